What follows belongs to an exercise in optimizing a design on an open flow for small area; a production flow would make more cautious choices. In this exercise RTL edits were held to simulation tests only and were not proved equivalent to the original. Runs are listed by start time; runs that overlapped did not see each other's results, and the first one shown may already differ from the original design. Some runs may be left out. An edit can pass the tests and still lose a function that they never use. Power is estimated from default activity; no workload was simulated.

## design.v

```verilog
`timescale 1ns / 1ps
module Btn_Debounce(
    input               iClk,
    input               iRst,
    input               iBtn,
    output              oBtn
    );
    parameter           COUNT   = 5,
                        WIDTH   = $clog2(COUNT),
                        SHIFT   = 4;
    reg     [SHIFT-1:0] rReg;
    reg     [SHIFT-1:0] rNext;
    reg                 rBtn;
    reg                 rEdge_reg;
    wire                wDebounce;
    reg     [WIDTH-1:0] rCounter;
    reg                 rDB_Clk;
    always  @(posedge iClk, posedge iRst)
    begin
        if  (iRst)
        begin
            rCounter    <= 0;
            rDB_Clk     <= 0;
        end
        else
        begin
            if  (rCounter == COUNT)
            begin
                rCounter    <= 0;
                rDB_Clk     <= 1'b1;
            end else
            begin
                rCounter    <= rCounter + 1'b1;
                rDB_Clk     <= 1'b0;
            end
        end
    end
    always  @(posedge iClk, posedge iRst)
    begin
        if  (iRst)
            rReg        <= 0;
        else if (rDB_Clk)
            rReg        <= rNext;
    end
    always  @(*)
    begin
        rNext   = {iBtn, rReg[SHIFT-1:1]};
    end
    assign  wDebounce   = &rReg;
    always  @(posedge iClk, posedge iRst)
    begin
        if  (iRst)
            rEdge_reg   <= 1'b0;
        else
            rEdge_reg   <= wDebounce;
    end
    assign  oBtn    = ~rEdge_reg & wDebounce;
endmodule
`timescale 1ns / 1ps
module Clock(
    input           iClk,
    input           iRst,
    input           iClock,
    input           iSet,
    input           iBtn_U,
    input           iBtn_D,
    input           iBtn_L,
    input           iBtn_R,
    output  [1:0]   oSet,
    output  [6:0]   omSec,
    output  [5:0]   oSec,
    output  [5:0]   oMin,
    output  [4:0]   oHour,
    output          omSec_Tick,
    output          oSec_Tick
    );
    wire            wHour_Up;
    wire            wHour_Down;
    wire            wMin_Up;
    wire            wMin_Down;
    wire            wSet_Hour;
    wire            wSet_Min;
    wire            wSet;
    assign  oSet =  (wSet_Hour) ? 2'b10 :
                    (wSet_Min ) ? 2'b01 : 2'b00;
    assign  wSet    = (iClock && iSet);
    Clock_Ctrl      U_CLK_Ctrl  (
        .iClk           (iClk),
        .iRst           (iRst),
        .iClock         (iClock),
        .iSet           (wSet),
        .iBtn_U         (iBtn_U),
        .iBtn_D         (iBtn_D),
        .iBtn_L         (iBtn_L),
        .iBtn_R         (iBtn_R),
        .oHour_Up       (wHour_Up),
        .oHour_Down     (wHour_Down),
        .oMin_Up        (wMin_Up),
        .oMin_Down      (wMin_Down),
        .oSet_Hour      (wSet_Hour),
        .oSet_Min       (wSet_Min)
    );
    Clock_DP        U_CLK_DP    (
        .iClk           (iClk),
        .iRst           (iRst),
        .iSet           (wSet),
        .iHour_Up       (wHour_Up),
        .iHour_Down     (wHour_Down),
        .iMin_Up        (wMin_Up),
        .iMin_Down      (wMin_Down),
        .omSec          (omSec),
        .oSec           (oSec),
        .oMin           (oMin),
        .oHour          (oHour),
        .omSec_Tick     (omSec_Tick),
        .oSec_Tick      (oSec_Tick)
    );
endmodule
`timescale 1ns / 1ps
module Clock_Ctrl(
    input           iClk,
    input           iRst,
    input           iClock,
    input           iSet,
    input           iBtn_U,
    input           iBtn_D,
    input           iBtn_L,
    input           iBtn_R,
    output          oHour_Up,
    output          oHour_Down,
    output          oMin_Up,
    output          oMin_Down,
    output          oSet_Hour,
    output          oSet_Min
);
    parameter       p_Clock = 2'b00,
                    p_Hour  = 2'b01,
                    p_Min   = 2'b10;
    reg     [1:0]   rState_Cur;
    reg     [1:0]   rState_Nxt;
    always  @(posedge iClk, posedge iRst)
    begin
        if  (iRst)
            rState_Cur  <= p_Clock;
        else
            rState_Cur  <= rState_Nxt;
    end
    always  @(*)
    begin
        rState_Nxt  = rState_Cur;
        case (rState_Cur)
            p_Clock : begin
                if  (iSet)
                    rState_Nxt  = p_Hour;
                else
                    rState_Nxt  = rState_Cur;
            end
            p_Hour  : begin
                if      (iBtn_R)
                    rState_Nxt  = p_Min;
                else if (!iSet)
                    rState_Nxt  = p_Clock;
                else
                    rState_Nxt  = rState_Cur;
            end
            p_Min   : begin
                if      (iBtn_L)
                    rState_Nxt  = p_Hour;
                else if (!iSet)
                    rState_Nxt  = p_Clock;
                else
                    rState_Nxt  = rState_Cur;
            end
            default :
                    rState_Nxt  = rState_Cur;
        endcase
    end
    assign  oHour_Up    = ((rState_Cur == p_Hour)   && iBtn_U   && iClock)  ? 1'b1 : 1'b0;
    assign  oHour_Down  = ((rState_Cur == p_Hour)   && iBtn_D   && iClock)  ? 1'b1 : 1'b0;
    assign  oMin_Up     = ((rState_Cur == p_Min)    && iBtn_U   && iClock)  ? 1'b1 : 1'b0;
    assign  oMin_Down   = ((rState_Cur == p_Min)    && iBtn_D   && iClock)  ? 1'b1 : 1'b0;
    assign  oSet_Hour   =  (rState_Cur == p_Hour)                           ? 1'b1 : 1'b0;
    assign  oSet_Min    =  (rState_Cur == p_Min)                            ? 1'b1 : 1'b0;
endmodule
`timescale 1ns / 1ps
module Clock_DP(
    input           iClk,
    input           iRst,
    input           iSet,
    input           iHour_Up,
    input           iHour_Down,
    input           iMin_Up,
    input           iMin_Down,
    output  [6:0]   omSec,
    output  [5:0]   oSec,
    output  [5:0]   oMin,
    output  [4:0]   oHour,
    output          omSec_Tick,
    output          oSec_Tick
    );
    wire            wTick_100Hz;
    wire            wTick_mSec;
    wire            wTick_Sec;
    wire            wTick_Min;
    assign  omSec_Tick  = wTick_100Hz;
    assign  oSec_Tick   = wTick_mSec;
    Tick_gen_100Hz  U_Tick_100Hz    (
        .iClk       (iClk),
        .iRst       (iRst),
        .iRun_Stop  (!iSet),
        .iClear     (1'b0),
        .oTick      (wTick_100Hz)
    );
    Tick_Counter    #   (
        .TICK_COUNT (100),
        .WIDTH      ($clog2(100)),
        .INIT_TIME  (0)
    )   U_CLK_mSec  (
        .iClk       (iClk),
        .iRst       (iRst),
        .iClear     (1'b0),
        .iDown      (1'b0),
        .iInc       (1'b0),
        .iDec       (1'b0),
        .iTick      (wTick_100Hz),
        .oTime      (omSec),
        .oTick      (wTick_mSec)
    );
    Tick_Counter    #   (
        .TICK_COUNT (60),
        .WIDTH      ($clog2(60)),
        .INIT_TIME  (0)
    )   U_CLK_Sec   (
        .iClk       (iClk),
        .iRst       (iRst),
        .iClear     (1'b0),
        .iDown      (1'b0),
        .iInc       (1'b0),
        .iDec       (1'b0),
        .iTick      (wTick_mSec),
        .oTime      (oSec),
        .oTick      (wTick_Sec)
    );
    Tick_Counter    #   (
        .TICK_COUNT (60),
        .WIDTH      ($clog2(60)),
        .INIT_TIME  (0)
    )   U_CLK_Min   (
        .iClk       (iClk),
        .iRst       (iRst),
        .iClear     (1'b0),
        .iDown      (1'b0),
        .iInc       (iMin_Up),
        .iDec       (iMin_Down),
        .iTick      (wTick_Sec),
        .oTime      (oMin),
        .oTick      (wTick_Min)
    );
    Tick_Counter    #   (
        .TICK_COUNT (24),
        .WIDTH      ($clog2(24)),
        .INIT_TIME  (12)
    )   U_CLK_Hour  (
        .iClk       (iClk),
        .iRst       (iRst),
        .iClear     (1'b0),
        .iDown      (1'b0),
        .iInc       (iHour_Up),
        .iDec       (iHour_Down),
        .iTick      (wTick_Min),
        .oTime      (oHour),
        .oTick      ()
    );
endmodule
`timescale 1ns / 1ps
module DHT_Ctrl(
    input           iClk,
    input           iRst,
    input           iDHT,
    input           iStart,
    input           iDHT_In,
    output          oDHT_Out,
    output          oDHT_En,
    input           iTick_10us,
    output  [7:0]   oHumid_int,
    output  [7:0]   oHumid_Dec,
    output  [7:0]   oTemp_int,
    output  [7:0]   oTemp_Dec,
    output          oDone
    );
    parameter       p_Idle  = 0,
                    p_Start = 1,
                    p_Wait  = 2,
                    p_SyncL = 3,
                    p_SyncH = 4,
                    p_Data  = 5,
                    p_Check = 6,
                    p_Error = 7;
    parameter       TICK        = 180,
                    WIDTH       = $clog2(TICK),
                    TIME_OVER   = 2_000,
                    AUTO_IDLE   = 10_000,
                    AUTO_ERR    = 100,
                    AUTOSTART   = $clog2(AUTO_IDLE);
    reg                 riDHT_Prev;  
    reg                 riDHT_sync1;
    reg                 riDHT_sync2;
    wire                wiDHT_Raw;
    wire                wiDHT;
    reg                 roEn_Cur;        
    reg                 roEn_Nxt;
    reg                 roDHT_Cur;       
    reg                 roDHT_Nxt;
    reg     [2:0]       rState_Cur;
    reg     [2:0]       rState_Nxt;
    reg     [WIDTH-1:0] rTick_Cur;
    reg     [WIDTH-1:0] rTick_Nxt;
    reg     [5:0]       rCount_Cur;
    reg     [5:0]       rCount_Nxt;
    reg     [39:0]      rData_Cur;
    reg     [39:0]      rData_Nxt;
    reg     [AUTOSTART-1:0] rAutostart_Cur;
    reg     [AUTOSTART-1:0] rAutostart_Nxt;
    wire                wValid;
    assign  oDHT_Out    = roDHT_Cur;
    assign  oDHT_En     = roEn_Cur;
    assign  wiDHT_Raw   = iDHT_In;
    assign  wiDHT       = riDHT_sync2;
    always  @(posedge iClk, posedge iRst)
    begin
        if  (iRst)
        begin
            riDHT_sync1 <= 1;
            riDHT_sync2 <= 1;
        end else
        begin
            riDHT_sync1 <= wiDHT_Raw;
            riDHT_sync2 <= riDHT_sync1;
        end
    end
    always  @(posedge iClk, posedge iRst)
    begin
        if  (iRst)
        begin
            rState_Cur  <= p_Idle;
            rTick_Cur   <= 0;
            rCount_Cur  <= 0;
            riDHT_Prev  <= 0;
            rData_Cur   <= 0;
            roEn_Cur    <= 1;
            roDHT_Cur   <= 1;
            rAutostart_Cur <= 0;
        end else
        begin
            rState_Cur  <= rState_Nxt;
            rTick_Cur   <= rTick_Nxt;
            rCount_Cur  <= rCount_Nxt;
            riDHT_Prev  <= wiDHT;
            rData_Cur   <= rData_Nxt;
            roEn_Cur    <= roEn_Nxt;
            roDHT_Cur   <= roDHT_Nxt;
            rAutostart_Cur <= rAutostart_Nxt;
        end
    end
    always  @(*)
    begin
        rState_Nxt  = rState_Cur;
        rTick_Nxt   = rTick_Cur;
        rCount_Nxt  = rCount_Cur;
        rData_Nxt   = rData_Cur;
        roEn_Nxt    = roEn_Cur;
        roDHT_Nxt   = roDHT_Cur;
        rAutostart_Nxt = rAutostart_Cur;    
        case (rState_Cur)
            p_Idle  :
            begin
                if  (iStart && iDHT)
                begin
                    rState_Nxt  = p_Start;
                    roEn_Nxt    = 1;
                    roDHT_Nxt   = 0;
                end else
                    rState_Nxt  = rState_Cur;
                if  (iTick_10us)
                begin
                    rAutostart_Nxt = rAutostart_Cur + 1;
                    if  (rAutostart_Cur >= AUTO_IDLE)
                    begin
                        rState_Nxt     = p_Start;
                        rAutostart_Nxt = 0;
                        roEn_Nxt    = 1;
                        roDHT_Nxt   = 0;
                    end
                end
            end
            p_Start :
            begin
                if  (iTick_10us)
                begin
                    if  (rTick_Cur >= (TICK - 1))
                    begin
                        rTick_Nxt   = 0;
                        rState_Nxt  = p_Wait;
                        roDHT_Nxt   = 1;
                    end else
                    begin
                        rTick_Nxt   = rTick_Cur + 1;
                    end
                end else
                    rState_Nxt  = rState_Cur;
            end
            p_Wait  :
            begin
                if  (iTick_10us)              
                begin
                    if  (rTick_Cur  >= 2)
                    begin
                        rTick_Nxt   = 0;
                        rState_Nxt  = p_SyncL;
                        roEn_Nxt    = 0;
                    end else
                        rTick_Nxt   = rTick_Cur + 1;
                end else
                    rState_Nxt  = rState_Cur;
            end
            p_SyncL :
            begin
                if  (iTick_10us)
                    rTick_Nxt   = rTick_Cur + 1;
                else
                    rTick_Nxt   = rTick_Cur;
                if  (!riDHT_Prev && wiDHT && (rTick_Cur  >= 5))
                begin
                    rState_Nxt  = p_SyncH;
                    rTick_Nxt   = 0;
                end else
                    rState_Nxt  = rState_Cur;
            end
            p_SyncH :
            begin
                if  (iTick_10us)
                    rTick_Nxt   = rTick_Cur + 1;
                else
                    rTick_Nxt   = rTick_Cur;
                if  (riDHT_Prev && !wiDHT && (rTick_Cur >= 5))
                begin
                    rState_Nxt  = p_Data;
                    rTick_Nxt   = 0;
                end else
                    rState_Nxt  = rState_Cur;
            end
            p_Data  :
            begin
                if  (iTick_10us)
                begin
                    if  (wiDHT)
                        rTick_Nxt   = rTick_Cur + 1;
                    else
                        rTick_Nxt  = rTick_Cur;
                end else
                    rTick_Nxt   = rTick_Cur;
                if  (riDHT_Prev && !wiDHT)
                begin
                    if  (rCount_Cur == 39)
                    begin
                        rState_Nxt  = p_Check;
                        rCount_Nxt  = 0;
                        rTick_Nxt   = 0;
                    end else
                    begin
                        rState_Nxt  = p_Data;
                        rCount_Nxt  = rCount_Cur + 1;
                        rTick_Nxt   = 0;
                    end
                    if  (rTick_Cur >= 4)
                        rData_Nxt   = {rData_Cur[38:0],1'b1};
                    else
                        rData_Nxt   = {rData_Cur[38:0],1'b0};
                end else
                    rCount_Nxt  = rCount_Cur;
            end
            p_Check :
            begin
                if  (wValid == 1)
                begin
                    rState_Nxt  = p_Idle;
                    roEn_Nxt    = 1;
                    roDHT_Nxt   = 1;
                end else
                begin
                    rState_Nxt  = p_Error;
                    rTick_Nxt   = 0;
                end
            end
            p_Error :
            begin
                if (iStart)
                    rState_Nxt  = p_Idle;
                else
                    rState_Nxt  = rState_Cur;
                if (iTick_10us)
                begin
                    rAutostart_Nxt = rAutostart_Cur + 1;
                    if  (rAutostart_Cur >= AUTO_ERR)
                    begin
                        rState_Nxt      = p_Idle;
                        rTick_Nxt       = 0;
                        rCount_Nxt      = 0;
                        rData_Nxt       = 0;
                        rAutostart_Nxt  = 0;
                    end
                end
            end
            default: ;
        endcase
    end
    assign  oHumid_int  =   rData_Cur[39:32];
    assign  oHumid_Dec  =   rData_Cur[31:24];
    assign  oTemp_int   =   rData_Cur[23:16];
    assign  oTemp_Dec   =   rData_Cur[15:8];
    assign  wValid      =   rState_Cur  == p_Check  &&
                            (rData_Cur[7:0] == (rData_Cur[39:32] + 
                                                rData_Cur[31:24] + 
                                                rData_Cur[23:16] + 
                                                rData_Cur[15:8]     ))  ? 1'b1 : 1'b0;
    assign  oDone       =   (rState_Cur == p_Check) && wValid           ? 1'b1 : 1'b0;
endmodule
`timescale 1ns / 1ps
module DHT_Sensor(
    input           iClk,
    input           iRst,
    input           iDHT,
    input           iStart,
    input           iDHT_In,
    output          oDHT_Out,
    output          oDHT_En,
    output  [7:0]   oHumid_int,
    output  [7:0]   oHumid_Dec,
    output  [7:0]   oTemp_int,
    output  [7:0]   oTemp_Dec
);
    wire            wTick;
    Tick_10uS   U_Tick_10uS (
        .iClk       (iClk),
        .iRst       (iRst),
        .iRun_Stop  (iDHT),
        .iClear     (!iDHT),
        .oTick      (wTick)
    );
    DHT_Ctrl    U_DHT_Ctrl  (
        .iClk       (iClk),
        .iRst       (iRst),
        .iDHT       (iDHT),
        .iStart     (iStart),
        .iDHT_In    (iDHT_In),
        .oDHT_Out   (oDHT_Out),
        .oDHT_En    (oDHT_En),
        .iTick_10us (wTick),
        .oHumid_int (oHumid_int),
        .oHumid_Dec (oHumid_Dec),
        .oTemp_int  (oTemp_int),
        .oTemp_Dec  (oTemp_Dec),
        .oDone      ()
    );
endmodule
`timescale 1ns / 1ps
module Fnd_Controller(
    input           iClk,
    input           iRst,
    input   [1:0]   iSet,
    input   [4:0]   iMode,
    input           iEnd,
    input   [31:0]  iData,
    output  [7:0]   oFnd_Data,
    output  [3:0]   oFnd_Com,
    output  [3:0]   oLed_Alarm,
    output  [9:0]   oLed,
    output  [3:0]   oDigit_Hour_10,
    output  [3:0]   oDigit_Hour_1,
    output  [3:0]   oDigit_Min_10,
    output  [3:0]   oDigit_Min_1,
    output  [3:0]   oDigit_Sec_10,
    output  [3:0]   oDigit_Sec_1,
    output  [3:0]   oDigit_mSec_10,
    output  [3:0]   oDigit_mSec_1
);
    wire            wClk_1kHz;
    wire            wTick_100Hz;
    wire    [6:0]   wmSec;
    wire    [2:0]   wSel;
    wire    [3:0]   wDigit_mSec_1;
    wire    [3:0]   wDigit_mSec_10;
    wire    [3:0]   wDigit__off_mSec_1;
    wire    [3:0]   wDigit__off_mSec_10;
    wire    [3:0]   wDigit_Sec_1;
    wire    [3:0]   wDigit_Sec_10;
    wire    [3:0]   wDigit_off_Sec_1;
    wire    [3:0]   wDigit_off_Sec_10;
    wire    [3:0]   wDigit_Min_1;
    wire    [3:0]   wDigit_Min_10;
    wire    [3:0]   wDigit_Hour_1;
    wire    [3:0]   wDigit_Hour_10;
    wire    [3:0]   wDigit_Ultra_1;
    wire    [3:0]   wDigit_Ultra_10;
    wire    [3:0]   wDigit_Ultra_100;     
    wire    [3:0]   wDigit_Temp_1;
    wire    [3:0]   wDigit_Temp_10;
    wire    [3:0]   wDigit_Humid_Dec_1;
    wire    [3:0]   wDigit_Humid_Dec_10;
    wire    [3:0]   wDigit_Humid_int_1;
    wire    [3:0]   wDigit_Humid_int_10;
    wire    [3:0]   wBCD_Sec_mSec;
    wire    [3:0]   wBCD_Hour_Min;
    wire    [3:0]   wBCD_Set_Hour;
    wire    [3:0]   wBCD_Set_Min;
    wire    [3:0]   wBCD_Set_Sec;
    wire    [3:0]   wBCD_Ultra;
    wire    [3:0]   wBCD_Temp;
    wire    [3:0]   wBCD_Humid;
    wire    [3:0]   wSet;
    wire            wDot;
    wire    [3:0]   wBCD_Data;
    assign  oDigit_Hour_10  = wDigit_Hour_10;
    assign  oDigit_Hour_1   = wDigit_Hour_1;
    assign  oDigit_Min_10   = wDigit_Min_10;
    assign  oDigit_Min_1    = wDigit_Min_1;
    assign  oDigit_Sec_10   = wDigit_Sec_10;
    assign  oDigit_Sec_1    = wDigit_Sec_1;
    assign  oDigit_mSec_10  = wDigit_mSec_10;
    assign  oDigit_mSec_1   = wDigit_mSec_1;
    Clk_Div_1kHz    U_Clk_1kHz  (
        .iClk               (iClk),
        .iRst               (iRst),
        .oClk_1kHz          (wClk_1kHz)
    );
    Tick_gen_100Hz  U_Tick_100Hz    (
        .iClk               (iClk),
        .iRst               (iRst),
        .iRun_Stop          (1'b1),
        .iClear             (1'b0),
        .oTick              (wTick_100Hz)
    );
    Tick_Counter    #           (
        .TICK_COUNT         (100),
        .WIDTH              ($clog2(100)),
        .INIT_TIME          (0)
    )   U_CLK_mSec          (
        .iClk               (iClk),
        .iRst               (iRst),
        .iClear             (1'b0),
        .iDown              (1'b0),
        .iInc               (1'b0),
        .iDec               (1'b0),
        .iTick              (wTick_100Hz),
        .oTime              (wmSec),
        .oTick              ()
    );
    Mod8_Counter    U_MOD8      (
        .iClk               (iClk),
        .iEn                (wClk_1kHz),
        .iRst               (iRst),
        .oSel               (wSel)
    );
    Decoder_2X4     U_Decoder   (
        .iSel               (wSel[1:0]),
        .oFnd_Com           (oFnd_Com)
    );
    Mux_Seg7        U_Mux       (
    .iMode                  ({iMode[4:3], iMode[0]}),
    .iSet                   (iSet),
    .iDigit_Hour_Min        (wBCD_Hour_Min),
    .iDigit_Sec_mSec        (wBCD_Sec_mSec),
    .iDigit_Set_Hour        (wBCD_Set_Hour),
    .iDigit_Set_Min         (wBCD_Set_Min),
    .iDigit_Set_Sec         (wBCD_Set_Sec),
    .iDigit_Ultra           (wBCD_Ultra),
    .iDigit_Temp            (wBCD_Temp),
    .iDigit_Humid           (wBCD_Humid),
    .oBCD_Data              (wBCD_Data)
    );
    Mux_8X1         U_Hour_Min  (
        .iSel               (wSel),
        .iDigit_1           (wDigit_Min_1),
        .iDigit_10          (wDigit_Min_10),
        .iDigit_100         (wDigit_Hour_1),
        .iDigit_1000        (wDigit_Hour_10),
        .iDigit_off_1       (4'he),
        .iDigit_off_10      (4'he),
        .iDigit_off_100     ({3'b111,wDot}),
        .iDigit_off_1000    (4'he),
        .oBCD_Data          (wBCD_Hour_Min)
    );
    Mux_8X1         U_Sec_mSec  (
        .iSel               (wSel),
        .iDigit_1           (wDigit_mSec_1),
        .iDigit_10          (wDigit_mSec_10),
        .iDigit_100         (wDigit_Sec_1),
        .iDigit_1000        (wDigit_Sec_10),
        .iDigit_off_1       (4'he),
        .iDigit_off_10      (4'he),
        .iDigit_off_100     ({3'b111,wDot}),
        .iDigit_off_1000    (4'he),
        .oBCD_Data          (wBCD_Sec_mSec)
    );
    Mux_8X1         U_Set_Hour  (
        .iSel               ({wDot,wSel[1:0]}),
        .iDigit_1           (wDigit_Min_1),
        .iDigit_10          (wDigit_Min_10),
        .iDigit_100         (wDigit_Hour_1),
        .iDigit_1000        (wDigit_Hour_10),
        .iDigit_off_1       (wDigit_Min_1),
        .iDigit_off_10      (wDigit_Min_10),
        .iDigit_off_100     (4'he),
        .iDigit_off_1000    (4'he),
        .oBCD_Data          (wBCD_Set_Hour)
    );
    Mux_8X1         U_Set_Min  (
        .iSel               ({wDot,wSel[1:0]}),
        .iDigit_1           (wDigit_Min_1),
        .iDigit_10          (wDigit_Min_10),
        .iDigit_100         (wDigit_Hour_1),
        .iDigit_1000        (wDigit_Hour_10),
        .iDigit_off_1       (4'he),
        .iDigit_off_10      (4'he),
        .iDigit_off_100     (wDigit_Hour_1),
        .iDigit_off_1000    (wDigit_Hour_10),
        .oBCD_Data          (wBCD_Set_Min)
    );
    Mux_8X1         U_Set_Sec   (
        .iSel               ({wDot,wSel[1:0]}),
        .iDigit_1           (wDigit_mSec_1),
        .iDigit_10          (wDigit_mSec_10),
        .iDigit_100         (wDigit_Sec_1),
        .iDigit_1000        (wDigit_Sec_10),
        .iDigit_off_1       (wDigit_mSec_1),
        .iDigit_off_10      (wDigit_mSec_10),
        .iDigit_off_100     (4'he),
        .iDigit_off_1000    (4'he),
        .oBCD_Data          (wBCD_Set_Sec)
    );
    Mux_8X1         U_Ultra     (
        .iSel               (wSel),
        .iDigit_1           (wDigit_Ultra_1),
        .iDigit_10          (wDigit_Ultra_10),
        .iDigit_100         (wDigit_Ultra_100),
        .iDigit_1000        (4'h0),
        .iDigit_off_1       (wDigit_Ultra_1),
        .iDigit_off_10      (wDigit_Ultra_10),
        .iDigit_off_100     (wDigit_Ultra_100),
        .iDigit_off_1000    (4'h0),
        .oBCD_Data          (wBCD_Ultra)
    );
    Mux_8X1         U_Temp      (
        .iSel               (wSel),
        .iDigit_1           (wDigit_Ultra_1),
        .iDigit_10          (wDigit_Ultra_10),
        .iDigit_100         (wDigit_Temp_1),
        .iDigit_1000        (wDigit_Temp_10),
        .iDigit_off_1       (4'he),
        .iDigit_off_10      (4'he),
        .iDigit_off_100     ({3'b111,wDot}),
        .iDigit_off_1000    (4'he),
        .oBCD_Data          (wBCD_Temp)
    );
    Mux_8X1         U_Humid     (
        .iSel               (wSel),
        .iDigit_1           (wDigit_Humid_Dec_1),
        .iDigit_10          (wDigit_Humid_Dec_10),
        .iDigit_100         (wDigit_Humid_int_1),
        .iDigit_1000        (wDigit_Humid_int_10),
        .iDigit_off_1       (4'he),
        .iDigit_off_10      (4'he),
        .iDigit_off_100     ({3'b111,wDot}),
        .iDigit_off_1000    (4'he),
        .oBCD_Data          (wBCD_Humid)
    );
    BCD_Decoder     U_BCD       (
        .iBcd               (wBCD_Data),
        .oFnd_Data          (oFnd_Data)
    );
    Mode_Led        U_Mode_Led  (
        .iMode              (iMode),
        .oLed               (oLed)
    );
    Digit_Spliter           #   (
        .DS_WIDTH           (5)
    )       U_DS_Hour           (
        .iData              (iData[23:19]),
        .oDigit_1           (wDigit_Hour_1),
        .oDigit_10          (wDigit_Hour_10),
        .oDigit_100         ()
    );
    Digit_Spliter           #   (
        .DS_WIDTH           (6)
    )       U_DS_Min            (
        .iData              (iData[18:13]),
        .oDigit_1           (wDigit_Min_1),
        .oDigit_10          (wDigit_Min_10),
        .oDigit_100         ()
    );
    Digit_Spliter           #   (
        .DS_WIDTH           (6)
    )       U_DS_Sec            (
        .iData              (iData[12:7]),
        .oDigit_1           (wDigit_Sec_1),
        .oDigit_10          (wDigit_Sec_10),
        .oDigit_100         ()
    );
    Digit_Spliter           #   (
        .DS_WIDTH           (7)
    )       U_DS_mSec           (
        .iData              (iData[6:0]),
        .oDigit_1           (wDigit_mSec_1),
        .oDigit_10          (wDigit_mSec_10),
        .oDigit_100         ()
    );
    Digit_Spliter           #   (
        .DS_WIDTH           (8)
    )       U_DS_Ultra          (
        .iData              (iData[7:0]),
        .oDigit_1           (wDigit_Ultra_1),
        .oDigit_10          (wDigit_Ultra_10),
        .oDigit_100         (wDigit_Ultra_100)
    );
    Digit_Spliter           #   (
        .DS_WIDTH           (8)
    )       U_DS_Temp_Int       (
        .iData              (iData[15:8]),
        .oDigit_1           (wDigit_Temp_1),
        .oDigit_10          (wDigit_Temp_10),
        .oDigit_100         ()
    );
    Digit_Spliter           #   (
        .DS_WIDTH           (8)
    )       U_DS_Humid_Dec      (
        .iData              (iData[23:16]),
        .oDigit_1           (wDigit_Humid_Dec_1),
        .oDigit_10          (wDigit_Humid_Dec_10),
        .oDigit_100         ()
    );
    Digit_Spliter           #   (
        .DS_WIDTH           (8)
    )       U_DS_Humid_Int      (
        .iData              (iData[31:24]),
        .oDigit_1           (wDigit_Humid_int_1),
        .oDigit_10          (wDigit_Humid_int_10),
        .oDigit_100         ()
    );
    Dot_Comp        U_Dot       (
        .imSec              (wmSec),
        .oDot               (wDot)
    );
    Alarm           U_Alarm     (
        .iEnd               (iEnd),
        .iDot               (wDot),
        .oLed_Alarm         (oLed_Alarm)
    );
endmodule
module Alarm(
    input           iEnd,
    input           iDot,
    output  [3:0]   oLed_Alarm
);
    assign  oLed_Alarm  =   (iEnd && iDot ) ? 4'b1010   :
                            (iEnd && !iDot) ? 4'b0101   :   4'b0000;
endmodule
module Dot_Comp(
    input   [6:0]   imSec,
    output          oDot
);
    assign  oDot    = (imSec >= 50) ? 1'b1 : 1'b0;
endmodule
module Clk_Div_1kHz(
    input           iClk,
    input           iRst,
    output          oClk_1kHz
);
    reg             rClk_1kHz;
    reg     [16:0]  rClk;
    always @(posedge iClk, posedge iRst)
    begin
        if (iRst)
        begin
            rClk        <= 0;
            rClk_1kHz   <= 0;
        end else
        begin
            if (rClk == 2 - 1)
            begin
                rClk        <= 0;
                rClk_1kHz   <= 1'b1;
            end else
            begin
                rClk        <= rClk + 1;
                rClk_1kHz   <= 1'b0; 
            end
        end            
    end
    assign  oClk_1kHz = rClk_1kHz;
endmodule
module Mod8_Counter(
    input           iClk,
    input           iEn,
    input           iRst,
    output  [2:0]   oSel
    );
    reg     [2:0]   rCounter;
    always @(posedge iClk, posedge iRst)
    begin
        if (iRst)   begin
            rCounter    <= 3'b0;
        end else if (iEn) begin
            rCounter    <= rCounter + 1;
        end 
    end
    assign  oSel = rCounter;
endmodule
module Decoder_2X4(
    input   [1:0]   iSel,
    output  [3:0]   oFnd_Com
);
    reg     [3:0]   rFnd_Com;
    always @(*)
    begin
        case (iSel)
            2'b00   : rFnd_Com = 4'b1110;
            2'b01   : rFnd_Com = 4'b1101;
            2'b10   : rFnd_Com = 4'b1011;
            2'b11   : rFnd_Com = 4'b0111;
            default : rFnd_Com = 4'b0000;
        endcase
    end
    assign  oFnd_Com = rFnd_Com;
endmodule
module Mode_Led(
    input   [4:0]  iMode,
    output  [9:0]   oLed
);
    reg     [9:0]   rLed;
    always @(*)
    begin
        case (iMode)
            5'h0    : rLed = 10'b00_0000_0001;   
            5'h1    : rLed = 10'b00_0000_0010;   
            5'h2    : rLed = 10'b00_0000_0100;   
            5'h3    : rLed = 10'b00_0000_1000;   
            5'h4    : rLed = 10'b00_0001_0000;   
            5'h5    : rLed = 10'b00_0010_0000;   
            5'h8    : rLed = 10'b00_0100_0000;   
            5'h9    : rLed = 10'b00_1000_0000;   
            5'h10   : rLed = 10'b01_0000_0000;   
            5'h11   : rLed = 10'b10_0000_0000;   
            default : rLed = 10'b00_0000_0000;
        endcase
    end
    assign  oLed    = rLed;
endmodule
module Mux_8X1(
    input   [2:0]   iSel,
    input   [3:0]   iDigit_1,
    input   [3:0]   iDigit_10,
    input   [3:0]   iDigit_100,
    input   [3:0]   iDigit_1000,
    input   [3:0]   iDigit_off_1,
    input   [3:0]   iDigit_off_10,
    input   [3:0]   iDigit_off_100,
    input   [3:0]   iDigit_off_1000,
    output  [3:0]   oBCD_Data
    );
    reg     [3:0]   rBCD_Data;
    always @(*)
    begin
        case (iSel)
            3'b000  : rBCD_Data = iDigit_1; 
            3'b001  : rBCD_Data = iDigit_10; 
            3'b010  : rBCD_Data = iDigit_100; 
            3'b011  : rBCD_Data = iDigit_1000;
            3'b100  : rBCD_Data = iDigit_off_1; 
            3'b101  : rBCD_Data = iDigit_off_10; 
            3'b110  : rBCD_Data = iDigit_off_100; 
            3'b111  : rBCD_Data = iDigit_off_1000; 
            default : rBCD_Data = iDigit_1;
        endcase
    end
    assign  oBCD_Data = rBCD_Data;
endmodule
module Mux_Seg7(
    input   [2:0]   iMode,
    input   [1:0]   iSet,
    input   [3:0]   iDigit_Hour_Min,
    input   [3:0]   iDigit_Sec_mSec,
    input   [3:0]   iDigit_Set_Hour,
    input   [3:0]   iDigit_Set_Min,
    input   [3:0]   iDigit_Set_Sec,
    input   [3:0]   iDigit_Ultra,
    input   [3:0]   iDigit_Temp,
    input   [3:0]   iDigit_Humid,
    output  [3:0]   oBCD_Data
    );
    reg     [3:0]   rBCD_Data;
    always @(*)
    begin
        case ({iMode,iSet})
            5'h0    : rBCD_Data = iDigit_Sec_mSec;
            5'h4    : rBCD_Data = iDigit_Hour_Min;
            5'h6    : rBCD_Data = iDigit_Set_Hour;
            5'h5    : rBCD_Data = iDigit_Set_Min;
            5'h3    : rBCD_Data = iDigit_Set_Sec;
            5'h7    : rBCD_Data = iDigit_Hour_Min;
            5'h8    : rBCD_Data = iDigit_Ultra;
            5'hc    : rBCD_Data = iDigit_Ultra;
            5'h10   : rBCD_Data = iDigit_Temp;       
            5'h14   : rBCD_Data = iDigit_Humid;      
            default : rBCD_Data = iDigit_Sec_mSec;
        endcase
    end
    assign  oBCD_Data   = rBCD_Data;
endmodule
module BCD_Decoder(
    input   [3:0]   iBcd,
    output  [7:0]   oFnd_Data
    );
    reg     [7:0]   rFnd_Data;
    always @(iBcd)  begin
        case (iBcd)
            4'h0    : rFnd_Data = 8'hc0;
            4'h1    : rFnd_Data = 8'hf9;
            4'h2    : rFnd_Data = 8'ha4;
            4'h3    : rFnd_Data = 8'hb0;
            4'h4    : rFnd_Data = 8'h99;
            4'h5    : rFnd_Data = 8'h92;
            4'h6    : rFnd_Data = 8'h82;
            4'h7    : rFnd_Data = 8'hf8;
            4'h8    : rFnd_Data = 8'h80;
            4'h9    : rFnd_Data = 8'h90;
            4'he    : rFnd_Data = 8'hff;
            4'hf    : rFnd_Data = 8'h7f;
            default : rFnd_Data = 8'hc0;
        endcase
    end
    assign  oFnd_Data = rFnd_Data;
endmodule
module Digit_Spliter    #(
    parameter               DS_WIDTH = 7
)   (
    input   [DS_WIDTH-1:0]  iData,
    output  [3:0]           oDigit_1,
    output  [3:0]           oDigit_10,
    output  [3:0]           oDigit_100
);
    assign  oDigit_1    =   iData       % 10;
    assign  oDigit_10   =   iData / 10  % 10;
    assign  oDigit_100  =   iData / 100 % 10;
endmodule
`timescale 1ns / 1ps
module Mux_Mode(
    input   [3:0]   iMode,
    input   [1:0]   iCLK_Set,
    input   [1:0]   iTIMER_Set,
    input   [23:0]  iCLK_Data,
    input   [23:0]  iSW_Data,
    input   [23:0]  iTIMER_Data,
    input   [8:0]   iUltra_Data,
    input   [31:0]  iDHT_Data,
    output  [1:0]   oMode_Set,
    output  [31:0]  oMode_Data
    );
    reg     [1:0]   rMode_Set;
    reg     [31:0]  rMode_Data;
    always @(*)
    begin
        case (iMode)
            4'b0000 : rMode_Data = {8'b0, iCLK_Data};
            4'b0001 : rMode_Data = {8'b0, iSW_Data};
            4'b0010 : rMode_Data = {8'b0, iTIMER_Data};
            4'b0100 : rMode_Data = {23'b0, iUltra_Data};
            4'b1000 : rMode_Data = iDHT_Data;
            default : rMode_Data = {8'b0, iCLK_Data};
        endcase
    end
    always @(*)
    begin
        case (iMode[1:0])
            2'b00   : rMode_Set = iCLK_Set;
            2'b10   : rMode_Set = iTIMER_Set;
            default : rMode_Set = iCLK_Set;
        endcase
    end
    assign  oMode_Set   = rMode_Set; 
    assign  oMode_Data  = rMode_Data;
endmodule
`timescale 1ns / 1ps
module Project_Sensor(
    input           iClk,
    input           iRst,
    input           iSet,
    input   [4:0]   iMode,       
    input           iFPGA_Btn_U,
    input           iFPGA_Btn_D,
    input           iFPGA_Btn_R,
    input           iFPGA_Btn_L,
    output  [3:0]   oFnd_Com,
    output  [7:0]   oFnd_Data,
    output  [3:0]   oLed_Alarm,
    output  [9:0]   oLed,
    input           iEcho,
    output          oTrig,
    input           iDHT_In,
    output          oDHT_Out,
    output          oDHT_En
    );
    wire            wFPGA_Btn_U;
    wire            wFPGA_Btn_D;
    wire            wFPGA_Btn_L;
    wire            wFPGA_Btn_R;
    Btn_Debounce    U_Btn_U     (
        .iClk           (iClk),
        .iRst           (iRst),
        .iBtn           (iFPGA_Btn_U),
        .oBtn           (wFPGA_Btn_U)
    );
    Btn_Debounce    U_Btn_D     (
        .iClk           (iClk),
        .iRst           (iRst),
        .iBtn           (iFPGA_Btn_D),
        .oBtn           (wFPGA_Btn_D)
    );
    Btn_Debounce    U_Btn_L     (
        .iClk           (iClk),
        .iRst           (iRst),
        .iBtn           (iFPGA_Btn_L),
        .oBtn           (wFPGA_Btn_L)
    );
    Btn_Debounce    U_Btn_R     (
        .iClk           (iClk),
        .iRst           (iRst),
        .iBtn           (iFPGA_Btn_R),
        .oBtn           (wFPGA_Btn_R)
    );
    Sensor_Clock   U_Sensor_Clock   (
        .iClk           (iClk),
        .iRst           (iRst),
        .iSet           (iSet),
        .iMode          (iMode),
        .iBtn_U         (wFPGA_Btn_U),
        .iBtn_D         (wFPGA_Btn_D),
        .iBtn_L         (wFPGA_Btn_L),
        .iBtn_R         (wFPGA_Btn_R),
        .oFnd_Com       (oFnd_Com),
        .oFnd_Data      (oFnd_Data),
        .oLed_Alarm     (oLed_Alarm),
        .oLed           (oLed),
        .oDigit_Hour_10 (),
        .oDigit_Hour_1  (),
        .oDigit_Min_10  (),
        .oDigit_Min_1   (),
        .oDigit_Sec_10  (),
        .oDigit_Sec_1   (),
        .oDigit_mSec_10 (),
        .oDigit_mSec_1  (),
        .iEcho          (iEcho),
        .oTrig          (oTrig),
        .iDHT_In        (iDHT_In),
        .oDHT_Out       (oDHT_Out),
        .oDHT_En        (oDHT_En)
    );
endmodule
`timescale 1ns / 1ps
module SR04_Ctrl(
    input           iClk,
    input           iRst,
    input           iUltra,
    input           iStart,
    input           iTick,
    input           imSec,
    input           iEcho,
    output          oTrig,
    output  [8:0]   oDistance
    );
    parameter       p_Idle      = 0,
                    p_Start     = 1,
                    p_Detect    = 2,
                    p_End       = 3,
                    p_Error     = 4;
    parameter       TICK        = $clog2(400*58),
                    DISTANCE    = $clog2(400),
                    TIMEOUT_CNT = 8000,
                    TIMEOUT     = $clog2(8192),
                    AUTOSTART   = $clog2(500);
    reg     [2:0]           rState_Cur;
    reg     [2:0]           rState_Nxt;
    reg     [TICK-1:0]      rTick_Cur;
    reg     [TICK-1:0]      rTick_Nxt;
    reg     [5:0]           rmSec_Cur;
    reg     [5:0]           rmSec_Nxt;
    reg                     rEcho_Prev;
    reg     [TIMEOUT-1:0]   rTimeout_Cur;  
    reg     [TIMEOUT-1:0]   rTimeout_Nxt;  
    reg     [AUTOSTART-1:0] rAutostart_Cur;  
    reg     [AUTOSTART-1:0] rAutostart_Nxt;  
    reg     [DISTANCE-1:0]  rDistance_Cur;
    reg     [DISTANCE-1:0]  rDistance_Nxt;
    always  @(posedge iClk, posedge iRst)
    begin
        if  (iRst)
        begin
            rState_Cur      <= p_Idle;
            rTick_Cur       <= 0;
            rmSec_Cur       <= 0;
            rEcho_Prev      <= 0;
            rTimeout_Cur    <= 0;  
            rAutostart_Cur  <= 0;  
            rDistance_Cur   <= 0;
        end else
        begin
            rState_Cur      <= rState_Nxt;
            rTick_Cur       <= rTick_Nxt;
            rmSec_Cur       <= rmSec_Nxt;
            rEcho_Prev      <= iEcho;
            rTimeout_Cur    <= rTimeout_Nxt;  
            rAutostart_Cur  <= rAutostart_Nxt;  
            rDistance_Cur   <= rDistance_Nxt;
        end    
    end
    always  @(*)
    begin
        rState_Nxt     = rState_Cur;
        rTick_Nxt      = rTick_Cur;
        rmSec_Nxt      = rmSec_Cur;
        rTimeout_Nxt   = rTimeout_Cur;  
        rAutostart_Nxt = rAutostart_Cur;
        rDistance_Nxt  = rDistance_Cur;
        case (rState_Cur)
            p_Idle      :
            begin
                if  (iUltra && iStart)
                    rState_Nxt  = p_Start;
                else if (imSec)
                begin
                    if  (rAutostart_Cur >= 50)
                    begin
                        rState_Nxt     = p_Start;
                        rAutostart_Nxt = 0;
                    end
                    else
                        rAutostart_Nxt = rAutostart_Cur + 1;
                end
                else
                    rState_Nxt  = rState_Cur;
            end
            p_Start     :
            begin
                if  (iTick)
                begin
                    if  (rTick_Cur == 10)
                    begin
                        rState_Nxt  = p_Detect;
                        rTick_Nxt   = 0;
                        rTimeout_Nxt = 0;
                    end else
                    begin
                        rTick_Nxt   = rTick_Cur + 1;
                    end
                end else
                    rState_Nxt  = rState_Cur;
                if  (imSec)
                begin
                    rTimeout_Nxt = rTimeout_Cur + 1;
                    if  (rTimeout_Cur >= TIMEOUT_CNT)
                    begin
                        rState_Nxt      = p_Error;
                        rTick_Nxt       = 0;
                        rTimeout_Nxt    = 0; 
                    end
                end
            end
            p_Detect    :
            begin
                if  (iTick && iEcho)
                    rTick_Nxt   = rTick_Cur + 1;
                else if (rEcho_Prev && !iEcho)
                begin
                    rState_Nxt  = p_End;
                    rTimeout_Nxt = 0;
                end else
                    rState_Nxt  = rState_Cur;
                if  (imSec)
                begin
                    rTimeout_Nxt = rTimeout_Cur + 1;
                    if  (rTimeout_Cur >= TIMEOUT_CNT)
                    begin
                        rState_Nxt      = p_Error;
                        rTick_Nxt       = 0;
                        rTimeout_Nxt    = 0; 
                    end
                end
            end
            p_End       :
            begin
                rDistance_Nxt = rTick_Cur / 58;
                if  (imSec)
                begin
                    if  (rmSec_Cur == 59)
                    begin
                        rState_Nxt  = p_Start;
                        rmSec_Nxt   = 0;
                        rTick_Nxt   = 0;
                    end else
                        rmSec_Nxt   = rmSec_Cur + 1;     
                end else
                    rState_Nxt  = rState_Cur;
            end
            p_Error:
            begin
                rDistance_Nxt = rTick_Cur / 58;
                if (imSec)
                begin
                    if (rAutostart_Cur >= 50)
                    begin
                        rState_Nxt     = p_Start;
                        rAutostart_Nxt = 0;
                    end
                    else
                        rAutostart_Nxt = rAutostart_Cur + 1;
                end
            end
            default     :
                    rState_Nxt  = rState_Cur;
        endcase
    end
    assign  oTrig       =   (rState_Cur == p_Start) ? 1'b1      : 1'b0;
    assign  oDistance   =   rDistance_Cur;
endmodule
`timescale 1ns / 1ps
module Sensor_Clock(
    input           iClk,
    input           iRst,
    input           iSet,
    input   [4:0]   iMode,
    input           iBtn_U,
    input           iBtn_D,
    input           iBtn_L,
    input           iBtn_R,
    output  [3:0]   oFnd_Com,
    output  [7:0]   oFnd_Data,
    output  [3:0]   oLed_Alarm,
    output  [9:0]   oLed,
    output  [3:0]   oDigit_Hour_10,
    output  [3:0]   oDigit_Hour_1,
    output  [3:0]   oDigit_Min_10,
    output  [3:0]   oDigit_Min_1,
    output  [3:0]   oDigit_Sec_10,
    output  [3:0]   oDigit_Sec_1,
    output  [3:0]   oDigit_mSec_10,
    output  [3:0]   oDigit_mSec_1,
    input           iEcho,
    output          oTrig,
    input           iDHT_In,
    output          oDHT_Out,
    output          oDHT_En
    );
    wire            wClock;
    wire            wStop_Watch;
    wire            wTimer;
    wire            wUltra;
    wire            wDHT;
    wire    [1:0]   wCLK_Set;
    wire    [6:0]   wmSec_CLK;
    wire    [5:0]   wSec_CLK;
    wire    [5:0]   wMin_CLK;
    wire    [4:0]   wHour_CLK;
    wire            wmSec_Tick;
    wire            wSec_Tick;
    wire    [6:0]   wmSec_SW;
    wire    [5:0]   wSec_SW;
    wire    [5:0]   wMin_SW;
    wire    [4:0]   wHour_SW;
    wire    [1:0]   wTIMER_Set;
    wire    [6:0]   wmSec_TIMER;
    wire    [5:0]   wSec_TIMER;
    wire    [5:0]   wMin_TIMER;
    wire    [4:0]   wHour_TIMER;
    wire    [7:0]   wHumid_int;
    wire    [7:0]   wHumid_Dec;
    wire    [7:0]   wTemp_int;
    wire    [7:0]   wTemp_Dec;
    wire    [23:0]  wCLK_Data   = {wHour_CLK, wMin_CLK, wSec_CLK, wmSec_CLK};
    wire    [23:0]  wSW_Data    = {wHour_SW, wMin_SW, wSec_SW, wmSec_SW};
    wire    [23:0]  wTIMER_Data = {wHour_TIMER, wMin_TIMER, wSec_TIMER, wmSec_TIMER};
    wire    [8:0]   wUltra_Data;
    wire    [31:0]  wDHT_Data   = {wHumid_int, wHumid_Dec, wTemp_int, wTemp_Dec};
    wire    [1:0]   wMode_Set;
    wire            wEnd;
    wire    [31:0]  wMode_Data;
    Top_Ctrl        U_Ctrl      (
        .iMode          (iMode[4:1]),
        .oClock         (wClock),
        .oStop_Watch    (wStop_Watch),
        .oTimer         (wTimer),
        .oUltra         (wUltra),
        .oDHT           (wDHT)
    );
    Clock           U_CLK       (
        .iClk           (iClk),
        .iRst           (iRst),
        .iClock         (wClock),
        .iSet           (iSet),
        .iBtn_U         (iBtn_U),
        .iBtn_D         (iBtn_D),
        .iBtn_L         (iBtn_L),
        .iBtn_R         (iBtn_R),
        .oSet           (wCLK_Set),
        .omSec          (wmSec_CLK),
        .oSec           (wSec_CLK),
        .oMin           (wMin_CLK),
        .oHour          (wHour_CLK),
        .omSec_Tick     (wmSec_Tick),
        .oSec_Tick      (wSec_Tick)
    );
    Stop_Watch      U_SW        (
        .iClk           (iClk),
        .iRst           (iRst),
        .iStop_Watch    (wStop_Watch),
        .iBtn_L         (iBtn_L),
        .iBtn_R         (iBtn_R),
        .omSec          (wmSec_SW),
        .oSec           (wSec_SW),
        .oMin           (wMin_SW),
        .oHour          (wHour_SW)
    );
    Timer           U_TIMER     (
        .iClk           (iClk),
        .iRst           (iRst),
        .iTimer         (wTimer),
        .iSet           (iSet),
        .iBtn_U         (iBtn_U),
        .iBtn_D         (iBtn_D),
        .iBtn_L         (iBtn_L),
        .iBtn_R         (iBtn_R),
        .oSet           (wTIMER_Set),
        .omSec          (wmSec_TIMER),
        .oSec           (wSec_TIMER),
        .oMin           (wMin_TIMER),
        .oHour          (wHour_TIMER),
        .oEnd           (wEnd)
    );
    Ultra_Sensor    U_Ultra_Sensor  (
        .iClk           (iClk),
        .iRst           (iRst),
        .iUltra         (wUltra),
        .iStart         (iBtn_R),
        .imSec          (wmSec_Tick),
        .iEcho          (iEcho),
        .oTrig          (oTrig),
        .oDistance      (wUltra_Data)
    );
    DHT_Sensor      U_DHT_Sensor    (
        .iClk           (iClk),
        .iRst           (iRst),
        .iDHT           (wDHT),
        .iStart         (iBtn_R),
        .iDHT_In        (iDHT_In),
        .oDHT_Out       (oDHT_Out),
        .oDHT_En        (oDHT_En),
        .oHumid_int     (wHumid_int),
        .oHumid_Dec     (wHumid_Dec),
        .oTemp_int      (wTemp_int),
        .oTemp_Dec      (wTemp_Dec)
    );
    Mux_Mode        U_Mode      (
        .iMode          (iMode[4:1]),
        .iCLK_Set       (wCLK_Set),
        .iTIMER_Set     (wTIMER_Set),
        .iCLK_Data      (wCLK_Data),
        .iSW_Data       (wSW_Data),
        .iTIMER_Data    (wTIMER_Data),
        .iUltra_Data    (wUltra_Data),
        .iDHT_Data      (wDHT_Data),
        .oMode_Set      (wMode_Set),
        .oMode_Data     (wMode_Data)
    );
    Fnd_Controller  U_FND       (
        .iClk           (iClk),
        .iRst           (iRst),
        .iSet           (wMode_Set),
        .iMode          (iMode),
        .iEnd           (wEnd),
        .iData          (wMode_Data),
        .oFnd_Data      (oFnd_Data),
        .oFnd_Com       (oFnd_Com),
        .oLed_Alarm     (oLed_Alarm),
        .oLed           (oLed),
        .oDigit_Hour_10 (oDigit_Hour_10),
        .oDigit_Hour_1  (oDigit_Hour_1),
        .oDigit_Min_10  (oDigit_Min_10),
        .oDigit_Min_1   (oDigit_Min_1),
        .oDigit_Sec_10  (oDigit_Sec_10),
        .oDigit_Sec_1   (oDigit_Sec_1),
        .oDigit_mSec_10 (oDigit_mSec_10),
        .oDigit_mSec_1  (oDigit_mSec_1)
    );
endmodule
`timescale 1ns / 1ps
module Stop_Watch(
    input           iClk,
    input           iRst,
    input           iStop_Watch,
    input           iBtn_L,
    input           iBtn_R,
    output  [6:0]   omSec,
    output  [5:0]   oSec,
    output  [5:0]   oMin,
    output  [4:0]   oHour
);
    wire            wRun_stop;
    wire            wClear;
    Stop_Watch_Ctrl U_SW_Ctrl   (
        .iClk           (iClk),
        .iRst           (iRst),
        .iStop_Watch    (iStop_Watch),
        .iBtn_L         (iBtn_L),
        .iBtn_R         (iBtn_R),
        .oRun_Stop      (wRun_stop),
        .oClear         (wClear)
    );
    Stop_Watch_DP   U_SW_DP     (
        .iClk           (iClk),
        .iRst           (iRst),
        .iRun_Stop      (wRun_stop),
        .iClear         (wClear),
        .omSec          (omSec),
        .oSec           (oSec),
        .oMin           (oMin),
        .oHour          (oHour)
    );
endmodule
`timescale 1ns / 1ps
module Stop_Watch_Ctrl(
    input           iClk,
    input           iRst,
    input           iStop_Watch,
    input           iBtn_L,
    input           iBtn_R,
    output          oRun_Stop,
    output          oClear
    );
    parameter       p_Stop  = 2'b00,
                    p_Run   = 2'b01,
                    p_Clear = 2'b10;
    reg     [1:0]   rState_Cur;
    reg     [1:0]   rState_Nxt;
    reg             rClear_Current;
    reg             rClear_next;
    always  @(posedge iClk, posedge iRst)
    begin
        if  (iRst)
        begin
            rState_Cur      <= p_Stop;
            rClear_Current  <= 1'b0;
        end
        else
        begin
            rState_Cur      <= rState_Nxt;
            rClear_Current  <= rClear_next;
        end
    end
    always  @(*)
    begin
        rState_Nxt  = rState_Cur;
        rClear_next = rClear_Current;
        case (rState_Cur)
            p_Stop :
            begin
                    rClear_next = 1'b0;
                if      (iBtn_L && iStop_Watch)
                    rState_Nxt  = p_Clear;
                else if (iBtn_R && iStop_Watch)
                    rState_Nxt  = p_Run;
                else
                    rState_Nxt  = rState_Cur;
            end
            p_Run   :
            begin
                if      (iBtn_R && iStop_Watch)
                    rState_Nxt  = p_Stop;
                else
                    rState_Nxt  = rState_Cur;
            end
            p_Clear :
            begin
                    rState_Nxt  = p_Stop;
                    rClear_next = 1'b1;
            end
            default :
            begin
                    rState_Nxt  = rState_Cur;
                    rClear_next = rClear_Current;
            end
        endcase
    end
    assign  oRun_Stop   = (rState_Cur == p_Run) ? 1'b1 : 1'b0;
    assign  oClear      =  rClear_Current       ? 1'b1 : 1'b0;
    endmodule
`timescale 1ns / 1ps
module Stop_Watch_DP(
    input           iClk,
    input           iRst,
    input           iRun_Stop,
    input           iClear,
    output  [6:0]   omSec,
    output  [5:0]   oSec,
    output  [5:0]   oMin,
    output  [4:0]   oHour
);
    wire            wTick_100Hz;
    wire            wTick_mSec;
    wire            wTick_Sec;
    wire            wTick_Min;
    Tick_gen_100Hz  U_Tick_SW_100Hz (
        .iClk       (iClk),
        .iRst       (iRst),
        .iRun_Stop  (iRun_Stop),
        .iClear     (iClear),
        .oTick      (wTick_100Hz)
    );
    Tick_Counter    #   (
        .TICK_COUNT (100),
        .WIDTH      ($clog2(100)),
        .INIT_TIME  (0)
    )   U_SW_mSec   (
        .iClk       (iClk),
        .iRst       (iRst),
        .iClear     (iClear),
        .iDown      (1'b0),
        .iInc       (1'b0),
        .iDec       (1'b0),
        .iTick      (wTick_100Hz),
        .oTime      (omSec),
        .oTick      (wTick_mSec)
    );
    Tick_Counter    #   (
        .TICK_COUNT (60),
        .WIDTH      ($clog2(60)),
        .INIT_TIME  (0)
    )   U_SW_Sec    (
        .iClk       (iClk),
        .iRst       (iRst),
        .iClear     (iClear),
        .iDown      (1'b0),
        .iInc       (1'b0),
        .iDec       (1'b0),
        .iTick      (wTick_mSec),
        .oTime      (oSec),
        .oTick      (wTick_Sec)
    );
    Tick_Counter    #   (
        .TICK_COUNT (60),
        .WIDTH      ($clog2(60)),
        .INIT_TIME  (0)
    )   U_SW_Min    (
        .iClk       (iClk),
        .iRst       (iRst),
        .iClear     (iClear),
        .iDown      (1'b0),
        .iInc       (1'b0),
        .iDec       (1'b0),
        .iTick      (wTick_Sec),
        .oTime      (oMin),
        .oTick      (wTick_Min)
    );
    Tick_Counter    #   (
        .TICK_COUNT (24),
        .WIDTH      ($clog2(24)),
        .INIT_TIME  (0)
    )   U_SW_Hour   (
        .iClk       (iClk),
        .iRst       (iRst),
        .iClear     (iClear),
        .iDown      (1'b0),
        .iInc       (1'b0),
        .iDec       (1'b0),
        .iTick      (wTick_Min),
        .oTime      (oHour),
        .oTick      ()
    );
endmodule
 module Tick_gen_100Hz   (
    input       iClk,
    input       iRst,
    input       iRun_Stop,
    input       iClear,
    output      oTick
);
    parameter   COUNT = (2 - 1);
    reg     [$clog2(COUNT) : 0]   rCounter;
    reg                           rTick;
    always @(posedge iClk, posedge iRst)
    begin
        if (iRst)
        begin
            rCounter    <= 0;
            rTick       <= 0;
        end else
        begin
            if      (iRun_Stop)
            begin
                if  (rCounter == COUNT)
                begin
                    rCounter    <= 0;
                    rTick       <= 1;
                end else
                begin
                    rCounter    <= rCounter + 1;
                    rTick       <= 0;
                end
            end
            else if (iClear)
                rCounter    <= 0;
            else
                rTick   <= 0;
        end
    end
    assign  oTick   = rTick;
endmodule
module Tick_Counter     #(
    parameter           TICK_COUNT  = 100,
                        WIDTH       = $clog2(TICK_COUNT),
                        INIT_TIME   = 0
)   (
    input               iClk,
    input               iRst,
    input               iClear,
    input               iDown,
    input               iInc,
    input               iDec,
    input               iTick,
    output  [WIDTH-1:0] oTime,
    output              oTick
);
    reg     [WIDTH-1:0] rCounter_Cur;
    reg     [WIDTH-1:0] rCounter_Nxt;
    reg                 rTick_Cur;
    reg                 rTick_Nxt;
    always  @(posedge iClk, posedge iRst)
    begin
        if  (iRst)
        begin
            rCounter_Cur    <= INIT_TIME;
            rTick_Cur       <= 0;
        end else
        begin
            rCounter_Cur    <= rCounter_Nxt;
            rTick_Cur       <= rTick_Nxt;
        end
    end
    always  @(*)
    begin
        rCounter_Nxt    =   rCounter_Cur;
        rTick_Nxt       =   rTick_Cur;
        if  (iTick)
        begin
            if      (iDown)
            begin
                if  (rCounter_Cur == 0)
                begin
                    rCounter_Nxt    = TICK_COUNT - 1;
                    rTick_Nxt       = 1;
                end
                else
                begin
                    rCounter_Nxt    = rCounter_Cur - 1;
                    rTick_Nxt       = 0;
                end
            end
            else if (!iDown)
            begin
                if  (rCounter_Cur == (TICK_COUNT-1))
                begin
                    rCounter_Nxt    = 0;
                    rTick_Nxt       = 1;
                end else
                begin
                    rCounter_Nxt    = rCounter_Cur + 1;
                    rTick_Nxt       = 0;
                end
            end
        end
        else
            rTick_Nxt   = 0;  
        if      (iClear)
            rCounter_Nxt = 0; 
        else if (iInc)
        begin
            if  (rCounter_Cur == (TICK_COUNT-1))
                rCounter_Nxt = 0;
            else
                rCounter_Nxt = rCounter_Cur + 1;
        end
        else if (iDec)
        begin
            if  (rCounter_Cur == 0)
                rCounter_Nxt = (TICK_COUNT-1);
            else
                rCounter_Nxt = rCounter_Cur - 1;
        end
    end
    assign  oTime   = rCounter_Cur;
    assign  oTick   = rTick_Cur;
endmodule
`timescale 1ns / 1ps
module Tick_10uS(
    input                   iClk,
    input                   iRst,
    input                   iRun_Stop,
    input                   iClear,
    output                  oTick
);
    parameter               COUNT   = 2,
                            WIDTH   = $clog2(COUNT);
    reg     [WIDTH-1: 0]    rCounter;
    reg                     rTick;
    always @(posedge iClk, posedge iRst)
    begin
        if (iRst)
        begin
            rCounter    <= 0;
            rTick       <= 0;
        end else
        begin
            if      (iRun_Stop)
            begin
                if  (rCounter == (COUNT-1))
                begin
                    rCounter    <= 0;
                    rTick       <= 1;
                end else
                begin
                    rCounter    <= rCounter + 1;
                    rTick       <= 0;
                end
            end
            else if (iClear)
                rCounter    <= 0;
            else
                rTick   <= 0;
        end
    end
    assign  oTick   = rTick;
endmodule
`timescale 1ns / 1ps
module Tick_1MHz(
    input                   iClk,
    input                   iRst,
    input                   iRun_Stop,
    input                   iClear,
    output                  oTick
);
    parameter               COUNT   = 2,
                            WIDTH   = $clog2(COUNT);
    reg     [WIDTH-1: 0]    rCounter;
    reg                     rTick;
    always @(posedge iClk, posedge iRst)
    begin
        if (iRst)
        begin
            rCounter    <= 0;
            rTick       <= 0;
        end else
        begin
            if      (iRun_Stop)
            begin
                if  (rCounter == (COUNT-1))
                begin
                    rCounter    <= 0;
                    rTick       <= 1;
                end else
                begin
                    rCounter    <= rCounter + 1;
                    rTick       <= 0;
                end
            end
            else if (iClear)
                rCounter    <= 0;
            else
                rTick   <= 0;
        end
    end
    assign  oTick   = rTick;
endmodule
`timescale 1ns / 1ps
module Timer(
    input           iClk,
    input           iRst,
    input           iTimer,
    input           iSet,
    input           iBtn_U,
    input           iBtn_D,
    input           iBtn_L,
    input           iBtn_R,
    output  [1:0]   oSet,
    output  [6:0]   omSec,
    output  [5:0]   oSec,
    output  [5:0]   oMin,
    output  [4:0]   oHour,
    output          oEnd
    );
    wire            wSet;
    wire            wRun_Stop;
    wire            wClear;
    wire            wDown;
    wire            wHour_Up;
    wire            wHour_Down;
    wire            wMin_Up;
    wire            wMin_Down;
    wire            wSec_Up;
    wire            wSec_Down;
    wire            wSet_Hour;
    wire            wSet_Min;
    wire            wSet_Sec;
    wire            wEnd;
    assign  oSet    =   (wSet_Hour) ? 2'b10 :
                        (wSet_Min ) ? 2'b01 :
                        (wSet_Sec ) ? 2'b11 : 2'b00;  
    assign  wSet    =   (iTimer && iSet);
    Timer_Ctrl      U_Timer_Ctrl    (
        .iClk           (iClk),
        .iRst           (iRst),
        .iTimer         (iTimer),
        .iSet           (wSet),
        .iEnd           (wEnd),
        .iBtn_U         (iBtn_U),
        .iBtn_D         (iBtn_D),
        .iBtn_L         (iBtn_L),
        .iBtn_R         (iBtn_R),
        .oRun_Stop      (wRun_Stop),
        .oClear         (wClear),
        .oDown          (wDown),
        .oHour_Up       (wHour_Up),
        .oHour_Down     (wHour_Down),
        .oMin_Up        (wMin_Up),
        .oMin_Down      (wMin_Down),
        .oSec_Up        (wSec_Up),
        .oSec_Down      (wSec_Down),
        .oSet_Hour      (wSet_Hour),
        .oSet_Min       (wSet_Min),
        .oSet_Sec       (wSet_Sec),
        .oEnd           (oEnd)
    );
    Timer_DP        U_Timer_DP      (
        .iClk           (iClk),
        .iRst           (iRst),
        .iRun_Stop      (wRun_Stop),
        .iClear         (wClear),
        .iDown          (wDown),
        .iHour_Up       (wHour_Up),
        .iHour_Down     (wHour_Down),
        .iMin_Up        (wMin_Up),
        .iMin_Down      (wMin_Down),
        .iSec_Up        (wSec_Up),
        .iSec_Down      (wSec_Down),
        .omSec          (omSec),
        .oSec           (oSec),
        .oMin           (oMin),
        .oHour          (oHour),
        .oEnd           (wEnd)
    );
endmodule
`timescale 1ns / 1ps
module Timer_Ctrl(
    input           iClk,
    input           iRst,
    input           iTimer,
    input           iSet,
    input           iEnd,
    input           iBtn_U,
    input           iBtn_D,
    input           iBtn_L,
    input           iBtn_R,
    output          oRun_Stop,
    output          oClear,
    output          oDown,
    output          oHour_Up,
    output          oHour_Down,
    output          oMin_Up,
    output          oMin_Down,
    output          oSec_Up,
    output          oSec_Down,
    output          oSet_Hour,
    output          oSet_Min,
    output          oSet_Sec,
    output          oEnd
);
    parameter       p_Timer = 3'b000,
                    p_Run   = 3'b001,
                    p_Clear = 3'b010,
                    p_Hour  = 3'b011,
                    p_Min   = 3'b100,
                    p_Sec   = 3'b101,
                    p_End   = 3'b110;
    reg     [2:0]   rState_Cur;
    reg     [2:0]   rState_Nxt;
    reg             rClear_Current;
    reg             rClear_next;
    reg     [2:0]   rBlink_Counter;
    always  @(posedge iClk, posedge iRst)
    begin
        if  (iRst)
        begin
            rState_Cur      <= p_Timer;
            rClear_Current  <= 1'b0;
        end
        else
        begin
            rState_Cur      <= rState_Nxt;
            rClear_Current  <= rClear_next;
        end
    end
    always  @(*)
    begin
        rState_Nxt  = rState_Cur;
        rClear_next = rClear_Current;
        case (rState_Cur)
            p_Timer :
            begin
                    rClear_next = 1'b0;
                if      (iSet   && iTimer)
                    rState_Nxt  = p_Sec;
                else if (iBtn_L && iTimer)
                    rState_Nxt  = p_Clear;
                else if (iBtn_R && iTimer)
                    rState_Nxt  = p_Run;
                else
                    rState_Nxt  = rState_Cur;
            end
            p_Run   :
            begin
                if      (iBtn_R && iTimer)
                    rState_Nxt  = p_Timer;
                else if (iEnd)
                    rState_Nxt  = p_End;
                else
                    rState_Nxt  = rState_Cur;
            end
            p_Clear :
            begin
                    rState_Nxt  = p_Timer;
                    rClear_next = 1'b1;
            end
            p_Hour  :
            begin
                if      (iBtn_R)
                    rState_Nxt  = p_Min;
                else if (!iSet  && iTimer)
                    rState_Nxt  = p_Timer;
                else
                    rState_Nxt  = rState_Cur;
            end
            p_Min   :
            begin
                if      (iBtn_R)
                    rState_Nxt  = p_Sec;
                else if (iBtn_L)
                    rState_Nxt  = p_Hour;
                else if (!iSet  && iTimer)
                    rState_Nxt  = p_Timer;
                else
                    rState_Nxt  = rState_Cur;
            end
            p_Sec   :
            begin
                if      (iBtn_L)
                    rState_Nxt  = p_Min;
                else if (!iSet  && iTimer)
                    rState_Nxt  = p_Timer;
                else
                    rState_Nxt  = rState_Cur;
            end
            p_End   :
            begin
                if      (iBtn_U)
                    rState_Nxt  = p_Timer;
                else
                    rState_Nxt  = rState_Cur;
            end
            default :
            begin
                    rState_Nxt  = rState_Cur;
                    rClear_next = rClear_Current;
            end
        endcase
    end
    assign  oRun_Stop   =  (rState_Cur == p_Run)                            ? 1'b1 : 1'b0;
    assign  oClear      =   rClear_Current                                  ? 1'b1 : 1'b0;
    assign  oDown       =  (rState_Cur == p_Run)                            ? 1'b1 : 1'b0;          
    assign  oHour_Up    = ((rState_Cur == p_Hour)   && iBtn_U   && iTimer)  ? 1'b1 : 1'b0;
    assign  oHour_Down  = ((rState_Cur == p_Hour)   && iBtn_D   && iTimer)  ? 1'b1 : 1'b0;
    assign  oMin_Up     = ((rState_Cur == p_Min)    && iBtn_U   && iTimer)  ? 1'b1 : 1'b0;
    assign  oMin_Down   = ((rState_Cur == p_Min)    && iBtn_D   && iTimer)  ? 1'b1 : 1'b0;
    assign  oSec_Up     = ((rState_Cur == p_Sec)    && iBtn_U   && iTimer)  ? 1'b1 : 1'b0;
    assign  oSec_Down   = ((rState_Cur == p_Sec)    && iBtn_D   && iTimer)  ? 1'b1 : 1'b0;
    assign  oSet_Hour   =  (rState_Cur == p_Hour)                           ? 1'b1 : 1'b0;
    assign  oSet_Min    =  (rState_Cur == p_Min)                            ? 1'b1 : 1'b0;
    assign  oSet_Sec    =  (rState_Cur == p_Sec)                            ? 1'b1 : 1'b0;
    assign  oEnd        =  (rState_Cur == p_End)                            ? 1'b1 : 1'b0;
    endmodule
`timescale 1ns / 1ps
module Timer_DP(
    input           iClk,
    input           iRst,
    input           iRun_Stop,
    input           iClear,
    input           iDown,
    input           iHour_Up,
    input           iHour_Down,
    input           iMin_Up,
    input           iMin_Down,
    input           iSec_Up,
    input           iSec_Down,
    output  [6:0]   omSec,
    output  [5:0]   oSec,
    output  [5:0]   oMin,
    output  [4:0]   oHour,
    output          oEnd
);
    wire            wTick_100Hz;
    wire            wTick_mSec;
    wire            wTick_Sec;
    wire            wTick_Min;
    assign  oEnd        =   (omSec == 0 &&
                             oSec  == 0 &&
                             oMin  == 0 &&
                             oHour == 0         )   == 1 ? 1'b1 : 1'b0;
    Tick_gen_100Hz  U_Tick_Timer_100Hz (
        .iClk       (iClk),
        .iRst       (iRst),
        .iRun_Stop  (iRun_Stop),
        .iClear     (iClear),
        .oTick      (wTick_100Hz)
    );
    Tick_Counter    #   (
        .TICK_COUNT (100),
        .WIDTH      ($clog2(100)),
        .INIT_TIME  (0)
    )   U_TIMER_mSec    (
        .iClk       (iClk),
        .iRst       (iRst),
        .iClear     (iClear),
        .iDown      (iDown),
        .iInc       (1'b0),
        .iDec       (1'b0),
        .iTick      (wTick_100Hz),
        .oTime      (omSec),
        .oTick      (wTick_mSec)
    );
    Tick_Counter    #   (
        .TICK_COUNT (60),
        .WIDTH      ($clog2(60)),
        .INIT_TIME  (0)
    )   U_TIMER_Sec     (
        .iClk       (iClk),
        .iRst       (iRst),
        .iClear     (iClear),
        .iDown      (iDown),
        .iInc       (iSec_Up),
        .iDec       (iSec_Down),
        .iTick      (wTick_mSec),
        .oTime      (oSec),
        .oTick      (wTick_Sec)
    );
    Tick_Counter    #   (
        .TICK_COUNT (60),
        .WIDTH      ($clog2(60)),
        .INIT_TIME  (0)
    )   U_TIMER_Min     (
        .iClk       (iClk),
        .iRst       (iRst),
        .iClear     (iClear),
        .iDown      (iDown),
        .iInc       (iMin_Up),
        .iDec       (iMin_Down),
        .iTick      (wTick_Sec),
        .oTime      (oMin),
        .oTick      (wTick_Min)
    );
    Tick_Counter    #   (
        .TICK_COUNT (24),
        .WIDTH      ($clog2(24)),
        .INIT_TIME  (0)
    )   U_TIMER_Hour    (
        .iClk       (iClk),
        .iRst       (iRst),
        .iClear     (iClear),
        .iDown      (iDown),
        .iInc       (iHour_Up),
        .iDec       (iHour_Down),
        .iTick      (wTick_Min),
        .oTime      (oHour),
        .oTick      ()
    );
endmodule
`timescale 1ns / 1ps
module Top_Ctrl(
    input       [3:0]   iMode,
    output              oClock,
    output              oStop_Watch,
    output              oTimer,
    output              oUltra,
    output              oDHT
    );
    assign oClock       = (iMode == 4'b0000) ? 1'b1 : 1'b0;
    assign oStop_Watch  = (iMode == 4'b0001) ? 1'b1 : 1'b0;
    assign oTimer       = (iMode == 4'b0010) ? 1'b1 : 1'b0;
    assign oUltra       = (iMode == 4'b0100) ? 1'b1 : 1'b0;
    assign oDHT         = (iMode == 4'b1000) ? 1'b1 : 1'b0;
endmodule
`timescale 1ns / 1ps
module Ultra_Sensor(
    input           iClk,
    input           iRst,
    input           iUltra,
    input           iStart,
    input           imSec,
    input           iEcho,
    output          oTrig,
    output  [8:0]   oDistance
    );
    wire            wTick;
    Tick_1MHz       U_Tick_1MHz     (
        .iClk       (iClk),
        .iRst       (iRst),
        .iRun_Stop  (iUltra),
        .iClear     (!iUltra),
        .oTick      (wTick)
    );
    SR04_Ctrl       U_SR04_Ctrl     (
        .iClk       (iClk),
        .iRst       (iRst),
        .iUltra     (iUltra),
        .iStart     (iStart),
        .iTick      (wTick),
        .imSec      (imSec),
        .iEcho      (iEcho),
        .oTrig      (oTrig),
        .oDistance  (oDistance)
    );
endmodule
```

## run.sh

```bash
#!/bin/bash
# synth_recipe.tcl (not shown) runs the flow's synth.tcl, then flattens the netlist and writes it again
# the make line also repeats each setting of config.mk as NAME=value (left out here)
make -C /OpenROAD-flow-scripts/flow DESIGN_CONFIG=/design/flow/config.mk WORK_HOME=/design/flow/orfs CLKGATE_MAP_FILE= SYNTH_SCRIPT=/design/flow/synth_recipe.tcl finish
```

## config.mk

```make
export PLATFORM = sky130hd
export DESIGN_NAME = Project_Sensor
export DESIGN_NICKNAME = Project_Sensor
export VERILOG_FILES = /design/flow/design.v
export SDC_FILE = /design/flow/constraint.sdc
export NUM_CORES = 4
export LEC_CHECK = 0
export CAP_MARGIN = 20
export CORE_MARGIN = 2
export CORE_UTILIZATION = 40
export SLEW_MARGIN = 20
```

## constraint.sdc

```tcl
create_clock -name core_clock -period 14.0 [get_ports {iClk}]
set_input_delay 2.8000 -clock core_clock [delete_from_list [all_inputs] [get_ports {iClk}]]
set_output_delay 2.8000 -clock core_clock [all_outputs]
set_load 0.01 [all_outputs]
```

==> results of run 1 <==
power groups by stage:
stage	registers, W	clock network, W	logic, W
floorplan	0.00105	0	0.00111
global placement	0.00119	0	0.00135
detailed placement	0.00119	0	0.00135
CTS	0.00117	0.00110	0.00136
global route	0.00120	0.00113	0.00155
finish	0.00118	0.00107	0.00138
critical path: cells and delay by family:
kind	cells	cell delay [ns]
compound gates	11	2.36
simple gates	10	2.21
buf+inv	7	1.97
fa+ha+maj	5	1.30
per-layer routing:
metal | up-vias | global-route usage | share of wire
met3 | 116 | 0.0292 | 0.057
met4 | 2 | 0.0538 | 0.022
li1 | 11968 | - | -
met5 | - | 0 | 0.00011
met1 | 11685 | 0.314 | 0.47
met2 | 720 | 0.346 | 0.45
cell usage after synthesis, types with 16 or more instances:
cell type,count,area [µm²]
a211oi_1,28,210
a21o_1,30,225
a21oi_1,234,1170
a221oi_1,16,140
a22o_1,19,166
a22oi_1,21,158
a31oi_1,51,319
and2_1,39,244
and3_1,46,288
buf_2,29,145
clkbuf_1,119,447
dfrtp_1,292,7310
ha_1,111,1390
inv_1,129,484
mux2_2,24,270
mux2i_1,22,220
nand2_1,369,1390
nand2b_1,34,213
nand3_1,157,786
nand3b_1,38,285
nand4_1,38,238
nor2_1,353,1330
nor2b_1,26,163
nor3_1,126,631
nor3b_1,18,135
nor4_1,34,213
o211ai_1,27,203
o21a_1,21,158
o21ai_0,246,1230
o21ai_1,16,80.1
o221ai_1,18,158
o22ai_1,32,200
o31ai_1,18,135
or2_2,20,125
or3_1,29,181
xnor2_1,93,815
xor2_1,41,359
area by class of cell:
class	count	area [µm²]
fill	6336	34800
tap	846	1060
sequential	298	7460
clock buffer	55	1110
clock inverter	12	262
multi-input combinational	2676	16700
inverter	141	544
timing repair buffer	110	938
antenna	1	2.50
logic make-up (layout without fill, tap and decap cells):
| logic type | after synthesis | in the layout | synth area share |
|---|---|---|---|
| AND/OR/NAND/NOR | 1368 | 1368 | 0.260 |
| AO/OA/AOI/OAI | 993 | 993 | 0.261 |
| buffers and inverters | 311 | 318 | 0.0493 |
| flip-flops | 298 | 298 | 0.294 |
| XOR/XNOR | 135 | 135 | 0.0469 |
| adder cells (fa/ha/maj) | 133 | 133 | 0.0689 |
| multiplexers | 47 | 47 | 0.0198 |
| other | 0 | 1 | 0 |
final timing paths:
path | startpoint | endpoint | slack [ns] | cells after the start
setup / recovery | iMode[1] | oFnd_Data[3] | 0.57 | 33
hold / removal | U_Sensor_Clock.U_DHT_Sensor.U_DHT_Ctrl.riDHT_sync1$_DFF_PP1_ | U_Sensor_Clock.U_DHT_Sensor.U_DHT_Ctrl.riDHT_sync2$_DFF_PP1_ | 0.35 | 0
setup reg to reg | flip-flop | flip-flop | 6.04 | 24
hold reg to reg | U_Sensor_Clock.U_DHT_Sensor.U_DHT_Ctrl.riDHT_sync1$_DFF_PP1_ | U_Sensor_Clock.U_DHT_Sensor.U_DHT_Ctrl.riDHT_sync2$_DFF_PP1_ | 0.35 | 0
max in group asynchronous | iRst | U_Btn_U.rEdge_reg$_DFF_PP0_ | 9.16 | 4
min in group asynchronous | iRst | U_Btn_R.rCounter[1]$_DFF_PP0_ | 2.76 | 2
metrics by stage:
| stage | setup TNS [ns] | worst slack (ns) | utilization | cells | hold slack, ns |
|---|---|---|---|---|---|
| 4_1_cts | 0 | 0.169 | 0.446 | 4136 | 0.355 |
| 3_5_place_dp | 0 | 0.186 | 0.424 | 4069 | 0.347 |
| 3_3_place_gp | 0 | 0.310 | 0.424 | 4069 | 0.346 |
| 2_1_floorplan | 0 | 1.56 | - | 3285 | 0.345 |
| 6_report | 0 | 0.566 | 0.447 | 4139 | 0.354 |
| 5_1_grt | -0.0128 | -0.0128 | 0.447 | 4138 | 0.361 |
repair_timing:
action | in CTS | in global routing
gates resized for setup | 0 | 10
buffers inserted | 0 | 2
setup endpoints to repair | 0 | 8
endpoints found under the hold margin | 0 | 0
==> notes.md, run 1 <==
status no timing/DRC/antenna violations; max reg flops 40; Pwr Total about 0.0036 W; Clock Tree Root clkbuf_16; WL per Instance approximately 18 µm; clock latency (worst-skew pair) about 0.55 ns; Max Cap Violations 0; PwrDens 129 nW/µm²; Die Y 256 µm; DIE WIDTH approximately 260 µm; routed vias/inst 5.92; Max VDD drop a little over 70 µV; largest registers U_Sensor_Clock.U_DHT_Sensor.U_DHT_Ctrl.rData_Cur (40), U_Sensor_Clock.U_FND.U_Clk_1kHz.rClk (17), U_Sensor_Clock.U_Ultra_Sensor.U_SR04_Ctrl.rTick_Cur (15); Post-DP HPWL 53700 µm; TritonCTS Sinks 298; fraction of layout cells with a size suffix above 1 0.0759; Worst setup EP type primary output; Final Cycle Share 0.960; Pins Over Slew Limit 0; Syn Inst Count 3285; Pre-Repair DR Iteration Count 8; htree depth 2; Core ar. 63000 µm²; DRT antenna net count 0; Setup Skew approximately 0.015 ns; max frequency 74.4 MHz; class of the worst hold path flip-flop to flip-flop; Final #Nets 3403; # rows 92; crit path kind input port to primary output; number of synthesized register bits around 300; largest register by flop count U_Sensor_Clock.U_DHT_Sensor.U_DHT_Ctrl.rData_Cur; Least-Margin Pin Slew 1.14 ns; GRT overflow 0; area grow syn2layout 10.8%; Post-synth top flop dfrtp_1; Worst slew margin 0.235; commonest non-fill, non-tap cell in the layout nand2_1; vias in the first global route 22389; CP peak stage delay 0.57 ns; Crit-path slowest cell clkdlybuf4s50_1; Tmin final 13.43 ns; synthesized area per cell 7.73 µm²; Remaining DRCs 0; die area around 66000 µm²; initial core utilization 0.403; most frequent cells in the layout nand2_1 (368), nor2_1 (352), dfrtp_1 (292); design area about 28000 µm²; Seq/Total Area, Yosys 0.294; number of library cell types mapped by synthesis around 120; top-level I/O count 43; combinational share of power 0.381; routability cong. 0.943; Startpoint Class input port; Synthesis Warnings 21; CP required 11.20 ns; Final Hold Vio Count 0; first-pass GRT wire length 120000 µm; Int Power 0.00221 W; Net Sw Power 0.00142 W; Total GRT Usage 0.218; syn nets 3424; Synth async-reset ratio 1.00; clock share of power 0.295; Pleak between 10 and 15 nW; CP Max Fanout 19; Num CTS Buffers 37; Arr. time, crit path 10.63 ns; Reg power frac 0.324; Synth Cell Area 25400 µm²; number of vias in the routed layout 24491; post-cts hold buffer count 0; placed instance area 26700 µm²; Net Sw Frac 0.390; TritonCTS clock tree yes; First DRT Iteration DRCs 2415; initial antenna violation count 1; Post-Route WL 73500 µm; Worst-path clk slew 0.05 ns; input/output buffers 42; final setup fails 0; EDFF count, synth 0; largest net degree at the start of global routing 143; Max clock buf depth 3
==> run 2: changes to the inputs <==
==> design.v (replaced) <==
`timescale 1ns / 1ps
module ps_tick_gen (
    input       iClk,
    input       iRst,
    input       iRun,
    input       iClear,
    output reg  oTick
);
    reg rCnt;
    always @(posedge iClk, posedge iRst)
    begin
        if (iRst) begin
            rCnt  <= 1'b0;
            oTick <= 1'b0;
        end else if (iRun) begin
            rCnt  <= ~rCnt;
            oTick <= rCnt;
        end else if (iClear)
            rCnt  <= 1'b0;
        else
            oTick <= 1'b0;
    end
endmodule
module ps_counter #(
    parameter N    = 100,
    parameter W    = 7,
    parameter INIT = 0
) (
    input               iClk,
    input               iRst,
    input               iClear,
    input               iDown,
    input               iInc,
    input               iDec,
    input               iTick,
    output reg [W-1:0]  oTime,
    output reg          oTick
);
    wire        wTop = (oTime == N - 1);
    wire        wBot = (oTime == 0);
    wire [W-1:0] wUp = wTop ? {W{1'b0}} : oTime + 1'b1;
    wire [W-1:0] wDn = wBot ? N - 1     : oTime - 1'b1;
    reg  [W-1:0] rNxt;
    always @(*)
    begin
        rNxt = oTime;
        if (iTick)
            rNxt = iDown ? wDn : wUp;
        if (iClear)
            rNxt = {W{1'b0}};
        else if (iInc)
            rNxt = wUp;
        else if (iDec)
            rNxt = wDn;
    end
    always @(posedge iClk, posedge iRst)
    begin
        if (iRst) begin
            oTime <= INIT;
            oTick <= 1'b0;
        end else begin
            oTime <= rNxt;
            oTick <= iTick & (iDown ? wBot : wTop);
        end
    end
endmodule
module ps_time #(
    parameter HOUR_INIT = 0
) (
    input           iClk,
    input           iRst,
    input           iClear,
    input           iDown,
    input           iTick,
    input           iSec_Up,
    input           iSec_Down,
    input           iMin_Up,
    input           iMin_Down,
    input           iHour_Up,
    input           iHour_Down,
    output  [6:0]   omSec,
    output  [5:0]   oSec,
    output  [5:0]   oMin,
    output  [4:0]   oHour
);
    wire wT1, wT2, wT3;
    ps_counter #(.N(100), .W(7), .INIT(0)) U_mSec (
        .iClk(iClk), .iRst(iRst), .iClear(iClear), .iDown(iDown),
        .iInc(1'b0), .iDec(1'b0), .iTick(iTick), .oTime(omSec), .oTick(wT1));
    ps_counter #(.N(60), .W(6), .INIT(0)) U_Sec (
        .iClk(iClk), .iRst(iRst), .iClear(iClear), .iDown(iDown),
        .iInc(iSec_Up), .iDec(iSec_Down), .iTick(wT1), .oTime(oSec), .oTick(wT2));
    ps_counter #(.N(60), .W(6), .INIT(0)) U_Min (
        .iClk(iClk), .iRst(iRst), .iClear(iClear), .iDown(iDown),
        .iInc(iMin_Up), .iDec(iMin_Down), .iTick(wT2), .oTime(oMin), .oTick(wT3));
    ps_counter #(.N(24), .W(5), .INIT(HOUR_INIT)) U_Hour (
        .iClk(iClk), .iRst(iRst), .iClear(iClear), .iDown(iDown),
        .iInc(iHour_Up), .iDec(iHour_Down), .iTick(wT3), .oTime(oHour), .oTick());
endmodule
module ps_bin2bcd (
    input   [7:0]   iBin,
    output  [3:0]   oOnes,
    output  [3:0]   oTens,
    output  [3:0]   oHund
);
    assign oOnes = iBin % 10;
    assign oTens = (iBin / 10) % 10;
    assign oHund = iBin / 100;
endmodule
module Project_Sensor(
    input           iClk,
    input           iRst,
    input           iSet,
    input   [4:0]   iMode,
    input           iFPGA_Btn_U,
    input           iFPGA_Btn_D,
    input           iFPGA_Btn_R,
    input           iFPGA_Btn_L,
    output  [3:0]   oFnd_Com,
    output  [7:0]   oFnd_Data,
    output  [3:0]   oLed_Alarm,
    output  [9:0]   oLed,
    input           iEcho,
    output          oTrig,
    input           iDHT_In,
    output          oDHT_Out,
    output          oDHT_En
    );
    wire wClock = (iMode[4:1] == 4'b0000);
    wire wSW    = (iMode[4:1] == 4'b0001);
    wire wTimer = (iMode[4:1] == 4'b0010);
    wire wUltra = (iMode[4:1] == 4'b0100);
    wire wDHT   = (iMode[4:1] == 4'b1000);
    reg     [2:0]   rDiv;
    always @(posedge iClk, posedge iRst)
    begin
        if (iRst)
            rDiv <= 3'd0;
        else if (rDiv[2] & rDiv[1])
            rDiv <= 3'd1;
        else
            rDiv <= rDiv + 1'b1;
    end
    wire wSample   = rDiv[2] & rDiv[1];
    wire wStrobe   = (rDiv == 3'd1);
    wire wScanTick = ~rDiv[0] & (rDiv[2] | rDiv[1]);
    reg     [2:0]   rRunU, rRunD, rRunL, rRunR;
    always @(posedge iClk, posedge iRst)
    begin
        if (iRst) begin
            rRunU <= 3'd0;
            rRunD <= 3'd0;
            rRunL <= 3'd0;
            rRunR <= 3'd0;
        end else if (wSample) begin
            rRunU <= iFPGA_Btn_U ? (rRunU[2] ? 3'd5 : rRunU + 1'b1) : 3'd0;
            rRunD <= iFPGA_Btn_D ? (rRunD[2] ? 3'd5 : rRunD + 1'b1) : 3'd0;
            rRunL <= iFPGA_Btn_L ? (rRunL[2] ? 3'd5 : rRunL + 1'b1) : 3'd0;
            rRunR <= iFPGA_Btn_R ? (rRunR[2] ? 3'd5 : rRunR + 1'b1) : 3'd0;
        end
    end
    wire wBtn_U = wStrobe & (rRunU == 3'd4);
    wire wBtn_D = wStrobe & (rRunD == 3'd4);
    wire wBtn_L = wStrobe & (rRunL == 3'd4);
    wire wBtn_R = wStrobe & (rRunR == 3'd4);
    reg     [7:0]   rScan;
    always @(posedge iClk, posedge iRst)
    begin
        if (iRst)
            rScan <= 8'd0;
        else if (wScanTick)
            rScan <= (rScan == 8'd199) ? 8'd0 : rScan + 1'b1;
    end
    wire    [2:0]   wSel = rScan[2:0];
    wire            wDot = (rScan >= 8'd50 && rScan < 8'd100) || (rScan >= 8'd150);
    wire            wClk_Set = wClock & iSet;
    reg     [1:0]   rClk_St;         
    always @(posedge iClk, posedge iRst)
    begin
        if (iRst)
            rClk_St <= 2'b00;
        else case (rClk_St)
            2'b00 : if (wClk_Set) rClk_St <= 2'b10;
            2'b10 : if (wBtn_R) rClk_St <= 2'b01;
                    else if (!wClk_Set) rClk_St <= 2'b00;
            2'b01 : if (wBtn_L) rClk_St <= 2'b10;
                    else if (!wClk_Set) rClk_St <= 2'b00;
            default : ;
        endcase
    end
    wire    [1:0]   wCLK_Set = rClk_St;
    wire            wClk_Hour = (rClk_St == 2'b10);
    wire            wClk_Min  = (rClk_St == 2'b01);
    wire            wClk_Tick;
    ps_tick_gen U_Clk_Tick (.iClk(iClk), .iRst(iRst), .iRun(!wClk_Set),
                            .iClear(1'b0), .oTick(wClk_Tick));
    wire    [6:0]   wmSec_CLK;
    wire    [5:0]   wSec_CLK, wMin_CLK;
    wire    [4:0]   wHour_CLK;
    ps_time #(.HOUR_INIT(12)) U_Clk_Time (
        .iClk(iClk), .iRst(iRst), .iClear(1'b0), .iDown(1'b0), .iTick(wClk_Tick),
        .iSec_Up(1'b0), .iSec_Down(1'b0),
        .iMin_Up(wClk_Min & wBtn_U & wClock), .iMin_Down(wClk_Min & wBtn_D & wClock),
        .iHour_Up(wClk_Hour & wBtn_U & wClock), .iHour_Down(wClk_Hour & wBtn_D & wClock),
        .omSec(wmSec_CLK), .oSec(wSec_CLK), .oMin(wMin_CLK), .oHour(wHour_CLK));
    reg     [1:0]   rSW_St;
    always @(posedge iClk, posedge iRst)
    begin
        if (iRst)
            rSW_St <= 2'b00;
        else case (rSW_St)
            2'b01 : if (wBtn_R && wSW) rSW_St <= 2'b00;
            2'b10 : rSW_St <= 2'b11;
            default : if (wBtn_L && wSW) rSW_St <= 2'b10;
                      else if (wBtn_R && wSW) rSW_St <= 2'b01;
                      else rSW_St <= 2'b00;
        endcase
    end
    wire            wSW_Run   = (rSW_St == 2'b01);
    wire            wSW_Clear = (rSW_St == 2'b11);
    wire            wSW_Tick;
    ps_tick_gen U_SW_Tick (.iClk(iClk), .iRst(iRst), .iRun(wSW_Run),
                           .iClear(wSW_Clear), .oTick(wSW_Tick));
    wire    [6:0]   wmSec_SW;
    wire    [5:0]   wSec_SW, wMin_SW;
    wire    [4:0]   wHour_SW;
    ps_time #(.HOUR_INIT(0)) U_SW_Time (
        .iClk(iClk), .iRst(iRst), .iClear(wSW_Clear), .iDown(1'b0), .iTick(wSW_Tick),
        .iSec_Up(1'b0), .iSec_Down(1'b0), .iMin_Up(1'b0), .iMin_Down(1'b0),
        .iHour_Up(1'b0), .iHour_Down(1'b0),
        .omSec(wmSec_SW), .oSec(wSec_SW), .oMin(wMin_SW), .oHour(wHour_SW));
    localparam  T_TIMER = 3'd0, T_RUN = 3'd1, T_CLEAR = 3'd2, T_HOUR = 3'd3,
                T_MIN = 3'd4, T_SEC = 3'd5, T_END = 3'd6, T_TCLR = 3'd7;
    reg     [2:0]   rTm_St;
    wire            wTm_Set = wTimer & iSet;
    wire            wTm_Zero;
    always @(posedge iClk, posedge iRst)
    begin
        if (iRst)
            rTm_St <= T_TIMER;
        else case (rTm_St)
            T_TIMER, T_TCLR :
                if (wTm_Set) rTm_St <= T_SEC;
                else if (wBtn_L && wTimer) rTm_St <= T_CLEAR;
                else if (wBtn_R && wTimer) rTm_St <= T_RUN;
                else rTm_St <= T_TIMER;
            T_RUN :
                if (wBtn_R && wTimer) rTm_St <= T_TIMER;
                else if (wTm_Zero) rTm_St <= T_END;
            T_CLEAR :
                rTm_St <= T_TCLR;
            T_HOUR :
                if (wBtn_R) rTm_St <= T_MIN;
                else if (!iSet && wTimer) rTm_St <= T_TIMER;
            T_MIN :
                if (wBtn_R) rTm_St <= T_SEC;
                else if (wBtn_L) rTm_St <= T_HOUR;
                else if (!iSet && wTimer) rTm_St <= T_TIMER;
            T_SEC :
                if (wBtn_L) rTm_St <= T_MIN;
                else if (!iSet && wTimer) rTm_St <= T_TIMER;
            default :    
                if (wBtn_U) rTm_St <= T_TIMER;
        endcase
    end
    wire            wTm_Run   = (rTm_St == T_RUN);
    wire            wTm_Clear = (rTm_St == T_TCLR);
    wire            wTm_End   = (rTm_St == T_END);
    wire            wTm_Hour  = (rTm_St == T_HOUR);
    wire            wTm_Min   = (rTm_St == T_MIN);
    wire            wTm_Sec   = (rTm_St == T_SEC);
    wire    [1:0]   wTIMER_Set = wTm_Hour ? 2'b10 : wTm_Min ? 2'b01 : wTm_Sec ? 2'b11 : 2'b00;
    wire            wTm_Tick;
    ps_tick_gen U_Tm_Tick (.iClk(iClk), .iRst(iRst), .iRun(wTm_Run),
                           .iClear(wTm_Clear), .oTick(wTm_Tick));
    wire    [6:0]   wmSec_TM;
    wire    [5:0]   wSec_TM, wMin_TM;
    wire    [4:0]   wHour_TM;
    ps_time #(.HOUR_INIT(0)) U_Tm_Time (
        .iClk(iClk), .iRst(iRst), .iClear(wTm_Clear), .iDown(wTm_Run), .iTick(wTm_Tick),
        .iSec_Up(wTm_Sec & wBtn_U & wTimer), .iSec_Down(wTm_Sec & wBtn_D & wTimer),
        .iMin_Up(wTm_Min & wBtn_U & wTimer), .iMin_Down(wTm_Min & wBtn_D & wTimer),
        .iHour_Up(wTm_Hour & wBtn_U & wTimer), .iHour_Down(wTm_Hour & wBtn_D & wTimer),
        .omSec(wmSec_TM), .oSec(wSec_TM), .oMin(wMin_TM), .oHour(wHour_TM));
    assign wTm_Zero = (wmSec_TM == 0) && (wSec_TM == 0) && (wMin_TM == 0) && (wHour_TM == 0);
    wire            wUs_Tick;
    ps_tick_gen U_Us_Tick (.iClk(iClk), .iRst(iRst), .iRun(wUltra),
                           .iClear(!wUltra), .oTick(wUs_Tick));
    localparam  U_IDLE = 3'd0, U_START = 3'd1, U_DETECT = 3'd2, U_END = 3'd3, U_ERROR = 3'd4;
    reg     [2:0]   rUs_St;
    reg     [9:0]   rUs_Q;           
    reg     [5:0]   rUs_R;           
    reg             rEcho_Prev;
    reg     [12:0]  rUs_TO;
    reg     [5:0]   rUs_Auto;
    reg     [8:0]   rUs_Dist;
    reg     [2:0]   rUs_St_N;
    reg     [9:0]   rUs_Q_N;
    reg     [5:0]   rUs_R_N;
    reg     [12:0]  rUs_TO_N;
    reg     [5:0]   rUs_Auto_N;
    wire            wmSec = wClk_Tick;
    wire            wQ_Wrap = (rUs_Q == 10'd564) && (rUs_R == 6'd55);
    wire            wR_Top  = (rUs_R == 6'd57);
    always @(*)
    begin
        rUs_St_N   = rUs_St;
        rUs_Q_N    = rUs_Q;
        rUs_R_N    = rUs_R;
        rUs_TO_N   = rUs_TO;
        rUs_Auto_N = rUs_Auto;
        case (rUs_St)
            U_IDLE, U_ERROR : begin
                if (rUs_St == U_IDLE && wUltra && wBtn_R)
                    rUs_St_N = U_START;
                else if (wmSec) begin
                    if (rUs_Auto >= 6'd50) begin
                        rUs_St_N   = U_START;
                        rUs_Auto_N = 6'd0;
                    end else
                        rUs_Auto_N = rUs_Auto + 1'b1;
                end
            end
            U_START, U_DETECT : begin
                if (rUs_St == U_START) begin
                    if (wUs_Tick) begin
                        if (rUs_R == 6'd10) begin
                            rUs_St_N = U_DETECT;
                            rUs_R_N  = 6'd0;
                            rUs_TO_N = 13'd0;
                        end else
                            rUs_R_N  = rUs_R + 1'b1;
                    end
                end else begin
                    if (wUs_Tick && iEcho) begin
                        if (wQ_Wrap) begin
                            rUs_Q_N = 10'd0;
                            rUs_R_N = 6'd0;
                        end else if (wR_Top) begin
                            rUs_Q_N = rUs_Q + 1'b1;
                            rUs_R_N = 6'd0;
                        end else
                            rUs_R_N = rUs_R + 1'b1;
                    end else if (rEcho_Prev && !iEcho) begin
                        rUs_St_N = U_END;
                        rUs_R_N  = 6'd0;
                        rUs_TO_N = 13'd0;
                    end
                end
                if (wmSec) begin
                    rUs_TO_N = rUs_TO + 1'b1;
                    if (rUs_TO >= 13'd8000) begin
                        rUs_St_N = U_ERROR;
                        rUs_Q_N  = 10'd0;
                        rUs_R_N  = 6'd0;
                        rUs_TO_N = 13'd0;
                    end
                end
            end
            U_END : begin
                if (wmSec) begin
                    if (rUs_R == 6'd59) begin
                        rUs_St_N = U_START;
                        rUs_Q_N  = 10'd0;
                        rUs_R_N  = 6'd0;
                    end else
                        rUs_R_N  = rUs_R + 1'b1;
                end
            end
            default : ;
        endcase
    end
    always @(posedge iClk, posedge iRst)
    begin
        if (iRst) begin
            rUs_St     <= U_IDLE;
            rUs_Q      <= 10'd0;
            rUs_R      <= 6'd0;
            rEcho_Prev <= 1'b0;
            rUs_TO     <= 13'd0;
            rUs_Auto   <= 6'd0;
            rUs_Dist   <= 9'd0;
        end else begin
            rUs_St     <= rUs_St_N;
            rUs_Q      <= rUs_Q_N;
            rUs_R      <= rUs_R_N;
            rEcho_Prev <= iEcho;
            rUs_TO     <= rUs_TO_N;
            rUs_Auto   <= rUs_Auto_N;
            if (rUs_St == U_END || rUs_St == U_ERROR)
                rUs_Dist <= rUs_Q[8:0];
        end
    end
    assign  oTrig = (rUs_St == U_START);
    wire            wDht_Tick;
    ps_tick_gen U_Dht_Tick (.iClk(iClk), .iRst(iRst), .iRun(wDHT),
                            .iClear(!wDHT), .oTick(wDht_Tick));
    localparam  D_IDLE = 3'd0, D_START = 3'd1, D_WAIT = 3'd2, D_SYNCL = 3'd3,
                D_SYNCH = 3'd4, D_DATA = 3'd5, D_CHECK = 3'd6, D_ERROR = 3'd7;
    reg             rSync1, rSync2, rPrev;
    reg             rEn;
    reg     [2:0]   rD_St;
    reg     [7:0]   rD_Tick;
    reg     [5:0]   rD_Cnt;
    reg     [39:0]  rData;
    reg     [13:0]  rD_Auto;
    reg             rEn_N;
    reg     [2:0]   rD_St_N;
    reg     [7:0]   rD_Tick_N;
    reg     [5:0]   rD_Cnt_N;
    reg     [39:0]  rData_N;
    reg     [13:0]  rD_Auto_N;
    wire            wLine = rSync2;
    wire            wValid = (rData[7:0] == (rData[39:32] + rData[31:24] + rData[23:16] + rData[15:8]));
    always @(*)
    begin
        rEn_N     = rEn;
        rD_St_N   = rD_St;
        rD_Tick_N = rD_Tick;
        rD_Cnt_N  = rD_Cnt;
        rData_N   = rData;
        rD_Auto_N = rD_Auto;
        case (rD_St)
            D_IDLE : begin
                if (wBtn_R && wDHT) begin
                    rD_St_N = D_START;
                    rEn_N   = 1'b1;
                end
                if (wDht_Tick) begin
                    rD_Auto_N = rD_Auto + 1'b1;
                    if (rD_Auto >= 14'd10000) begin
                        rD_St_N   = D_START;
                        rD_Auto_N = 14'd0;
                        rEn_N     = 1'b1;
                    end
                end
            end
            D_START : begin
                if (wDht_Tick) begin
                    if (rD_Tick >= 8'd179) begin
                        rD_Tick_N = 8'd0;
                        rD_St_N   = D_WAIT;
                    end else
                        rD_Tick_N = rD_Tick + 1'b1;
                end
            end
            D_WAIT : begin
                if (wDht_Tick) begin
                    if (rD_Tick >= 8'd2) begin
                        rD_Tick_N = 8'd0;
                        rD_St_N   = D_SYNCL;
                        rEn_N     = 1'b0;
                    end else
                        rD_Tick_N = rD_Tick + 1'b1;
                end
            end
            D_SYNCL, D_SYNCH : begin
                if (wDht_Tick)
                    rD_Tick_N = rD_Tick + 1'b1;
                if (rD_St == D_SYNCL ? (!rPrev && wLine && rD_Tick >= 8'd5)
                                     : (rPrev && !wLine && rD_Tick >= 8'd5)) begin
                    rD_St_N   = (rD_St == D_SYNCL) ? D_SYNCH : D_DATA;
                    rD_Tick_N = 8'd0;
                end
            end
            D_DATA : begin
                if (wDht_Tick && wLine)
                    rD_Tick_N = rD_Tick + 1'b1;
                if (rPrev && !wLine) begin
                    if (rD_Cnt == 6'd39) begin
                        rD_St_N  = D_CHECK;
                        rD_Cnt_N = 6'd0;
                    end else
                        rD_Cnt_N = rD_Cnt + 1'b1;
                    rD_Tick_N = 8'd0;
                    rData_N   = {rData[38:0], (rD_Tick >= 8'd4)};
                end
            end
            D_CHECK : begin
                if (wValid) begin
                    rD_St_N = D_IDLE;
                    rEn_N   = 1'b1;
                end else begin
                    rD_St_N   = D_ERROR;
                    rD_Tick_N = 8'd0;
                end
            end
            default : begin      
                if (wBtn_R)
                    rD_St_N = D_IDLE;
                if (wDht_Tick) begin
                    rD_Auto_N = rD_Auto + 1'b1;
                    if (rD_Auto >= 14'd100) begin
                        rD_St_N   = D_IDLE;
                        rD_Tick_N = 8'd0;
                        rD_Cnt_N  = 6'd0;
                        rData_N   = 40'd0;
                        rD_Auto_N = 14'd0;
                    end
                end
            end
        endcase
    end
    always @(posedge iClk, posedge iRst)
    begin
        if (iRst) begin
            rSync1  <= 1'b1;
            rSync2  <= 1'b1;
            rPrev   <= 1'b0;
            rEn     <= 1'b1;
            rD_St   <= D_IDLE;
            rD_Tick <= 8'd0;
            rD_Cnt  <= 6'd0;
            rData   <= 40'd0;
            rD_Auto <= 14'd0;
        end else begin
            rSync1  <= iDHT_In;
            rSync2  <= rSync1;
            rPrev   <= rSync2;
            rEn     <= rEn_N;
            rD_St   <= rD_St_N;
            rD_Tick <= rD_Tick_N;
            rD_Cnt  <= rD_Cnt_N;
            rData   <= rData_N;
            rD_Auto <= rD_Auto_N;
        end
    end
    assign  oDHT_En  = rEn;
    assign  oDHT_Out = (rD_St != D_START);
    reg     [31:0]  rMode_Data;
    always @(*)
    begin
        case (iMode[4:1])
            4'b0001 : rMode_Data = {8'b0, wHour_SW, wMin_SW, wSec_SW, wmSec_SW};
            4'b0010 : rMode_Data = {8'b0, wHour_TM, wMin_TM, wSec_TM, wmSec_TM};
            4'b0100 : rMode_Data = {23'b0, rUs_Dist};
            4'b1000 : rMode_Data = rData[39:8];
            default : rMode_Data = {8'b0, wHour_CLK, wMin_CLK, wSec_CLK, wmSec_CLK};
        endcase
    end
    wire    [1:0]   wMode_Set = (iMode[2:1] == 2'b10) ? wTIMER_Set : wCLK_Set;
    reg     [2:0]   rView;
    always @(*)
    begin
        case ({iMode[4], iMode[3], iMode[0], wMode_Set})
            5'h04, 5'h07 : rView = 3'd1;
            5'h06   : rView = 3'd2;
            5'h05   : rView = 3'd3;
            5'h03   : rView = 3'd4;
            5'h08, 5'h0c : rView = 3'd5;
            5'h10   : rView = 3'd6;
            5'h14   : rView = 3'd7;
            default : rView = 3'd0;
        endcase
    end
    reg     [2:0]   rKind;
    reg             rHigh;       
    always @(*)
    begin
        rHigh = wSel[1];
        rKind = {2'b00, wSel[0]};
        case (rView)
            3'd2 : if (wDot && wSel[1]) rKind = 3'd3;            
            3'd3 : if (wDot && !wSel[1]) rKind = 3'd3;           
            3'd4 : if (wDot && wSel[1]) rKind = 3'd3;            
            3'd5 : begin
                rHigh = 1'b0;
                if (wSel[1:0] == 2'd2) rKind = 3'd2;
                else if (wSel[1:0] == 2'd3) rKind = 3'd5;
            end
            default : if (wSel[2]) rKind = (wSel[1:0] == 2'd2) ? 3'd4 : 3'd3;
        endcase
    end
    reg     [7:0]   rBin;
    always @(*)
    begin
        case (rView)
            3'd1, 3'd2, 3'd3 : rBin = rHigh ? {3'b0, rMode_Data[23:19]} : {2'b0, rMode_Data[18:13]};
            3'd5    : rBin = rMode_Data[7:0];
            3'd6    : rBin = rHigh ? rMode_Data[15:8] : rMode_Data[7:0];
            3'd7    : rBin = rHigh ? rMode_Data[31:24] : rMode_Data[23:16];
            default : rBin = rHigh ? {2'b0, rMode_Data[12:7]} : {1'b0, rMode_Data[6:0]};
        endcase
    end
    wire    [3:0]   wOnes, wTens, wHund;
    ps_bin2bcd U_BCD (.iBin(rBin), .oOnes(wOnes), .oTens(wTens), .oHund(wHund));
    reg     [3:0]   rDigit;
    always @(*)
    begin
        case (rKind)
            3'd0    : rDigit = wOnes;
            3'd1    : rDigit = wTens;
            3'd2    : rDigit = wHund;
            3'd4    : rDigit = {3'b111, wDot};
            3'd5    : rDigit = 4'h0;
            default : rDigit = 4'he;
        endcase
    end
    reg     [7:0]   rSeg;
    always @(*)
    begin
        case (rDigit)
            4'h1    : rSeg = 8'hf9;
            4'h2    : rSeg = 8'ha4;
            4'h3    : rSeg = 8'hb0;
            4'h4    : rSeg = 8'h99;
            4'h5    : rSeg = 8'h92;
            4'h6    : rSeg = 8'h82;
            4'h7    : rSeg = 8'hf8;
            4'h8    : rSeg = 8'h80;
            4'h9    : rSeg = 8'h90;
            4'he    : rSeg = 8'hff;
            4'hf    : rSeg = 8'h7f;
            default : rSeg = 8'hc0;
        endcase
    end
    assign  oFnd_Data = rSeg;
    assign  oFnd_Com  = ~(4'b0001 << wSel[1:0]);
    assign  oLed_Alarm = wTm_End ? (wDot ? 4'b1010 : 4'b0101) : 4'b0000;
    reg     [9:0]   rLed;
    always @(*)
    begin
        case (iMode)
            5'h00   : rLed = 10'b00_0000_0001;
            5'h01   : rLed = 10'b00_0000_0010;
            5'h02   : rLed = 10'b00_0000_0100;
            5'h03   : rLed = 10'b00_0000_1000;
            5'h04   : rLed = 10'b00_0001_0000;
            5'h05   : rLed = 10'b00_0010_0000;
            5'h08   : rLed = 10'b00_0100_0000;
            5'h09   : rLed = 10'b00_1000_0000;
            5'h10   : rLed = 10'b01_0000_0000;
            5'h11   : rLed = 10'b10_0000_0000;
            default : rLed = 10'b00_0000_0000;
        endcase
    end
    assign  oLed = rLed;
endmodule
==> run 2 against run 1 <==
Net effect:
- synthesized cell count down 30%
- total power shrank 1.8%
- largest power group unchanged
- non-clock buffer count down 9
- die area decreased by 27%
- flip-flop and latch count shrank 54
- critical endpoint is now oFnd_Data[4]
- critical path depth down 1
- global-route usage is 0.82 points higher
==> notes.md, run 2 <==
clock share of power 0.229; initial antenna violation count 0; Seq/Total Area, Yosys 0.331; WHS roughly 0.35 ns; fillcell total 4498; input/output buffers 42; number of synthesized register bits 244; most frequent CP cell ha_1; Clock Tree Root clkbuf_16; Setup Skew 0.0140 ns; CP Max Fanout 35; top-level I/O count 43; Final Hold Vio Count 0; Int Power 0.00207 W; Startpoint Class input port; post-cts hold buffer count 0; Least-Margin Pin Slew ~1.0 ns; max frequency 73.7 MHz; CP required 11.20 ns; area of the multi-input gates between 10000 and 15000 µm²; routed vias/inst 5.95; largest cells by area after synthesis dfrtp_1 (32%), nand2_1 (6.1%), o21ai_0 (6.1%); Worst-path clk slew ~0.060 ns; Total GRT Usage 0.226; TritonCTS clock tree yes; First DRT Iteration DRCs 1361; WL per Instance around 19 µm; Worst Path Buf+Inv 5; most frequent cells in the layout nand2_1 (298), dfrtp_1 (239), nor2_1 (229); Final #Nets between 2000 and 2500; count leader, synth nand2_1; Crit-path slowest cell clkdlybuf4s50_1; largest registers rData (40), rD_Auto (14), rUs_TO (13); synthesized area per cell 8.07 µm²; area grow syn2layout 11.9%; largest net degree at the start of global routing 109; ant diodes 0; Net Sw Power 0.00150 W; Num CTS Buffers 29; Net Sw Frac 0.421; Worst setup EP type primary output; Post-Route WL 54400 µm; Synthesis Warnings 6; number of library cell types mapped by synthesis around 110; final setup fails 0; Final Cycle Share 0.969; Synth area leader dfrtp_1; routability cong. 0.973; initial core utilization 0.406; Pins Over Slew Limit 0; crit path kind input port to primary output; DIE WIDTH 219 µm; commonest non-fill, non-tap cell in the layout nand2_1; Die Y around 220 µm; syn nets roughly 2400; Reg power frac 0.256; vias in the first global route 16417; Tmin final around 14 ns; fraction of layout cells with a size suffix above 1 0.0866; status no timing/DRC/antenna violations; area share of the largest cell type after synthesis 0.324; clock latency (worst-skew pair) 0.58 ns; number of vias in the routed layout ~17000; die area between 40000 and 50000 µm²; Worst slew margin 0.322; PwrDens 173 nW/µm²; max reg flops 40; Reg area 6110 µm²; CP peak stage delay 0.61 ns; Post-DP HPWL 39300 µm; # rows 78; Place WS approximately 0.0017 ns; Pleak ~8.6 nW; Pre-Repair DR Iteration Count 5; Synth async-reset ratio 1.00; TritonCTS Sinks 244; EDFF count, synth 0; Core ar. between 40000 and 50000 µm²; Max Cap Violations 0; Synth Cell Area 18400 µm²; Syn Inst Count 2287; synth cell count leaders nand2_1 (298), dfrtp_1 (239), nor2_1 (229), o21ai_0 (223), a21oi_1 (132); class of the worst hold path flip-flop to flip-flop; Remaining DRCs 0; Max clock buf depth 3; combinational share of power 0.515; cell family with most CP delay compound AO/OA/AOI/OAI gates; final worst setup slack 0.440 ns; Post-synth top flop dfrtp_1; GRT overflow 0; Arr. time, crit path 10.76 ns; first-pass GRT wire length 88400 µm; Max VDD drop 425 µV; htree depth 1; largest register by flop count rData; DRT antenna net count 0
## run 2: cell type report
class | instances | area share
Clock buffer | 41 | 0.0412
Multi-Input combinational cell | 1817 | 0.557
Tap cell | 600 | 0.0364
Sequential cell | 244 | 0.296
Inverter | 94 | 0.0175
Timing Repair Buffer | 101 | 0.0430
Clock inverter | 12 | 0.00849
## run 2: path summary, 6_finish.rpt
kind	slack, ns	to	cells after the start	start
max reg2reg	9.61	rD_Tick[6]$_DFFE_PP0P_	18	rData[9]$_DFFE_PP0P_
max in group asynchronous	8.86	rScan[3]$_DFFE_PP0P_	4	iRst
min reg2reg	0.35	rSync2$_DFF_PP1_	0	rSync1$_DFF_PP1_
max	0.44	oFnd_Data[4]	32	iMode[1]
min in group asynchronous	2.75	rD_Auto[6]$_DFFE_PP0P_	2	iRst
min	0.35	rSync2$_DFF_PP1_	0	rSync1$_DFF_PP1_
## run 2: per-layer routing
layer	wire (µm)	part of all wire	up-vias	track usage
li1	-	-	8305	-
met1	25100	0.46	8381	0.322
met2	24800	0.46	542	0.360
met3	2900	0.053	91	0.0241
met4	1600	0.029	0	0.0725
met5	0	0	-	0
## run 2: logic make-up after synthesis
logic type	Yosys count	synth area share
xor+xnor	73	0.0357
simple gates	922	0.243
fa+ha+maj	97	0.0715
flops	244	0.331
mux	37	0.0216
compound gates	687	0.247
buf+inv	227	0.0507
## run 2: power by group through the flow
stage	clock [W]	combinational, W	sequential [W]
2_1_floorplan	0	0.00130	0.000835
3_3_place_gp	0	0.00171	0.000922
3_5_place_dp	0	0.00174	0.000923
4_1_cts	0.000838	0.00174	0.000910
5_1_grt	0.000867	0.00201	0.000928
6_report	0.000815	0.00184	0.000913
## run 2: per-stage QoR
step                       util  instance area [µm²]  instances  power (W)  TNS (ns)
after floorplan               -                18400       2287    0.00213         0
after global placement    0.428                19500       2849    0.00263         0
after detailed placement  0.428                19500       2849    0.00266         0
after CTS                 0.451                20500       2902    0.00349         0
after global routing      0.454                20600       2909    0.00380  -0.00220
final                     0.454                20600       2909    0.00357         0
## run 2: repair_timing
action,4_1_cts,5_1_grt
gates cloned,0,1
pin swaps,1,5
setup buffers,0,6
resized for setup,0,17
endpoints found under the setup margin,1,8
endpoints found under the hold margin,0,0
==> run 3: changes to the inputs <==
--- a/design.v
+++ b/design.v
@@ -103,34 +103,46 @@
     output  [3:0]   oTens,
     output  [3:0]   oHund
 );
-    assign oOnes = iBin % 10;
-    assign oTens = (iBin / 10) % 10;
-    assign oHund = iBin / 100;
+    function [3:0] fAdd3(input [3:0] iD);
+        case (iD)
+            4'd5    : fAdd3 = 4'd8;
+            4'd6    : fAdd3 = 4'd9;
+            4'd7    : fAdd3 = 4'd10;
+            4'd8    : fAdd3 = 4'd11;
+            4'd9    : fAdd3 = 4'd12;
+            default : fAdd3 = iD;
+        endcase
+    endfunction
+    reg [19:0] rS;
+    integer i;
+    always @(*)
+    begin
+        rS = {12'd0, iBin};
+        for (i = 0; i < 8; i = i + 1) begin
+            rS[11:8]  = fAdd3(rS[11:8]);
+            rS[15:12] = fAdd3(rS[15:12]);
+            rS[19:16] = fAdd3(rS[19:16]);
+            rS = rS << 1;
+        end
+    end
+    assign oOnes = rS[11:8];
+    assign oTens = rS[15:12];
+    assign oHund = rS[19:16];
 endmodule
-module Project_Sensor(
+module ps_base (
     input           iClk,
     input           iRst,
-    input           iSet,
-    input   [4:0]   iMode,
     input           iFPGA_Btn_U,
     input           iFPGA_Btn_D,
-    input           iFPGA_Btn_R,
     input           iFPGA_Btn_L,
-    output  [3:0]   oFnd_Com,
-    output  [7:0]   oFnd_Data,
-    output  [3:0]   oLed_Alarm,
-    output  [9:0]   oLed,
-    input           iEcho,
-    output          oTrig,
-    input           iDHT_In,
-    output          oDHT_Out,
-    output          oDHT_En
-    );
-    wire wClock = (iMode[4:1] == 4'b0000);
-    wire wSW    = (iMode[4:1] == 4'b0001);
-    wire wTimer = (iMode[4:1] == 4'b0010);
-    wire wUltra = (iMode[4:1] == 4'b0100);
-    wire wDHT   = (iMode[4:1] == 4'b1000);
+    input           iFPGA_Btn_R,
+    output          oBtn_U,
+    output          oBtn_D,
+    output          oBtn_L,
+    output          oBtn_R,
+    output  [2:0]   oSel,
+    output          oDot
+);
     reg     [2:0]   rDiv;
     always @(posedge iClk, posedge iRst)
     begin
@@ -173,6 +185,29 @@
     end
     wire    [2:0]   wSel = rScan[2:0];
     wire            wDot = (rScan >= 8'd50 && rScan < 8'd100) || (rScan >= 8'd150);
+    assign oBtn_U = wBtn_U;
+    assign oBtn_D = wBtn_D;
+    assign oBtn_L = wBtn_L;
+    assign oBtn_R = wBtn_R;
+    assign oSel   = wSel;
+    assign oDot   = wDot;
+endmodule
+module ps_clock (
+    input           iClk,
+    input           iRst,
+    input           wClock,
+    input           iSet,
+    input           wBtn_U,
+    input           wBtn_D,
+    input           wBtn_L,
+    input           wBtn_R,
+    output  [1:0]   oSet,
+    output  [6:0]   wmSec_CLK,
+    output  [5:0]   wSec_CLK,
+    output  [5:0]   wMin_CLK,
+    output  [4:0]   wHour_CLK,
+    output          wClk_Tick
+);
     wire            wClk_Set = wClock & iSet;
     reg     [1:0]   rClk_St;         
     always @(posedge iClk, posedge iRst)
@@ -191,18 +226,27 @@
     wire    [1:0]   wCLK_Set = rClk_St;
     wire            wClk_Hour = (rClk_St == 2'b10);
     wire            wClk_Min  = (rClk_St == 2'b01);
-    wire            wClk_Tick;
     ps_tick_gen U_Clk_Tick (.iClk(iClk), .iRst(iRst), .iRun(!wClk_Set),
                             .iClear(1'b0), .oTick(wClk_Tick));
-    wire    [6:0]   wmSec_CLK;
-    wire    [5:0]   wSec_CLK, wMin_CLK;
-    wire    [4:0]   wHour_CLK;
     ps_time #(.HOUR_INIT(12)) U_Clk_Time (
         .iClk(iClk), .iRst(iRst), .iClear(1'b0), .iDown(1'b0), .iTick(wClk_Tick),
         .iSec_Up(1'b0), .iSec_Down(1'b0),
         .iMin_Up(wClk_Min & wBtn_U & wClock), .iMin_Down(wClk_Min & wBtn_D & wClock),
         .iHour_Up(wClk_Hour & wBtn_U & wClock), .iHour_Down(wClk_Hour & wBtn_D & wClock),
         .omSec(wmSec_CLK), .oSec(wSec_CLK), .oMin(wMin_CLK), .oHour(wHour_CLK));
+    assign oSet = wCLK_Set;
+endmodule
+module ps_stopwatch (
+    input           iClk,
+    input           iRst,
+    input           wSW,
+    input           wBtn_L,
+    input           wBtn_R,
+    output  [6:0]   wmSec_SW,
+    output  [5:0]   wSec_SW,
+    output  [5:0]   wMin_SW,
+    output  [4:0]   wHour_SW
+);
     reg     [1:0]   rSW_St;
     always @(posedge iClk, posedge iRst)
     begin
@@ -221,14 +265,28 @@
     wire            wSW_Tick;
     ps_tick_gen U_SW_Tick (.iClk(iClk), .iRst(iRst), .iRun(wSW_Run),
                            .iClear(wSW_Clear), .oTick(wSW_Tick));
-    wire    [6:0]   wmSec_SW;
-    wire    [5:0]   wSec_SW, wMin_SW;
-    wire    [4:0]   wHour_SW;
     ps_time #(.HOUR_INIT(0)) U_SW_Time (
         .iClk(iClk), .iRst(iRst), .iClear(wSW_Clear), .iDown(1'b0), .iTick(wSW_Tick),
         .iSec_Up(1'b0), .iSec_Down(1'b0), .iMin_Up(1'b0), .iMin_Down(1'b0),
         .iHour_Up(1'b0), .iHour_Down(1'b0),
         .omSec(wmSec_SW), .oSec(wSec_SW), .oMin(wMin_SW), .oHour(wHour_SW));
+endmodule
+module ps_timer (
+    input           iClk,
+    input           iRst,
+    input           wTimer,
+    input           iSet,
+    input           wBtn_U,
+    input           wBtn_D,
+    input           wBtn_L,
+    input           wBtn_R,
+    output  [1:0]   wTIMER_Set,
+    output  [6:0]   wmSec_TM,
+    output  [5:0]   wSec_TM,
+    output  [5:0]   wMin_TM,
+    output  [4:0]   wHour_TM,
+    output          wTm_End
+);
     localparam  T_TIMER = 3'd0, T_RUN = 3'd1, T_CLEAR = 3'd2, T_HOUR = 3'd3,
                 T_MIN = 3'd4, T_SEC = 3'd5, T_END = 3'd6, T_TCLR = 3'd7;
     reg     [2:0]   rTm_St;
@@ -265,17 +323,14 @@
     end
     wire            wTm_Run   = (rTm_St == T_RUN);
     wire            wTm_Clear = (rTm_St == T_TCLR);
-    wire            wTm_End   = (rTm_St == T_END);
+    assign wTm_End   = (rTm_St == T_END);
     wire            wTm_Hour  = (rTm_St == T_HOUR);
     wire            wTm_Min   = (rTm_St == T_MIN);
     wire            wTm_Sec   = (rTm_St == T_SEC);
-    wire    [1:0]   wTIMER_Set = wTm_Hour ? 2'b10 : wTm_Min ? 2'b01 : wTm_Sec ? 2'b11 : 2'b00;
+    assign wTIMER_Set = wTm_Hour ? 2'b10 : wTm_Min ? 2'b01 : wTm_Sec ? 2'b11 : 2'b00;
     wire            wTm_Tick;
     ps_tick_gen U_Tm_Tick (.iClk(iClk), .iRst(iRst), .iRun(wTm_Run),
                            .iClear(wTm_Clear), .oTick(wTm_Tick));
-    wire    [6:0]   wmSec_TM;
-    wire    [5:0]   wSec_TM, wMin_TM;
-    wire    [4:0]   wHour_TM;
     ps_time #(.HOUR_INIT(0)) U_Tm_Time (
         .iClk(iClk), .iRst(iRst), .iClear(wTm_Clear), .iDown(wTm_Run), .iTick(wTm_Tick),
         .iSec_Up(wTm_Sec & wBtn_U & wTimer), .iSec_Down(wTm_Sec & wBtn_D & wTimer),
@@ -283,6 +338,17 @@
         .iHour_Up(wTm_Hour & wBtn_U & wTimer), .iHour_Down(wTm_Hour & wBtn_D & wTimer),
         .omSec(wmSec_TM), .oSec(wSec_TM), .oMin(wMin_TM), .oHour(wHour_TM));
     assign wTm_Zero = (wmSec_TM == 0) && (wSec_TM == 0) && (wMin_TM == 0) && (wHour_TM == 0);
+endmodule
+module ps_ultra (
+    input           iClk,
+    input           iRst,
+    input           wUltra,
+    input           wBtn_R,
+    input           wClk_Tick,
+    input           iEcho,
+    output          oTrig,
+    output  [8:0]   oDistance
+);
     wire            wUs_Tick;
     ps_tick_gen U_Us_Tick (.iClk(iClk), .iRst(iRst), .iRun(wUltra),
                            .iClear(!wUltra), .oTick(wUs_Tick));
@@ -392,6 +458,18 @@
         end
     end
     assign  oTrig = (rUs_St == U_START);
+    assign oDistance = rUs_Dist;
+endmodule
+module ps_dht (
+    input           iClk,
+    input           iRst,
+    input           wDHT,
+    input           wBtn_R,
+    input           iDHT_In,
+    output          oDHT_Out,
+    output          oDHT_En,
+    output  [31:0]  oData
+);
     wire            wDht_Tick;
     ps_tick_gen U_Dht_Tick (.iClk(iClk), .iRst(iRst), .iRun(wDHT),
                             .iClear(!wDHT), .oTick(wDht_Tick));
@@ -527,6 +605,34 @@
     end
     assign  oDHT_En  = rEn;
     assign  oDHT_Out = (rD_St != D_START);
+    assign oData = rData[39:8];
+endmodule
+module ps_display (
+    input   [4:0]   iMode,
+    input   [1:0]   wCLK_Set,
+    input   [1:0]   wTIMER_Set,
+    input   [6:0]   wmSec_CLK,
+    input   [5:0]   wSec_CLK,
+    input   [5:0]   wMin_CLK,
+    input   [4:0]   wHour_CLK,
+    input   [6:0]   wmSec_SW,
+    input   [5:0]   wSec_SW,
+    input   [5:0]   wMin_SW,
+    input   [4:0]   wHour_SW,
+    input   [6:0]   wmSec_TM,
+    input   [5:0]   wSec_TM,
+    input   [5:0]   wMin_TM,
+    input   [4:0]   wHour_TM,
+    input   [8:0]   rUs_Dist,
+    input   [31:0]  wDHT_Data,
+    input           wTm_End,
+    input   [2:0]   wSel,
+    input           wDot,
+    output  [3:0]   oFnd_Com,
+    output  [7:0]   oFnd_Data,
+    output  [3:0]   oLed_Alarm,
+    output  [9:0]   oLed
+);
     reg     [31:0]  rMode_Data;
     always @(*)
     begin
@@ -534,7 +640,7 @@
             4'b0001 : rMode_Data = {8'b0, wHour_SW, wMin_SW, wSec_SW, wmSec_SW};
             4'b0010 : rMode_Data = {8'b0, wHour_TM, wMin_TM, wSec_TM, wmSec_TM};
             4'b0100 : rMode_Data = {23'b0, rUs_Dist};
-            4'b1000 : rMode_Data = rData[39:8];
+            4'b1000 : rMode_Data = wDHT_Data;
             default : rMode_Data = {8'b0, wHour_CLK, wMin_CLK, wSec_CLK, wmSec_CLK};
         endcase
     end
@@ -636,3 +742,79 @@
     end
     assign  oLed = rLed;
 endmodule
+module Project_Sensor(
+    input           iClk,
+    input           iRst,
+    input           iSet,
+    input   [4:0]   iMode,
+    input           iFPGA_Btn_U,
+    input           iFPGA_Btn_D,
+    input           iFPGA_Btn_R,
+    input           iFPGA_Btn_L,
+    output  [3:0]   oFnd_Com,
+    output  [7:0]   oFnd_Data,
+    output  [3:0]   oLed_Alarm,
+    output  [9:0]   oLed,
+    input           iEcho,
+    output          oTrig,
+    input           iDHT_In,
+    output          oDHT_Out,
+    output          oDHT_En
+    );
+    wire wClock = (iMode[4:1] == 4'b0000);
+    wire wSW    = (iMode[4:1] == 4'b0001);
+    wire wTimer = (iMode[4:1] == 4'b0010);
+    wire wUltra = (iMode[4:1] == 4'b0100);
+    wire wDHT   = (iMode[4:1] == 4'b1000);
+    wire            wBtn_U, wBtn_D, wBtn_L, wBtn_R;
+    wire    [2:0]   wSel;
+    wire            wDot;
+    ps_base U_Base (
+        .iClk(iClk), .iRst(iRst),
+        .iFPGA_Btn_U(iFPGA_Btn_U), .iFPGA_Btn_D(iFPGA_Btn_D),
+        .iFPGA_Btn_L(iFPGA_Btn_L), .iFPGA_Btn_R(iFPGA_Btn_R),
+        .oBtn_U(wBtn_U), .oBtn_D(wBtn_D), .oBtn_L(wBtn_L), .oBtn_R(wBtn_R),
+        .oSel(wSel), .oDot(wDot));
+    wire    [1:0]   wCLK_Set;
+    wire    [6:0]   wmSec_CLK;
+    wire    [5:0]   wSec_CLK, wMin_CLK;
+    wire    [4:0]   wHour_CLK;
+    wire            wClk_Tick;
+    ps_clock U_Clock (
+        .iClk(iClk), .iRst(iRst), .wClock(wClock), .iSet(iSet),
+        .wBtn_U(wBtn_U), .wBtn_D(wBtn_D), .wBtn_L(wBtn_L), .wBtn_R(wBtn_R),
+        .oSet(wCLK_Set), .wmSec_CLK(wmSec_CLK), .wSec_CLK(wSec_CLK),
+        .wMin_CLK(wMin_CLK), .wHour_CLK(wHour_CLK), .wClk_Tick(wClk_Tick));
+    wire    [6:0]   wmSec_SW;
+    wire    [5:0]   wSec_SW, wMin_SW;
+    wire    [4:0]   wHour_SW;
+    ps_stopwatch U_SW (
+        .iClk(iClk), .iRst(iRst), .wSW(wSW), .wBtn_L(wBtn_L), .wBtn_R(wBtn_R),
+        .wmSec_SW(wmSec_SW), .wSec_SW(wSec_SW), .wMin_SW(wMin_SW), .wHour_SW(wHour_SW));
+    wire    [1:0]   wTIMER_Set;
+    wire    [6:0]   wmSec_TM;
+    wire    [5:0]   wSec_TM, wMin_TM;
+    wire    [4:0]   wHour_TM;
+    wire            wTm_End;
+    ps_timer U_Timer (
+        .iClk(iClk), .iRst(iRst), .wTimer(wTimer), .iSet(iSet),
+        .wBtn_U(wBtn_U), .wBtn_D(wBtn_D), .wBtn_L(wBtn_L), .wBtn_R(wBtn_R),
+        .wTIMER_Set(wTIMER_Set), .wmSec_TM(wmSec_TM), .wSec_TM(wSec_TM),
+        .wMin_TM(wMin_TM), .wHour_TM(wHour_TM), .wTm_End(wTm_End));
+    wire    [8:0]   wDist;
+    ps_ultra U_Ultra (
+        .iClk(iClk), .iRst(iRst), .wUltra(wUltra), .wBtn_R(wBtn_R),
+        .wClk_Tick(wClk_Tick), .iEcho(iEcho), .oTrig(oTrig), .oDistance(wDist));
+    wire    [31:0]  wDHT_Data;
+    ps_dht U_DHT (
+        .iClk(iClk), .iRst(iRst), .wDHT(wDHT), .wBtn_R(wBtn_R), .iDHT_In(iDHT_In),
+        .oDHT_Out(oDHT_Out), .oDHT_En(oDHT_En), .oData(wDHT_Data));
+    ps_display U_Disp (
+        .iMode(iMode), .wCLK_Set(wCLK_Set), .wTIMER_Set(wTIMER_Set),
+        .wmSec_CLK(wmSec_CLK), .wSec_CLK(wSec_CLK), .wMin_CLK(wMin_CLK), .wHour_CLK(wHour_CLK),
+        .wmSec_SW(wmSec_SW), .wSec_SW(wSec_SW), .wMin_SW(wMin_SW), .wHour_SW(wHour_SW),
+        .wmSec_TM(wmSec_TM), .wSec_TM(wSec_TM), .wMin_TM(wMin_TM), .wHour_TM(wHour_TM),
+        .rUs_Dist(wDist), .wDHT_Data(wDHT_Data), .wTm_End(wTm_End),
+        .wSel(wSel), .wDot(wDot),
+        .oFnd_Com(oFnd_Com), .oFnd_Data(oFnd_Data), .oLed_Alarm(oLed_Alarm), .oLed(oLed));
+endmodule
==> flow/run.sh (new file) <==
#!/bin/bash
# Layout flow: the standard ORFS flow (standard.sh) with three changes:
#  - synthesis maps logic with an area-oriented ABC script (flow/abc_area.script);
#    everything else in synthesis, including the registers, is the standard synthesis;
#  - ports are buffered with the smallest buffer (sky130_fd_sc_hd__buf_1);
#  - CTS uses small leaf buffers, larger sink clusters and no dummy loads.
# Each tool's output goes to the ORFS logs under orfs/logs; make's own output to flow_make.log.
set -euo pipefail
cd "$(dirname "$0")/.."
export BUFFER_PORTS_ARGS="-buffer_cell sky130_fd_sc_hd__buf_1"
W=$PWD

cat > "$W/flow_synth.tcl" <<EOT
proc abc {args} {
  set i [lsearch -exact \$args -script]
  if {\$i >= 0} { lset args [expr {\$i + 1}] {$W/flow/abc_area.script} }
  puts "abc with area script: \$args"
  yosys abc {*}\$args
}
source {$W/synth_recipe.tcl}
EOT

sed -E "s#SYNTH_SCRIPT=[^ ]+#SYNTH_SCRIPT=$W/flow_synth.tcl#" standard.sh > flow_standard.sh
grep -q "SYNTH_SCRIPT=$W/flow_synth.tcl" flow_standard.sh

CTS="-sink_clustering_enable -repair_clock_nets -dont_use_dummy_load -buf_list sky130_fd_sc_hd__clkbuf_8 -sink_clustering_size 12 -sink_clustering_max_diameter 60"
export CTS_ARGS="$CTS"
bash flow_standard.sh finish > "$W/flow_make.log" 2>&1
==> flow/abc_area.script (new file) <==
strash
&get -n
&fraig -x
&put
dc2
strash
&get -n
&dc2
&dch -f
&nf -R 1000
&put
strash
&get -n
&dc2
&dch -f
&nf -R 1000
&put
==> standard.sh (new file) <==
#!/bin/bash
# synth_recipe.tcl (not shown) runs the flow's synth.tcl, then flattens the netlist and writes it again
# the make line also repeats each setting of config.mk as NAME=value (left out here)
make -C /OpenROAD-flow-scripts/flow DESIGN_CONFIG=/design/flow/config.mk WORK_HOME=/design/flow/orfs CLKGATE_MAP_FILE= SYNTH_SCRIPT=/design/flow/synth_recipe.tcl "${@:-finish}"
--- a/config.mk
+++ b/config.mk
@@ -5,6 +5,7 @@
 export SDC_FILE = /design/flow/constraint.sdc
 export NUM_CORES = 4
 export LEC_CHECK = 0
+export ABC_AREA = 1
 export CAP_MARGIN = 20
 export CORE_MARGIN = 2
 export CORE_UTILIZATION = 40
removed: run.sh
==> run 3 against run 2 <==
Net effect:
- still clean
- combinational power down 59%
- clock skew up 0.060 ns
- die area down 18%
- synthesized cell count down 25%
- sequential power down 4.5%
- global-route usage down 1.4 points
- worst setup slack better by 0.57 ns
- critical endpoint is now oFnd_Data[5]
==> notes.md, run 3 <==
status no timing/DRC/antenna violations; Syn Inst Count 1706; Die Y approximately 200 µm; number of library cell types mapped by synthesis 64; count leader, synth dfrtp_1; top-level I/O count 43; Seq/Total Area, Yosys 0.407; Pleak a little over 7 nW; Tmin final 12.99 ns; number of synthesized register bits between 200 and 250; area share of the largest cell type after synthesis 0.399; placed instance area roughly 16000 µm²; PwrDens 126 nW/µm²; largest cells by area after synthesis dfrtp_1 (40%), ha_1 (6.4%), nor2_1 (5.3%); first-pass GRT wire length ~67000 µm; Least-Margin Pin Slew 1.04 ns; CP peak stage delay 0.47 ns; largest registers U_DHT.rData (40), U_DHT.rD_Auto (14), U_Ultra.rUs_TO (13); Worst-path clk slew approximately 0.07 ns; Final TNS setup 0 ns; clock latency (worst-skew pair) 0.64 ns; input/output buffers 42; Remaining DRCs 0; Worst Path Buf+Inv 6; TritonCTS clock tree yes; Total GRT Usage 0.212; die area approximately 39000 µm²; synthesized area per cell 8.79 µm²; RSZ-0062 raised after global routing no; dpl cells 2235; CP required approximately 11 ns; Worst slew margin 0.301; initial core utilization 0.408; largest net degree at the start of global routing 106; Synth area leader dfrtp_1; Synth Cell Area 15000 µm²; Pre-Repair DR Iteration Count 9; # rows 70; commonest non-fill, non-tap cell in the layout dfrtp_1; Synth async-reset ratio 1.00; post-cts hold buffer count 0; Max VDD drop 91.2 µV; most frequent CP cell o21ai_0; Final Hold Vio Count 0; syn nets 1811; number of vias in the routed layout about 13000; most frequent cells in the layout dfrtp_1 (239), nor2_1 (209), nand2_1 (165); Final Cycle Share 0.928; Max clock buf depth 3; Post-synth top flop dfrtp_1; initial antenna violation count 0; max frequency around 77 MHz; DIE WIDTH 198 µm; EDFF count, synth 0; cell family with most CP delay compound AO/OA/AOI/OAI gates; Clock Tree Root clkbuf_8; Startpoint Class input port; Worst path depth 32; final setup fails 0; Arr. time, crit path 10.19 ns; Worst setup EP type primary output; crit path kind input port to primary output; Non-Filler Instances between 2000 and 2500; design area 16300 µm²; fraction of layout cells with a size suffix above 1 0.0356; DRT antenna net count 0; TritonCTS Sinks between 200 and 250; Max Cap Violations 0; hold path cells 0; routability cong. 0.906; WL per Instance about 18 µm; CP Max Fanout 8; synth cell count leaders dfrtp_1 (239), nor2_1 (210), nand2_1 (165), a21oi_1 (154), o21ai_0 (99); routed vias/inst 5.91; Num CTS Buffers 30; ant diodes 0; Post-DP HPWL 30300 µm; htree depth 1; Pins Over Slew Limit 0; max reg flops 40; vias in the first global route 12563; Post-Route WL 41000 µm; area grow syn2layout 8.93%; largest register by flop count U_DHT.rData; r2r setup slk 9.25 ns; Setup Buffers After CTS 0; GRT overflow 0; Core ar. roughly 37000 µm²; Synthesis Warnings 13; First DRT Iteration DRCs around 1200; Crit-path slowest cell nor2b_1; Setup Skew 0.0745 ns; Worst Reg-to-Reg Cells 18; Final #Nets 1904; class of the worst hold path flip-flop to flip-flop
==> run 3: cell types whose count changed after synthesis, moves of 37 or more <==
cell	delta
a22o_1	+37
clkbuf_1	-93
clkinv_1	+85
inv_1	-89
nand2_1	-133
o21ai_0	-124
==> run 3: worst paths after layout <==
| check | from | to |
|---|---|---|
| max reg2reg | U_DHT.rData[9]$_DFFE_PP0P_ | U_DHT.rD_Tick[7]$_DFFE_PP0P_ |
| min reg2reg | U_DHT.rSync1$_DFF_PP1_ | U_DHT.rSync2$_DFF_PP1_ |
| min in group asynchronous | iRst | U_Ultra.rUs_TO[12]$_DFFE_PP0P_ |
| min | U_DHT.rSync1$_DFF_PP1_ | U_DHT.rSync2$_DFF_PP1_ |
| max | iMode[2] | oFnd_Data[5] |
| max in group asynchronous | iRst | U_Timer.U_Tm_Time.U_Hour.oTime[3]$_DFFE_PP0P_ |
==> run 3: stage by stage <==
step	setup WS, ns	hold slack [ns]	power (W)	utilization
floorplan	0.395	0.345	0.00140	-
global placement	1.30	0.346	0.00160	0.433
detailed placement	0.974	0.347	0.00162	0.433
CTS	0.947	0.343	0.00207	0.444
global route	0.146	0.341	0.00222	0.444
finish	1.01	0.343	0.00206	0.444
==> run 3: area by class of cell <==
| type | count | area, µm² |
|---|---|---|
| sequential | 244 | 6110 |
| timing repair buffer | 63 | 315 |
| inverter | 86 | 330 |
| multi-input combinational | 1374 | 8590 |
| fill | 3611 | 20400 |
| tap | 468 | 586 |
| clock buffer | 30 | 413 |
==> run 3: worst reg2reg max path, delay by kind of cell (launching register included) <==
family / cells / cell delay (ns)
DFF: 1 / 0.47
AOI/OAI and AO/OA: 5 / 0.70
and+or+nand+nor: 6 / 1.56
adders and majority gates: 4 / 1.65
buffers and inverters: 2 / 0.14
xor gates and xnor gates: 1 / 0.13
==> run 3: kinds of logic after synthesis <==
family / after synthesis / share of synthesized area
buf+inv: 88 / 0.0225
compound gates: 489 / 0.211
xor+xnor: 63 / 0.0368
simple gates: 716 / 0.229
fa+ha+maj: 91 / 0.0829
flops: 244 / 0.407
mux: 15 / 0.0108
==> run 3: layer usage <==
metal | routed length, µm | global-route usage | share of wire | up-vias
li1 | - | - | - | 6420
met1 | 19300 | 0.303 | 0.47 | 6493
met2 | 18400 | 0.332 | 0.45 | 418
met3 | 2540 | 0.0347 | 0.062 | 61
met4 | 897 | 0.0624 | 0.022 | 0
met5 | 0 | 0 | 0 | -
==> run 3: where the power goes <==
group          internal, W  total [W]  switching (W)
registers         0.000769   0.000872       0.000104
logic             0.000275   0.000746       0.000471
clock network     0.000189   0.000441       0.000253
==> run 3: what timing repair did <==
item | in CTS | in global routing
gates resized for setup | 0 | 1
setup endpoints to repair | 0 | 4
hold endpoints to repair | 0 | 0
==> run 4: changes to the inputs <==
--- a/design.v
+++ b/design.v
@@ -38,28 +38,20 @@
 );
     wire        wTop = (oTime == N - 1);
     wire        wBot = (oTime == 0);
-    wire [W-1:0] wUp = wTop ? {W{1'b0}} : oTime + 1'b1;
-    wire [W-1:0] wDn = wBot ? N - 1     : oTime - 1'b1;
-    reg  [W-1:0] rNxt;
-    always @(*)
-    begin
-        rNxt = oTime;
-        if (iTick)
-            rNxt = iDown ? wDn : wUp;
-        if (iClear)
-            rNxt = {W{1'b0}};
-        else if (iInc)
-            rNxt = wUp;
-        else if (iDec)
-            rNxt = wDn;
-    end
+    wire        wDn  = !iInc & (iDec | iDown);
+    wire        wEv  = iInc | iDec | iTick;
+    wire [W-1:0] wStep = oTime + (wDn ? {W{1'b1}} : {{(W-1){1'b0}}, 1'b1});
+    wire [W-1:0] wNxt  = wDn ? (wBot ? N - 1 : wStep) : (wTop ? {W{1'b0}} : wStep);
     always @(posedge iClk, posedge iRst)
     begin
         if (iRst) begin
             oTime <= INIT;
             oTick <= 1'b0;
         end else begin
-            oTime <= rNxt;
+            if (iClear)
+                oTime <= {W{1'b0}};
+            else if (wEv)
+                oTime <= wNxt;
             oTick <= iTick & (iDown ? wBot : wTop);
         end
     end
@@ -160,21 +152,21 @@
     always @(posedge iClk, posedge iRst)
     begin
         if (iRst) begin
-            rRunU <= 3'd0;
-            rRunD <= 3'd0;
-            rRunL <= 3'd0;
-            rRunR <= 3'd0;
+            rRunU <= 3'b000;
+            rRunD <= 3'b000;
+            rRunL <= 3'b000;
+            rRunR <= 3'b000;
         end else if (wSample) begin
-            rRunU <= iFPGA_Btn_U ? (rRunU[2] ? 3'd5 : rRunU + 1'b1) : 3'd0;
-            rRunD <= iFPGA_Btn_D ? (rRunD[2] ? 3'd5 : rRunD + 1'b1) : 3'd0;
-            rRunL <= iFPGA_Btn_L ? (rRunL[2] ? 3'd5 : rRunL + 1'b1) : 3'd0;
-            rRunR <= iFPGA_Btn_R ? (rRunR[2] ? 3'd5 : rRunR + 1'b1) : 3'd0;
+            rRunU <= iFPGA_Btn_U ? {rRunU[2] | rRunU[1], rRunU[0], ~rRunU[2]} : 3'b000;
+            rRunD <= iFPGA_Btn_D ? {rRunD[2] | rRunD[1], rRunD[0], ~rRunD[2]} : 3'b000;
+            rRunL <= iFPGA_Btn_L ? {rRunL[2] | rRunL[1], rRunL[0], ~rRunL[2]} : 3'b000;
+            rRunR <= iFPGA_Btn_R ? {rRunR[2] | rRunR[1], rRunR[0], ~rRunR[2]} : 3'b000;
         end
     end
-    wire wBtn_U = wStrobe & (rRunU == 3'd4);
-    wire wBtn_D = wStrobe & (rRunD == 3'd4);
-    wire wBtn_L = wStrobe & (rRunL == 3'd4);
-    wire wBtn_R = wStrobe & (rRunR == 3'd4);
+    wire wBtn_U = wStrobe & (rRunU == 3'b110);
+    wire wBtn_D = wStrobe & (rRunD == 3'b110);
+    wire wBtn_L = wStrobe & (rRunL == 3'b110);
+    wire wBtn_R = wStrobe & (rRunR == 3'b110);
     reg     [7:0]   rScan;
     always @(posedge iClk, posedge iRst)
     begin
@@ -365,9 +357,15 @@
     reg     [5:0]   rUs_R_N;
     reg     [12:0]  rUs_TO_N;
     reg     [5:0]   rUs_Auto_N;
+    function [5:0] fStep6(input [5:0] iS);
+        fStep6 = {iS[4:0], ~(iS[5] ^ iS[4])};
+    endfunction
+    function [12:0] fStep13(input [12:0] iS);
+        fStep13 = {iS[11:0], ~(iS[12] ^ iS[3] ^ iS[2] ^ iS[0])};
+    endfunction
     wire            wmSec = wClk_Tick;
-    wire            wQ_Wrap = (rUs_Q == 10'd564) && (rUs_R == 6'd55);
-    wire            wR_Top  = (rUs_R == 6'd57);
+    wire            wQ_Wrap = (rUs_Q == 10'd564) && (rUs_R == 6'd37);    
+    wire            wR_Top  = (rUs_R == 6'd21);                            
     always @(*)
     begin
         rUs_St_N   = rUs_St;
@@ -380,22 +378,22 @@
                 if (rUs_St == U_IDLE && wUltra && wBtn_R)
                     rUs_St_N = U_START;
                 else if (wmSec) begin
-                    if (rUs_Auto >= 6'd50) begin
+                    if (rUs_Auto == 6'd19) begin           
                         rUs_St_N   = U_START;
                         rUs_Auto_N = 6'd0;
                     end else
-                        rUs_Auto_N = rUs_Auto + 1'b1;
+                        rUs_Auto_N = fStep6(rUs_Auto);
                 end
             end
             U_START, U_DETECT : begin
                 if (rUs_St == U_START) begin
                     if (wUs_Tick) begin
-                        if (rUs_R == 6'd10) begin
+                        if (rUs_R == 6'd47) begin          
                             rUs_St_N = U_DETECT;
                             rUs_R_N  = 6'd0;
                             rUs_TO_N = 13'd0;
                         end else
-                            rUs_R_N  = rUs_R + 1'b1;
+                            rUs_R_N  = fStep6(rUs_R);
                     end
                 end else begin
                     if (wUs_Tick && iEcho) begin
@@ -406,7 +404,7 @@
                             rUs_Q_N = rUs_Q + 1'b1;
                             rUs_R_N = 6'd0;
                         end else
-                            rUs_R_N = rUs_R + 1'b1;
+                            rUs_R_N = fStep6(rUs_R);
                     end else if (rEcho_Prev && !iEcho) begin
                         rUs_St_N = U_END;
                         rUs_R_N  = 6'd0;
@@ -414,8 +412,8 @@
                     end
                 end
                 if (wmSec) begin
-                    rUs_TO_N = rUs_TO + 1'b1;
-                    if (rUs_TO >= 13'd8000) begin
+                    rUs_TO_N = fStep13(rUs_TO);
+                    if (rUs_TO == 13'd5900) begin       
                         rUs_St_N = U_ERROR;
                         rUs_Q_N  = 10'd0;
                         rUs_R_N  = 6'd0;
@@ -425,12 +423,12 @@
             end
             U_END : begin
                 if (wmSec) begin
-                    if (rUs_R == 6'd59) begin
+                    if (rUs_R == 6'd20) begin          
                         rUs_St_N = U_START;
                         rUs_Q_N  = 10'd0;
                         rUs_R_N  = 6'd0;
                     end else
-                        rUs_R_N  = rUs_R + 1'b1;
+                        rUs_R_N  = fStep6(rUs_R);
                 end
             end
             default : ;
@@ -442,7 +440,6 @@
             rUs_St     <= U_IDLE;
             rUs_Q      <= 10'd0;
             rUs_R      <= 6'd0;
-            rEcho_Prev <= 1'b0;
             rUs_TO     <= 13'd0;
             rUs_Auto   <= 6'd0;
             rUs_Dist   <= 9'd0;
@@ -450,7 +447,6 @@
             rUs_St     <= rUs_St_N;
             rUs_Q      <= rUs_Q_N;
             rUs_R      <= rUs_R_N;
-            rEcho_Prev <= iEcho;
             rUs_TO     <= rUs_TO_N;
             rUs_Auto   <= rUs_Auto_N;
             if (rUs_St == U_END || rUs_St == U_ERROR)
@@ -458,6 +454,8 @@
         end
     end
     assign  oTrig = (rUs_St == U_START);
+    always @(posedge iClk)
+        rEcho_Prev <= iEcho;
     assign oDistance = rUs_Dist;
 endmodule
 module ps_dht (
@@ -470,6 +468,9 @@
     output          oDHT_En,
     output  [31:0]  oData
 );
+    function [5:0] fStep6(input [5:0] iS);
+        fStep6 = {iS[4:0], ~(iS[5] ^ iS[4])};
+    endfunction
     wire            wDht_Tick;
     ps_tick_gen U_Dht_Tick (.iClk(iClk), .iRst(iRst), .iRun(wDHT),
                             .iClear(!wDHT), .oTick(wDht_Tick));
@@ -488,6 +489,14 @@
     reg     [5:0]   rD_Cnt_N;
     reg     [39:0]  rData_N;
     reg     [13:0]  rD_Auto_N;
+    function [6:0] fStep7(input [6:0] iS);
+        fStep7 = {iS[5:0], ~(iS[6] ^ iS[5])};
+    endfunction
+    wire    [13:0]  wAuto_Inc = (rD_Auto[6:0] == 7'd75)                          
+                              ? {fStep7(rD_Auto[13:7]), 7'd0}
+                              : {rD_Auto[13:7], fStep7(rD_Auto[6:0])};
+    wire            wAuto_Idle = (rD_Auto == {7'd22, 7'd0});                     
+    wire            wAuto_Err  = (rD_Auto[13:7] != 7'd0);                        
     wire            wLine = rSync2;
     wire            wValid = (rData[7:0] == (rData[39:32] + rData[31:24] + rData[23:16] + rData[15:8]));
     always @(*)
@@ -505,8 +514,8 @@
                     rEn_N   = 1'b1;
                 end
                 if (wDht_Tick) begin
-                    rD_Auto_N = rD_Auto + 1'b1;
-                    if (rD_Auto >= 14'd10000) begin
+                    rD_Auto_N = wAuto_Inc;
+                    if (wAuto_Idle) begin
                         rD_St_N   = D_START;
                         rD_Auto_N = 14'd0;
                         rEn_N     = 1'b1;
@@ -545,11 +554,11 @@
                 if (wDht_Tick && wLine)
                     rD_Tick_N = rD_Tick + 1'b1;
                 if (rPrev && !wLine) begin
-                    if (rD_Cnt == 6'd39) begin
+                    if (rD_Cnt == 6'd45) begin       
                         rD_St_N  = D_CHECK;
                         rD_Cnt_N = 6'd0;
                     end else
-                        rD_Cnt_N = rD_Cnt + 1'b1;
+                        rD_Cnt_N = fStep6(rD_Cnt);
                     rD_Tick_N = 8'd0;
                     rData_N   = {rData[38:0], (rD_Tick >= 8'd4)};
                 end
@@ -567,8 +576,8 @@
                 if (wBtn_R)
                     rD_St_N = D_IDLE;
                 if (wDht_Tick) begin
-                    rD_Auto_N = rD_Auto + 1'b1;
-                    if (rD_Auto >= 14'd100) begin
+                    rD_Auto_N = wAuto_Inc;
+                    if (wAuto_Err) begin
                         rD_St_N   = D_IDLE;
                         rD_Tick_N = 8'd0;
                         rD_Cnt_N  = 6'd0;
@@ -582,9 +591,6 @@
     always @(posedge iClk, posedge iRst)
     begin
         if (iRst) begin
-            rSync1  <= 1'b1;
-            rSync2  <= 1'b1;
-            rPrev   <= 1'b0;
             rEn     <= 1'b1;
             rD_St   <= D_IDLE;
             rD_Tick <= 8'd0;
@@ -592,9 +598,6 @@
             rData   <= 40'd0;
             rD_Auto <= 14'd0;
         end else begin
-            rSync1  <= iDHT_In;
-            rSync2  <= rSync1;
-            rPrev   <= rSync2;
             rEn     <= rEn_N;
             rD_St   <= rD_St_N;
             rD_Tick <= rD_Tick_N;
@@ -604,6 +607,12 @@
         end
     end
     assign  oDHT_En  = rEn;
+    always @(posedge iClk)
+    begin
+        rSync1 <= iDHT_In;
+        rSync2 <= rSync1;
+        rPrev  <= rSync2;
+    end
     assign  oDHT_Out = (rD_St != D_START);
     assign oData = rData[39:8];
 endmodule
==> run 4 against run 3 <==
Net effect:
- flip-flop and latch count is the same
- cell count shrank 1.2%
- sequential power grew 7.0%
- clock power shrank 4%
- clock skew grew 0.0095 ns
- core utilization shrank 0.40 points
- non-clock buffer count shrank 5
- design area shrank 1.8%
==> notes.md, run 4 <==
status no timing/DRC/antenna violations; Post-DP HPWL 29100 µm; htree depth 1; largest cells by area after synthesis dfrtp_1 (40%), nand2_1 (7.0%), ha_1 (6.1%); number of library cell types mapped by synthesis between 60 and 70; hold endpoint U_DHT.rSync2$_DFF_P_; Synth area leader dfrtp_1; Startpoint Class input port; area grow syn2layout 8.72%; Arr. time, crit path 9.91 ns; Post-synth top flop dfrtp_1; Post-Route WL 39400 µm; Pre-Repair DR Iteration Count 7; Num CTS Buffers 28; routed vias/inst 5.71; Max clock buf depth 3; Final Cycle Share 0.908; Max Cap Violations 0; Least-Margin Pin Slew 1.05 ns; CP required 11.20 ns; die area 38400 µm²; synthesized area per cell around 8.8 µm²; Max VDD drop just under 70 µV; input/output buffers 42; Final TNS setup 0 ns; Worst-path clk slew 0.08 ns; CP peak stage delay 0.44 ns; Final Hold Vio Count 0; Syn Inst Count 1685; hold_sp U_DHT.rSync1$_DFF_P_; clock latency (worst-skew pair) a little over 0.6 ns; clock share of power 0.199; Synth Cell Area 14800 µm²; Pwr Total 0.00212 W; routability cong. about 0.9; Net Sw Power between 0.0008 and 0.0009 W; r2r startpoint U_DHT.rData[9]$_DFFE_PP0P_; Final #Nets about 1900; Core ar. 36400 µm²; Clock Tree Root clkbuf_8; initial core utilization 0.405; crit path kind input port to primary output; max reg flops 40; hold path cells 0; DIE WIDTH about 200 µm; # rows 70; Int Power 0.00128 W; largest registers U_DHT.rData (40), U_DHT.rD_Auto (14), U_Ultra.rUs_TO (13); Total GRT Usage 0.208; combinational share of power 0.361; placed instance area between 15000 and 20000 µm²; Net Sw Frac 0.398; Remaining DRCs 0; largest family of logic cells by synthesized area simple AND/OR/NAND/NOR gates; EDFF count, synth 0; largest net degree at the start of global routing 127; vias in the first global route 12027; area share of the largest cell type after synthesis 0.402; XOR/XNOR Fraction of Synth Area 0.0374; post-synthesis adder-cell area fraction 0.0882; compound-gate portion of the synthesized area 0.193; DRT antenna net count 0; fillcell total 3599; Setup Buffers After CTS 0; class of the worst hold path flip-flop to flip-flop; First DRT Iteration DRCs ~1100; CP Max Fanout 9; most frequent cells in the layout nand2_1 (275), dfrtp_1 (237), nor2_1 (194); Setup Skew 0.0840 ns; post-CTS sizing 0; Die Y 196 µm; r2r endpoint U_DHT.rD_Tick[7]$_DFFE_PP0P_; PwrDens 132 nW/µm²; design area roughly 16000 µm²; WL per Instance between 15 and 20 µm; number of synthesized register bits 244; Seq/Total Area, Yosys 0.413; max frequency 78.7 MHz; Tmin final 12.71 ns; number of vias in the routed layout 12769; top-level I/O count between 40 and 50; most frequent CP cell nand2_1; final setup fails 0; post-cts hold buffer count 0; fraction of layout cells with a size suffix above 1 0.0305; initial antenna violation count 0; largest register by flop count U_DHT.rData; Synth async-reset ratio 0.984; syn nets 1791; Worst Reg-to-Reg Cells 19; first-pass GRT wire length 64800 µm; Post-Synth Simple-Gate Area 0.233; Pins Over Slew Limit 0; Worst setup EP type primary output; Reg power frac 0.440; mux cell area share after synthesis 0.0183; synth cell count leaders nand2_1 (275), dfrtp_1 (237), nor2_1 (194), a21oi_1 (135), o21ai_0 (117); WHS 0.363 ns; TritonCTS clock tree yes; TritonCTS Sinks 244; r2r setup slk between 9 and 10 ns; Crit-path slowest cell nor2b_1; Worst slew margin 0.294; commonest non-fill, non-tap cell in the layout nand2_1; Synthesis Warnings 13; RSZ-0062 raised after global routing no; count leader, synth nand2_1; GRT overflow 0; Pleak 7.03 nW
-- run 4: changes by cell type in the layout (fill, tap and decap cells not counted), sizes merged, moves of 13 or more --
cell    change
a21oi      -19
a22o       -31
and3       -13
clkinv     -23
nand2     +110
nand3      -16
nor2       -16
nor3       -20
o21ai      +18
-- run 4: cell families (layout without fill, tap and decap cells) --
group / Yosys count / in the layout
multiplexers: 25 / 25
buffers and inverters: 65 / 149
flip-flops: 244 / 244
adder cells (fa/ha/maj): 92 / 92
XOR/XNOR: 63 / 63
other: 0 / 1
AND/OR/NAND/NOR: 747 / 747
AO/OA/AOI/OAI: 449 / 449
-- run 4: worst max-delay path, delay by kind of cell --
family	cells	cell delay, ns
AND/OR/NAND/NOR	16	2.35
AO/OA/AOI/OAI	12	2.82
multiplexers	1	0.35
adder cells (fa/ha/maj)	2	0.41
buffers and inverters	7	1.17
-- run 4: power by group through the flow --
stage               registers, W  logic, W  clock network (W)
finish                  0.000933  0.000767           0.000423
global route            0.000954  0.000882           0.000465
CTS                     0.000932  0.000767           0.000441
detailed placement      0.000945  0.000764                  0
global placement        0.000943  0.000744                  0
floorplan               0.000907  0.000589                  0
-- run 4: final cells by class --
| cell class | count | area, µm² | area share |
|---|---|---|---|
| Antenna cell | 1 | 2.50 | 0.000156 |
| Clock buffer | 28 | 385 | 0.0240 |
| Inverter | 63 | 244 | 0.0152 |
| Multi-Input combinational cell | 1376 | 8460 | 0.527 |
| Sequential cell | 244 | 6090 | 0.380 |
| Tap cell | 468 | 586 | 0.0365 |
| Timing Repair Buffer | 58 | 278 | 0.0173 |
-- run 4: layer usage --
layer  global-route usage  up-vias  part of all wire
met5                    0        -                 0
met2                0.332      247              0.45
met3               0.0222       53             0.050
li1                     -     6265                 -
met1                0.306     6204              0.48
met4               0.0421        0             0.018
-- run 4: worst max-delay path by stage --
| stage | slack (ns) | endpoint | cells after the start | startpoint |
|---|---|---|---|---|
| 2_1_floorplan | 0.92 | oFnd_Data[3] | 26 | iMode[2] |
| 3_3_place_gp | 1.73 | oFnd_Data[3] | 36 | iMode[2] |
| 3_5_place_dp | 1.47 | oFnd_Data[3] | 38 | iMode[2] |
| 4_1_cts | 1.43 | oFnd_Data[3] | 38 | iMode[2] |
| 5_1_grt | 0.41 | oFnd_Data[3] | 38 | iMode[2] |
| 6_report | 1.29 | oFnd_Data[3] | 38 | iMode[2] |
-- run 4: through the flow --
step,setup WS [ns],util,std cells
after floorplan,0.920,-,1685
after global placement,1.73,0.429,2209
after detailed placement,1.47,0.429,2209
after CTS,1.43,0.440,2237
after global routing,0.410,0.440,2237
final,1.29,0.440,2238
==> run 5: changes to the inputs <==
==> flow/abc_area.script (replaced) <==
strash
&get -n
&fraig -x
&deepsyn -T 60
&put
strash
&get -n
&dc2
&dch -f
&nf -R 1000
&put
strash
&get -n
&dc2
&dch -f
&nf -R 1000
&put
==> run 5 against run 4 <==
Net effect:
- total power is 10% lower
- first-iteration DRC count is 7.1% lower
- die area is 5.1% lower
- still clean
- largest cell class unchanged
- clock skew is 0.041 ns lower
- core utilization is 0.064 points higher
- flip-flop and latch count stayed put
- sequential power is 5.8% lower
- design area is 5.3% lower
==> notes.md, run 5 <==
synth cell count leaders dfrtp_1 (237), nor2_1 (149), nand2_1 (146), a21oi_1 (113), a22o_1 (85); die area 36500 µm²; synthesized area per cell 9.57 µm²; final setup fails 0; Worst Setup EP oFnd_Data[4]; Synthesis Warnings 13; largest cells by area after synthesis dfrtp_1 (42%), ha_1 (6.4%), a22o_1 (5.3%); area grow syn2layout 8.65%; WL per Instance 18.6 µm; Startpoint Class input port; largest register by flop count U_DHT.rData; Worst-path clk slew around 0.080 ns; top-level I/O count 43; Core ar. around 34000 µm²; WHS 0.367 ns; Arr. time, crit path 9.25 ns; most frequent cells in the layout dfrtp_1 (237), nor2_1 (148), nand2_1 (146); htree depth 1; r2r endpoint U_DHT.rD_Tick[7]$_DFFE_PP0P_; r2r startpoint U_DHT.rData[9]$_DFFE_PP0P_; Pleak 6.82 nW; Pins Over Slew Limit 0; CP required 11.20 ns; GRT overflow 0; Max clock buf depth 3; largest net degree at the start of global routing 107; PwrDens 126 nW/µm²; Worst Setup SP iMode[2]; Total GRT Usage 0.207; Synth Cell Area 14000 µm²; TritonCTS clock tree yes; Num CTS Buffers 29; Post-Route WL 37100 µm; clock latency (worst-skew pair) 0.60 ns; Synth area leader dfrtp_1; max frequency 83.0 MHz; crit path kind input port to primary output; vias in the first global route between 10000 and 15000; ant diodes 0; Post-synth top flop dfrtp_1; DIE WIDTH 191 µm; first-pass GRT wire length 60000 µm; Max Cap Violations 0; Worst setup EP type primary output; Tmin final 12.05 ns; input/output buffers 42; Seq/Total Area, Yosys 0.435; Final Hold Vio Count 0; Final TNS setup 0 ns; Synth async-reset ratio 0.984; status no timing/DRC/antenna violations; Setup Skew 0.0425 ns; Worst Reg-to-Reg Cells 21; First DRT Iteration DRCs 1023; Post-DP HPWL 27200 µm; commonest non-fill, non-tap cell in the layout dfrtp_1; initial core utilization 0.406; routability cong. 0.894; number of synthesized register bits approximately 240; Worst slew margin 0.252; fraction of layout cells with a size suffix above 1 0.0299; Max VDD drop 180 µV; routed vias/inst 5.79; number of vias in the routed layout 11538; Crit-path slowest cell nor4_2; Die Y 191 µm; Syn Inst Count 1461; TritonCTS Sinks 244; post-CTS sizing 0; CP peak stage delay 0.89 ns; Least-Margin Pin Slew 1.12 ns; post-cts hold buffer count 0; syn nets between 1500 and 2000; Remaining DRCs 0; initial antenna violation count 0; Setup Buffers After CTS 0; count leader, synth dfrtp_1; Final #Nets 1647; most frequent CP cell o21ai_0; Pre-Repair DR Iteration Count 9; largest registers U_DHT.rData (40), U_DHT.rD_Auto (14), U_Ultra.rUs_TO (13); r2r setup slk 9.07 ns; RSZ-0062 raised after global routing no; max reg flops 40; DRT antenna net count 0; CP Max Fanout 13; class of the worst hold path flip-flop to flip-flop; EDFF count, synth 0; number of library cell types mapped by synthesis 57; Final Cycle Share 0.861; Clock Tree Root clkbuf_8; area share of the largest cell type after synthesis 0.424; # rows around 70
==> run 5: worst min path at each step <==
stage | from | cells past startpoint | slack, ns | end
floorplan | U_DHT.rSync1$_DFF_P_ | 0 | 0.31 | U_DHT.rSync2$_DFF_P_
global placement | U_DHT.rSync1$_DFF_P_ | 0 | 0.32 | U_DHT.rSync2$_DFF_P_
detailed placement | U_DHT.rSync1$_DFF_P_ | 0 | 0.32 | U_DHT.rSync2$_DFF_P_
CTS | U_DHT.rSync1$_DFF_P_ | 0 | 0.37 | U_DHT.rSync2$_DFF_P_
global route | U_DHT.rSync1$_DFF_P_ | 0 | 0.39 | U_DHT.rSync2$_DFF_P_
finish | U_DHT.rSync1$_DFF_P_ | 0 | 0.37 | U_DHT.rSync2$_DFF_P_
==> run 5: per-stage QoR <==
stage               worst slack [ns]  cells  total power [W]  instance area [µm²]  utilization
floorplan                       1.81   1461          0.00131                14000            -
global placement                2.44   1965          0.00148                14800        0.429
detailed placement              2.14   1965          0.00149                14800        0.429
CTS                             2.09   1994          0.00193                15200        0.441
global route                    1.20   1994          0.00206                15200        0.441
finish                          1.95   1994          0.00191                15200        0.441
==> run 5: final cells by class <==
cell class / instances / area, µm²
Multi-Input combinational cell: 1149 / 7650
Sequential cell: 244 / 6090
Inverter: 66 / 255
Timing Repair Buffer: 51 / 225
Clock buffer: 29 / 399
Fill cell: 3363 / 19300
Tap cell: 455 / 569
==> run 5: logic make-up (layout without fill, tap and decap cells) <==
group,after synthesis,in the layout,share of synthesized area
compound gates,426,426,0.209
flops,244,244,0.435
xor+xnor,68,68,0.0426
mux,16,16,0.0124
buf+inv,68,146,0.0188
simple gates,547,547,0.189
fa+ha+maj,92,92,0.0931
==> run 5: power breakdown <==
part,switching [W],total [W],internal [W]
registers,0.000107,0.000879,0.000772
clock network,0.000245,0.000427,0.000182
logic,0.000366,0.000603,0.000237
total,0.000718,0.00191,0.00119
==> run 5: layer usage <==
layer / track usage / part of all wire
met5: 0 / 0
met4: 0.0799 / 0.038
met3: 0.0352 / 0.053
met2: 0.330 / 0.45
met1: 0.282 / 0.46
==> run 5: critical path: cells and delay by family <==
kind / cells / cell delay (ns)
compound gates: 13 / 2.15
mux: 1 / 0.37
buf+inv: 5 / 1.00
simple gates: 10 / 2.48
xor+xnor: 1 / 0.27
fa+ha+maj: 1 / 0.17
==> run 6: changes to the inputs <==
--- a/flow/run.sh
+++ b/flow/run.sh
@@ -1,7 +1,9 @@
 #!/bin/bash
-# Layout flow: the standard ORFS flow (standard.sh) with three changes:
-#  - synthesis maps logic with an area-oriented ABC script (flow/abc_area.script);
-#    everything else in synthesis, including the registers, is the standard synthesis;
+# Layout flow: the standard ORFS flow (standard.sh) with these changes:
+#  - synthesis maps logic with an area-oriented ABC script (flow/abc_area.script), and
+#    leaves adders to ABC instead of mapping them to half/full-adder cells first
+#    (ADDER_MAP_FILE empty); everything else in synthesis, including the registers,
+#    is the standard synthesis;
 #  - ports are buffered with the smallest buffer (sky130_fd_sc_hd__buf_1);
 #  - CTS uses small leaf buffers, larger sink clusters and no dummy loads.
 # Each tool's output goes to the ORFS logs under orfs/logs; make's own output to flow_make.log.
@@ -25,4 +27,4 @@
 
 CTS="-sink_clustering_enable -repair_clock_nets -dont_use_dummy_load -buf_list sky130_fd_sc_hd__clkbuf_8 -sink_clustering_size 12 -sink_clustering_max_diameter 60"
 export CTS_ARGS="$CTS"
-bash flow_standard.sh finish > "$W/flow_make.log" 2>&1
+bash flow_standard.sh finish ADDER_MAP_FILE= > "$W/flow_make.log" 2>&1
==> run 6 against run 5 <==
Net effect:
- critical endpoint unchanged
- total power increased by 7.0%
- synthesized area down 9.0%
- sequential share of layout area grew 3.9 points
- register-to-register slack better by 0.12 ns
- highest routed layer unchanged
- still clean
- critical path depth up 1
- clock power down 9.6%
- non-clock buffer count increased by 2
- flip-flop and latch count is the same
==> notes.md, run 6 <==
Startpoint Class input port; largest net degree at the start of global routing approximately 100; top-level I/O count 43; Max VDD drop ~110 µV; final setup fails 0; Total GRT Usage 0.210; met2 usage 0.319; syn nets approximately 1400; CP required 11.20 ns; number of vias in the routed layout ~11000; Num CTS Buffers 24; Remaining DRCs 0; Least-Margin Pin Slew 1.04 ns; htree depth 1; initial core utilization 0.404; Tmin final roughly 12 ns; Setup Buffers After CTS 0; Core ar. 31500 µm²; DIE WIDTH between 150 and 200 µm; largest registers U_DHT.rData (40), U_DHT.rD_Auto (14), U_Ultra.rUs_TO (13); PwrDens 148 nW/µm²; post-layout util 0.439; input/output buffers 42; status no timing/DRC/antenna violations; area share of the largest cell type after synthesis 0.466; Synth area leader dfrtp_1; Pleak 6.04 nW; EDFF count, synth 0; Arr. time, crit path 9.67 ns; class of the worst hold path flip-flop to flip-flop; die area 33300 µm²; largest cells by area after synthesis dfrtp_1 (47%), a22o_1 (5.3%), nor2_1 (4.9%); fraction of layout cells with a size suffix above 1 0.0311; number of synthesized register bits 244; Syn Inst Count between 1000 and 1500; Max Cap Violations 0; routed vias/inst 5.89; area grow syn2layout 8.65%; Final Cycle Share 0.891; synth cell count leaders dfrtp_1 (237), nor2_1 (166), nand2_1 (130), a21oi_1 (119), o21ai_0 (83); Setup Skew 0.0493 ns; Final Hold Vio Count 0; initial antenna violation count 1; commonest non-fill, non-tap cell in the layout dfrtp_1; crit path kind input port to primary output; GRT overflow 0; Synthesis Warnings 13; global-route met1 utilization 0.310; first-pass GRT wire length around 56000 µm; Pins Over Slew Limit 0; Clock Tree Root clkbuf_8; Worst-path clk slew 0.09 ns; most frequent CP cell nor2b_1; Worst setup EP type primary output; Pre-Repair DR Iteration Count 6; Worst slew margin 0.308; synthesized area per cell 9.28 µm²; Synth Cell Area approximately 13000 µm²; Final TNS setup 0 ns; GR peak layer met2; Final #Nets 1462; Max clock buf depth 3; Die Y 182 µm; routability cong. approximately 0.93; TritonCTS Sinks ~240; ant diodes 0; max reg flops 40; number of library cell types mapped by synthesis 66; Pwr Total between 0.002 and 0.0025 W; CP peak stage delay 0.83 ns; vias in the first global route 10259; Worst Path Buf+Inv 3; count leader, synth dfrtp_1; Synth async-reset ratio 0.984; Seq/Total Area, Yosys 0.478; Post-synth top flop dfrtp_1; largest register by flop count U_DHT.rData; Post-DP HPWL about 25000 µm; Post-Route WL 34700 µm; post-CTS sizing 0; cell family with most CP delay simple AND/OR/NAND/NOR gates; TritonCTS clock tree yes; max frequency 80.2 MHz; # rows 65; CP Max Fanout 11; DRT antenna net count 0; RSZ-0062 raised after global routing no; clock latency (worst-skew pair) 0.56 ns; most frequent cells in the layout dfrtp_1 (237), nor2_1 (165), nand2_1 (130); WL per Instance between 15 and 20 µm; post-cts hold buffer count 0; grt met3 use 0.0375; Crit-path slowest cell nor3b_1; First DRT Iteration DRCs 1018
## run 6: stage by stage
stage | hold WS [ns] | std cells | setup WS [ns] | area, µm²
6_report | 0.348 | 1848 | 1.53 | 13800
5_1_grt | 0.353 | 1848 | 0.702 | 13800
4_1_cts | 0.351 | 1848 | 1.66 | 13800
3_5_place_dp | 0.330 | 1824 | 1.71 | 13500
3_3_place_gp | 0.312 | 1824 | 1.97 | 13500
2_1_floorplan | 0.310 | 1371 | 0.753 | 12700
## run 6: final cells by class
class	instances	area, µm²
Clock buffer	24	330
Fill cell	3023	17600
Inverter	23	93.8
Multi-Input combinational cell	1102	6570
Sequential cell	244	6090
Tap cell	402	503
Timing Repair Buffer	53	240
## run 6: final timing paths
| path | start | to | slack (ns) | depth (start not counted) |
|---|---|---|---|---|
| min | U_DHT.rSync1$_DFF_P_ | U_DHT.rSync2$_DFF_P_ | 0.35 | 0 |
| min in group asynchronous | iRst | U_Ultra.rUs_Auto[2]$_DFFE_PP0P_ | 2.39 | 2 |
| max | iMode[2] | oFnd_Data[4] | 1.53 | 32 |
| max in group asynchronous | iRst | U_DHT.rData[22]$_DFFE_PP0P_ | 9.41 | 4 |
| max reg2reg | U_DHT.rData[26]$_DFFE_PP0P_ | U_DHT.rD_Tick[7]$_DFFE_PP0P_ | 9.19 | 21 |
| min reg2reg | U_DHT.rSync1$_DFF_P_ | U_DHT.rSync2$_DFF_P_ | 0.35 | 0 |
## run 6: logic make-up (layout without fill, tap and decap cells)
family | count (synthesis) | after routing | share of synthesized area
and+or+nand+nor | 597 | 597 | 0.229
buffers and inverters | 25 | 100 | 0.00796
adders and majority gates | 2 | 2 | 0.00157
AOI/OAI and AO/OA | 415 | 415 | 0.220
muxes | 16 | 16 | 0.0137
DFF | 244 | 244 | 0.478
xor gates and xnor gates | 72 | 72 | 0.0495
## run 6: per-layer routing
metal  part of all wire  wire (µm)
met5                  0          0
met4              0.019        676
met3              0.068       2360
met2               0.44      15200
met1               0.47      16500
## run 6: power by group
part	leakage [nW]	total, W	internal [W]	switching (W)
clock	0.173	0.000386	0.000153	0.000233
sequential	3.23	0.000920	0.000799	0.000121
combinational	2.63	0.000738	0.000287	0.000451
==> run 7: changes to the inputs <==
--- a/flow/run.sh
+++ b/flow/run.sh
@@ -25,6 +25,6 @@
 sed -E "s#SYNTH_SCRIPT=[^ ]+#SYNTH_SCRIPT=$W/flow_synth.tcl#" standard.sh > flow_standard.sh
 grep -q "SYNTH_SCRIPT=$W/flow_synth.tcl" flow_standard.sh
 
-CTS="-sink_clustering_enable -repair_clock_nets -dont_use_dummy_load -buf_list sky130_fd_sc_hd__clkbuf_8 -sink_clustering_size 12 -sink_clustering_max_diameter 60"
+CTS="-sink_clustering_enable -repair_clock_nets -dont_use_dummy_load -buf_list sky130_fd_sc_hd__clkbuf_8 -sink_clustering_size 16 -sink_clustering_max_diameter 60"
 export CTS_ARGS="$CTS"
 bash flow_standard.sh finish ADDER_MAP_FILE= > "$W/flow_make.log" 2>&1
==> run 7 against run 6 <==
Net effect:
- design area about the same
- worst setup slack got worse by 0.11 ns
- largest power group unchanged
- still clean
- non-clock buffer count increased by 4
- via count increased by 0.40%
- flip-flop and latch count unchanged
- routed wire length decreased by 1.1%
- sequential power decreased by 0.9%
- first-iteration DRC count decreased by 7.9%
- clock power increased by 1%
- clock-buffer cell count increased by 1
- critical path depth increased by 1
- combinational power decreased by 11%
==> notes.md, run 7 <==
GRT overflow 0; hold endpoint U_DHT.rSync2$_DFF_P_; TritonCTS clock tree yes; RSZ-0062 raised after global routing no; Pre-Repair DR Iteration Count 10; EDFF count, synth 0; Crit-path slowest cell a2111oi_0; Final #Nets 1446; Final Hold Vio Count 0; Core ar. 31400 µm²; Total GRT Usage 0.207; CP Max Fanout 10; area share of the largest cell type after synthesis 0.468; r2r startpoint U_DHT.rData[17]$_DFFE_PP0P_; routability cong. roughly 0.90; Place WS 1.60 ns; Reg power frac 0.465; Seq/Total Area, Yosys 0.481; Worst-path clk slew 0.06 ns; TritonCTS Sinks 244; crit path kind input port to primary output; largest cells by area after synthesis dfrtp_1 (47%), a22o_1 (5.5%), nor2_1 (4.5%); Setup Buffers After CTS 0; routed vias/inst 5.96; fraction of layout cells with a size suffix above 1 0.0357; vias in the first global route 10048; most frequent CP cell nand2_1; Synth area leader dfrtp_1; input/output buffers 42; final worst setup slack approximately 1.4 ns; post-layout util 0.441; Final TNS setup 0 ns; Num CTS Buffers 25; post-cts hold buffer count 0; Final Cycle Share 0.898; WHS 0.328 ns; Max VDD drop 135 µV; combinational share of power 0.336; syn nets about 1400; Net Sw Frac 0.378; class of the worst hold path flip-flop to flip-flop; Pleak roughly 6.0 nW; DRT antenna net count 0; Remaining DRCs 0; die area roughly 33000 µm²; CP peak stage delay 0.64 ns; Synth Cell Area 12700 µm²; synth cell count leaders dfrtp_1 (237), nor2_1 (151), nand2_1 (141), a21oi_1 (106), o21ai_0 (86); count leader, synth dfrtp_1; Syn Inst Count 1350; First DRT Iteration DRCs 938; Post-Route WL 34300 µm; top-level I/O count 43; Worst Reg-to-Reg Cells 25; area of the multi-input gates approximately 6500 µm²; final setup fails 0; r2r endpoint U_DHT.rD_Tick[7]$_DFFE_PP0P_; Synthesis Warnings 13; cell family with most CP delay compound AO/OA/AOI/OAI gates; initial antenna violation count 0; largest register by flop count U_DHT.rData; status no timing/DRC/antenna violations; largest registers U_DHT.rData (40), U_DHT.rD_Auto (14), U_Ultra.rUs_TO (13); Worst Path Buf+Inv 3; max frequency 79.5 MHz; Least-Margin Pin Slew 1.11 ns; WL per Instance 18.7 µm; r2r setup slk 8.51 ns; Startpoint Class input port; clock latency (worst-skew pair) 0.57 ns; htree depth 1; Net Sw Power 0.000742 W; DIE WIDTH 182 µm; Clock Tree Root clkbuf_8; Pins Over Slew Limit 0; commonest non-fill, non-tap cell in the layout dfrtp_1; Synth async-reset ratio 0.984; Die Y 182 µm; hold path cells 0; clock share of power 0.199; initial core utilization 0.404; post-CTS sizing 0; Max Cap Violations 0; PwrDens 142 nW/µm²; Tmin final 12.58 ns; Worst Setup SP iMode[2]; # rows 65; Reg area 6090 µm²; fillcell total just over 3000; number of vias in the routed layout between 10000 and 15000; first-pass GRT wire length 55200 µm; area grow syn2layout 9.27%; largest net degree at the start of global routing 98; number of synthesized register bits around 240; Worst setup EP type primary output; synthesized area per cell 9.38 µm²; Post-DP HPWL 24800 µm; Post-synth top flop dfrtp_1; Int Power 0.00122 W; Arr. time, crit path 9.78 ns; Worst slew margin 0.260; most frequent cells in the layout dfrtp_1 (237), nor2_1 (150), nand2_1 (141); hold_sp U_DHT.rSync1$_DFF_P_; Max clock buf depth 3; number of library cell types mapped by synthesis 68; CP required 11.20 ns; max reg flops 40; Setup Skew 0.0535 ns; ant diodes 0
[run 7: cell count changes after synthesis, moves of 9 or more]
cell and change:
nor3_1 -9, nand2_1 +11, a21oi_1 -13, nor2_1 -15, or2_0 -9
[run 7: worst reg2reg max path: cells and delay by family (launching register included)]
family          cells  cell delay, ns
flops               1            0.50
xor+xnor            1            0.19
compound gates      8            1.71
buf+inv             1            0.08
simple gates       15            2.87
[run 7: metal layers]
layer	GRT usage	up-vias	wire length (µm)	part of all wire
li1	-	5215	-	-
met1	0.309	5362	16500	0.48
met2	0.308	288	14700	0.43
met3	0.0335	57	2170	0.063
met4	0.0655	0	998	0.029
met5	0	-	0	0
[run 7: how the worst max path moves through the flow]
| stage | cells past startpoint | end |
|---|---|---|
| final | 33 | oFnd_Data[0] |
| after global routing | 33 | oFnd_Data[0] |
| after CTS | 33 | oFnd_Data[0] |
| after detailed placement | 33 | oFnd_Data[0] |
| after global placement | 33 | oFnd_Data[0] |
| after floorplan | 27 | oFnd_Data[0] |
[run 7: cells by family (layout without fill, tap and decap cells)]
family,after synthesis,count (layout),share of synthesized area
AND/OR/NAND/NOR,590,590,0.231
AO/OA/AOI/OAI,411,411,0.220
flip-flops,244,244,0.481
XOR/XNOR,66,66,0.0456
buffers and inverters,21,101,0.00681
multiplexers,15,15,0.0128
adder cells (fa/ha/maj),3,3,0.00237
[run 7: through the flow]
stage | cells | area, µm² | power (W)
3_3_place_gp | 1806 | 13500 | 0.00157
3_5_place_dp | 1806 | 13500 | 0.00158
2_1_floorplan | 1350 | 12700 | 0.00139
4_1_cts | 1831 | 13800 | 0.00198
5_1_grt | 1832 | 13800 | 0.00211
6_report | 1832 | 13800 | 0.00196
[run 7: final cells by class]
cell class,count,area share
timing repair buffer,57,0.0212
tap,402,0.0363
multi-input combinational,1085,0.472
inverter,19,0.00569
clock buffer,25,0.0249
sequential,244,0.440
[run 7: power by group through the flow]
stage               sequential [W]  clock [W]  combinational, W
finish                    0.000912   0.000391          0.000660
global route              0.000931   0.000437          0.000743
floorplan                 0.000893          0          0.000499
global placement          0.000924          0          0.000645
detailed placement        0.000923          0          0.000658
CTS                       0.000912   0.000405          0.000658

==> static timing again, ports no longer ideal <==
The results above use ideal ports. As a check the final layouts listed here were re-extracted and re-timed, cells and wires unchanged.
Step 1 sets driving cells, clkbuf_16 on the clock port and buf_2 on the other inputs (assumed; they add their load-dependent delay and slew).
Step 2 moves the port delays by t, midway between the first and last clock arrival at a register: inputs arrive t later, outputs are due t later. That takes back most of the time a late clock gives input paths.
a / b / c = no drivers / after step 1 / after step 2; a / b = the first two.
run | t (ns) | setup WS [ns] | latest minus earliest clock arrival (ns)
run 1 | 0.607 | 0.566 / 0.497 / 0.497 | 0.017 / 0.017
run 2 | 0.631 | 0.440 / 0.416 / 0.416 | 0.015 / 0.015
run 3 | 0.653 | 1.012 / 0.990 / 0.990 | 0.080 / 0.080
run 4 | 0.619 | 1.291 / 1.268 / 1.268 | 0.089 / 0.089
run 5 | 0.626 | 1.953 / 1.929 / 1.929 | 0.056 / 0.056
run 6 | 0.589 | 1.533 / 1.506 / 1.506 | 0.053 / 0.053
run 7 | 0.591 | 1.422 / 1.393 / 1.393 | 0.057 / 0.057
After both steps every run listed still meets setup and hold. The setup slack of run 1, which loses most, moves by -0.069 ns with the drivers and by -0.069 ns with both steps.
